From an optimization exercise on the open Yosys and OpenROAD flow, aimed at small area; shortcuts taken in it are not production practice.
Where RTL was checked, it was by simulation tests only, not by an equivalence proof against the original.
Runs are listed by start time; runs that overlapped did not see each other's results, and the first one shown may already differ from the original design.
Not every run is shown, and edits may drop behaviour that the tests do not exercise.
For run 22, only the layout was checked, not whether the RTL still works.
In runs 13 to 23 the design's own scripts or RTL, not TritonCTS, make the clock network.
The flow treats the clock pin as an ideal source. Dropping or thinning the clock tree relies on that and would not hold on a real chip.
Power is estimated from default activity; no workload was simulated.

`flow/config.mk`:
```
export PLATFORM = sky130hd
export DESIGN_NAME = rotary_combination_lock
export DESIGN_NICKNAME = rotary_combination_lock
export VERILOG_FILES = /design/flow/design.v
export SDC_FILE = /design/flow/constraint.sdc
export NUM_CORES = 4
export LEC_CHECK = 0
export CAP_MARGIN = 20
export CORE_MARGIN = 2
export CORE_UTILIZATION = 40
export SLEW_MARGIN = 20
```
`flow/run.sh`:
```
#!/bin/bash
# synth_recipe.tcl (not shown) runs the flow's synth.tcl, then flattens the netlist and writes it again
# the make line also repeats each setting of config.mk as NAME=value (left out here)
make -C /OpenROAD-flow-scripts/flow DESIGN_CONFIG=/design/flow/config.mk WORK_HOME=/design/flow/orfs CLKGATE_MAP_FILE= SYNTH_SCRIPT=/design/flow/synth_recipe.tcl finish
```
`flow/constraint.sdc`:
```
create_clock -name core_clock -period 10.0 [get_ports {Clk}]
set_input_delay 2.0000 -clock core_clock [delete_from_list [all_inputs] [get_ports {Clk}]]
set_output_delay 2.0000 -clock core_clock [all_outputs]
set_load 0.01 [all_outputs]
```
`flow/design.v`:
```
`timescale 1ns / 1ps
module rotary_combination_lock(
    output wire LCD_E, LCD_RW, LCD_RS,
    output wire [3:0] SF_D,
    output wire [2:0] J1,
    input Clk,
    input Rst,
    input Center,
    input South,
    input wire rotA, rotB
);
    wire CenterSync, SouthSync;
    wire Right, Left;
    wire Locked;
    wire [4:0] Count;
    synchronizer syncA(CenterSync, Center, Clk, Rst);
    synchronizer syncB(SouthSync, South, Clk, Rst);
    rotary_encoder_module U0(
         .Left(Left),
         .Right(Right),
         .Clk(Clk),
         .Rst(Rst),
         .rotA(rotA),
         .rotB(rotB)
    );
    combination_lock_fsm U1(
         .Locked(Locked),
         .Right(Right),
         .state(J1),
         .Left(Left),
         .Center(CenterSync),
         .Clk(Clk),
         .South(SouthSync),
         .Count(Count),
         .Rst(Rst)
    );
    up_down_counter U2(
        .Count(Count),
        .Up (Left),
        .Down(Right),
        .Clk(Clk),
        .South(South),
        .Rst(Rst)
    );
    lcd_driver U3(Clk, Rst, South, Count, Locked, SF_D, LCD_E,
        LCD_RS, LCD_RW);
endmodule
`timescale 1ns / 1ps
module synchronizer(
     output wire OutSignal, 
     input wire InSignal, 
     input wire Clk,
     input wire Rst
);
     reg buff0, buff1, buff2;
     always@(posedge Clk)
            if (Rst)
            begin
               buff0 <= 1'b0;
               buff1 <= 1'b0;
               buff2 <= 1'b0;
            end
            else
            begin
               buff0 <= InSignal;
               buff1 <= buff0;
               buff2  <= buff1;
            end
     assign OutSignal = buff2;
endmodule
`timescale 1ns / 1ps
module combination_lock_fsm(output reg [2:0] state,
  output wire Locked,  
  input wire Right, Left,  
  input wire [4:0] Count,  
  input wire Center,  
  input wire Clk, South,  
  input wire Rst
  );
  parameter S0 = 3'b000,
            S1 = 3'b001,
            S2 = 3'b010,
            S3 = 3'b011,
            S4 = 3'b100,
            S5 = 3'b101;
  reg [2:0] nextState;
  always @ ( * ) begin
    case (state)
      S0: begin
        if (Right)
            nextState = S1;
        else
            nextState = S0;
        end
      S1: begin
        if (Left)
            if(Count == 5'b01101)
            	nextState = S2;
            else
            	nextState = S0;
        else
            nextState = S1;
        end
      S2: begin
        if (Right)
            if (Count == 5'b00111)
                nextState = S3;
            else
                nextState = S0;
        else
            nextState = S2;
        end
      S3: begin
        if (Left)
            if (Count == 5'b10001)
                nextState = S4;
            else
                nextState = S0;
        else
            nextState = S3;
        end
      S4: begin
        if (Center)
            if (Count == 5'b10001)
                nextState = S5;
            else
                nextState = S0;
            else if (Right)
                nextState = S0;
        else
            nextState = S4;
        end
      S5: begin
        nextState = S5;
        end
    default: begin
        nextState = S0;
    end
    endcase
  end
    assign Locked = (state == S5) ? 0:1;
    always@ (posedge Clk)
        if (Rst | South)
            state <= S0;
        else
            state <= nextState;
endmodule  
`timescale 1ns / 1ps
module up_down_counter(
  output reg [4:0] Count,
  input wire Up, Down,
  input wire Clk, South,
  input wire Rst
  );
  always @ (posedge Clk) begin
    if (Rst | South)
      Count <= 0;
    else if (Up)
      begin
      if (Count == 19)
        Count <= 0;
      else
        Count <= Count +1;
      end
    else if (Down)
      if (Count == 0)
        Count <= 19;
      else
        Count <= Count - 1;
end
endmodule  
`timescale 1ns / 1ps
module lcd_driver(clk, Rst, reset, Position, Locked, SF_D, LCD_E,
	LCD_RS, LCD_RW);
input [4:0] Position;  
input Locked;  
input clk, Rst, reset;
reg [63:0] status_ascii;  
reg [15:0] count_ascii;  
output [3:0] SF_D;
reg [3:0] SF_D;
output LCD_E, LCD_RS, LCD_RW;
reg LCD_E;
reg LCD_RS;
reg LCD_RW;
reg [20:0] count;
reg [7:0] d;
wire [255:0] display_data;
always @ (posedge clk)
if (Rst)
begin
	count <= 21'd0;
	d <= 8'd0;
	SF_D <= 4'd0;
	LCD_E <= 1'b0;
	LCD_RS <= 1'b0;
	LCD_RW <= 1'b0;
end
else
begin
case (reset)
1'b1:
begin
	count <= count + 21'd1;
	if ((count == 21'd750000) && (d==8'd0))
	begin
		d <= d + 8'd1;
		count <= 21'd0;
		SF_D <= 4'b0011;
		LCD_E <= 1'b1;
	end
	if ((count == 21'd20) && (d==8'd1))
	begin
		d <= d + 8'd1;
		count <= 21'd0;
		SF_D <= 4'b0000;
		LCD_E <= 1'b0;
	end
	if ((count == 21'd205000) && (d==8'd2))
	begin
		d <= d + 8'd1;
		count <= 21'd0;
		SF_D <= 4'b0011;
		LCD_E <= 1'b1;
	end
	if ((count == 21'd20) && (d==8'd3))
	begin
		d <= d + 8'd1;
		count <= 21'd0;
		SF_D <= 4'b0000;
		LCD_E <= 1'b0;
	end
	if ((count == 21'd5000) &&(d==8'd4))
	begin
		d <= d + 8'd1;
		count <= 21'd0;
		SF_D <= 4'b0011;
		LCD_E <= 1'b1;
	end
	if ((count == 21'd20) && (d==8'd5))
	begin
		d <= d + 8'd1;
		count <= 21'd0;
		SF_D <= 4'b0000;
		LCD_E <= 1'b0;
	end
	if ((count == 21'd2200) && (d==8'd6))
	begin
		d <= d + 8'd1;
		count <= 21'd0;
		SF_D <= 4'b0010;
		LCD_E <= 1'b1;
	end
	if ((count == 21'd20) && (d==8'd7))
	begin
		d <= d + 8'd1;
		count <= 21'd0;
		SF_D <= 4'b0000;
		LCD_E <= 1'b0;
	end
	if ((count == 21'd2200) && (d==8'd8))
	begin
		d <= d + 8'd1;
		count <= 21'd0;
		SF_D <= 4'b0010;
		LCD_E <= 1'b1;
	end
	if ((count == 21'd20) && (d==8'd9))
	begin
		d <= d + 8'd1;
		count <= 21'd0;
		SF_D <= 4'b0000;
		LCD_E <= 1'b0;
	end
	if ((count == 21'd60) && (d==8'd10))
	begin
		d <= d + 8'd1;
		count <= 21'd0;
		SF_D <= 4'b1000;
		LCD_E <= 1'b1;
	end
	if ((count == 21'd20) && (d==8'd11))
	begin
		d <= d + 8'd1;
		count <= 21'd0;
		SF_D <= 4'b0000;
		LCD_E <= 1'b0;
	end
	if ((count == 21'd2200) && (d==8'd12))
	begin
		d <= d + 8'd1;
		count <= 21'd0;
		SF_D <= 4'b0000;
		LCD_E <= 1'b1;
	end
	if ((count == 21'd20) && (d==8'd13))
	begin
		d <= d + 8'd1;
		count <= 21'd0;
		SF_D <= 4'b0000;
		LCD_E <= 1'b0;
	end
	if ((count == 21'd60) && (d==8'd14))
	begin
		d <= d + 8'd1;
		count <= 21'd0;
		SF_D <= 4'b0110;
		LCD_E <= 1'b1;
	end
	if ((count == 21'd20) && (d==8'd15))
	begin
		d <= d + 8'd1;
		count <= 21'd0;
		SF_D <= 4'b0000;
		LCD_E <= 1'b0;
	end
	if ((count == 21'd2200) && (d==8'd16))
	begin
		d <= d + 8'd1;
		count <= 21'd0;
		SF_D <= 4'b0000;
		LCD_E <= 1'b1;
	end
	if ((count == 21'd20) && (d==8'd17))
	begin
		d <= d + 8'd1;
		count <= 21'd0;
		SF_D <= 4'b0000;
		LCD_E <= 1'b0;
	end
	if ((count == 21'd60) && (d==8'd18))
	begin
		d <= d + 8'd1;
		count <= 21'd0;
		SF_D <= 4'b1111;
		LCD_E <= 1'b1;
	end
	if ((count == 21'd20) && (d==8'd19))
	begin
		d <= d + 8'd1;
		count <= 21'd0;
		SF_D <= 4'b0000;
		LCD_E <= 1'b0;
	end
	if ((count == 21'd2200) && (d==8'd20))
	begin
		d <= d + 8'd1;
		count <= 21'd0;
		SF_D <= 4'b0000;
		LCD_E <= 1'b1;
	end
	if ((count == 21'd20) && (d==8'd21))
	begin
		d <= d + 8'd1;
		count <= 21'd0;
		SF_D <= 4'b0000;
		LCD_E <= 1'b0;
	end
	if ((count == 21'd60) && (d==8'd22))
	begin
		d <= d + 8'd1;
		count <= 21'd0;
		SF_D <= 4'b0001;
		LCD_E <= 1'b1;
	end
	if ((count == 21'd20) && (d==8'd23))
	begin
		d <= d + 8'd1;
		count <= 21'd0;
		SF_D <= 4'b0000;
		LCD_E <= 1'b0;
	end
	if ((count == 21'd80000) && (d==8'd24))
	begin
		d <= d + 8'd1;
		count <= 21'd0;
		SF_D <= 4'b0000;
		LCD_E <= 1'b0;
	end
end
1'b0:
begin
	count <= count + 21'd1;
	if ((count == 21'd2000) && (d==8'd25))
	begin
		d <= d + 8'd1;
		count <= 21'd0;
		SF_D <= 4'b1000;
		LCD_E <= 1'b1;
		LCD_RS <= 1'b0;
		LCD_RW <=1'b0;
	end
	if ((count == 21'd20) && (d==8'd26))
	begin
		d <= d + 8'd1;
		count <= 21'd0;
		SF_D <= 4'b0000;
		LCD_E <= 1'b0;
		LCD_RS <= 1'b0;
		LCD_RW <=1'b0;
	end
	if ((count == 21'd60) && (d==8'd27))
	begin
		d <= d + 8'd1;
		count <= 21'd0;
		SF_D <= 4'b0000;
		LCD_E <= 1'b1;
		LCD_RS <= 1'b0;
		LCD_RW <=1'b0;
	end
	if ((count == 21'd20) && (d==8'd28))
	begin
		d <= d + 8'd1;
		count <= 21'd0;
		SF_D <= 4'b0000;
		LCD_E <= 1'b0;
	end
	if ((count == 21'd2200) && (d==8'd29))
	begin
		d <= d + 8'd1;
		count <= 21'd0;
		SF_D <= display_data[255:252];
		LCD_E <= 1'b1;
		LCD_RS <= 1'b1;
		LCD_RW <=1'b0;
	end
	if ((count == 21'd20) && (d==8'd30))
	begin
		d <= d + 8'd1;
		count <= 21'd0;
		SF_D <= 4'b0000;
		LCD_E <= 1'b0;
	end
	if ((count == 21'd60) && (d==8'd31))
	begin
		d <= d + 8'd1;
		count <= 21'd0;
		SF_D <= display_data[251:248];
		LCD_E <= 1'b1;
		LCD_RS <= 1'b1;
		LCD_RW <=1'b0;
	end
	if ((count == 21'd20) && (d==8'd32))
	begin
		d <= d + 8'd1;
		count <= 21'd0;
		SF_D <= 4'b0000;
		LCD_E <= 1'b0;
	end
	if ((count == 21'd2200) && (d==8'd33))
	begin
		d <= d + 8'd1;
		count <= 21'd0;
		SF_D <= display_data[247:244];
		LCD_E <= 1'b1;
		LCD_RS <= 1'b1;
		LCD_RW <=1'b0;
	end
	if ((count == 21'd20) && (d==8'd34))
	begin
		d <= d + 8'd1;
		count <= 21'd0;
		SF_D <= 4'b0000;
		LCD_E <= 1'b0;
	end
	if ((count == 21'd60) && (d==8'd35))
	begin
		d <= d + 8'd1;
		count <= 21'd0;
		SF_D <= display_data[243:240];
		LCD_E <= 1'b1;
		LCD_RS <= 1'b1;
		LCD_RW <=1'b0;
	end
	if ((count == 21'd20) && (d==8'd36))
	begin
		d <= d + 8'd1;
		count <= 21'd0;
		SF_D <= 4'b0000;
		LCD_E <= 1'b0;
	end
	if ((count == 21'd2200) && (d==8'd37))
	begin
		d <= d + 8'd1;
		count <= 21'd0;
		SF_D <= display_data[239:236];
		LCD_E <= 1'b1;
		LCD_RS <= 1'b1;
		LCD_RW <=1'b0;
	end
	if ((count == 21'd20) && (d==8'd38))
	begin
		d <= d + 8'd1;
		count <= 21'd0;
		SF_D <= 4'b0000;
		LCD_E <= 1'b0;
	end
	if ((count == 21'd60) && (d==8'd39))
	begin
		d <= d + 8'd1;
		count <= 21'd0;
		SF_D <= display_data[235:232];
		LCD_E <= 1'b1;
		LCD_RS <= 1'b1;
		LCD_RW <=1'b0;
	end
	if ((count == 21'd20) && (d==8'd40))
	begin
		d <= d + 8'd1;
		count <= 21'd0;
		SF_D <= 4'b0000;
		LCD_E <= 1'b0;
	end
	if ((count == 21'd2200) && (d==8'd41))
	begin
		d <= d + 8'd1;
		count <= 21'd0;
		SF_D <= display_data[231:228];
		LCD_E <= 1'b1;
		LCD_RS <= 1'b1;
		LCD_RW <=1'b0;
	end
	if ((count == 21'd20) && (d==8'd42))
	begin
		d <= d + 8'd1;
		count <= 21'd0;
		SF_D <= 4'b0000;
		LCD_E <= 1'b0;
	end
	if ((count == 21'd60) && (d==8'd43))
	begin
		d <= d + 8'd1;
		count <= 21'd0;
		SF_D <= display_data[227:224];
		LCD_E <= 1'b1;
		LCD_RS <= 1'b1;
		LCD_RW <=1'b0;
	end
	if ((count == 21'd20) && (d==8'd44))
	begin
		d <= d + 8'd1;
		count <= 21'd0;
		SF_D <= 4'b0000;
		LCD_E <= 1'b0;
	end
	if ((count == 21'd2200) && (d==8'd45))
	begin
		d <= d + 8'd1;
		count <= 21'd0;
		SF_D <= display_data[223:220];
		LCD_E <= 1'b1;
		LCD_RS <= 1'b1;
		LCD_RW <=1'b0;
	end
	if ((count == 21'd20) && (d==8'd46))
	begin
		d <= d + 8'd1;
		count <= 21'd0;
		SF_D <= 4'b0000;
		LCD_E <= 1'b0;
	end
	if ((count == 21'd60) && (d==8'd47))
	begin
		d <= d + 8'd1;
		count <= 21'd0;
		SF_D <= display_data[219:216];
		LCD_E <= 1'b1;
		LCD_RS <= 1'b1;
		LCD_RW <=1'b0;
	end
	if ((count == 21'd20) && (d==8'd48))
	begin
		d <= d + 8'd1;
		count <= 21'd0;
		SF_D <= 4'b0000;
		LCD_E <= 1'b0;
	end
	if ((count == 21'd2200) && (d==8'd49))
	begin
		d <= d + 8'd1;
		count <= 21'd0;
		SF_D <= display_data[215:212];
		LCD_E <= 1'b1;
		LCD_RS <= 1'b1;
		LCD_RW <=1'b0;
	end
	if ((count == 21'd20) && (d==8'd50))
	begin
		d <= d + 8'd1;
		count <= 21'd0;
		SF_D <= 4'b0000;
		LCD_E <= 1'b0;
	end
	if ((count == 21'd60) && (d==8'd51))
	begin
		d <= d + 8'd1;
		count <= 21'd0;
		SF_D <= display_data[211:208];
		LCD_E <= 1'b1;
		LCD_RS <= 1'b1;
		LCD_RW <=1'b0;
	end
	if ((count == 21'd20) && (d==8'd52))
	begin
		d <= d + 8'd1;
		count <= 21'd0;
		SF_D <= 4'b0000;
		LCD_E <= 1'b0;
	end
	if ((count == 21'd2200) && (d==8'd53))
	begin
		d <= d + 8'd1;
		count <= 21'd0;
		SF_D <= display_data[207:204];
		LCD_E <= 1'b1;
		LCD_RS <= 1'b1;
		LCD_RW <=1'b0;
	end
	if ((count == 21'd20) && (d==8'd54))
	begin
		d <= d + 8'd1;
		count <= 21'd0;
		SF_D <= 4'b0000;
		LCD_E <= 1'b0;
	end
	if ((count == 21'd60) && (d==8'd55))
	begin
		d <= d + 8'd1;
		count <= 21'd0;
		SF_D <= display_data[203:200];
		LCD_E <= 1'b1;
		LCD_RS <= 1'b1;
		LCD_RW <=1'b0;
	end
	if ((count == 21'd20) && (d==8'd56))
	begin
		d <= d + 8'd1;
		count <= 21'd0;
		SF_D <= 4'b0000;
		LCD_E <= 1'b0;
	end
	if ((count == 21'd2200) && (d==8'd57))
	begin
		d <= d + 8'd1;
		count <= 21'd0;
		SF_D <= display_data[199:196];
		LCD_E <= 1'b1;
		LCD_RS <= 1'b1;
		LCD_RW <=1'b0;
	end
	if ((count == 21'd20) && (d==8'd58))
	begin
		d <= d + 8'd1;
		count <= 21'd0;
		SF_D <= 4'b0000;
		LCD_E <= 1'b0;
	end
	if ((count == 21'd60) && (d==8'd59))
	begin
		d <= d + 8'd1;
		count <= 21'd0;
		SF_D <= display_data[195:192];
		LCD_E <= 1'b1;
		LCD_RS <= 1'b1;
		LCD_RW <=1'b0;
	end
	if ((count == 21'd20) && (d==8'd60))
	begin
		d <= d + 8'd1;
		count <= 21'd0;
		SF_D <= 4'b0000;
		LCD_E <= 1'b0;
	end
	if ((count == 21'd2200) && (d==8'd61))
	begin
		d <= d + 8'd1;
		count <= 21'd0;
		SF_D <= display_data[191:188];
		LCD_E <= 1'b1;
		LCD_RS <= 1'b1;
		LCD_RW <=1'b0;
	end
	if ((count == 21'd20) && (d==8'd62))
	begin
		d <= d + 8'd1;
		count <= 21'd0;
		SF_D <= 4'b0000;
		LCD_E <= 1'b0;
	end
	if ((count == 21'd60) && (d==8'd63))
	begin
		d <= d + 8'd1;
		count <= 21'd0;
		SF_D <= display_data[187:184];
		LCD_E <= 1'b1;
		LCD_RS <= 1'b1;
		LCD_RW <=1'b0;
	end
	if ((count == 21'd20) && (d==8'd64))
	begin
		d <= d + 8'd1;
		count <= 21'd0;
		SF_D <= 4'b0000;
		LCD_E <= 1'b0;
	end
	if ((count == 21'd2200) && (d==8'd65))
	begin
		d <= d + 8'd1;
		count <= 21'd0;
		SF_D <= display_data[183:180];
		LCD_E <= 1'b1;
		LCD_RS <= 1'b1;
		LCD_RW <=1'b0;
	end
	if ((count == 21'd20) && (d==8'd66))
	begin
		d <= d + 8'd1;
		count <= 21'd0;
		SF_D <= 4'b0000;
		LCD_E <= 1'b0;
	end
	if ((count == 21'd60) && (d==8'd67))
	begin
		d <= d + 8'd1;
		count <= 21'd0;
		SF_D <= display_data[179:176];
		LCD_E <= 1'b1;
		LCD_RS <= 1'b1;
		LCD_RW <=1'b0;
	end
	if ((count == 21'd20) && (d==8'd68))
	begin
		d <= d + 8'd1;
		count <= 21'd0;
		SF_D <= 4'b0000;
		LCD_E <= 1'b0;
	end
	if ((count == 21'd2200) && (d==8'd69))
	begin
		d <= d + 8'd1;
		count <= 21'd0;
		SF_D <= display_data[175:172];
		LCD_E <= 1'b1;
		LCD_RS <= 1'b1;
		LCD_RW <=1'b0;
	end
	if ((count == 21'd20) && (d==8'd70))
	begin
		d <= d + 8'd1;
		count <= 21'd0;
		SF_D <= 4'b0000;
		LCD_E <= 1'b0;
	end
	if ((count == 21'd60) && (d==8'd71))
	begin
		d <= d + 8'd1;
		count <= 21'd0;
		SF_D <= display_data[171:168];
		LCD_E <= 1'b1;
		LCD_RS <= 1'b1;
		LCD_RW <=1'b0;
	end
	if ((count == 21'd20) && (d==8'd72))
	begin
		d <= d + 8'd1;
		count <= 21'd0;
		SF_D <= 4'b0000;
		LCD_E <= 1'b0;
	end
	if ((count == 21'd2200) && (d==8'd73))
	begin
		d <= d + 8'd1;
		count <= 21'd0;
		SF_D <= display_data[167:164];
		LCD_E <= 1'b1;
		LCD_RS <= 1'b1;
		LCD_RW <=1'b0;
	end
	if ((count == 21'd20) && (d==8'd74))
	begin
		d <= d + 8'd1;
		count <= 21'd0;
		SF_D <= 4'b0000;
		LCD_E <= 1'b0;
	end
	if ((count == 21'd60) && (d==8'd75))
	begin
		d <= d + 8'd1;
		count <= 21'd0;
		SF_D <= display_data[163:160];
		LCD_E <= 1'b1;
		LCD_RS <= 1'b1;
		LCD_RW <=1'b0;
	end
	if ((count == 21'd20) && (d==8'd76))
	begin
		d <= d + 8'd1;
		count <= 21'd0;
		SF_D <= 4'b0000;
		LCD_E <= 1'b0;
	end
	if ((count == 21'd2200) && (d==8'd77))
	begin
		d <= d + 8'd1;
		count <= 21'd0;
		SF_D <= display_data[159:156];
		LCD_E <= 1'b1;
		LCD_RS <= 1'b1;
		LCD_RW <=1'b0;
	end
	if ((count == 21'd20) && (d==8'd78))
	begin
		d <= d + 8'd1;
		count <= 21'd0;
		SF_D <= 4'b0000;
		LCD_E <= 1'b0;
	end
	if ((count == 21'd60) && (d==8'd79))
	begin
		d <= d + 8'd1;
		count <= 21'd0;
		SF_D <= display_data[155:152];
		LCD_E <= 1'b1;
		LCD_RS <= 1'b1;
		LCD_RW <=1'b0;
	end
	if ((count == 21'd20) && (d==8'd80))
	begin
		d <= d + 8'd1;
		count <= 21'd0;
		SF_D <= 4'b0000;
		LCD_E <= 1'b0;
	end
	if ((count == 21'd2200) && (d==8'd81))
	begin
		d <= d + 8'd1;
		count <= 21'd0;
		SF_D <= display_data[151:148];
		LCD_E <= 1'b1;
		LCD_RS <= 1'b1;
		LCD_RW <=1'b0;
	end
	if ((count == 21'd20) && (d==8'd82))
	begin
		d <= d + 8'd1;
		count <= 21'd0;
		SF_D <= 4'b0000;
		LCD_E <= 1'b0;
	end
	if ((count == 21'd60) && (d==8'd83))
	begin
		d <= d + 8'd1;
		count <= 21'd0;
		SF_D <= display_data[147:144];
		LCD_E <= 1'b1;
		LCD_RS <= 1'b1;
		LCD_RW <=1'b0;
	end
	if ((count == 21'd20) && (d==8'd84))
	begin
		d <= d + 8'd1;
		count <= 21'd0;
		SF_D <= 4'b0000;
		LCD_E <= 1'b0;
	end
	if ((count == 21'd2200) && (d==8'd85))
	begin
		d <= d + 8'd1;
		count <= 21'd0;
		SF_D <= display_data[143:140];
		LCD_E <= 1'b1;
		LCD_RS <= 1'b1;
		LCD_RW <=1'b0;
	end
	if ((count == 21'd20) && (d==8'd86))
	begin
		d <= d + 8'd1;
		count <= 21'd0;
		SF_D <= 4'b0000;
		LCD_E <= 1'b0;
	end
	if ((count == 21'd60) && (d==8'd87))
	begin
		d <= d + 8'd1;
		count <= 21'd0;
		SF_D <= display_data[139:136];
		LCD_E <= 1'b1;
		LCD_RS <= 1'b1;
		LCD_RW <=1'b0;
	end
	if ((count == 21'd20) && (d==8'd88))
	begin
		d <= d + 8'd1;
		count <= 21'd0;
		SF_D <= 4'b0000;
		LCD_E <= 1'b0;
	end
	if ((count == 21'd2200) && (d==8'd89))
	begin
		d <= d + 8'd1;
		count <= 21'd0;
		SF_D <= display_data[135:132];
		LCD_E <= 1'b1;
		LCD_RS <= 1'b1;
		LCD_RW <=1'b0;
	end
	if ((count == 21'd20) && (d==8'd90))
	begin
		d <= d + 8'd1;
		count <= 21'd0;
		SF_D <= 4'b0000;
		LCD_E <= 1'b0;
	end
	if ((count == 21'd60) && (d==8'd91))
	begin
		d <= d + 8'd1;
		count <= 21'd0;
		SF_D <= display_data[131:128];
		LCD_E <= 1'b1;
		LCD_RS <= 1'b1;
		LCD_RW <=1'b0;
	end
	if ((count == 21'd20) && (d==8'd92))
	begin
		d <= d + 8'd1;
		count <= 21'd0;
		SF_D <= 4'b0000;
		LCD_E <= 1'b0;
	end
	if ((count == 21'd2000) && (d==8'd93))
	begin
		d <= d + 8'd1;
		count <= 21'd0;
		SF_D <= 4'b1100;
		LCD_E <= 1'b1;
		LCD_RS <= 1'b0;
		LCD_RW <=1'b0;
	end
	if ((count == 21'd20) && (d==8'd94))
	begin
		d <= d + 8'd1;
		count <= 21'd0;
		SF_D <= 4'b0000;
		LCD_E <= 1'b0;
	end
	if ((count == 21'd60) && (d==8'd95))
	begin
		d <= d + 8'd1;
		count <= 21'd0;
		SF_D <= 4'b0000;
		LCD_E <= 1'b1;
		LCD_RS <= 1'b0;
		LCD_RW <=1'b0;
	end
	if ((count == 21'd20) && (d==8'd96))
	begin
		d <= d + 8'd1;
		count <= 21'd0;
		SF_D <= 4'b0000;
		LCD_E <= 1'b0;
	end
	if ((count == 21'd2200) && (d==8'd97))
	begin
		d <= d + 8'd1;
		count <= 21'd0;
		SF_D <= display_data[127:124];
		LCD_E <= 1'b1;
		LCD_RS <= 1'b1;
		LCD_RW <=1'b0;
	end
	if ((count == 21'd20) && (d==8'd98))
	begin
		d <= d + 8'd1;
		count <= 21'd0;
		SF_D <= 4'b0000;
		LCD_E <= 1'b0;
	end
	if ((count == 21'd60) && (d==8'd99))
	begin
		d <= d + 8'd1;
		count <= 21'd0;
		SF_D <= display_data[123:120];
		LCD_E <= 1'b1;
		LCD_RS <= 1'b1;
		LCD_RW <=1'b0;
	end
	if ((count == 21'd20) && (d==8'd100))
	begin
		d <= d + 8'd1;
		count <= 21'd0;
		SF_D <= 4'b0000;
		LCD_E <= 1'b0;
	end
	if ((count == 21'd2200) && (d==8'd101))
	begin
		d <= d + 8'd1;
		count <= 21'd0;
		SF_D <= display_data[119:116];
		LCD_E <= 1'b1;
		LCD_RS <= 1'b1;
		LCD_RW <=1'b0;
	end
	if ((count == 21'd20) && (d==8'd102))
	begin
		d <= d + 8'd1;
		count <= 21'd0;
		SF_D <= 4'b0000;
		LCD_E <= 1'b0;
	end
	if ((count == 21'd60) && (d==8'd103))
	begin
		d <= d + 8'd1;
		count <= 21'd0;
		SF_D <= display_data[115:112];
		LCD_E <= 1'b1;
		LCD_RS <= 1'b1;
		LCD_RW <=1'b0;
	end
	if ((count == 21'd20) && (d==8'd104))
	begin
		d <= d + 8'd1;
		count <= 21'd0;
		SF_D <= 4'b0000;
		LCD_E <= 1'b0;
	end
	if ((count == 21'd2200) && (d==8'd105))
	begin
		d <= d + 8'd1;
		count <= 21'd0;
		SF_D <= display_data[111:108];
		LCD_E <= 1'b1;
		LCD_RS <= 1'b1;
		LCD_RW <=1'b0;
	end
	if ((count == 21'd20) && (d==8'd106))
	begin
		d <= d + 8'd1;
		count <= 21'd0;
		SF_D <= 4'b0000;
		LCD_E <= 1'b0;
	end
	if ((count == 21'd60) && (d==8'd107))
	begin
		d <= d + 8'd1;
		count <= 21'd0;
		SF_D <= display_data[107:104];
		LCD_E <= 1'b1;
		LCD_RS <= 1'b1;
		LCD_RW <=1'b0;
	end
	if ((count == 21'd20) && (d==8'd108))
	begin
		d <= d + 8'd1;
		count <= 21'd0;
		SF_D <= 4'b0000;
		LCD_E <= 1'b0;
	end
	if ((count == 21'd2200) && (d==8'd109))
	begin
		d <= d + 8'd1;
		count <= 21'd0;
		SF_D <= display_data[103:100];
		LCD_E <= 1'b1;
		LCD_RS <= 1'b1;
		LCD_RW <=1'b0;
	end
	if ((count == 21'd20) && (d==8'd110))
	begin
		d <= d + 8'd1;
		count <= 21'd0;
		SF_D <= 4'b0000;
		LCD_E <= 1'b0;
	end
	if ((count == 21'd60) && (d==8'd111))
	begin
		d <= d + 8'd1;
		count <= 21'd0;
		SF_D <= display_data[99:96];
		LCD_E <= 1'b1;
		LCD_RS <= 1'b1;
		LCD_RW <=1'b0;
	end
	if ((count == 21'd20) && (d==8'd112))
	begin
		d <= d + 8'd1;
		count <= 21'd0;
		SF_D <= 4'b0000;
		LCD_E <= 1'b0;
	end
	if ((count == 21'd2200) && (d==8'd113))
	begin
		d <= d + 8'd1;
		count <= 21'd0;
		SF_D <= display_data[95:92];
		LCD_E <= 1'b1;
		LCD_RS <= 1'b1;
		LCD_RW <=1'b0;
	end
	if ((count == 21'd20) && (d==8'd114))
	begin
		d <= d + 8'd1;
		count <= 21'd0;
		SF_D <= 4'b0000;
		LCD_E <= 1'b0;
	end
	if ((count == 21'd60) && (d==8'd115))
	begin
		d <= d + 8'd1;
		count <= 21'd0;
		SF_D <= display_data[91:88];
		LCD_E <= 1'b1;
		LCD_RS <= 1'b1;
		LCD_RW <=1'b0;
	end
	if ((count == 21'd20) && (d==8'd116))
	begin
		d <= d + 8'd1;
		count <= 21'd0;
		SF_D <= 4'b0000;
		LCD_E <= 1'b0;
	end
	if ((count == 21'd2200) && (d==8'd117))
	begin
		d <= d + 8'd1;
		count <= 21'd0;
		SF_D <= display_data[87:84];
		LCD_E <= 1'b1;
		LCD_RS <= 1'b1;
		LCD_RW <=1'b0;
	end
	if ((count == 21'd20) && (d==8'd118))
	begin
		d <= d + 8'd1;
		count <= 21'd0;
		SF_D <= 4'b0000;
		LCD_E <= 1'b0;
	end
	if ((count == 21'd60) && (d==8'd119))
	begin
		d <= d + 8'd1;
		count <= 21'd0;
		SF_D <= display_data[83:80];
		LCD_E <= 1'b1;
		LCD_RS <= 1'b1;
		LCD_RW <=1'b0;
	end
	if ((count == 21'd20) && (d==8'd120))
	begin
		d <= d + 8'd1;
		count <= 21'd0;
		SF_D <= 4'b0000;
		LCD_E <= 1'b0;
	end
	if ((count == 21'd2200) && (d==8'd121))
	begin
		d <= d + 8'd1;
		count <= 21'd0;
		SF_D <= display_data[79:76];
		LCD_E <= 1'b1;
		LCD_RS <= 1'b1;
		LCD_RW <=1'b0;
	end
	if ((count == 21'd20) && (d==8'd122))
	begin
		d <= d + 8'd1;
		count <= 21'd0;
		SF_D <= 4'b0000;
		LCD_E <= 1'b0;
	end
	if ((count == 21'd60) && (d==8'd123))
	begin
		d <= d + 8'd1;
		count <= 21'd0;
		SF_D <= display_data[75:72];
		LCD_E <= 1'b1;
		LCD_RS <= 1'b1;
		LCD_RW <=1'b0;
	end
	if ((count == 21'd20) && (d==8'd124))
	begin
		d <= d + 8'd1;
		count <= 21'd0;
		SF_D <= 4'b0000;
		LCD_E <= 1'b0;
	end
	if ((count == 21'd2200) && (d==8'd125))
	begin
		d <= d + 8'd1;
		count <= 21'd0;
		SF_D <= display_data[71:68];
		LCD_E <= 1'b1;
		LCD_RS <= 1'b1;
		LCD_RW <=1'b0;
	end
	if ((count == 21'd20) && (d==8'd126))
	begin
		d <= d + 8'd1;
		count <= 21'd0;
		SF_D <= 4'b0000;
		LCD_E <= 1'b0;
	end
	if ((count == 21'd60) && (d==8'd127))
	begin
		d <= d + 8'd1;
		count <= 21'd0;
		SF_D <= display_data[67:64];
		LCD_E <= 1'b1;
		LCD_RS <= 1'b1;
		LCD_RW <=1'b0;
	end
	if ((count == 21'd20) && (d==8'd128))
	begin
		d <= d + 8'd1;
		count <= 21'd0;
		SF_D <= 4'b0000;
		LCD_E <= 1'b0;
	end
	if ((count == 21'd2200) && (d==8'd129))
	begin
		d <= d + 8'd1;
		count <= 21'd0;
		SF_D <= display_data[63:60];
		LCD_E <= 1'b1;
		LCD_RS <= 1'b1;
		LCD_RW <=1'b0;
	end
	if ((count == 21'd20) && (d==8'd130))
	begin
		d <= d + 8'd1;
		count <= 21'd0;
		SF_D <= 4'b0000;
		LCD_E <= 1'b0;
	end
	if ((count == 21'd60) && (d==8'd131))
	begin
		d <= d + 8'd1;
		count <= 21'd0;
		SF_D <= display_data[59:56];
		LCD_E <= 1'b1;
		LCD_RS <= 1'b1;
		LCD_RW <=1'b0;
	end
	if ((count == 21'd20) && (d==8'd132))
	begin
		d <= d + 8'd1;
		count <= 21'd0;
		SF_D <= 4'b0000;
		LCD_E <= 1'b0;
	end
	if ((count == 21'd2200) && (d==8'd133))
	begin
		d <= d + 8'd1;
		count <= 21'd0;
		SF_D <= display_data[55:52];
		LCD_E <= 1'b1;
		LCD_RS <= 1'b1;
		LCD_RW <=1'b0;
	end
	if ((count == 21'd20) && (d==8'd134))
	begin
		d <= d + 8'd1;
		count <= 21'd0;
		SF_D <= 4'b0000;
		LCD_E <= 1'b0;
	end
	if ((count == 21'd60) && (d==8'd135))
	begin
		d <= d + 8'd1;
		count <= 21'd0;
		SF_D <= display_data[51:48];
		LCD_E <= 1'b1;
		LCD_RS <= 1'b1;
		LCD_RW <=1'b0;
	end
	if ((count == 21'd20) && (d==8'd136))
	begin
		d <= d + 8'd1;
		count <= 21'd0;
		SF_D <= 4'b0000;
		LCD_E <= 1'b0;
	end
	if ((count == 21'd2200) && (d==8'd137))
	begin
		d <= d + 8'd1;
		count <= 21'd0;
		SF_D <= display_data[47:44];
		LCD_E <= 1'b1;
		LCD_RS <= 1'b1;
		LCD_RW <=1'b0;
	end
	if ((count == 21'd20) && (d==8'd138))
	begin
		d <= d + 8'd1;
		count <= 21'd0;
		SF_D <= 4'b0000;
		LCD_E <= 1'b0;
	end
	if ((count == 21'd60) && (d==8'd139))
	begin
		d <= d + 8'd1;
		count <= 21'd0;
		SF_D <= display_data[43:40];
		LCD_E <= 1'b1;
		LCD_RS <= 1'b1;
		LCD_RW <=1'b0;
	end
	if ((count == 21'd20) && (d==8'd140))
	begin
		d <= d + 8'd1;
		count <= 21'd0;
		SF_D <= 4'b0000;
		LCD_E <= 1'b0;
	end
	if ((count == 21'd2200) && (d==8'd141))
	begin
		d <= d + 8'd1;
		count <= 21'd0;
		SF_D <= display_data[39:36];
		LCD_E <= 1'b1;
		LCD_RS <= 1'b1;
		LCD_RW <=1'b0;
	end
	if ((count == 21'd20) && (d==8'd142))
	begin
		d <= d + 8'd1;
		count <= 21'd0;
		SF_D <= 4'b0000;
		LCD_E <= 1'b0;
	end
	if ((count == 21'd60) && (d==8'd143))
	begin
		d <= d + 8'd1;
		count <= 21'd0;
		SF_D <= display_data[35:32];
		LCD_E <= 1'b1;
		LCD_RS <= 1'b1;
		LCD_RW <=1'b0;
	end
	if ((count == 21'd20) && (d==8'd144))
	begin
		d <= d + 8'd1;
		count <= 21'd0;
		SF_D <= 4'b0000;
		LCD_E <= 1'b0;
	end
	if ((count == 21'd2200) && (d==8'd145))
	begin
		d <= d + 8'd1;
		count <= 21'd0;
		SF_D <= display_data[31:28];
		LCD_E <= 1'b1;
		LCD_RS <= 1'b1;
		LCD_RW <=1'b0;
	end
	if ((count == 21'd20) && (d==8'd146))
	begin
		d <= d + 8'd1;
		count <= 21'd0;
		SF_D <= 4'b0000;
		LCD_E <= 1'b0;
	end
	if ((count == 21'd60) && (d==8'd147))
	begin
		d <= d + 8'd1;
		count <= 21'd0;
		SF_D <= display_data[27:24];
		LCD_E <= 1'b1;
		LCD_RS <= 1'b1;
		LCD_RW <=1'b0;
	end
	if ((count == 21'd20) && (d==8'd148))
	begin
		d <= d + 8'd1;
		count <= 21'd0;
		SF_D <= 4'b0000;
		LCD_E <= 1'b0;
	end
	if ((count == 21'd2200) && (d==8'd149))
	begin
		d <= d + 8'd1;
		count <= 21'd0;
		SF_D <= display_data[23:20];
		LCD_E <= 1'b1;
		LCD_RS <= 1'b1;
		LCD_RW <=1'b0;
	end
	if ((count == 21'd20) && (d==8'd150))
	begin
		d <= d + 8'd1;
		count <= 21'd0;
		SF_D <= 4'b0000;
		LCD_E <= 1'b0;
	end
	if ((count == 21'd60) && (d==8'd151))
	begin
		d <= d + 8'd1;
		count <= 21'd0;
		SF_D <= display_data[19:16];
		LCD_E <= 1'b1;
		LCD_RS <= 1'b1;
		LCD_RW <=1'b0;
	end
	if ((count == 21'd20) && (d==8'd152))
	begin
		d <= d + 8'd1;
		count <= 21'd0;
		SF_D <= 4'b0000;
		LCD_E <= 1'b0;
	end
	if ((count == 21'd2200) && (d==8'd153))
	begin
		d <= d + 8'd1;
		count <= 21'd0;
		SF_D <= display_data[15:12];
		LCD_E <= 1'b1;
		LCD_RS <= 1'b1;
		LCD_RW <=1'b0;
	end
	if ((count == 21'd20) && (d==8'd154))
	begin
		d <= d + 8'd1;
		count <= 21'd0;
		SF_D <= 4'b0000;
		LCD_E <= 1'b0;
	end
	if ((count == 21'd60) && (d==8'd155))
	begin
		d <= d + 8'd1;
		count <= 21'd0;
		SF_D <= display_data[11:8];
		LCD_E <= 1'b1;
		LCD_RS <= 1'b1;
		LCD_RW <=1'b0;
	end
	if ((count == 21'd20) && (d==8'd156))
	begin
		d <= d + 8'd1;
		count <= 21'd0;
		SF_D <= 4'b0000;
		LCD_E <= 1'b0;
	end
	if ((count == 21'd2200) && (d==8'd157))
	begin
		d <= d + 8'd1;
		count <= 21'd0;
		SF_D <= display_data[7:4];
		LCD_E <= 1'b1;
		LCD_RS <= 1'b1;
		LCD_RW <=1'b0;
	end
	if ((count == 21'd20) && (d==8'd158))
	begin
		d <= d + 8'd1;
		count <= 21'd0;
		SF_D <= 4'b0000;
		LCD_E <= 1'b0;
	end
	if ((count == 21'd60) && (d==8'd159))
	begin
		d <= d + 8'd1;
		count <= 21'd0;
		SF_D <= display_data[3:0];
		LCD_E <= 1'b1;
		LCD_RS <= 1'b1;
		LCD_RW <=1'b0;
	end
	if ((count == 21'd20) && (d==8'd160))
	begin
		d <= 8'd25;
		count <= 21'd0;
		SF_D <= 4'b0000;
		LCD_E <= 1'b0;
	end
end
endcase
end
always@(*)
    if(Locked) 
        status_ascii = {8'h20, 8'h20, 8'h4c, 8'h4f, 8'h43,
		 8'h4b, 8'h45, 8'h44};
    else  
        status_ascii = {8'h55, 8'h4e, 8'h4c, 8'h4f, 8'h43,
		8'h4b, 8'h45, 8'h44};
always@(*) 
    case(Position)
        5'd0:  count_ascii = 16'h3030;
        5'd1:  count_ascii = 16'h3031;
        5'd2:  count_ascii = 16'h3032;
        5'd3:  count_ascii = 16'h3033;
        5'd4:  count_ascii = 16'h3034;
        5'd5:  count_ascii = 16'h3035;
        5'd6:  count_ascii = 16'h3036;
        5'd7:  count_ascii = 16'h3037;
        5'd8:  count_ascii = 16'h3038;
        5'd9:  count_ascii = 16'h3039;
        5'd10: count_ascii = 16'h3130;
        5'd11: count_ascii = 16'h3131;
        5'd12: count_ascii = 16'h3132;
        5'd13: count_ascii = 16'h3133;
        5'd14: count_ascii = 16'h3134;
        5'd15: count_ascii = 16'h3135;
        5'd16: count_ascii = 16'h3136;
        5'd17: count_ascii = 16'h3137;
        5'd18: count_ascii = 16'h3138;
        5'd19: count_ascii = 16'h3139;
        5'd20: count_ascii = 16'h3230;
        5'd21: count_ascii = 16'h3231;
        5'd22: count_ascii = 16'h3232;
        5'd23: count_ascii = 16'h3233;
        5'd24: count_ascii = 16'h3234;
        5'd25: count_ascii = 16'h3235;
        5'd26: count_ascii = 16'h3236;
        5'd27: count_ascii = 16'h3237;
        5'd28: count_ascii = 16'h3238;
        5'd29: count_ascii = 16'h3239;
        5'd30: count_ascii = 16'h3330;
        5'd31: count_ascii = 16'h3331;
    endcase
assign display_data = {8'h3e, count_ascii, 8'h20,
 	8'h20, status_ascii, {19{8'h20}}};
endmodule
`timescale 1 ns / 1 ps
`default_nettype none
module rotary_encoder_module(
     output wire Left, Right,
     input Clk, Rst,
     input wire rotA, rotB
);
     wire buffA, buffB;  
     reg rotary_q1, rotary_q2;
     reg rotary_event, rotary_left;
     reg rotary_q1_old;
     synchronizer syncA(buffA, rotA, Clk, Rst);
     synchronizer syncB(buffB, rotB, Clk, Rst);
     always@(posedge Clk)
          if(Rst)
               rotary_q1 <= 1'b0;
          else if(buffA & buffB)
               rotary_q1 <= 1'b1;
          else if(~buffA & ~ buffB)
               rotary_q1 <= 1'b0;
     always@(posedge Clk)
          if(Rst)
               rotary_q2 <= 1'b0;
          else if(~buffA & buffB)
               rotary_q2 <= 1'b1;
          else if(buffA & ~buffB)
               rotary_q2 <= 1'b0;
    always@(posedge Clk)
          if(Rst)
               rotary_q1_old <= 1'b0;
          else
               rotary_q1_old <= rotary_q1;
     always@(posedge Clk)
          if(Rst)
               rotary_event <= 1'b0;
          else
               rotary_event <= ~rotary_q1_old & rotary_q1;
     always@(posedge Clk)
          if(Rst)
               rotary_left <= 1'b0;
          else if(~rotary_q1_old & rotary_q1)
               rotary_left <= rotary_q2;
     assign Left  = rotary_event & rotary_left;
     assign Right = rotary_event & ~rotary_left;
endmodule
```
==> results.py, run 1 <==
metrics = {
    "worst_setup_path": {
        "cp-start-kind": "flop",
        "crit_family": "simple AND/OR/NAND/NOR gates",
        "critPathMaxStageDelay_ps": 800,
        "cp_cell_sequence": "nor4_4 > nand4_1 > nor3_2 > a221oi_1 > a31oi_1 > a21oi_1 > and4_4 > nor2_2 > a311oi_1",
        "critPathSlowestCell": "nor3_2",
        "worstPathRequired_ps": 10170,
        "critical_path_arrival_ps": 4730,
        "cp_max_fo": 18,
        "critPathKind": "flop to flop",
        "path_buf_inv": 0,
        "endpoint_kind": "flop",
    },
    "yosys": {
        "syn_area_per_cell_um2": 7.18,
        "ys_types": 87,
        "synth_edf_count": 0,
        "ys_dominant_reg_cell": "dfxtp_1",
        "syn_nets": 851,
        "synth_seq_area_share_pct": 22.2,
        "yosys_warnings": 5,
        "synth.ff_latch_count": 66,
        "syn_inst": 829,
        "synth_async_sr_flop_share_pct": 0,
        "synth_area_um2": 5950,
    },
    "routing": {
        "wire_per_inst_um": 24.8,
        "drt_iter0_markers": 1211,
        "routed_via_density": 6.85,
        "drt_pass1_iterations": 6,
        "vias": 6870,
        "ant_nets": 0,
        "drc_errors": 0,
        "wirelength_mm": 24.9,
    },
    "die": {
        "dieArea_um2": 15900,
        "rows": 44,
        "fp.dieW_um": 126,
        "core-area_um2": 14500,
        "die_h_um": 126,
        "io_pins": 16,
        "start_util_pct": 40.9,
    },
    "power_and_ir_drop": {
        "comb_power_share_pct": 7.6,
        "power_w": 0.000652,
        "seqPwrFrac_pct": 41.4,
        "net-switching-power_w": 0.000171,
        "leakage_nw": 2.23,
        "p_int_w": 0.000481,
        "switching_share_pct": 26.3,
        "vdd_drop_max_mv": 0.122,
        "p_per_area_nw_per_um2": 100,
        "p_clk_share_pct": 51.1,
    },
    "grt": {
        "grt_pass1_vias": 6254,
        "grt_use_total_pct": 30.6,
        "grt_pass1_wl_mm": 37.8,
        "grt.overflow.total": 0,
        "antenna_found_initial": 0,
        "grt_max_degree": 50,
    },
    "sta": {
        "final-max-slew-violation-count": 0,
        "setup-violations-final": 0,
        "fin_crit_sh_pct": 45.7,
        "clock.fmax_mhz": 219,
        "skew_ps": 17.0,
        "worst_slack_ps": 5430,
        "relSlewSlack_pct": 31.3,
        "worst_slew_pin_slew_ps": 1020,
        "finalCriticalPeriod_ps": 4570,
        "grt_setup_unrepaired": "no",
        "tns_ps": 0,
        "finalHoldViolCount": 0,
    },
    "clocking": {
        "cts_resized": 0,
        "cts_root_buf": "clkbuf_16",
        "clkLatencyLatePin_ps": 350,
        "clkTransAtPathRegs_ps": 60,
        "postCtsHoldBufs": 0,
        "cts_buffers": 9,
        "cts.sinks": 66,
        "postCtsSetupRepairBufs": 0,
        "htreeDepth": 3,
        "cts_tree": "yes",
        "clk_path_buf_depth": 2,
    },
    "placement": {
        "hpwlAfterDp_mm": 17.8,
        "place_ws_ps": 5190,
        "dp_cells": 987,
        "place_congestion": 1.04,
        "port_buffers": 14,
    },
    "final_layout": {
        "nets": 836,
        "synthToLayoutAreaGrowth_pct": 9.23,
        "final_cells": 1003,
        "num_antenna_cells": 0,
        "drive_gt1_share_pct": 8.55,
    },
    "hold_path": {
        "hold_path_class": "flop to flop",
    },
    "flow_run": {
        "drv_cap": 0,
    },
    "status": {
        "status": "timing/DRC/antenna clean",
    },
}
[final cells by class]
type	count	area, µm²
repair buffers	29	248
fillers	1558	8030
flip-flops and latches	66	1320
clock inverters	7	82.6
inverters	30	113
clock buffers	9	225
well taps	184	230
multi-input cells	678	4280
[final timing paths]
path | from | end | slack [ps] | cells past startpoint
max | U3.count[9]$_SDFF_PP0_ | U3.SF_D[1]$_SDFFE_PP0P_ | 5430 | 9
max reg2reg | U3.count[9]$_SDFF_PP0_ | U3.SF_D[1]$_SDFFE_PP0P_ | 5430 | 9
min reg2reg | U0.syncB.buff1$_SDFF_PP0_ | U0.syncB.buff2$_SDFF_PP0_ | 430 | 1
min | U0.syncB.buff1$_SDFF_PP0_ | U0.syncB.buff2$_SDFF_PP0_ | 430 | 1
[registers in the layout, summed over array words and instances, names as in the netlist, 3 cells and up]
signal          cells
U3.SF_D             4
U2.Count            5
U3.count           21
U1.state            3
U3.count_ascii      6
U3.d                8
[logic make-up after synthesis]
| logic type | after synthesis | share of synthesized area [%] |
|---|---|---|
| AOI/OAI and AO/OA | 242 | 27.2 |
| xor gates and xnor gates | 21 | 3.09 |
| adders and majority gates | 16 | 3.36 |
| buffers and inverters | 85 | 6.01 |
| DFF | 66 | 22.2 |
| muxes | 11 | 1.85 |
| other | 1 | 0.0630 |
| and+or+nand+nor | 387 | 36.2 |
[cells in the mapped netlist, types with 21 or more instances]
| cell | number | area (µm²) |
|---|---|---|
| a21oi_1 | 59 | 295 |
| nor3_1 | 47 | 235 |
| clkbuf_1 | 33 | 124 |
| inv_1 | 29 | 109 |
| nor2_1 | 72 | 270 |
| o21ai_0 | 46 | 230 |
| dfxtp_1 | 66 | 1320 |
| nand2_1 | 85 | 319 |
| nand4_1 | 21 | 131 |
| nand3_1 | 33 | 165 |
| nor2b_1 | 24 | 150 |
| o22ai_1 | 22 | 138 |
[per-layer routing]
metal / GRT usage, % / share of wire [%]
met2: 43.5 / 41
met5: 0 / 0
met1: 43.5 / 42
met4: 15.3 / 6.2
met3: 6.71 / 11
[power groups by stage]
stage                     combinational, W  sequential (W)  clock (W)
after global routing             0.0000519        0.000270   0.000351
after global placement           0.0000477        0.000276          0
final                            0.0000493        0.000270   0.000333
after CTS                        0.0000475        0.000270   0.000340
after detailed placement         0.0000471        0.000275          0
after floorplan                  0.0000319        0.000275          0
[cells in the final DEF (no fill, tap or decap), drive strengths merged, types with 5 or more instances in the layout]
master and instances:
or4 9, nor3 54, and2 7, o21ai 49, o22ai 22, a22oi 9, nand3 34, nor4 14
dfxtp 66, a221oi 7, and3b 5, and4 7, and3 10, a21oi 59, mux2i 11, nor2 75
buf 16, xor2 14, or2 6, clkdlybuf4s50 13, ha 16, inv 33, o2111ai 5, a211oi 13
or3 7, clkbuf 9, nor4b 5, xnor2 7, a2111oi 5, nand2 87, nand4 24, a21o 5
a31oi 14, nand2b 6, nor2b 24, o32ai 8
[per-stage QoR]
stage | instance area (µm²) | hold slack (ps) | util (%)
2_1_floorplan | 5950 | 414 | -
3_3_place_gp | 6180 | 415 | 42.5
3_5_place_dp | 6180 | 424 | 42.5
4_1_cts | 6490 | 439 | 44.7
5_1_grt | 6500 | 459 | 44.7
6_report | 6500 | 433 | 44.7
==> inputs of run 2 (changes only) <==
==> flow/design.v (replaced) <==
`timescale 1ns / 1ps
module rotary_combination_lock(
    output wire LCD_E, LCD_RW, LCD_RS,
    output wire [3:0] SF_D,
    output wire [2:0] J1,
    input Clk,
    input Rst,
    input Center,
    input South,
    input wire rotA, rotB
);
    wire CenterSync, SouthSync;
    wire Right, Left;
    wire Locked;
    wire Tens;
    wire [3:0] Ones;
    synchronizer syncA(CenterSync, Center, Clk, Rst);
    synchronizer syncB(SouthSync, South, Clk, Rst);
    rotary_encoder_module U0(
         .Left(Left), .Right(Right), .Clk(Clk), .Rst(Rst),
         .rotA(rotA), .rotB(rotB));
    combination_lock_fsm U1(
         .state(J1), .Locked(Locked), .Right(Right), .Left(Left),
         .Tens(Tens), .Ones(Ones), .Center(CenterSync), .Clk(Clk),
         .South(SouthSync), .Rst(Rst));
    up_down_counter U2(
        .Tens(Tens), .Ones(Ones), .Up(Left), .Down(Right),
        .Clk(Clk), .South(South), .Rst(Rst));
    lcd_driver U3(Clk, Rst, South, Tens, Ones, Locked, SF_D, LCD_E,
        LCD_RS, LCD_RW);
endmodule
`timescale 1ns / 1ps
module synchronizer(
     output wire OutSignal,
     input wire InSignal,
     input wire Clk,
     input wire Rst
);
     reg buff0, buff1, buff2;
     always @(posedge Clk)
          if (Rst) begin
               buff0 <= 1'b0;
               buff1 <= 1'b0;
               buff2 <= 1'b0;
          end else begin
               buff0 <= InSignal;
               buff1 <= buff0;
               buff2 <= buff1;
          end
     assign OutSignal = buff2;
endmodule
`timescale 1ns / 1ps
module combination_lock_fsm(output reg [2:0] state,
  output wire Locked,
  input wire Right, Left,
  input wire Tens,
  input wire [3:0] Ones,
  input wire Center,
  input wire Clk, South,
  input wire Rst
  );
  wire at13 = Tens & (Ones == 4'd3);
  wire at7  = ~Tens & (Ones == 4'd7);
  wire at17 = Tens & (Ones == 4'd7);
  reg [2:0] nextState;
  always @(*) begin
    nextState = state;
    case (state)
      3'd0: if (Right) nextState = 3'd1;
      3'd1: if (Left) nextState = at13 ? 3'd2 : 3'd0;
      3'd2: if (Right) nextState = at7 ? 3'd3 : 3'd0;
      3'd3: if (Left) nextState = at17 ? 3'd4 : 3'd0;
      3'd4: if (Center) nextState = at17 ? 3'd5 : 3'd0;
            else if (Right) nextState = 3'd0;
      3'd5: nextState = 3'd5;
      default: nextState = 3'd0;
    endcase
  end
  assign Locked = (state != 3'd5);
  always @(posedge Clk)
    if (Rst | South)
      state <= 3'd0;
    else
      state <= nextState;
endmodule
`timescale 1ns / 1ps
module up_down_counter(
  output reg Tens,
  output reg [3:0] Ones,
  input wire Up, Down,
  input wire Clk, South,
  input wire Rst
  );
  always @(posedge Clk)
    if (Rst | South) begin
      Tens <= 1'b0;
      Ones <= 4'd0;
    end else if (Up) begin
      if (Ones == 4'd9) begin
        Ones <= 4'd0;
        Tens <= ~Tens;
      end else
        Ones <= Ones + 4'd1;
    end else if (Down) begin
      if (Ones == 4'd0) begin
        Ones <= 4'd9;
        Tens <= ~Tens;
      end else
        Ones <= Ones - 4'd1;
    end
endmodule
`timescale 1ns / 1ps
module lcd_driver(clk, Rst, reset, Tens, Ones, Locked, SF_D, LCD_E,
	LCD_RS, LCD_RW);
input clk, Rst, reset;
input Tens;
input [3:0] Ones;
input Locked;
output reg [3:0] SF_D;
output LCD_E;
output reg LCD_RS;
output LCD_RW;
localparam [20:0] K20     = 21'h100002;
localparam [20:0] K60     = 21'h140008;
localparam [20:0] K2000   = 21'h04ad05;
localparam [20:0] K2200   = 21'h0f672f;
localparam [20:0] K5000   = 21'h1d4136;
localparam [20:0] K80000  = 21'h145731;
localparam [20:0] K205000 = 21'h0532fd;
localparam [20:0] K750000 = 21'h06848b;
reg [20:0] x;
reg E, s1, A, L;
reg [3:0] c;
assign LCD_E = E;
assign LCD_RW = 1'b0;
wire P = A & c[3];                        
wire k24 = P & (c == 4'd15) & ~s1 & ~E;   
wire low = ~(|x[19:0]);
wire fire = low & ~x[20] & (P ? reset : ~reset);
wire fb = x[20] ^ x[1] ^ low;
reg [20:0] K;
always @(*) begin
	if (~E)
		K = k24 ? K2000 : K20;
	else if (~s1) begin
		if (P & (c == 4'd9)) K = K205000;
		else if (P & (c == 4'd10)) K = K2200;
		else K = K60;
	end else begin
		if (P & (c == 4'd9)) K = K5000;
		else if (P & (c == 4'd14)) K = K80000;
		else if (~A & (c == 4'd15)) K = K2000;
		else K = K2200;
	end
end
reg [3:0] N;
always @(*) begin
	N = 4'h0;
	if (P) begin
		if (~s1)
			case (c)
				4'd9, 4'd10: N = 4'h3;
				4'd11: N = 4'h2;
				default: N = 4'h0;
			endcase
		else
			case (c)
				4'd9: N = 4'h3;
				4'd10: N = 4'h2;
				4'd11: N = 4'h8;
				4'd12: N = 4'h6;
				4'd13: N = 4'hf;
				4'd14: N = 4'h1;
				default: N = 4'h0;
			endcase
	end else if (A) begin
		N = s1 ? 4'h0 : (L ? 4'hc : 4'h8);
	end else if (L) begin
		N = s1 ? 4'h0 : 4'h2;
	end else if (~s1) begin
		case (c)
			4'd0, 4'd1, 4'd2: N = 4'h3;
			4'd5: N = Locked ? 4'h2 : 4'h5;
			4'd6: N = Locked ? 4'h2 : 4'h4;
			4'd7, 4'd8, 4'd9, 4'd10, 4'd11, 4'd12: N = 4'h4;
			default: N = 4'h2;
		endcase
	end else begin
		case (c)
			4'd0: N = 4'he;
			4'd1: N = {3'b000, Tens};
			4'd2: N = Ones;
			4'd5: N = Locked ? 4'h0 : 4'h5;
			4'd6: N = Locked ? 4'h0 : 4'he;
			4'd7: N = 4'hc;
			4'd8: N = 4'hf;
			4'd9: N = 4'h3;
			4'd10: N = 4'hb;
			4'd11: N = 4'h5;
			4'd12: N = 4'h4;
			default: N = 4'h0;
		endcase
	end
end
wire grp = (s1 & E) | k24;
always @(posedge clk)
if (Rst) begin
	x <= K750000;
	E <= 1'b0;
	s1 <= 1'b0;
	c <= 4'd9;
	A <= 1'b1;
	L <= 1'b1;
	SF_D <= 4'd0;
	LCD_RS <= 1'b0;
end else if (fire) begin
	x <= K;
	SF_D <= E ? 4'd0 : N;
	if (~E & ~s1 & ~P)
		LCD_RS <= ~A;
	if (~k24)
		{s1, E} <= {s1, E} + 2'd1;
	if (grp) begin
		c <= (A & (c == 4'd0)) ? 4'd0 : c + 4'd1;
		if (c == 4'd15)
			L <= ~L;
		A <= A ? (c != 4'd0) : (c == 4'd15);
	end
end else begin
	x <= {x[19:0], fb};
end
endmodule
`timescale 1 ns / 1 ps
`default_nettype none
module rotary_encoder_module(
     output wire Left, Right,
     input wire Clk, Rst,
     input wire rotA, rotB
);
     wire buffA, buffB;
     reg rotary_q1, rotary_q2;
     reg [1:0] pulse;  
     synchronizer syncA(buffA, rotA, Clk, Rst);
     synchronizer syncB(buffB, rotB, Clk, Rst);
     wire rise = ~rotary_q1 & buffA & buffB;
     wire pend = pulse[1] & pulse[0];
     always @(posedge Clk)
          if (Rst) begin
               rotary_q1 <= 1'b0;
               rotary_q2 <= 1'b0;
               pulse <= 2'b00;
          end else begin
               if (buffA & buffB)
                    rotary_q1 <= 1'b1;
               else if (~buffA & ~buffB)
                    rotary_q1 <= 1'b0;
               if (~buffA & buffB)
                    rotary_q2 <= 1'b1;
               else if (buffA & ~buffB)
                    rotary_q2 <= 1'b0;
               pulse[1] <= rise | (pend & rotary_q2);
               pulse[0] <= rise | (pend & ~rotary_q2);
          end
     assign Left  = pulse[1] & ~pulse[0];
     assign Right = pulse[0] & ~pulse[1];
endmodule
`default_nettype wire
--- a/flow/config.mk
+++ b/flow/config.mk
@@ -5,6 +5,7 @@
 export SDC_FILE = /design/flow/constraint.sdc
 export NUM_CORES = 4
 export LEC_CHECK = 0
+export ABC_AREA = 1
 export CAP_MARGIN = 20
 export CORE_MARGIN = 2
 export CORE_UTILIZATION = 40
==> run 2 against run 1 <==
Net effect: critical path depth down 8; non-clock buffer count down 14; utilization up 2.7 points; global-route usage down 13 points; sequential cell count down 8; clock power down 34%; first-iteration DRC count down 87%; final area down 46%; largest power group is now sequential cells.
==> results.py, run 2 <==
metrics = {
    "final_layout": {
        "drive_gt1_share_pct": 8.46,
        "final_cells": 572,
        "num_antenna_cells": 0,
        "mostFrequentLayoutCell": "nand2_1",
        "fin_area_um2": 3480,
        "final_cell_mix": "nand2_1, nor2_1, inv_1, dfxtp_1, a21oi_1",
        "largest_register_ff_count": 21,
        "nets": 484,
        "regMostFlops": "U3.x",
        "synthToLayoutAreaGrowth_pct": 13.1,
    },
    "routing": {
        "routed_via_density": 4.98,
        "ant_nets": 0,
        "drt_pass1_iterations": 4,
        "drc_errors": 0,
        "vias": 2851,
        "drt_iter0_markers": 159,
        "wirelength_mm": 7.04,
        "wire_per_inst_um": 12.3,
    },
    "sta": {
        "grt_setup_unrepaired": "no",
        "worst_slack_ps": 6570,
        "setup-violations-final": 0,
        "final-max-slew-violation-count": 0,
        "finalCriticalPeriod_ps": 3430,
        "worst_slew_pin_slew_ps": 553,
        "fin_crit_sh_pct": 34.3,
        "clock.fmax_mhz": 291,
        "finalHoldViolCount": 0,
        "relSlewSlack_pct": 63.1,
        "tns_ps": 0,
        "hold_slack_ps": 405,
        "skew_ps": 6.64,
    },
    "grt": {
        "grt_pass1_wl_mm": 12.0,
        "grt_pass1_vias": 2598,
        "grt.overflow.total": 0,
        "antenna_found_initial": 0,
        "grt_use_total_pct": 17.7,
        "grt_max_degree": 30,
    },
    "yosys": {
        "synth_seq_area_share_pct": 37.8,
        "synth_area_um2": 3080,
        "yosys_warnings": 5,
        "syn_area_per_cell_um2": 6.76,
        "syn_nets": 471,
        "synth_top_family_by_area": "simple AND/OR/NAND/NOR gates",
        "syn_inst": 455,
        "synth_edf_count": 0,
        "yosysTopAreaCell": "dfxtp_1",
        "yosys-top-cells-count": "nand2_1, nor2_1, inv_1, dfxtp_1, a21oi_1",
        "ys_dominant_reg_cell": "dfxtp_1",
        "synth_top_area_share_pct": 37.8,
        "synth.ff_latch_count": 58,
        "ys_types": 37,
        "synth-adder-area-share_pct": 4.07,
        "synthSimpleGateAreaFrac_pct": 31.7,
        "synth.most_common_cell": "nand2_1",
        "synth_compound_area_share_pct": 14.3,
        "synth_async_sr_flop_share_pct": 0,
        "synthMuxAreaShare_pct": 0,
        "synth_area_leaders": "dfxtp_1, nand2_1, nor2_1",
        "synth_xor_area_share_pct": 0.854,
    },
    "die": {
        "die_h_um": 91.7,
        "rows": 31,
        "io_pins": 16,
        "dieArea_um2": 8410,
        "start_util_pct": 42.0,
        "core-area_um2": 7330,
        "fp.dieW_um": 91.7,
    },
    "clocking": {
        "postCtsHoldBufs": 0,
        "cts_buffers": 9,
        "clkLatencyLatePin_ps": 330,
        "cts.sinks": 58,
        "clkTransAtPathRegs_ps": 70,
        "cts_root_buf": "clkbuf_8",
        "htreeDepth": 3,
        "postCtsSetupRepairBufs": 0,
        "clk_path_buf_depth": 2,
        "cts_resized": 0,
        "cts_tree": "yes",
    },
    "power_and_ir_drop": {
        "vdd_drop_max_mv": 0.0855,
        "p_per_area_nw_per_um2": 138,
        "p_int_w": 0.000374,
        "p_clk_share_pct": 45.9,
        "leakage_nw": 1.53,
        "switching_share_pct": 22.2,
        "comb_power_share_pct": 3.9,
        "net-switching-power_w": 0.000107,
        "seqPwrFrac_pct": 50.2,
    },
    "worst_setup_path": {
        "critPathKind": "flop to primary output",
        "cp-start-kind": "flop",
        "cp_cell_sequence": "clkdlybuf4s50_1",
        "path_buf_inv": 1,
        "endpoint_kind": "primary output",
        "critPathMaxStageDelay_ps": 600,
        "critical_path_arrival_ps": 1430,
        "crit_family": "buffers and inverters",
        "critPathSlowestCell": "clkdlybuf4s50_1",
        "worstPathRequired_ps": 8000,
        "cp_max_fo": 9,
    },
    "status": {
        "status": "timing/DRC/antenna clean",
    },
    "placement": {
        "place_ws_ps": 6390,
        "place_congestion": 0.909,
        "dp_cells": 556,
        "hpwlAfterDp_mm": 5.31,
        "placed_area_um2": 3270,
        "port_buffers": 14,
    },
    "flow_run": {
        "drv_cap": 0,
    },
    "hold_path": {
        "hold_path_class": "flop to flop",
    },
}
-- run 2: cell types whose count changed in the layout (fill, tap and decap cells not counted), moves of 21 or more --
cell and delta:
nor3_1 -43, inv_1 +36, nor2b_1 -24, a21oi_1 -22
o21ai_0 -22, o22ai_1 -21
-- run 2: logic make-up after synthesis --
family | count (synthesis)
other | 1
adders and majority gates | 10
and+or+nand+nor | 218
DFF | 58
buffers and inverters | 84
AOI/OAI and AO/OA | 81
xor gates and xnor gates | 3
-- run 2: cell type report --
cell class / instances / area [µm²]
clock buffers: 12 / 155
clock inverters: 4 / 50.0
fillers: 748 / 3850
inverters: 71 / 272
multi-input cells: 313 / 1570
flip-flops and latches: 58 / 1160
well taps: 99 / 124
repair buffers: 15 / 148
-- run 2: power groups by stage --
stage                     clock network, W  logic (W)  registers (W)
final                             0.000221  0.0000187       0.000241
after global routing              0.000237  0.0000215       0.000242
after CTS                         0.000227  0.0000189       0.000241
after detailed placement                 0  0.0000189       0.000247
after global placement                   0  0.0000186       0.000247
after floorplan                          0  0.0000136       0.000246
-- run 2: worst paths after layout --
| kind | to | depth (start not counted) | startpoint | slack, ps |
|---|---|---|---|---|
| worst max-delay path | LCD_E | 1 | U3.E$_SDFFE_PP0P_ | 6570 |
| worst min-delay path | U0.syncB.buff2$_SDFF_PP0_ | 2 | U0.syncB.buff1$_SDFF_PP0_ | 400 |
| worst max register to register | U3.x[20]$_SDFF_PP0_ | 11 | U3.c[1]$_SDFFE_PP0P_ | 8060 |
| worst min register to register | U0.syncB.buff2$_SDFF_PP0_ | 2 | U0.syncB.buff1$_SDFF_PP0_ | 400 |
-- run 2: through the flow --
step | power [W] | util, %
global route | 0.000500 | 47.5
floorplan | 0.000259 | -
finish | 0.000481 | 47.5
CTS | 0.000487 | 47.5
global placement | 0.000265 | 44.7
detailed placement | 0.000265 | 44.7
-- run 2: per-layer routing --
layer  part of all wire (%)  up-vias  track usage [%]
li1                       -     1483                -
met1                     48     1301             23.1
met2                     47       54             28.4
met3                    3.5       13             4.44
met4                    1.7        0             6.44
met5                      0        -                0
==> inputs of run 3 (changes only) <==
==> flow/flow/run.sh (new file) <==
#!/bin/bash
# Own layout flow: the standard ORFS flow with an area-oriented ABC
# mapping script, minimum-size port buffers and a clock tree without dummy
# loads. Each tool's output goes to the logs under orfs/logs and to
# flow_*.log in this folder.
set -euo pipefail
W=$PWD
rm -rf "$W/scripts_mod"
cp -r "$FLOW_HOME/scripts" "$W/scripts_mod"
cp "$W/flow/abc_area.script" "$W/scripts_mod/abc_area.script"
CTS="-sink_clustering_enable -repair_clock_nets -dont_use_dummy_load"
bash standard.sh SCRIPTS_DIR="$W/scripts_mod" \
  "BUFFER_PORTS_ARGS=-buffer_cell sky130_fd_sc_hd__buf_1" \
  "CTS_ARGS=$CTS" finish > "$W/flow_standard.log" 2>&1
==> flow/flow/abc_area.script (new file) <==
strash
&get -n
&deepsyn -T 30
&put
dch -f
amap
==> flow/standard.sh (new file) <==
#!/bin/bash
# synth_recipe.tcl (not shown) runs the flow's synth.tcl, then flattens the netlist and writes it again
# the make line also repeats each setting of config.mk as NAME=value (left out here)
make -C /OpenROAD-flow-scripts/flow DESIGN_CONFIG=/design/flow/config.mk WORK_HOME=/design/flow/orfs CLKGATE_MAP_FILE= SYNTH_SCRIPT=/design/flow/synth_recipe.tcl "${@:-finish}"
removed: flow/run.sh
==> run 3 against run 2 <==
Net effect: routed wire length down 18%; clock-buffer cell count down 3; worst setup slack worse by 1200 ps; critical path depth up 12; register-to-register slack worse by 2200 ps; global-route usage down 0.17 points; critical path type is now primary input to flop.
==> results.py, run 3 <==
metrics = {
    "die": {
        "rows": 29,
        "die_h_um": 83.9,
        "core-area_um2": 6280,
        "dieArea_um2": 7040,
        "fp.dieW_um": 83.9,
        "start_util_pct": 40.7,
        "io_pins": 16,
    },
    "final_layout": {
        "final_util_pct": 45.0,
        "nets": 357,
        "num_antenna_cells": 0,
        "regMostFlops": "U3.x",
        "final_cell_mix": "nor2_1, dfxtp_1, clkinv_1, nand2_1, o21ai_0",
        "drive_gt1_share_pct": 2.95,
        "largest_register_ff_count": 21,
        "mostFrequentLayoutCell": "nor2_1",
        "synthToLayoutAreaGrowth_pct": 10.7,
    },
    "grt": {
        "met1_usage_pct": 22.6,
        "grt_pass1_wl_mm": 9.69,
        "grt_use_met3_pct": 6.23,
        "grtUsageMet2_pct": 26.5,
        "grt_use_total_pct": 17.6,
        "grt-busiest-layer": "met2",
        "grt_pass1_vias": 2056,
        "grt_max_degree": 37,
        "antenna_found_initial": 0,
        "grt.overflow.total": 0,
    },
    "hold_path": {
        "whs_endpoint": "U3.x[15]$_SDFF_PP1_",
        "hold_path_class": "flop to flop",
        "min_path_cells": 1,
        "hold_path_startpoint": "U3.x[14]$_SDFF_PP0_",
    },
    "power_and_ir_drop": {
        "vdd_drop_max_mv": 0.0759,
        "power_w": 0.000412,
        "leakage_nw": 1.01,
        "p_per_area_nw_per_um2": 146,
    },
    "sta": {
        "final-max-slew-violation-count": 0,
        "tns_ps": 0,
        "relSlewSlack_pct": 62.4,
        "finalHoldViolCount": 0,
        "fin_crit_sh_pct": 46.1,
        "clock.fmax_mhz": 217,
        "grt_setup_unrepaired": "no",
        "setup-violations-final": 0,
        "skew_ps": 29.1,
        "worst_slew_pin_slew_ps": 560,
        "finalCriticalPeriod_ps": 4610,
    },
    "yosys": {
        "synth_async_sr_flop_share_pct": 0,
        "syn_inst": 316,
        "syn_nets": 332,
        "synth_seq_area_share_pct": 45.5,
        "synth_top_area_share_pct": 45.5,
        "synth.ff_latch_count": 58,
        "yosys_warnings": 5,
        "ys_types": 38,
        "ys_dominant_reg_cell": "dfxtp_1",
        "synth.most_common_cell": "nor2_1",
        "synth_area_leaders": "dfxtp_1, nor2_1, clkinv_1",
        "synth_area_um2": 2550,
        "syn_area_per_cell_um2": 8.08,
        "yosys-top-cells-count": "nor2_1, dfxtp_1, clkinv_1, nand2_1, o21ai_0",
        "yosysTopAreaCell": "dfxtp_1",
        "synth_edf_count": 0,
    },
    "clocking": {
        "clkTransAtPathRegs_ps": 50,
        "cts_tree": "yes",
        "cts_root_buf": "clkbuf_8",
        "clkLatencyLatePin_ps": 340,
        "cts.sinks": 58,
        "cts_resized": 0,
        "clk_path_buf_depth": 2,
        "postCtsSetupRepairBufs": 0,
        "postCtsHoldBufs": 0,
        "cts_buffers": 9,
        "htreeDepth": 3,
    },
    "worst_setup_path": {
        "reg2reg_slack_ps": 5860,
        "startpoint": "South",
        "crit_family": "simple AND/OR/NAND/NOR gates",
        "worstRegToRegCells": 15,
        "worstPathRequired_ps": 10200,
        "cp_cell_sequence": "buf_1 > a211oi_1 > o21ai_0 > nor2_1 > clkinv_1 > nor2_1 > nor2_1 > or2_0 > o21ai_0 > nor2_1 > clkinv_1 > nor2_1 > or4_1",
        "cp-start-kind": "primary input",
        "path_buf_inv": 3,
        "critical_path_arrival_ps": 4810,
        "endpoint_kind": "flop",
        "r2r-start": "U3.c[3]$_SDFFE_PP1P_",
        "critPathKind": "primary input to flop",
        "crit_path_frequent_cell": "nor2_1",
        "critPathMaxStageDelay_ps": 410,
        "critPathSlowestCell": "or4_1",
        "cp_max_fo": 6,
        "regToRegEndpoint": "U3.x[1]$_SDFF_PP1_",
    },
    "status": {
        "status": "timing/DRC/antenna clean",
    },
    "routing": {
        "ant_nets": 0,
        "wirelength_mm": 5.79,
        "vias": 2218,
        "drc_errors": 0,
        "drt_pass1_iterations": 5,
        "wire_per_inst_um": 13.9,
        "drt_iter0_markers": 147,
        "routed_via_density": 5.33,
    },
    "placement": {
        "port_buffers": 14,
        "hpwlAfterDp_mm": 4.21,
        "place_congestion": 0.907,
    },
    "flow_run": {
        "drv_cap": 0,
    },
}
[run 3: cell count changes in the layout (fill, tap and decap cells not counted), moves of 6 or more]
cell	change
a21oi_1	-28
buf_1	+14
clkdlybuf4s50_1	-14
clkinv_1	+46
inv_1	-65
nand2_1	-64
nand3_1	-27
nor2_1	-9
nor2_2	-6
nor2b_1	+11
nor3_1	+7
o21ai_0	-7
o21ai_1	-6
[run 3: metrics by stage]
stage | worst slack (ps) | cells | hold WS (ps) | area [µm²]
after floorplan | 5620 | 316 | 400 | 2550
after global placement | 5240 | 407 | 416 | 2700
after detailed placement | 5100 | 407 | 413 | 2700
after CTS | 5440 | 416 | 425 | 2830
after global routing | 5110 | 416 | 449 | 2830
final | 5390 | 416 | 423 | 2830
[run 3: power breakdown]
group,switching [W],internal (W),leakage [nW]
Sequential,0.00000308,0.000238,0.475
Clock,0.0000765,0.0000795,0.0647
Combinational,0.00000881,0.00000595,0.469
Total,0.0000884,0.000324,1.01
[run 3: final cells by class]
cell class	count	area [µm²]
timing repair buffer	15	60.1
fill	649	3450
clock buffer	9	124
sequential	58	1160
tap	77	96.3
inverter	46	173
multi-input combinational	211	1210
[run 3: worst reg2reg max path: stages, from the launching register on]
cell and delay (ps):
dfxtp_1 460, clkinv_1 300, nor2_1 300, clkinv_1 190, a211oi_1 320, o21ai_0 200, nor2_1 290, clkinv_1 190
nor2_1 290, nor2_1 160, or2_0 300, o21ai_0 360, nor2_1 110, clkinv_1 70, nor2_1 50, or4_1 410
[run 3: worst max path at each step]
stage	to	slack (ps)	depth (start not counted)
final	U3.x[1]$_SDFF_PP1_	5390	13
after global routing	U3.x[1]$_SDFF_PP1_	5110	13
after CTS	U3.x[1]$_SDFF_PP1_	5440	13
after detailed placement	U3.x[1]$_SDFF_PP1_	5100	13
after global placement	U3.x[1]$_SDFF_PP1_	5240	13
after floorplan	U3.x[1]$_SDFF_PP1_	5620	12
[run 3: kinds of logic (layout without fill, tap and decap cells)]
kind of cell,after synthesis,in the layout,synth area share [%]
flip-flops,58,58,45.5
AND/OR/NAND/NOR,127,127,22.5
AO/OA/AOI/OAI,73,73,19.9
other,1,1,0.147
buffers and inverters,47,70,7.06
adder cells (fa/ha/maj),10,10,4.90
[run 3: per-layer routing]
layer | part of all wire, % | wire length (µm)
met5 | 0 | 0
met4 | 1.8 | 105
met3 | 5.5 | 318
met2 | 44 | 2560
met1 | 49 | 2810
==> inputs of run 4 (changes only) <==
--- a/flow/flow/run.sh
+++ b/flow/flow/run.sh
@@ -8,7 +8,7 @@
 rm -rf "$W/scripts_mod"
 cp -r "$FLOW_HOME/scripts" "$W/scripts_mod"
 cp "$W/flow/abc_area.script" "$W/scripts_mod/abc_area.script"
-CTS="-sink_clustering_enable -repair_clock_nets -dont_use_dummy_load"
+CTS="-sink_clustering_enable -repair_clock_nets -dont_use_dummy_load -buf_list sky130_fd_sc_hd__clkbuf_4 -root_buf sky130_fd_sc_hd__clkbuf_4 -sink_clustering_size 30 -sink_clustering_max_diameter 150"
 bash standard.sh SCRIPTS_DIR="$W/scripts_mod" \
   "BUFFER_PORTS_ARGS=-buffer_cell sky130_fd_sc_hd__buf_1" \
   "CTS_ARGS=$CTS" finish > "$W/flow_standard.log" 2>&1
==> run 4 against run 3 <==
Net effect: sequential cell count unchanged; critical path depth did not move; combinational power about the same; die area is the same; critical path type unchanged.
==> results.py, run 4 <==
metrics = {
    "grt": {
        "grt_pass1_wl_mm": 9.72,
        "grt_use_total_pct": 17.4,
        "grt_max_degree": 37,
        "grt.overflow.total": 0,
        "antenna_found_initial": 0,
        "grt_pass1_vias": 2046,
    },
    "placement": {
        "place_ws_ps": 5100,
        "port_buffers": 14,
        "place_congestion": 0.907,
        "hpwlAfterDp_mm": 4.21,
    },
    "clocking": {
        "clkLatencyLatePin_ps": 410,
        "htreeDepth": 3,
        "cts.sinks": 58,
        "cts_buffers": 9,
        "cts_resized": 0,
        "postCtsHoldBufs": 0,
        "clkTransAtPathRegs_ps": 120,
        "cts_tree": "yes",
        "postCtsSetupRepairBufs": 0,
        "cts_root_buf": "clkbuf_4",
        "clk_path_buf_depth": 2,
    },
    "routing": {
        "drt_iter0_markers": 166,
        "wirelength_mm": 5.78,
        "drc_errors": 0,
        "drt_pass1_iterations": 4,
        "routed_via_density": 5.33,
        "vias": 2218,
        "wire_per_inst_um": 13.9,
        "ant_nets": 0,
    },
    "die": {
        "core-area_um2": 6280,
        "fp.dieW_um": 83.9,
        "dieArea_um2": 7040,
        "rows": 29,
        "io_pins": 16,
        "start_util_pct": 40.7,
        "die_h_um": 83.9,
    },
    "power_and_ir_drop": {
        "leakage_nw": 0.985,
        "vdd_drop_max_mv": 0.0941,
        "p_per_area_nw_per_um2": 133,
    },
    "yosys": {
        "synth_async_sr_flop_share_pct": 0,
        "synthSimpleGateAreaFrac_pct": 22.5,
        "synth_compound_area_share_pct": 19.9,
        "ys_dominant_reg_cell": "dfxtp_1",
        "synth_area_leaders": "dfxtp_1, nor2_1, clkinv_1",
        "yosys-top-cells-count": "nor2_1, dfxtp_1, clkinv_1, nand2_1, o21ai_0",
        "synth_xor_area_share_pct": 0,
        "yosys_warnings": 5,
        "synth.ff_latch_count": 58,
        "synthMuxAreaShare_pct": 0,
        "synth_top_area_share_pct": 45.5,
        "ys_types": 38,
        "synth_top_family_by_area": "simple AND/OR/NAND/NOR gates",
        "synth_edf_count": 0,
        "synth_seq_area_share_pct": 45.5,
        "syn_area_per_cell_um2": 8.08,
        "synth.most_common_cell": "nor2_1",
        "yosysTopAreaCell": "dfxtp_1",
        "synth_area_um2": 2550,
        "synth-adder-area-share_pct": 4.90,
        "syn_nets": 332,
        "syn_inst": 316,
    },
    "worst_setup_path": {
        "worstPathRequired_ps": 10250,
        "endpoint_kind": "flop",
        "crit_path_frequent_cell": "nor2_1",
        "critical_path_arrival_ps": 4810,
        "cp_max_fo": 6,
        "critPathMaxStageDelay_ps": 410,
        "critPathSlowestCell": "or4_1",
        "worstRegToRegCells": 15,
        "critPathKind": "primary input to flop",
        "cp_cell_sequence": "buf_1 > a211oi_1 > o21ai_0 > nor2_1 > clkinv_1 > nor2_1 > nor2_1 > or2_0 > o21ai_0 > nor2_1 > clkinv_1 > nor2_1 > or4_1",
        "cp-start-kind": "primary input",
    },
    "sta": {
        "tns_ps": 0,
        "grt_setup_unrepaired": "no",
        "clock.fmax_mhz": 219,
        "skew_ps": 51.2,
        "worst_slack_ps": 5440,
        "setup-violations-final": 0,
        "finalCriticalPeriod_ps": 4560,
        "relSlewSlack_pct": 62.5,
        "fin_crit_sh_pct": 45.6,
        "finalHoldViolCount": 0,
        "worst_slew_pin_slew_ps": 558,
        "final-max-slew-violation-count": 0,
    },
    "hold_path": {
        "min_path_cells": 1,
        "hold_path_class": "flop to flop",
    },
    "final_layout": {
        "drive_gt1_share_pct": 2.95,
        "largest_register_ff_count": 21,
        "fill_cells": 660,
        "mostFrequentLayoutCell": "nor2_1",
        "num_antenna_cells": 0,
        "synthToLayoutAreaGrowth_pct": 8.48,
        "regMostFlops": "U3.x",
        "final_cell_mix": "nor2_1, dfxtp_1, clkinv_1, nand2_1, o21ai_0",
        "final_util_pct": 44.1,
        "nets": 357,
    },
    "status": {
        "status": "timing/DRC/antenna clean",
    },
    "flow_run": {
        "drv_cap": 0,
    },
}
[run 4: cell types whose count changed in the layout (fill, tap and decap cells not counted)]
| cell | delta |
|---|---|
| clkbuf_4 | +9 |
| clkbuf_8 | -9 |
[run 4: cell families after synthesis]
family | after synthesis
other | 1
AOI/OAI and AO/OA | 73
adders and majority gates | 10
buffers and inverters | 47
DFF | 58
and+or+nand+nor | 127
[run 4: critical path: cells and delay by family]
family                 cells  cell delay, ps
AOI/OAI and AO/OA          3             820
buffers and inverters      3             370
and+or+nand+nor            7            1600
[run 4: worst paths after layout]
path,slack (ps),end,from
setup reg to reg,5850,U3.x[1]$_SDFF_PP1_,U3.c[3]$_SDFFE_PP1P_
hold / removal,420,syncA.buff2$_SDFF_PP0_,syncA.buff1$_SDFF_PP0_
hold reg to reg,420,syncA.buff2$_SDFF_PP0_,syncA.buff1$_SDFF_PP0_
setup / recovery,5440,U3.x[1]$_SDFF_PP1_,South
[run 4: final cells by class]
type	instances	area, µm²	area share, %
clock buffer	9	67.6	2.44
sequential	58	1160	41.9
timing repair buffer	15	60.1	2.17
tap	77	96.3	3.48
multi-input combinational	211	1210	43.7
inverter	46	173	6.24
[run 4: layer usage]
layer / GRT usage (%) / routed length [µm] / share of wire (%)
met5: 0 / 0 / 0
met4: 6.45 / 129 / 2.2
met3: 5.64 / 283 / 4.9
met2: 26.5 / 2550 / 44
met1: 23.0 / 2820 / 49
[run 4: per-stage QoR]
| stage | std cells | total power [W] | hold slack (ps) | area (µm²) |
|---|---|---|---|---|
| after floorplan | 316 | 0.000255 | 400 | 2550 |
| after detailed placement | 407 | 0.000261 | 413 | 2700 |
| after CTS | 416 | 0.000375 | 426 | 2770 |
| final | 416 | 0.000368 | 418 | 2770 |
| after global routing | 416 | 0.000389 | 439 | 2770 |
| after global placement | 407 | 0.000261 | 416 | 2700 |
[run 4: where the power goes]
part | switching [W] | internal [W]
combinational | 0.00000884 | 0.00000594
clock | 0.0000710 | 0.0000417
sequential | 0.00000311 | 0.000238
total | 0.0000830 | 0.000285
==> inputs of run 5 (changes only) <==
--- a/flow/flow/run.sh
+++ b/flow/flow/run.sh
@@ -8,7 +8,7 @@
 rm -rf "$W/scripts_mod"
 cp -r "$FLOW_HOME/scripts" "$W/scripts_mod"
 cp "$W/flow/abc_area.script" "$W/scripts_mod/abc_area.script"
-CTS="-sink_clustering_enable -repair_clock_nets -dont_use_dummy_load -buf_list sky130_fd_sc_hd__clkbuf_4 -root_buf sky130_fd_sc_hd__clkbuf_4 -sink_clustering_size 30 -sink_clustering_max_diameter 150"
+CTS="-sink_clustering_enable -repair_clock_nets -dont_use_dummy_load -buf_list sky130_fd_sc_hd__clkbuf_8 -root_buf sky130_fd_sc_hd__clkbuf_8 -sink_clustering_size 60 -sink_clustering_max_diameter 300"
 bash standard.sh SCRIPTS_DIR="$W/scripts_mod" \
   "BUFFER_PORTS_ARGS=-buffer_cell sky130_fd_sc_hd__buf_1" \
   "CTS_ARGS=$CTS" finish > "$W/flow_standard.log" 2>&1
==> run 5 against run 4 <==
Net effect: largest power group unchanged; clock power up 38%; synthesized cell count unchanged; sequential cell count unchanged; power up 12%; register-to-register slack about the same; die area unchanged; global-route usage up 0.17 points; cell count unchanged; utilization up 0.90 points; clock-buffer cell count unchanged; critical endpoint unchanged.
==> results.py, run 5 <==
metrics = {
    "clocking": {
        "clk_path_buf_depth": 2,
        "htreeDepth": 3,
        "cts_tree": "yes",
        "cts_root_buf": "clkbuf_8",
        "cts.sinks": 58,
        "cts_buffers": 9,
        "clkLatencyLatePin_ps": 340,
        "postCtsSetupRepairBufs": 0,
        "clkTransAtPathRegs_ps": 50,
        "cts_resized": 0,
        "postCtsHoldBufs": 0,
    },
    "final_layout": {
        "mostFrequentLayoutCell": "nor2_1",
        "fill_cells": 649,
        "drive_gt1_share_pct": 2.95,
        "seq_area_um2": 1160,
        "final_util_pct": 45.0,
        "synthToLayoutAreaGrowth_pct": 10.7,
        "nets": 357,
        "fin_area_um2": 2830,
        "num_antenna_cells": 0,
        "multi_input_area_um2": 1210,
        "largest_register_ff_count": 21,
        "final_cell_mix": "nor2_1, dfxtp_1, clkinv_1, nand2_1, o21ai_0",
        "regMostFlops": "U3.x",
    },
    "power_and_ir_drop": {
        "leakage_nw": 1.01,
        "vdd_drop_max_mv": 0.0759,
        "power_w": 0.000412,
        "p_per_area_nw_per_um2": 146,
    },
    "routing": {
        "wire_per_inst_um": 13.9,
        "ant_nets": 0,
        "drt_iter0_markers": 147,
        "routed_via_density": 5.33,
        "drc_errors": 0,
        "vias": 2218,
        "wirelength_mm": 5.79,
        "drt_pass1_iterations": 5,
    },
    "yosys": {
        "yosysTopAreaCell": "dfxtp_1",
        "synth.ff_latch_count": 58,
        "yosys_warnings": 5,
        "syn_inst": 316,
        "synth_edf_count": 0,
        "yosys-top-cells-count": "nor2_1, dfxtp_1, clkinv_1, nand2_1, o21ai_0",
        "ys_types": 38,
        "synth.most_common_cell": "nor2_1",
        "synth_area_um2": 2550,
        "syn_nets": 332,
        "synth_top_area_share_pct": 45.5,
        "synth_area_leaders": "dfxtp_1, nor2_1, clkinv_1",
        "synth_async_sr_flop_share_pct": 0,
        "ys_dominant_reg_cell": "dfxtp_1",
        "syn_area_per_cell_um2": 8.08,
        "synth_seq_area_share_pct": 45.5,
    },
    "sta": {
        "setup-violations-final": 0,
        "fin_crit_sh_pct": 46.1,
        "worst_slew_pin_slew_ps": 560,
        "tns_ps": 0,
        "finalCriticalPeriod_ps": 4610,
        "grt_setup_unrepaired": "no",
        "worst_slack_ps": 5390,
        "final-max-slew-violation-count": 0,
        "skew_ps": 29.1,
        "finalHoldViolCount": 0,
        "relSlewSlack_pct": 62.4,
        "clock.fmax_mhz": 217,
    },
    "placement": {
        "hpwlAfterDp_mm": 4.21,
        "placed_area_um2": 2700,
        "place_ws_ps": 5100,
        "port_buffers": 14,
        "place_congestion": 0.907,
    },
    "grt": {
        "grt_pass1_wl_mm": 9.69,
        "grtUsageMet2_pct": 26.5,
        "antenna_found_initial": 0,
        "grt_max_degree": 37,
        "grt-busiest-layer": "met2",
        "met1_usage_pct": 22.6,
        "grt_use_total_pct": 17.6,
        "grt_use_met3_pct": 6.23,
        "grt_pass1_vias": 2056,
        "grt.overflow.total": 0,
    },
    "flow_run": {
        "drv_cap": 0,
    },
    "die": {
        "io_pins": 16,
        "core-area_um2": 6280,
        "fp.dieW_um": 83.9,
        "rows": 29,
        "die_h_um": 83.9,
        "dieArea_um2": 7040,
        "start_util_pct": 40.7,
    },
    "worst_setup_path": {
        "critical_path_arrival_ps": 4810,
        "critPathKind": "primary input to flop",
        "reg2reg_slack_ps": 5860,
        "crit_family": "simple AND/OR/NAND/NOR gates",
        "path_buf_inv": 3,
        "cp_max_fo": 6,
        "r2r-start": "U3.c[3]$_SDFFE_PP1P_",
        "critPathSlowestCell": "or4_1",
        "cp_cell_sequence": "buf_1 > a211oi_1 > o21ai_0 > nor2_1 > clkinv_1 > nor2_1 > nor2_1 > or2_0 > o21ai_0 > nor2_1 > clkinv_1 > nor2_1 > or4_1",
        "crit_path_frequent_cell": "nor2_1",
        "cp-start-kind": "primary input",
        "endpoint_kind": "flop",
        "critPathMaxStageDelay_ps": 410,
        "startpoint": "South",
        "worstPathRequired_ps": 10200,
    },
    "hold_path": {
        "hold_path_startpoint": "U3.x[14]$_SDFF_PP0_",
        "hold_path_class": "flop to flop",
    },
    "status": {
        "status": "timing/DRC/antenna clean",
    },
}
run 5: final timing paths:
path / cells past startpoint / endpoint
max: 13 / U3.x[1]$_SDFF_PP1_
max reg2reg: 15 / U3.x[1]$_SDFF_PP1_
min reg2reg: 1 / U3.x[15]$_SDFF_PP1_
min: 1 / U3.x[15]$_SDFF_PP1_
run 5: logic make-up after synthesis:
| logic type | count (synthesis) | synth area share [%] |
|---|---|---|
| adder cells (fa/ha/maj) | 10 | 4.90 |
| flip-flops | 58 | 45.5 |
| AND/OR/NAND/NOR | 127 | 22.5 |
| other | 1 | 0.147 |
| buffers and inverters | 47 | 7.06 |
| AO/OA/AOI/OAI | 73 | 19.9 |
run 5: per-layer routing:
metal / wire length [µm] / vias to the layer above
met5: 0 / -
met4: 105 / 0
met3: 318 / 9
met2: 2560 / 60
met1: 2810 / 1015
li1: - / 1134
run 5: stage by stage:
stage	hold WS, ps	std cells
detailed placement	413	407
global route	449	416
global placement	416	407
finish	423	416
floorplan	400	316
CTS	425	416
run 5: power by group:
group	internal, W	switching, W	total (W)
combinational	0.00000595	0.00000881	0.0000148
sequential	0.000238	0.00000308	0.000241
clock	0.0000795	0.0000765	0.000156
total	0.000324	0.0000884	0.000412
run 5: worst reg2reg max path, cell delays in order (launching register included):
cell and delay, ps:
dfxtp_1 460, clkinv_1 300, nor2_1 300, clkinv_1 190, a211oi_1 320, o21ai_0 200
nor2_1 290, clkinv_1 190, nor2_1 290, nor2_1 160, or2_0 300, o21ai_0 360
nor2_1 110, clkinv_1 70, nor2_1 50, or4_1 410
run 5: final cells by class:
| type | count | area share, % |
|---|---|---|
| Timing Repair Buffer | 15 | 2.13 |
| Tap cell | 77 | 3.41 |
| Clock buffer | 9 | 4.38 |
| Inverter | 46 | 6.11 |
| Multi-Input combinational cell | 211 | 42.9 |
| Sequential cell | 58 | 41.1 |
==> inputs of run 6 (changes only) <==
==> flow/flow/run.sh (replaced) <==
#!/bin/bash
# Own layout flow: the standard ORFS flow with an area-oriented ABC
# mapping script, minimum-size port buffers and a clock tree without dummy
# loads. Each tool's output goes to the logs under orfs/logs and to
# flow_*.log in this folder.
set -euo pipefail
W=$PWD
rm -rf "$W/scripts_mod"
cp -r "$FLOW_HOME/scripts" "$W/scripts_mod"
cp "$W/flow/abc_area.script" "$W/scripts_mod/abc_area.script"
CTS="-sink_clustering_enable -repair_clock_nets -dont_use_dummy_load -buf_list sky130_fd_sc_hd__clkbuf_4 -root_buf sky130_fd_sc_hd__clkbuf_4 -sink_clustering_size 30 -sink_clustering_max_diameter 150"
bash standard.sh SCRIPTS_DIR="$W/scripts_mod" ADDER_MAP_FILE= \
  "BUFFER_PORTS_ARGS=-buffer_cell sky130_fd_sc_hd__buf_1" \
  "CTS_ARGS=$CTS" finish > "$W/flow_standard.log" 2>&1
==> run 6 against run 5 <==
Net effect: via count is 5.8% lower; highest routed layer unchanged; synthesized area is 7.5% lower; sequential cell count stayed put.
==> results.py, run 6 <==
metrics = {
    "worst_setup_path": {
        "critPathKind": "primary input to flop",
        "reg2reg_slack_ps": 6330,
        "endpoint_kind": "flop",
        "worstPathRequired_ps": 10330,
        "worstRegToRegCells": 16,
        "startpoint": "South",
        "critical_path_arrival_ps": 4600,
        "cp_max_fo": 6,
        "regToRegEndpoint": "U3.x[20]$_SDFF_PP0_",
        "cp-start-kind": "primary input",
        "r2r-start": "U3.x[2]$_SDFF_PP0_",
    },
    "final_layout": {
        "final_cell_mix": "nor2_1, dfxtp_1, clkinv_1, nand2_1, o21ai_0",
        "nets": 332,
        "drive_gt1_share_pct": 3.40,
        "regMostFlops": "U3.x",
        "mostFrequentLayoutCell": "nor2_1",
        "multi_input_area_um2": 1070,
        "largest_register_ff_count": 21,
        "synthToLayoutAreaGrowth_pct": 9.22,
        "num_antenna_cells": 0,
        "fill_cells": 588,
        "seq_area_um2": 1160,
    },
    "die": {
        "start_util_pct": 42.1,
        "fp.dieW_um": 80.8,
        "die_h_um": 80.8,
        "io_pins": 16,
        "dieArea_um2": 6530,
        "core-area_um2": 5610,
        "rows": 27,
    },
    "yosys": {
        "synth_area_leaders": "dfxtp_1, nor2_1, clkinv_1",
        "synth_top_area_share_pct": 49.2,
        "synth_seq_area_share_pct": 49.2,
        "synth_area_um2": 2360,
        "ys_types": 36,
        "syn_nets": 306,
        "yosys-top-cells-count": "nor2_1, dfxtp_1, clkinv_1, nand2_1, o21ai_0",
        "synth.most_common_cell": "nor2_1",
        "ys_dominant_reg_cell": "dfxtp_1",
        "yosysTopAreaCell": "dfxtp_1",
        "synth_async_sr_flop_share_pct": 0,
        "synth.ff_latch_count": 58,
        "synth_edf_count": 0,
        "syn_area_per_cell_um2": 7.87,
        "syn_inst": 300,
        "yosys_warnings": 5,
    },
    "sta": {
        "fin_crit_sh_pct": 42.7,
        "final-max-slew-violation-count": 0,
        "hold_slack_ps": 443,
        "worst_slew_pin_slew_ps": 623,
        "clock.fmax_mhz": 234,
        "finalCriticalPeriod_ps": 4270,
        "finalHoldViolCount": 0,
        "grt_setup_unrepaired": "no",
        "worst_slack_ps": 5730,
        "skew_ps": 22.1,
        "setup-violations-final": 0,
        "relSlewSlack_pct": 58.2,
        "tns_ps": 0,
    },
    "routing": {
        "routed_via_density": 5.28,
        "drt_iter0_markers": 155,
        "vias": 2089,
        "drt_pass1_iterations": 4,
        "drc_errors": 0,
        "ant_nets": 0,
        "wire_per_inst_um": 13.1,
        "wirelength_mm": 5.19,
    },
    "clocking": {
        "clkLatencyLatePin_ps": 400,
        "cts.sinks": 58,
        "cts_root_buf": "clkbuf_4",
        "htreeDepth": 3,
        "cts_resized": 0,
        "cts_buffers": 9,
        "clk_path_buf_depth": 2,
        "postCtsHoldBufs": 0,
        "clkTransAtPathRegs_ps": 100,
        "postCtsSetupRepairBufs": 0,
        "cts_tree": "yes",
    },
    "grt": {
        "grt_use_met3_pct": 6.67,
        "antenna_found_initial": 0,
        "met1_usage_pct": 23.3,
        "grt.overflow.total": 0,
        "grt_pass1_wl_mm": 8.87,
        "grtUsageMet2_pct": 27.5,
        "grt_pass1_vias": 1930,
        "grt_max_degree": 38,
        "grt_use_total_pct": 17.8,
        "grt-busiest-layer": "met2",
    },
    "power_and_ir_drop": {
        "p_per_area_nw_per_um2": 142,
        "vdd_drop_max_mv": 0.0802,
        "leakage_nw": 0.919,
    },
    "placement": {
        "hpwlAfterDp_mm": 3.72,
        "place_congestion": 0.911,
        "place_ws_ps": 5380,
        "port_buffers": 14,
    },
    "flow_run": {
        "drv_cap": 0,
    },
    "status": {
        "status": "timing/DRC/antenna clean",
    },
    "hold_path": {
        "hold_path_startpoint": "syncA.buff0$_SDFF_PP0_",
        "min_path_cells": 1,
        "whs_endpoint": "syncA.buff1$_SDFF_PP0_",
        "hold_path_class": "flop to flop",
    },
}
[run 6: how the worst max path moves through the flow]
| stage | endpoint | slack [ps] | cells after the start |
|---|---|---|---|
| final | U3.x[20]$_SDFF_PP0_ | 5730 | 15 |
| after detailed placement | U3.x[13]$_SDFF_PP0_ | 5380 | 14 |
| after CTS | U3.x[20]$_SDFF_PP0_ | 5780 | 15 |
| after global routing | U3.x[2]$_SDFF_PP0_ | 5340 | 14 |
| after floorplan | U3.x[2]$_SDFF_PP0_ | 5270 | 12 |
| after global placement | U3.x[13]$_SDFF_PP0_ | 5500 | 14 |
[run 6: routing by layer]
metal,vias up,share of wire (%)
li1,1080,-
met1,944,49
met2,56,44
met3,9,5.7
met4,0,1.5
met5,-,0
[run 6: final cells by class]
class                      count  share of cell area, %
inverter                      33                   4.80
timing repair buffer          16                   2.62
tap                           72                   3.49
sequential                    58                   45.0
clock buffer                   9                   2.62
multi-input combinational    208                   41.4
[run 6: through the flow]
stage / cells / util (%) / total power, W / instance area [µm²]
6_report: 396 / 46.0 / 0.000367 / 2580
5_1_grt: 396 / 46.0 / 0.000386 / 2580
4_1_cts: 396 / 46.0 / 0.000373 / 2580
3_5_place_dp: 387 / 44.8 / 0.000259 / 2510
3_3_place_gp: 387 / 44.8 / 0.000259 / 2510
2_1_floorplan: 300 / - / 0.000254 / 2360
[run 6: critical path, stage by stage]
cell and delay, ps:
buf_1 110, nor2_1 60, a2111oi_0 340, buf_4 220
clkinv_1 140, nor2_1 160, clkinv_1 130, nor2_1 170
clkinv_1 130, a21oi_1 280, a311oi_1 160, nor3_1 360
a21o_1 220, nor2_1 50, nor2_1 70
[run 6: cells by family (layout without fill, tap and decap cells)]
| kind of cell | after synthesis | count (layout) | share of synthesized area, % |
|---|---|---|---|
| other | 1 | 1 | 0.159 |
| AND/OR/NAND/NOR | 149 | 149 | 29.0 |
| AO/OA/AOI/OAI | 58 | 58 | 16.1 |
| flip-flops | 58 | 58 | 49.2 |
| buffers and inverters | 34 | 58 | 5.56 |
[run 6: power by group]
part	total, W	switching (W)	internal, W
combinational	0.0000130	0.00000771	0.00000532
clock	0.000114	0.0000720	0.0000417
sequential	0.000241	0.00000315	0.000238
==> inputs of run 7 (changes only) <==
--- a/flow/flow/run.sh
+++ b/flow/flow/run.sh
@@ -8,7 +8,7 @@
 rm -rf "$W/scripts_mod"
 cp -r "$FLOW_HOME/scripts" "$W/scripts_mod"
 cp "$W/flow/abc_area.script" "$W/scripts_mod/abc_area.script"
-CTS="-sink_clustering_enable -repair_clock_nets -dont_use_dummy_load -buf_list sky130_fd_sc_hd__clkbuf_4 -root_buf sky130_fd_sc_hd__clkbuf_4 -sink_clustering_size 30 -sink_clustering_max_diameter 150"
+CTS="-sink_clustering_enable -repair_clock_nets -dont_use_dummy_load -buf_list sky130_fd_sc_hd__clkbuf_16 -root_buf sky130_fd_sc_hd__clkbuf_16 -sink_clustering_size 60 -sink_clustering_max_diameter 500 -sink_clustering_levels 1"
 bash standard.sh SCRIPTS_DIR="$W/scripts_mod" ADDER_MAP_FILE= \
   "BUFFER_PORTS_ARGS=-buffer_cell sky130_fd_sc_hd__buf_1" \
   "CTS_ARGS=$CTS" finish > "$W/flow_standard.log" 2>&1
==> run 7 against run 6 <==
Net effect: final area rose by 6.1%; die area did not move; cell count did not move; combinational power barely moved; worst hold slack got worse by 11 ps; critical endpoint is now U3.x[2]$_SDFF_PP0_; largest power group is now clock.
==> results.py, run 7 <==
metrics = {
    "worst_setup_path": {
        "path_buf_inv": 5,
        "endpoint": "U3.x[2]$_SDFF_PP0_",
        "cp_cell_sequence": "buf_1 > nor2_1 > a2111oi_0 > buf_4 > clkinv_1 > nor2_1 > clkinv_1 > nor2_1 > clkinv_1 > a21oi_1 > a311oi_1 > nor3_1 > a21o_1 > a21oi_1",
        "critPathKind": "primary input to flop",
        "r2r-start": "U3.x[2]$_SDFF_PP0_",
        "path_depth": 14,
        "reg2reg_slack_ps": 6270,
        "critPathSlowestCell": "nor3_1",
        "endpoint_kind": "flop",
        "crit_family": "compound AO/OA/AOI/OAI gates",
        "startpoint": "South",
        "cp_max_fo": 6,
        "worstPathRequired_ps": 10210,
        "critical_path_arrival_ps": 4580,
        "worstRegToRegCells": 15,
        "regToRegEndpoint": "U3.x[2]$_SDFF_PP0_",
        "cp-start-kind": "primary input",
        "critPathMaxStageDelay_ps": 380,
    },
    "yosys": {
        "synth_area_leaders": "dfxtp_1, nor2_1, clkinv_1",
        "yosysTopAreaCell": "dfxtp_1",
        "synth.most_common_cell": "nor2_1",
        "syn_nets": 306,
        "synth_edf_count": 0,
        "syn_inst": 300,
        "synth_top_area_share_pct": 49.2,
        "yosys-top-cells-count": "nor2_1, dfxtp_1, clkinv_1, nand2_1, o21ai_0",
        "syn_area_per_cell_um2": 7.87,
        "synth_seq_area_share_pct": 49.2,
        "ys_types": 36,
        "synth_area_um2": 2360,
        "synth.ff_latch_count": 58,
        "ys_dominant_reg_cell": "dfxtp_1",
        "yosys_warnings": 5,
        "synth_async_sr_flop_share_pct": 0,
    },
    "final_layout": {
        "final_util_pct": 48.8,
        "final_cell_mix": "nor2_1, dfxtp_1, clkinv_1, nand2_1, o21ai_0",
        "nets": 332,
        "multi_input_area_um2": 1070,
        "final_cells": 396,
        "largest_register_ff_count": 21,
        "num_antenna_cells": 0,
        "regMostFlops": "U3.x",
        "mostFrequentLayoutCell": "nor2_1",
        "seq_area_um2": 1160,
        "drive_gt1_share_pct": 3.40,
        "synthToLayoutAreaGrowth_pct": 15.9,
        "fill_cells": 565,
    },
    "sta": {
        "clock.fmax_mhz": 229,
        "tns_ps": 0,
        "relSlewSlack_pct": 54.8,
        "skew_ps": 15.9,
        "grt_setup_unrepaired": "no",
        "final-max-slew-violation-count": 0,
        "finalHoldViolCount": 0,
        "worst_slew_pin_slew_ps": 673,
        "finalCriticalPeriod_ps": 4370,
        "setup-violations-final": 0,
        "fin_crit_sh_pct": 43.7,
    },
    "die": {
        "die_h_um": 80.8,
        "start_util_pct": 42.1,
        "rows": 27,
        "core-area_um2": 5610,
        "fp.dieW_um": 80.8,
        "dieArea_um2": 6530,
        "io_pins": 16,
    },
    "grt": {
        "grt.overflow.total": 0,
        "grt_pass1_vias": 1943,
        "grt_pass1_wl_mm": 8.97,
        "grt_use_total_pct": 18.4,
        "grt_max_degree": 38,
        "antenna_found_initial": 0,
    },
    "clocking": {
        "clk_path_buf_depth": 2,
        "cts_tree": "yes",
        "postCtsSetupRepairBufs": 0,
        "cts_buffers": 9,
        "cts.sinks": 58,
        "htreeDepth": 3,
        "postCtsHoldBufs": 0,
        "clkTransAtPathRegs_ps": 50,
        "cts_root_buf": "clkbuf_16",
        "cts_resized": 0,
        "clkLatencyLatePin_ps": 320,
    },
    "placement": {
        "hpwlAfterDp_mm": 3.72,
        "port_buffers": 14,
        "dp_cells": 387,
        "place_congestion": 0.911,
    },
    "routing": {
        "vias": 2079,
        "ant_nets": 0,
        "routed_via_density": 5.25,
        "drt_pass1_iterations": 4,
        "drc_errors": 0,
        "drt_iter0_markers": 131,
        "wire_per_inst_um": 13.4,
        "wirelength_mm": 5.32,
    },
    "flow_run": {
        "drv_cap": 0,
    },
    "power_and_ir_drop": {
        "p_per_area_nw_per_um2": 182,
        "leakage_nw": 0.988,
        "vdd_drop_max_mv": 0.107,
    },
    "status": {
        "status": "timing/DRC/antenna clean",
    },
    "hold_path": {
        "hold_path_class": "flop to flop",
    },
}
run 7: logic make-up (layout without fill, tap and decap cells):
group                  count (synthesis)  in the layout  share of synthesized area, %
AOI/OAI and AO/OA                     58             58                          16.1
buffers and inverters                 34             58                          5.56
DFF                                   58             58                          49.2
other                                  1              1                         0.159
and+or+nand+nor                      149            149                          29.0
run 7: how the worst min path moves through the flow:
stage	slack [ps]	depth (start not counted)	from	to
2_1_floorplan	400	1	U3.x[0]$_SDFF_PP1_	U3.x[1]$_SDFF_PP1_
3_3_place_gp	410	1	U3.x[14]$_SDFF_PP0_	U3.x[15]$_SDFF_PP1_
3_5_place_dp	420	1	syncA.buff0$_SDFF_PP0_	syncA.buff1$_SDFF_PP0_
4_1_cts	430	1	syncA.buff0$_SDFF_PP0_	syncA.buff1$_SDFF_PP0_
5_1_grt	450	1	U0.syncA.buff0$_SDFF_PP0_	U0.syncA.buff1$_SDFF_PP0_
6_report	430	1	syncA.buff0$_SDFF_PP0_	syncA.buff1$_SDFF_PP0_
run 7: power by group:
part | total [W] | leakage, nW | switching (W) | internal (W)
clock network | 0.000244 | 0.111 | 0.0000877 | 0.000156
registers | 0.000242 | 0.475 | 0.00000318 | 0.000239
logic | 0.0000131 | 0.402 | 0.00000775 | 0.00000532
run 7: routing by layer:
metal  global-route usage, %  wire length (µm)  vias up  part of all wire, %
li1                        -                 -     1084                    -
met1                    23.7              2600      940                   49
met2                    27.9              2400       50                   45
met3                    7.33               272        5                  5.1
met4                    6.95                42        0                 0.79
met5                       0                 0        -                    0
run 7: final cells by class:
type	instances	share of cell area, %
clock buffers	9	8.23
inverters	33	4.53
well taps	72	3.29
multi-input cells	208	39.0
repair buffers	16	2.47
flip-flops and latches	58	42.4
run 7: metrics by stage:
step	total power [W]	area (µm²)	hold WS (ps)	worst slack, ps
3_3_place_gp	0.000259	2510	415	5500
4_1_cts	0.000507	2740	433	5690
5_1_grt	0.000521	2740	450	5250
6_report	0.000499	2740	432	5630
2_1_floorplan	0.000254	2360	400	5270
3_5_place_dp	0.000259	2510	420	5380
==> inputs of run 8 (changes only) <==
==> flow/flow/run.sh (replaced) <==
#!/bin/bash
# Own layout flow: the standard ORFS flow with an area-oriented ABC
# mapping script, minimum-size port buffers and a clock tree without dummy
# loads. Each tool's output goes to the logs under orfs/logs and to
# flow_*.log in this folder.
set -euo pipefail
W=$PWD
rm -rf "$W/scripts_mod"
cp -r "$FLOW_HOME/scripts" "$W/scripts_mod"
cp "$W/flow/abc_area.script" "$W/scripts_mod/abc_area.script"
CTS="-repair_clock_nets -dont_use_dummy_load -buf_list sky130_fd_sc_hd__clkbuf_2 -root_buf sky130_fd_sc_hd__clkbuf_4"
bash standard.sh SCRIPTS_DIR="$W/scripts_mod" ADDER_MAP_FILE= \
  "BUFFER_PORTS_ARGS=-buffer_cell sky130_fd_sc_hd__buf_1" \
  "CTS_ARGS=$CTS" finish > "$W/flow_standard.log" 2>&1
==> run 8 against run 7 <==
Net effect: critical path depth grew 1; largest cell class unchanged; synthesized area is the same; cell count is the same; clock power shrank 53%; sequential power is essentially flat; highest routed layer unchanged; register-to-register slack gained 60 ps; clock-buffer cell count is the same; synthesized cell count is the same; sequential share of layout area grew 2.6 points; sequential cell count is the same; global-route usage shrank 0.63 points; final area shrank 5.8%.
==> results.py, run 8 <==
metrics = {
    "status": {
        "status": "timing/DRC/antenna clean",
    },
    "final_layout": {
        "final_cell_mix": "nor2_1, dfxtp_1, clkinv_1, nand2_1, o21ai_0",
        "final_util_pct": 46.0,
        "seq_area_um2": 1160,
        "mostFrequentLayoutCell": "nor2_1",
        "multi_input_area_um2": 1070,
        "regMostFlops": "U3.x",
        "final_cells": 396,
        "nets": 332,
        "drive_gt1_share_pct": 3.40,
        "fill_cells": 588,
        "synthToLayoutAreaGrowth_pct": 9.22,
        "num_antenna_cells": 0,
        "largest_register_ff_count": 21,
    },
    "routing": {
        "wirelength_mm": 5.19,
        "drt_pass1_iterations": 4,
        "routed_via_density": 5.28,
        "wire_per_inst_um": 13.1,
        "drt_iter0_markers": 155,
        "vias": 2089,
        "drc_errors": 0,
        "ant_nets": 0,
    },
    "grt": {
        "grt_pass1_vias": 1930,
        "grt.overflow.total": 0,
        "grt_pass1_wl_mm": 8.87,
        "grt_use_total_pct": 17.8,
        "antenna_found_initial": 0,
        "grt_max_degree": 38,
    },
    "worst_setup_path": {
        "cp_cell_sequence": "buf_1 > nor2_1 > a2111oi_0 > buf_4 > clkinv_1 > nor2_1 > clkinv_1 > nor2_1 > clkinv_1 > a21oi_1 > a311oi_1 > nor3_1 > a21o_1 > nor2_1 > nor2_1",
        "path_depth": 15,
        "cp-start-kind": "primary input",
        "worstPathRequired_ps": 10330,
        "critPathKind": "primary input to flop",
        "worstRegToRegCells": 16,
        "r2r-start": "U3.x[2]$_SDFF_PP0_",
        "path_buf_inv": 5,
        "startpoint": "South",
        "critical_path_arrival_ps": 4600,
        "cp_max_fo": 6,
        "endpoint_kind": "flop",
        "crit_path_frequent_cell": "nor2_1",
        "critPathMaxStageDelay_ps": 360,
        "critPathSlowestCell": "nor3_1",
        "crit_family": "compound AO/OA/AOI/OAI gates",
    },
    "die": {
        "core-area_um2": 5610,
        "start_util_pct": 42.1,
        "die_h_um": 80.8,
        "fp.dieW_um": 80.8,
        "io_pins": 16,
        "rows": 27,
        "dieArea_um2": 6530,
    },
    "sta": {
        "relSlewSlack_pct": 58.2,
        "grt_setup_unrepaired": "no",
        "skew_ps": 22.1,
        "worst_slew_pin_slew_ps": 623,
        "tns_ps": 0,
        "clock.fmax_mhz": 234,
        "hold_slack_ps": 443,
        "final-max-slew-violation-count": 0,
        "setup-violations-final": 0,
        "finalCriticalPeriod_ps": 4270,
        "finalHoldViolCount": 0,
        "fin_crit_sh_pct": 42.7,
    },
    "clocking": {
        "cts.sinks": 58,
        "clkTransAtPathRegs_ps": 100,
        "postCtsSetupRepairBufs": 0,
        "clk_path_buf_depth": 2,
        "htreeDepth": 3,
        "cts_resized": 0,
        "cts_tree": "yes",
        "cts_root_buf": "clkbuf_4",
        "clkLatencyLatePin_ps": 400,
        "cts_buffers": 9,
        "postCtsHoldBufs": 0,
    },
    "power_and_ir_drop": {
        "switching_share_pct": 22.5,
        "vdd_drop_max_mv": 0.0802,
        "seqPwrFrac_pct": 65.5,
        "p_int_w": 0.000285,
        "net-switching-power_w": 0.0000828,
        "leakage_nw": 0.919,
        "p_clk_share_pct": 30.9,
        "p_per_area_nw_per_um2": 142,
        "comb_power_share_pct": 3.5,
    },
    "yosys": {
        "syn_area_per_cell_um2": 7.87,
        "synth_edf_count": 0,
        "synth_async_sr_flop_share_pct": 0,
        "yosys-top-cells-count": "nor2_1, dfxtp_1, clkinv_1, nand2_1, o21ai_0",
        "synth.most_common_cell": "nor2_1",
        "syn_nets": 306,
        "synth_area_leaders": "dfxtp_1, nor2_1, clkinv_1",
        "yosys_warnings": 5,
        "synth_top_area_share_pct": 49.2,
        "ys_types": 36,
        "yosysTopAreaCell": "dfxtp_1",
        "synth_area_um2": 2360,
        "synth_seq_area_share_pct": 49.2,
        "syn_inst": 300,
        "synth.ff_latch_count": 58,
        "ys_dominant_reg_cell": "dfxtp_1",
    },
    "hold_path": {
        "hold_path_class": "flop to flop",
        "hold_path_startpoint": "syncA.buff0$_SDFF_PP0_",
        "min_path_cells": 1,
    },
    "flow_run": {
        "drv_cap": 0,
    },
    "placement": {
        "port_buffers": 14,
        "place_congestion": 0.911,
        "hpwlAfterDp_mm": 3.72,
        "dp_cells": 387,
    },
}
## run 8: cell types whose count changed in the layout (fill, tap and decap cells not counted)
cell       change
clkbuf_16      -9
clkbuf_4       +9
## run 8: cell type report
cell class                      count  area share, %
Sequential cell                    58           45.0
Multi-Input combinational cell    208           41.4
Inverter                           33           4.80
Tap cell                           72           3.49
Clock buffer                        9           2.62
Timing Repair Buffer               16           2.62
## run 8: cell families after synthesis
logic type / Yosys count / share of synthesized area (%)
DFF: 58 / 49.2
and+or+nand+nor: 149 / 29.0
buffers and inverters: 34 / 5.56
other: 1 / 0.159
AOI/OAI and AO/OA: 58 / 16.1
## run 8: power by group through the flow
stage | clock (W) | combinational [W] | sequential [W]
finish | 0.000114 | 0.0000130 | 0.000241
detailed placement | 0 | 0.0000133 | 0.000246
CTS | 0.000119 | 0.0000133 | 0.000241
global placement | 0 | 0.0000132 | 0.000246
global route | 0.000130 | 0.0000150 | 0.000242
floorplan | 0 | 0.00000847 | 0.000245
## run 8: path summary, 6_finish.rpt
check,endpoint,slack [ps]
min reg2reg,syncA.buff1$_SDFF_PP0_,440
max reg2reg,U3.x[20]$_SDFF_PP0_,6330
max,U3.x[20]$_SDFF_PP0_,5730
min,syncA.buff1$_SDFF_PP0_,440
## run 8: metal layers
| metal | up-vias | part of all wire, % | track usage (%) |
|---|---|---|---|
| met2 | 56 | 44 | 27.5 |
| met1 | 944 | 49 | 23.3 |
| li1 | 1080 | - | - |
| met5 | - | 0 | 0 |
| met4 | 0 | 1.5 | 4.92 |
| met3 | 9 | 5.7 | 6.67 |
## run 8: stage by stage
step                instance area [µm²]  power (W)  worst slack, ps
floorplan                          2360   0.000254             5270
global route                       2580   0.000386             5340
global placement                   2510   0.000259             5500
detailed placement                 2510   0.000259             5380
CTS                                2580   0.000373             5780
finish                             2580   0.000367             5730
==> inputs of run 9 (changes only) <==
--- a/flow/flow/run.sh
+++ b/flow/flow/run.sh
@@ -8,7 +8,7 @@
 rm -rf "$W/scripts_mod"
 cp -r "$FLOW_HOME/scripts" "$W/scripts_mod"
 cp "$W/flow/abc_area.script" "$W/scripts_mod/abc_area.script"
-CTS="-repair_clock_nets -dont_use_dummy_load -buf_list sky130_fd_sc_hd__clkbuf_2 -root_buf sky130_fd_sc_hd__clkbuf_4"
+CTS="-sink_clustering_enable -repair_clock_nets -dont_use_dummy_load -buf_list sky130_fd_sc_hd__clkbuf_8 -root_buf sky130_fd_sc_hd__clkbuf_8 -sink_buffer_max_cap_derate 1.0 -sink_clustering_size 30 -sink_clustering_max_diameter 200"
 bash standard.sh SCRIPTS_DIR="$W/scripts_mod" ADDER_MAP_FILE= \
   "BUFFER_PORTS_ARGS=-buffer_cell sky130_fd_sc_hd__buf_1" \
   "CTS_ARGS=$CTS" finish > "$W/flow_standard.log" 2>&1
==> run 9 against run 8 <==
Net effect: fmax decreased by 1.8%; clock-buffer cell count unchanged; clock skew decreased by 8.7 ps; utilization increased by 1.0 points; worst setup slack got worse by 78 ps; worst hold slack got worse by 8.2 ps; critical path depth decreased by 1; largest cell class unchanged; synthesized area unchanged; sequential share of layout area decreased by 0.96 points; sequential power about the same; register-to-register slack about the same.
==> results.py, run 9 <==
metrics = {
    "routing": {
        "drt_pass1_iterations": 4,
        "vias": 2078,
        "wire_per_inst_um": 13.3,
        "wirelength_mm": 5.26,
        "routed_via_density": 5.25,
        "wl_met2_mm": 2.33,
        "maxUsedRoutingLayer": "met4",
        "drc_errors": 0,
        "dr_wl_met3_um": 271,
        "ant_nets": 0,
        "wl_met1_mm": 2.58,
        "drt_iter0_markers": 173,
    },
    "yosys": {
        "synth_compound_area_share_pct": 16.1,
        "ys_types": 36,
        "synth-adder-area-share_pct": 0,
        "yosysTopAreaCell": "dfxtp_1",
        "synth_seq_area_share_pct": 49.2,
        "synth.ff_latch_count": 58,
        "synth_async_sr_flop_share_pct": 0,
        "yosys_warnings": 5,
        "yosys-top-cells-count": "nor2_1, dfxtp_1, clkinv_1, nand2_1, o21ai_0",
        "synth.most_common_cell": "nor2_1",
        "syn_inst": 300,
        "synth_area_um2": 2360,
        "synth_xor_area_share_pct": 0,
        "syn_area_per_cell_um2": 7.87,
        "syn_nets": 306,
        "synth_edf_count": 0,
        "synthMuxAreaShare_pct": 0,
        "ys_dominant_reg_cell": "dfxtp_1",
        "synth_top_family_by_area": "simple AND/OR/NAND/NOR gates",
        "synth_top_area_share_pct": 49.2,
        "synth_area_leaders": "dfxtp_1, nor2_1, clkinv_1",
        "synthSimpleGateAreaFrac_pct": 29.0,
    },
    "placement": {
        "hpwlAfterDp_mm": 3.72,
        "port_buffers": 14,
        "place_congestion": 0.911,
        "place_ws_ps": 5380,
        "dp_cells": 387,
    },
    "sta": {
        "final-max-slew-violation-count": 0,
        "hold_slack_ps": 435,
        "worst_slew_pin_slew_ps": 655,
        "setup-violations-final": 0,
        "tns_ps": 0,
        "finalCriticalPeriod_ps": 4340,
        "fin_crit_sh_pct": 43.4,
        "relSlewSlack_pct": 56.0,
        "grt_setup_unrepaired": "no",
        "clock.fmax_mhz": 230,
        "skew_ps": 13.4,
        "finalHoldViolCount": 0,
        "worst_slack_ps": 5660,
    },
    "clocking": {
        "clkLatencyLatePin_ps": 340,
        "cts_tree": "yes",
        "clkTransAtPathRegs_ps": 60,
        "cts_resized": 0,
        "clk_path_buf_depth": 2,
        "postCtsSetupRepairBufs": 0,
        "cts.sinks": 58,
        "postCtsHoldBufs": 0,
        "cts_buffers": 9,
        "htreeDepth": 3,
        "cts_root_buf": "clkbuf_8",
    },
    "power_and_ir_drop": {
        "leakage_nw": 0.942,
        "p_int_w": 0.000323,
        "switching_share_pct": 21.6,
        "comb_power_share_pct": 3.2,
        "p_per_area_nw_per_um2": 156,
        "net-switching-power_w": 0.0000892,
        "vdd_drop_max_mv": 0.0985,
        "p_clk_share_pct": 38.3,
        "power_w": 0.000412,
        "seqPwrFrac_pct": 58.5,
    },
    "die": {
        "rows": 27,
        "dieArea_um2": 6530,
        "io_pins": 16,
        "core-area_um2": 5610,
        "start_util_pct": 42.1,
        "fp.dieW_um": 80.8,
        "die_h_um": 80.8,
    },
    "status": {
        "status": "timing/DRC/antenna clean",
    },
    "hold_path": {
        "hold_path_class": "flop to flop",
    },
    "final_layout": {
        "multi_input_area_um2": 1070,
        "seq_area_um2": 1160,
        "drive_gt1_share_pct": 3.40,
        "num_antenna_cells": 0,
        "largest_register_ff_count": 21,
        "fill_cells": 581,
        "mostFrequentLayoutCell": "nor2_1",
        "final_cell_mix": "nor2_1, dfxtp_1, clkinv_1, nand2_1, o21ai_0",
        "regMostFlops": "U3.x",
        "final_cells": 396,
        "nets": 332,
        "synthToLayoutAreaGrowth_pct": 11.6,
    },
    "grt": {
        "grt_max_degree": 38,
        "grt.overflow.total": 0,
        "grt_pass1_wl_mm": 8.93,
        "antenna_found_initial": 0,
        "grt_use_total_pct": 18.2,
        "grt_pass1_vias": 1932,
    },
    "worst_setup_path": {
        "critical_path_arrival_ps": 4550,
        "endpoint_kind": "flop",
        "critPathKind": "primary input to flop",
        "cp_max_fo": 6,
        "worstPathRequired_ps": 10210,
        "cp-start-kind": "primary input",
    },
    "flow_run": {
        "drv_cap": 0,
    },
}
-- run 9: cell types whose count changed in the layout (fill, tap and decap cells not counted) --
cell and delta:
clkbuf_4 -9, clkbuf_8 +9
-- run 9: per-layer routing --
layer	vias to the layer above	GRT usage [%]
met2	53	27.6
met4	0	6.44
met1	935	23.6
met5	-	0
met3	9	7.00
li1	1081	-
-- run 9: final timing paths --
path | startpoint | end | slack [ps] | depth (start not counted)
hold reg to reg | syncA.buff0$_SDFF_PP0_ | syncA.buff1$_SDFF_PP0_ | 440 | 1
hold / removal | syncA.buff0$_SDFF_PP0_ | syncA.buff1$_SDFF_PP0_ | 440 | 1
setup / recovery | South | U3.x[13]$_SDFF_PP0_ | 5660 | 14
setup reg to reg | U3.x[2]$_SDFF_PP0_ | U3.x[13]$_SDFF_PP0_ | 6320 | 15
-- run 9: kinds of logic (layout without fill, tap and decap cells) --
logic type	count (synthesis)	in the layout
buf+inv	34	58
flops	58	58
other cells	1	1
simple gates	149	149
compound gates	58	58
-- run 9: layout make-up --
class	count	share of cell area [%]
Sequential cell	58	44.1
Tap cell	72	3.42
Timing Repair Buffer	16	2.56
Inverter	33	4.70
Clock buffer	9	4.70
Multi-Input combinational cell	208	40.6
-- run 9: power groups by stage --
stage               Sequential, W  Combinational (W)  Clock [W]
detailed placement       0.000246          0.0000133          0
global placement         0.000246          0.0000132          0
CTS                      0.000241          0.0000133   0.000163
global route             0.000242          0.0000150   0.000175
floorplan                0.000245         0.00000847          0
finish                   0.000241          0.0000131   0.000158
-- run 9: metrics by stage --
stage          util [%]  instance area (µm²)
2_1_floorplan         -                 2360
3_3_place_gp       44.8                 2510
3_5_place_dp       44.8                 2510
4_1_cts            47.0                 2640
5_1_grt            47.0                 2640
6_report           47.0                 2640
-- run 9: worst max-delay path, stage by stage --
cell and delay, ps:
buf_1 110, nor2_1 60, a2111oi_0 340, buf_4 220, clkinv_1 150, nor2_1 160
clkinv_1 130, nor2_1 180, clkinv_1 130, a21oi_1 270, a311oi_1 170, nor3_1 360
a21o_1 220, nor3_1 60
==> inputs of run 10 (changes only) <==
==> flow/flow/run.sh (replaced) <==
#!/bin/bash
# Own layout flow: the standard ORFS flow with an area-oriented ABC
# mapping script, minimum-size port buffers and a clock tree without dummy
# loads. Each tool's output goes to the logs under orfs/logs and to
# flow_*.log in this folder.
set -euo pipefail
W=$PWD
rm -rf "$W/scripts_mod"
cp -r "$FLOW_HOME/scripts" "$W/scripts_mod"
cp "$W/flow/abc_area.script" "$W/scripts_mod/abc_area.script"
CTS="-sink_clustering_enable -repair_clock_nets -dont_use_dummy_load -buf_list sky130_fd_sc_hd__clkbuf_4 -root_buf sky130_fd_sc_hd__clkbuf_4 -sink_buffer_max_cap_derate 1.0 -sink_clustering_size 20 -sink_clustering_max_diameter 200"
bash standard.sh SCRIPTS_DIR="$W/scripts_mod" ADDER_MAP_FILE= \
  "BUFFER_PORTS_ARGS=-buffer_cell sky130_fd_sc_hd__buf_1" \
  "CTS_ARGS=$CTS" finish > "$W/flow_standard.log" 2>&1
==> run 10 against run 9 <==
Net effect: sequential cell count is the same; global-route usage shrank 0.40 points; first-iteration DRC count shrank 10%; sequential share of layout area grew 0.96 points; clock skew grew 8.7 ps.
==> results.py, run 10 <==
metrics = {
    "die": {
        "die_h_um": 80.8,
        "core-area_um2": 5610,
        "start_util_pct": 42.1,
        "rows": 27,
        "fp.dieW_um": 80.8,
        "dieArea_um2": 6530,
        "io_pins": 16,
    },
    "yosys": {
        "synth_area_um2": 2360,
        "syn_inst": 300,
        "ys_dominant_reg_cell": "dfxtp_1",
        "syn_area_per_cell_um2": 7.87,
        "synth_async_sr_flop_share_pct": 0,
        "yosys-top-cells-count": "nor2_1, dfxtp_1, clkinv_1, nand2_1, o21ai_0",
        "ys_types": 36,
        "synth_seq_area_share_pct": 49.2,
        "syn_nets": 306,
        "synth_edf_count": 0,
        "synth_area_leaders": "dfxtp_1, nor2_1, clkinv_1",
        "synth.ff_latch_count": 58,
        "yosys_warnings": 5,
        "synth_top_area_share_pct": 49.2,
        "yosysTopAreaCell": "dfxtp_1",
        "synth.most_common_cell": "nor2_1",
    },
    "power_and_ir_drop": {
        "net-switching-power_w": 0.0000828,
        "p_clk_share_pct": 30.9,
        "vdd_drop_max_mv": 0.0802,
        "seqPwrFrac_pct": 65.5,
        "comb_power_share_pct": 3.5,
        "p_int_w": 0.000285,
        "p_per_area_nw_per_um2": 142,
        "leakage_nw": 0.919,
        "switching_share_pct": 22.5,
    },
    "clocking": {
        "cts_buffers": 9,
        "cts_tree": "yes",
        "cts.sinks": 58,
        "clkLatencyLatePin_ps": 400,
        "htreeDepth": 3,
        "cts_root_buf": "clkbuf_4",
        "clk_path_buf_depth": 2,
        "postCtsHoldBufs": 0,
        "postCtsSetupRepairBufs": 0,
        "clkTransAtPathRegs_ps": 100,
        "cts_resized": 0,
    },
    "sta": {
        "skew_ps": 22.1,
        "relSlewSlack_pct": 58.2,
        "worst_slack_ps": 5730,
        "finalHoldViolCount": 0,
        "grt_setup_unrepaired": "no",
        "worst_slew_pin_slew_ps": 623,
        "fin_crit_sh_pct": 42.7,
        "tns_ps": 0,
        "final-max-slew-violation-count": 0,
        "clock.fmax_mhz": 234,
        "finalCriticalPeriod_ps": 4270,
        "setup-violations-final": 0,
    },
    "placement": {
        "dp_cells": 387,
        "place_congestion": 0.911,
        "hpwlAfterDp_mm": 3.72,
        "port_buffers": 14,
        "place_ws_ps": 5380,
    },
    "worst_setup_path": {
        "endpoint_kind": "flop",
        "crit_family": "compound AO/OA/AOI/OAI gates",
        "cp_cell_sequence": "buf_1 > nor2_1 > a2111oi_0 > buf_4 > clkinv_1 > nor2_1 > clkinv_1 > nor2_1 > clkinv_1 > a21oi_1 > a311oi_1 > nor3_1 > a21o_1 > nor2_1 > nor2_1",
        "path_buf_inv": 5,
        "critPathKind": "primary input to flop",
        "critPathMaxStageDelay_ps": 360,
        "cp_max_fo": 6,
        "cp-start-kind": "primary input",
        "critPathSlowestCell": "nor3_1",
        "crit_path_frequent_cell": "nor2_1",
        "critical_path_arrival_ps": 4600,
        "worstPathRequired_ps": 10330,
    },
    "routing": {
        "drt_pass1_iterations": 4,
        "drt_iter0_markers": 155,
        "drc_errors": 0,
        "wire_per_inst_um": 13.1,
        "vias": 2089,
        "wirelength_mm": 5.19,
        "routed_via_density": 5.28,
        "ant_nets": 0,
    },
    "hold_path": {
        "hold_path_class": "flop to flop",
    },
    "final_layout": {
        "fill_cells": 588,
        "final_cell_mix": "nor2_1, dfxtp_1, clkinv_1, nand2_1, o21ai_0",
        "nets": 332,
        "largest_register_ff_count": 21,
        "seq_area_um2": 1160,
        "regMostFlops": "U3.x",
        "final_cells": 396,
        "num_antenna_cells": 0,
        "mostFrequentLayoutCell": "nor2_1",
        "synthToLayoutAreaGrowth_pct": 9.22,
        "drive_gt1_share_pct": 3.40,
        "multi_input_area_um2": 1070,
    },
    "grt": {
        "grt_pass1_wl_mm": 8.87,
        "antenna_found_initial": 0,
        "grt_max_degree": 38,
        "grt_use_total_pct": 17.8,
        "grt.overflow.total": 0,
        "grt_pass1_vias": 1930,
    },
    "status": {
        "status": "timing/DRC/antenna clean",
    },
    "flow_run": {
        "drv_cap": 0,
    },
}
## run 10: path summary, 6_finish.rpt
check,depth (start not counted),startpoint,slack [ps],endpoint
min,1,syncA.buff0$_SDFF_PP0_,440,syncA.buff1$_SDFF_PP0_
max,15,South,5730,U3.x[20]$_SDFF_PP0_
max reg2reg,16,U3.x[2]$_SDFF_PP0_,6330,U3.x[20]$_SDFF_PP0_
min reg2reg,1,syncA.buff0$_SDFF_PP0_,440,syncA.buff1$_SDFF_PP0_
## run 10: metal layers
metal | up-vias | routed length, µm | track usage [%]
met2 | 56 | 2300 | 27.5
met5 | - | 0 | 0
met4 | 0 | 76 | 4.92
met3 | 9 | 296 | 6.67
met1 | 944 | 2520 | 23.3
li1 | 1080 | - | -
## run 10: layout make-up
cell class | count | share of cell area [%]
Tap cell | 72 | 3.49
Inverter | 33 | 4.80
Timing Repair Buffer | 16 | 2.62
Sequential cell | 58 | 45.0
Clock buffer | 9 | 2.62
Multi-Input combinational cell | 208 | 41.4
## run 10: per-stage QoR
| stage | power (W) | cell area [µm²] | utilization [%] | hold slack (ps) |
|---|---|---|---|---|
| floorplan | 0.000254 | 2360 | - | 400 |
| global placement | 0.000259 | 2510 | 44.8 | 415 |
| detailed placement | 0.000259 | 2510 | 44.8 | 420 |
| CTS | 0.000373 | 2580 | 46.0 | 446 |
| global route | 0.000386 | 2580 | 46.0 | 462 |
| finish | 0.000367 | 2580 | 46.0 | 443 |
## run 10: worst register-to-register path: cells and delay by family, from the launching register on
kind / cells / cell delay (ps)
AND/OR/NAND/NOR: 8 / 1700
AO/OA/AOI/OAI: 4 / 970
buffers and inverters: 4 / 620
flip-flops: 1 / 320
## run 10: cell families (layout without fill, tap and decap cells)
family	after synthesis	in the layout	share of synthesized area, %
AND/OR/NAND/NOR	149	149	29.0
flip-flops	58	58	49.2
AO/OA/AOI/OAI	58	58	16.1
other	1	1	0.159
buffers and inverters	34	58	5.56
## run 10: power groups by stage
stage | clock network (W) | registers (W) | logic [W]
3_5_place_dp | 0 | 0.000246 | 0.0000133
6_report | 0.000114 | 0.000241 | 0.0000130
2_1_floorplan | 0 | 0.000245 | 0.00000847
4_1_cts | 0.000119 | 0.000241 | 0.0000133
5_1_grt | 0.000130 | 0.000242 | 0.0000150
3_3_place_gp | 0 | 0.000246 | 0.0000132
==> inputs of run 11 (changes only) <==
--- a/flow/design.v
+++ b/flow/design.v
@@ -14,8 +14,8 @@
     wire Locked;
     wire Tens;
     wire [3:0] Ones;
-    synchronizer syncA(CenterSync, Center, Clk, Rst);
-    synchronizer syncB(SouthSync, South, Clk, Rst);
+    synchronizer_nr syncA(CenterSync, Center, Clk);
+    synchronizer_nr syncB(SouthSync, South, Clk);
     rotary_encoder_module U0(
          .Left(Left), .Right(Right), .Clk(Clk), .Rst(Rst),
          .rotA(rotA), .rotB(rotB));
@@ -47,6 +47,19 @@
                buff1 <= buff0;
                buff2 <= buff1;
           end
+     assign OutSignal = buff2;
+endmodule
+module synchronizer_nr(
+     output wire OutSignal,
+     input wire InSignal,
+     input wire Clk
+);
+     reg buff0, buff1, buff2;
+     always @(posedge Clk) begin
+          buff0 <= InSignal;
+          buff1 <= buff0;
+          buff2 <= buff1;
+     end
      assign OutSignal = buff2;
 endmodule
 `timescale 1ns / 1ps
@@ -91,22 +104,22 @@
   input wire Clk, South,
   input wire Rst
   );
+  wire o0 = Ones[0], o1 = Ones[1], o2 = Ones[2], o3 = Ones[3];
+  wire zero = ~(o3 | o2 | o1 | o0);
+  wire nine = o3 & o0;
+  wire [3:0] t;
+  assign t[0] = Up | Down;
+  assign t[1] = (Up & o0 & ~o3) | (Down & ~o0 & ~zero);
+  assign t[2] = (Up & o1 & o0) | (Down & ~o1 & ~o0 & ~zero);
+  assign t[3] = (Up & ((o2 & o1 & o0) | nine)) | (Down & ((o3 & ~o0) | zero));
+  wire tt = (Up & nine) | (Down & zero);
   always @(posedge Clk)
     if (Rst | South) begin
       Tens <= 1'b0;
       Ones <= 4'd0;
-    end else if (Up) begin
-      if (Ones == 4'd9) begin
-        Ones <= 4'd0;
-        Tens <= ~Tens;
-      end else
-        Ones <= Ones + 4'd1;
-    end else if (Down) begin
-      if (Ones == 4'd0) begin
-        Ones <= 4'd9;
-        Tens <= ~Tens;
-      end else
-        Ones <= Ones - 4'd1;
+    end else begin
+      Tens <= Tens ^ tt;
+      Ones <= Ones ^ t;
     end
 endmodule
 `timescale 1ns / 1ps
@@ -174,8 +187,8 @@
 				default: N = 4'h0;
 			endcase
 	end else if (A) begin
-		N = s1 ? 4'h0 : (L ? 4'hc : 4'h8);
-	end else if (L) begin
+		N = s1 ? 4'h0 : (L ? 4'h8 : 4'hc);
+	end else if (~L) begin
 		N = s1 ? 4'h0 : 4'h2;
 	end else if (~s1) begin
 		case (c)
@@ -210,7 +223,7 @@
 	s1 <= 1'b0;
 	c <= 4'd9;
 	A <= 1'b1;
-	L <= 1'b1;
+	L <= 1'b0;
 	SF_D <= 4'd0;
 	LCD_RS <= 1'b0;
 end else if (fire) begin
==> flow/flow/run.sh (replaced) <==
#!/bin/bash
# Own layout flow: the standard ORFS flow with
#  - an area-oriented ABC mapping script (flow/abc_area.script),
#  - minimum-size port buffers,
#  - a small hand-built clock buffer stage in place of TritonCTS
#    (flow/manual_cts.tcl).
# Tool output goes to flow_standard.log here and to the ORFS logs.
set -euo pipefail
W=$PWD
rm -rf "$W/scripts_mod"
cp -r "$FLOW_HOME/scripts" "$W/scripts_mod"
cp "$W/flow/abc_area.script" "$W/scripts_mod/abc_area.script"
cp "$W/flow/manual_cts.tcl" "$W/scripts_mod/manual_cts.tcl"
sed -i 's|^log_cmd clock_tree_synthesis {\*}\$cts_args|source $::env(SCRIPTS_DIR)/manual_cts.tcl|' "$W/scripts_mod/cts.tcl"
grep -q manual_cts.tcl "$W/scripts_mod/cts.tcl"
export MCTS_N=${MCTS_N:-2}
export MCTS_CELL=${MCTS_CELL:-sky130_fd_sc_hd__clkbuf_4}
bash standard.sh SCRIPTS_DIR="$W/scripts_mod" ADDER_MAP_FILE= \
  "BUFFER_PORTS_ARGS=-buffer_cell sky130_fd_sc_hd__buf_1" \
  finish > "$W/flow_standard.log" 2>&1
==> flow/flow/abc_area.script (replaced) <==
strash
&get -n
&deepsyn -J 100
&put
dch -f
amap
==> flow/flow/manual_cts.tcl (new file) <==
# Clock buffering in place of TritonCTS: the flip-flop clock pins are split
# into MCTS_N groups of nearby sinks (by x, then y), and each group is driven
# by one MCTS_CELL buffer placed at its centroid and fed from the clock port.
set mcts_n $::env(MCTS_N)
set mcts_cell $::env(MCTS_CELL)
set db [ord::get_db]
set block [ord::get_db_block]
set master [$db findMaster $mcts_cell]
foreach clk_port [get_ports [get_property [all_clocks] sources]] {
  set clk_net [$block findNet [get_full_name $clk_port]]
  set sinks {}
  foreach it [$clk_net getITerms] {
    set inst [$it getInst]
    set bb [$inst getBBox]
    lappend sinks [list [expr {([$bb xMin] + [$bb xMax]) / 2}] [expr {([$bb yMin] + [$bb yMax]) / 2}] $it]
  }
  set sinks [lsort -integer -index 0 $sinks]
  set n [llength $sinks]
  set per [expr {int(ceil(double($n) / $mcts_n))}]
  for {set g 0} {$g < $mcts_n} {incr g} {
    set grp [lrange $sinks [expr {$g * $per}] [expr {($g + 1) * $per - 1}]]
    if {[llength $grp] == 0} { continue }
    set sx 0; set sy 0
    foreach s $grp { incr sx [lindex $s 0]; incr sy [lindex $s 1] }
    set cx [expr {$sx / [llength $grp]}]
    set cy [expr {$sy / [llength $grp]}]
    set buf [odb::dbInst_create $block $master "mcts_buf_$g"]
    set net [odb::dbNet_create $block "mcts_net_$g"]
    $net setSigType CLOCK
    foreach s $grp {
      set it [lindex $s 2]
      $it disconnect
      $it connect $net
    }
    [$buf findITerm A] connect $clk_net
    [$buf findITerm X] connect $net
    $buf setLocation $cx $cy
    $buf setPlacementStatus PLACED
    puts "mcts: buffer mcts_buf_$g ($mcts_cell) drives [llength $grp] sinks at ($cx, $cy)"
  }
}
set_propagated_clock [all_clocks]
==> run 11 against run 10 <==
Net effect: the flow now stops in 4_1_cts; synthesized cell count up 3.0%; synthesized area is 0.37% lower.
==> results.py, run 11 <==
metrics = {
    "yosys": {
        "syn_inst": 309,
        "yosys_warnings": 6,
        "yosys-top-cells-count": "nor2_1, dfxtp_1, clkinv_1, nand2_1, o21ai_0",
        "synth_area_leaders": "dfxtp_1, nor2_1, clkinv_1",
        "synth_async_sr_flop_share_pct": 0,
        "synth.ff_latch_count": 58,
        "ys_types": 34,
        "synth_area_um2": 2350,
        "syn_nets": 315,
        "syn_area_per_cell_um2": 7.61,
        "yosysTopAreaCell": "dfxtp_1",
        "ys_dominant_reg_cell": "dfxtp_1",
        "synth_edf_count": 0,
        "synth_seq_area_share_pct": 49.4,
        "synth_top_area_share_pct": 49.4,
        "synth.most_common_cell": "nor2_1",
    },
    "placement": {
        "port_buffers": 14,
        "place_congestion": 0.922,
        "hpwlAfterDp_mm": 3.88,
    },
    "status": {
        "status": "stopped before the end",
        "haltStage": "4_1_cts",
        "stop_error": "[ERROR STA-0333] object '_f2771120c87f0000_p_Pin' is not a port.",
    },
    "die": {
        "die_h_um": 80.7,
        "fp.dieW_um": 80.7,
        "start_util_pct": 41.9,
        "rows": 27,
        "io_pins": 16,
    },
}
-- run 11: cell types whose count changed after synthesis, moves of 3 or more --
cell      change
clkinv_1      +3
a211oi_1      -6
nor2b_1       -7
nand2_1       +8
a21oi_1       +7
nand3_1       -5
or3_1         -3
nor2_1        +9
-- run 11: worst min path at each step --
stage                        startpoint             endpoint  cells past startpoint
detailed placement  syncB.buff1$_DFF_P_  syncB.buff2$_DFF_P_                      0
global placement    syncA.buff1$_DFF_P_  syncA.buff2$_DFF_P_                      0
floorplan           syncA.buff0$_DFF_P_  syncA.buff1$_DFF_P_                      0
-- run 11: power by group through the flow --
| stage | sequential, W | clock (W) | combinational, W |
|---|---|---|---|
| after floorplan | 0.000246 | 0 | 0.00000796 |
| after detailed placement | 0.000247 | 0 | 0.0000126 |
| after global placement | 0.000247 | 0 | 0.0000124 |
-- run 11: logic make-up after synthesis --
group,Yosys count,share of synthesized area (%)
buf+inv,37,6.06
other cells,1,0.159
compound gates,62,16.5
simple gates,151,27.9
flops,58,49.4
-- run 11: through the flow --
stage	utilization (%)	setup slack, ps	std cells	power (W)	instance area (µm²)
global placement	44.6	4760	396	0.000259	2500
detailed placement	44.6	4550	396	0.000259	2500
floorplan	-	4930	309	0.000254	2350
==> inputs of run 12 (changes only) <==
--- a/flow/flow/run.sh
+++ b/flow/flow/run.sh
@@ -13,8 +13,8 @@
 cp "$W/flow/manual_cts.tcl" "$W/scripts_mod/manual_cts.tcl"
 sed -i 's|^log_cmd clock_tree_synthesis {\*}\$cts_args|source $::env(SCRIPTS_DIR)/manual_cts.tcl|' "$W/scripts_mod/cts.tcl"
 grep -q manual_cts.tcl "$W/scripts_mod/cts.tcl"
-export MCTS_N=${MCTS_N:-2}
-export MCTS_CELL=${MCTS_CELL:-sky130_fd_sc_hd__clkbuf_4}
+export MCTS_N=${MCTS_N:-1}
+export MCTS_CELL=${MCTS_CELL:-sky130_fd_sc_hd__clkbuf_8}
 bash standard.sh SCRIPTS_DIR="$W/scripts_mod" ADDER_MAP_FILE= \
   "BUFFER_PORTS_ARGS=-buffer_cell sky130_fd_sc_hd__buf_1" \
   finish > "$W/flow_standard.log" 2>&1
==> run 12 against run 11 <==
Net effect: synthesized area stayed put; synthesized cell count stayed put; the flow again stops in 4_1_cts.
==> results.py, run 12 <==
metrics = {
    "status": {
        "status": "stopped before the end",
        "haltStage": "4_1_cts",
        "stop_error": "[ERROR STA-0333] object '_32713145847f0000_p_Pin' is not a port.",
    },
    "yosys": {
        "syn_inst": 309,
        "synth_edf_count": 0,
        "synth_top_family_by_area": "simple AND/OR/NAND/NOR gates",
        "synth_area_um2": 2350,
        "syn_area_per_cell_um2": 7.61,
        "ys_types": 34,
        "synth_xor_area_share_pct": 0,
        "synth_compound_area_share_pct": 16.5,
        "synth.most_common_cell": "nor2_1",
        "synthSimpleGateAreaFrac_pct": 27.9,
        "synth_async_sr_flop_share_pct": 0,
        "synth_area_leaders": "dfxtp_1, nor2_1, clkinv_1",
        "synth_seq_area_share_pct": 49.4,
        "synthMuxAreaShare_pct": 0,
        "yosysTopAreaCell": "dfxtp_1",
        "synth.ff_latch_count": 58,
        "synth-adder-area-share_pct": 0,
        "ys_dominant_reg_cell": "dfxtp_1",
        "yosys-top-cells-count": "nor2_1, dfxtp_1, clkinv_1, nand2_1, o21ai_0",
        "yosys_warnings": 6,
        "synth_top_area_share_pct": 49.4,
        "syn_nets": 315,
    },
    "die": {
        "die_h_um": 80.7,
        "fp.dieW_um": 80.7,
        "io_pins": 16,
        "start_util_pct": 41.9,
        "rows": 27,
    },
    "placement": {
        "place_congestion": 0.922,
        "hpwlAfterDp_mm": 3.88,
        "place_ws_ps": 4550,
        "port_buffers": 14,
    },
}
[run 12: cell counts after synthesis]
Identical to the previous run, type by type.
[run 12: power by group through the flow]
stage / combinational [W] / sequential, W / clock, W
2_1_floorplan: 0.00000796 / 0.000246 / 0
3_3_place_gp: 0.0000124 / 0.000247 / 0
3_5_place_dp: 0.0000126 / 0.000247 / 0
[run 12: worst max-delay path by stage]
stage / cells past startpoint / start / end
after floorplan: 14 / South / U3.x[1]$_SDFF_PP1_
after global placement: 19 / South / U3.x[9]$_SDFF_PP0_
after detailed placement: 19 / South / U3.x[9]$_SDFF_PP0_
[run 12: through the flow]
step	std cells	instance area, µm²	total power [W]
floorplan	309	2350	0.000254
global placement	396	2500	0.000259
detailed placement	396	2500	0.000259
[run 12: kinds of logic after synthesis]
group                  Yosys count
buffers and inverters           37
other                            1
DFF                             58
and+or+nand+nor                151
AOI/OAI and AO/OA               62
==> inputs of run 13 (changes only) <==
--- a/flow/flow/run.sh
+++ b/flow/flow/run.sh
@@ -13,7 +13,7 @@
 cp "$W/flow/manual_cts.tcl" "$W/scripts_mod/manual_cts.tcl"
 sed -i 's|^log_cmd clock_tree_synthesis {\*}\$cts_args|source $::env(SCRIPTS_DIR)/manual_cts.tcl|' "$W/scripts_mod/cts.tcl"
 grep -q manual_cts.tcl "$W/scripts_mod/cts.tcl"
-export MCTS_N=${MCTS_N:-1}
+export MCTS_N=${MCTS_N:-3}
 export MCTS_CELL=${MCTS_CELL:-sky130_fd_sc_hd__clkbuf_8}
 bash standard.sh SCRIPTS_DIR="$W/scripts_mod" ADDER_MAP_FILE= \
   "BUFFER_PORTS_ARGS=-buffer_cell sky130_fd_sc_hd__buf_1" \
--- a/flow/flow/manual_cts.tcl
+++ b/flow/flow/manual_cts.tcl
@@ -6,20 +6,38 @@
 set db [ord::get_db]
 set block [ord::get_db_block]
 set master [$db findMaster $mcts_cell]
-foreach clk_port [get_ports [get_property [all_clocks] sources]] {
-  set clk_net [$block findNet [get_full_name $clk_port]]
+foreach clk_src [get_property [all_clocks] sources] {
+  set clk_net [$block findNet [get_full_name $clk_src]]
   set sinks {}
   foreach it [$clk_net getITerms] {
     set inst [$it getInst]
     set bb [$inst getBBox]
     lappend sinks [list [expr {([$bb xMin] + [$bb xMax]) / 2}] [expr {([$bb yMin] + [$bb yMax]) / 2}] $it]
   }
+  # grid partition: cols columns by x, then each column split by y
+  set cols [expr {int(ceil(sqrt($mcts_n)))}]
   set sinks [lsort -integer -index 0 $sinks]
   set n [llength $sinks]
-  set per [expr {int(ceil(double($n) / $mcts_n))}]
-  for {set g 0} {$g < $mcts_n} {incr g} {
-    set grp [lrange $sinks [expr {$g * $per}] [expr {($g + 1) * $per - 1}]]
-    if {[llength $grp] == 0} { continue }
+  set groups {}
+  set left $mcts_n
+  set start 0
+  for {set c 0} {$c < $cols} {incr c} {
+    set ng [expr {int(ceil(double($left) / ($cols - $c)))}]
+    set cnt [expr {int(round(double($n - $start) * $ng / $left))}]
+    set colsinks [lsort -integer -index 1 [lrange $sinks $start [expr {$start + $cnt - 1}]]]
+    set start [expr {$start + $cnt}]
+    set left [expr {$left - $ng}]
+    set m [llength $colsinks]
+    set s0 0
+    for {set r 0} {$r < $ng} {incr r} {
+      set k [expr {int(round(double($m - $s0) / ($ng - $r)))}]
+      lappend groups [lrange $colsinks $s0 [expr {$s0 + $k - 1}]]
+      set s0 [expr {$s0 + $k}]
+    }
+  }
+  set g -1
+  foreach grp $groups {
+    incr g
     set sx 0; set sy 0
     foreach s $grp { incr sx [lindex $s 0]; incr sy [lindex $s 1] }
     set cx [expr {$sx / [llength $grp]}]
==> run 13 against run 12 <==
Net effect: now clean on timing, DRC and antenna; synthesized cell count is the same; synthesized area is the same.
==> results.py, run 13 <==
metrics = {
    "yosys": {
        "synth_async_sr_flop_share_pct": 0,
        "synth.most_common_cell": "nor2_1",
        "syn_nets": 315,
        "synth_top_area_share_pct": 49.4,
        "ys_dominant_reg_cell": "dfxtp_1",
        "synth_edf_count": 0,
        "syn_inst": 309,
        "yosysTopAreaCell": "dfxtp_1",
        "yosys-top-cells-count": "nor2_1, dfxtp_1, clkinv_1, nand2_1, o21ai_0",
        "syn_area_per_cell_um2": 7.61,
        "ys_types": 34,
        "synth_seq_area_share_pct": 49.4,
        "yosys_warnings": 6,
        "synth.ff_latch_count": 58,
        "synth_area_um2": 2350,
        "synth_area_leaders": "dfxtp_1, nor2_1, clkinv_1",
    },
    "routing": {
        "ant_nets": 0,
        "wirelength_mm": 5.14,
        "wire_per_inst_um": 12.9,
        "drc_errors": 0,
        "routed_via_density": 5.16,
        "drt_pass1_iterations": 4,
        "drt_iter0_markers": 105,
        "vias": 2058,
    },
    "final_layout": {
        "multi_input_area_um2": 1050,
        "nets": 335,
        "mostFrequentLayoutCell": "nor2_1",
        "fill_cells": 595,
        "regMostFlops": "U3.x",
        "num_antenna_cells": 0,
        "seq_area_um2": 1160,
        "synthToLayoutAreaGrowth_pct": 8.14,
        "final_cell_mix": "nor2_1, dfxtp_1, clkinv_1, nand2_1, o21ai_0",
        "largest_register_ff_count": 21,
        "drive_gt1_share_pct": 1.53,
    },
    "power_and_ir_drop": {
        "p_per_area_nw_per_um2": 134,
        "p_int_w": 0.000271,
        "seqPwrFrac_pct": 70.9,
        "leakage_nw": 0.916,
        "net-switching-power_w": 0.0000688,
        "power_w": 0.000340,
        "p_clk_share_pct": 25.4,
        "vdd_drop_max_mv": 0.0763,
        "comb_power_share_pct": 3.6,
        "switching_share_pct": 20.2,
    },
    "sta": {
        "hold_slack_ps": 330,
        "finalCriticalPeriod_ps": 5300,
        "worst_slew_pin_slew_ps": 529,
        "final-max-slew-violation-count": 0,
        "relSlewSlack_pct": 64.4,
        "setup-violations-final": 0,
        "fin_crit_sh_pct": 53.0,
        "grt_setup_unrepaired": "no",
        "skew_ps": 10.0,
        "finalHoldViolCount": 0,
        "tns_ps": 0,
        "worst_slack_ps": 4700,
        "clock.fmax_mhz": 189,
    },
    "status": {
        "status": "timing/DRC/antenna clean",
    },
    "flow_run": {
        "drv_cap": 0,
    },
    "die": {
        "die_h_um": 80.7,
        "rows": 27,
        "io_pins": 16,
        "core-area_um2": 5610,
        "start_util_pct": 41.9,
        "fp.dieW_um": 80.7,
        "dieArea_um2": 6510,
    },
    "worst_setup_path": {
        "worstPathRequired_ps": 10060,
        "endpoint_kind": "flop",
        "cp-start-kind": "primary input",
        "cp_max_fo": 5,
        "critPathKind": "primary input to flop",
        "critical_path_arrival_ps": 5360,
    },
    "grt": {
        "antenna_found_initial": 0,
        "grt_pass1_wl_mm": 8.81,
        "grt_pass1_vias": 1942,
        "grt_use_total_pct": 16.6,
        "grt_max_degree": 35,
        "grt.overflow.total": 0,
    },
    "clocking": {
        "clkTransAtPathRegs_ps": 120,
        "cts_resized": 0,
        "clkLatencyLatePin_ps": 170,
        "postCtsSetupRepairBufs": 0,
        "postCtsHoldBufs": 0,
    },
    "placement": {
        "hpwlAfterDp_mm": 3.88,
        "port_buffers": 14,
        "place_ws_ps": 4550,
        "place_congestion": 0.922,
    },
    "hold_path": {
        "hold_path_class": "flop to flop",
    },
}
==> run 13: cell counts after synthesis <==
Identical to the previous run, type by type.
==> run 13: area by class of cell <==
type	count	area share [%]
Buffer	3	1.62
Inverter	36	5.31
Multi-Input combinational cell	214	41.2
Sequential cell	58	45.6
Tap cell	72	3.54
Timing Repair Buffer	16	2.66
==> run 13: cells by family (layout without fill, tap and decap cells) <==
| kind of cell | count (synthesis) | after routing | synth area share, % |
|---|---|---|---|
| AOI/OAI and AO/OA | 62 | 62 | 16.5 |
| buffers and inverters | 37 | 55 | 6.06 |
| DFF | 58 | 58 | 49.4 |
| and+or+nand+nor | 151 | 151 | 27.9 |
| other | 1 | 1 | 0.159 |
==> run 13: routing by layer <==
layer	vias to the layer above	global-route usage, %	wire (µm)
met5	-	0	0
met2	46	28.7	2410
met1	925	23.0	2470
li1	1080	-	-
met3	7	1.35	194
met4	0	2.71	64
==> run 13: stage by stage <==
stage	cells	utilization (%)	cell area, µm²
6_report	399	45.4	2540
5_1_grt	399	45.4	2540
4_1_cts	399	45.4	2540
3_5_place_dp	396	44.6	2500
3_3_place_gp	396	44.6	2500
2_1_floorplan	309	-	2350
==> run 13: final timing paths <==
kind,cells after the start,slack [ps],startpoint,endpoint
setup / recovery,19,4700,South,U3.x[16]$_SDFF_PP0_
hold reg to reg,0,330,syncB.buff1$_DFF_P_,syncB.buff2$_DFF_P_
hold / removal,0,330,syncB.buff1$_DFF_P_,syncB.buff2$_DFF_P_
setup reg to reg,20,5470,U3.c[3]$_SDFFE_PP1P_,U3.x[16]$_SDFF_PP0_
==> run 13: power by group through the flow <==
stage	Sequential, W	Combinational (W)	Clock, W
2_1_floorplan	0.000246	0.00000796	0
3_3_place_gp	0.000247	0.0000124	0
3_5_place_dp	0.000247	0.0000126	0
4_1_cts	0.000242	0.0000127	0.0000901
5_1_grt	0.000243	0.0000142	0.0000982
6_report	0.000241	0.0000123	0.0000865
==> run 13: critical path, cell delays in order <==
cell       delay (ps)
buf_1             140
nor2_1             60
a2111oi_0         340
buf_4             210
clkinv_1           90
nor2_1            210
clkinv_1          120
o21ai_0           460
clkinv_1          230
nor2_1            220
nand2_1           100
nor2_1            200
a21oi_1           120
nor2_1            280
clkinv_1          150
nor2_1            210
nor2_1             60
nor2_1            100
nor2_1             50
==> inputs of run 14 (changes only) <==
--- a/flow/design.v
+++ b/flow/design.v
@@ -133,21 +133,21 @@
 output LCD_E;
 output reg LCD_RS;
 output LCD_RW;
-localparam [20:0] K20     = 21'h100002;
-localparam [20:0] K60     = 21'h140008;
-localparam [20:0] K2000   = 21'h04ad05;
-localparam [20:0] K2200   = 21'h0f672f;
-localparam [20:0] K5000   = 21'h1d4136;
-localparam [20:0] K80000  = 21'h145731;
-localparam [20:0] K205000 = 21'h0532fd;
-localparam [20:0] K750000 = 21'h06848b;
+localparam [20:0] K20      = 21'h100002;
+localparam [20:0] K60      = 21'h140008;
+localparam [20:0] K2000    = 21'h04ad05;
+localparam [20:0] K2200    = 21'h0f672f;
+localparam [20:0] K5000    = 21'h1d4136;
+localparam [20:0] K80000   = 21'h145731;
+localparam [20:0] K205000  = 21'h0532fd;
+localparam [20:0] K750000  = 21'h06848b;
 reg [20:0] x;
 reg E, s1, A, L;
 reg [3:0] c;
 assign LCD_E = E;
 assign LCD_RW = 1'b0;
-wire P = A & c[3];                        
-wire k24 = P & (c == 4'd15) & ~s1 & ~E;   
+wire P = A & (~c[0] | c[3]);   
+wire k24 = P & (c == 4'd0) & ~s1 & ~E;   
 wire low = ~(|x[19:0]);
 wire fire = low & ~x[20] & (P ? reset : ~reset);
 wire fb = x[20] ^ x[1] ^ low;
@@ -156,13 +156,13 @@
 	if (~E)
 		K = k24 ? K2000 : K20;
 	else if (~s1) begin
-		if (P & (c == 4'd9)) K = K205000;
-		else if (P & (c == 4'd10)) K = K2200;
+		if (P & (c == 4'd10)) K = K205000;
+		else if (P & (c == 4'd11)) K = K2200;
 		else K = K60;
 	end else begin
-		if (P & (c == 4'd9)) K = K5000;
-		else if (P & (c == 4'd14)) K = K80000;
-		else if (~A & (c == 4'd15)) K = K2000;
+		if (P & (c == 4'd10)) K = K5000;
+		else if (P & (c == 4'd15)) K = K80000;
+		else if (~A & (c == 4'd0)) K = K2000;
 		else K = K2200;
 	end
 end
@@ -172,18 +172,19 @@
 	if (P) begin
 		if (~s1)
 			case (c)
-				4'd9, 4'd10: N = 4'h3;
-				4'd11: N = 4'h2;
+				4'd10: N = 4'h3;
+				4'd11: N = 4'h3;
+				4'd12: N = 4'h2;
 				default: N = 4'h0;
 			endcase
 		else
 			case (c)
-				4'd9: N = 4'h3;
-				4'd10: N = 4'h2;
-				4'd11: N = 4'h8;
-				4'd12: N = 4'h6;
-				4'd13: N = 4'hf;
-				4'd14: N = 4'h1;
+				4'd10: N = 4'h3;
+				4'd11: N = 4'h2;
+				4'd12: N = 4'h8;
+				4'd13: N = 4'h6;
+				4'd14: N = 4'hf;
+				4'd15: N = 4'h1;
 				default: N = 4'h0;
 			endcase
 	end else if (A) begin
@@ -192,25 +193,32 @@
 		N = s1 ? 4'h0 : 4'h2;
 	end else if (~s1) begin
 		case (c)
-			4'd0, 4'd1, 4'd2: N = 4'h3;
-			4'd5: N = Locked ? 4'h2 : 4'h5;
-			4'd6: N = Locked ? 4'h2 : 4'h4;
-			4'd7, 4'd8, 4'd9, 4'd10, 4'd11, 4'd12: N = 4'h4;
+			4'd1: N = 4'h3;
+			4'd2: N = 4'h3;
+			4'd3: N = 4'h3;
+			4'd6: N = Locked ? 4'h2 : 4'h5;
+			4'd7: N = Locked ? 4'h2 : 4'h4;
+			4'd8: N = 4'h4;
+			4'd9: N = 4'h4;
+			4'd10: N = 4'h4;
+			4'd11: N = 4'h4;
+			4'd12: N = 4'h4;
+			4'd13: N = 4'h4;
 			default: N = 4'h2;
 		endcase
 	end else begin
 		case (c)
-			4'd0: N = 4'he;
-			4'd1: N = {3'b000, Tens};
-			4'd2: N = Ones;
-			4'd5: N = Locked ? 4'h0 : 4'h5;
-			4'd6: N = Locked ? 4'h0 : 4'he;
-			4'd7: N = 4'hc;
-			4'd8: N = 4'hf;
-			4'd9: N = 4'h3;
-			4'd10: N = 4'hb;
-			4'd11: N = 4'h5;
-			4'd12: N = 4'h4;
+			4'd1: N = 4'he;
+			4'd2: N = {3'b000, Tens};
+			4'd3: N = Ones;
+			4'd6: N = Locked ? 4'h0 : 4'h5;
+			4'd7: N = Locked ? 4'h0 : 4'he;
+			4'd8: N = 4'hc;
+			4'd9: N = 4'hf;
+			4'd10: N = 4'h3;
+			4'd11: N = 4'hb;
+			4'd12: N = 4'h5;
+			4'd13: N = 4'h4;
 			default: N = 4'h0;
 		endcase
 	end
@@ -221,7 +229,7 @@
 	x <= K750000;
 	E <= 1'b0;
 	s1 <= 1'b0;
-	c <= 4'd9;
+	c <= 4'd10;
 	A <= 1'b1;
 	L <= 1'b0;
 	SF_D <= 4'd0;
@@ -234,10 +242,10 @@
 	if (~k24)
 		{s1, E} <= {s1, E} + 2'd1;
 	if (grp) begin
-		c <= (A & (c == 4'd0)) ? 4'd0 : c + 4'd1;
-		if (c == 4'd15)
+		c <= (A & (c == 4'd1)) ? 4'd1 : c + 4'd1;
+		if (c == 4'd0)
 			L <= ~L;
-		A <= A ? (c != 4'd0) : (c == 4'd15);
+		A <= A ? (c != 4'd1) : (c == 4'd0);
 	end
 end else begin
 	x <= {x[19:0], fb};
==> run 14 against run 13 <==
Net effect: first-iteration DRC count up 45%; critical path type unchanged; final area down 0.64%; worst setup slack better by 880 ps; fmax up 20%; combinational power about the same; largest cell class unchanged; critical endpoint is now U3.x[3]$_SDFF_PP1_; sequential power about the same; clock power down 2%.
==> results.py, run 14 <==
metrics = {
    "power_and_ir_drop": {
        "p_per_area_nw_per_um2": 134,
        "p_int_w": 0.000271,
        "p_clk_share_pct": 25.1,
        "switching_share_pct": 19.9,
        "power_w": 0.000338,
        "vdd_drop_max_mv": 0.0680,
        "net-switching-power_w": 0.0000671,
        "leakage_nw": 0.849,
        "seqPwrFrac_pct": 71.4,
        "comb_power_share_pct": 3.6,
    },
    "final_layout": {
        "nets": 326,
        "largest_register_ff_count": 21,
        "mostFrequentLayoutCell": "nor2_1",
        "final_cell_mix": "nor2_1, dfxtp_1, clkinv_1, nand2_1",
        "regMostFlops": "U3.x",
        "drive_gt1_share_pct": 1.57,
        "fill_cells": 577,
        "synthToLayoutAreaGrowth_pct": 8.19,
        "num_antenna_cells": 0,
    },
    "grt": {
        "antenna_found_initial": 0,
        "grt_pass1_vias": 1867,
        "grt_max_degree": 38,
        "grt_use_total_pct": 15.9,
        "grt.overflow.total": 0,
        "grt_pass1_wl_mm": 8.57,
    },
    "routing": {
        "wire_per_inst_um": 13.0,
        "vias": 2077,
        "routed_via_density": 5.33,
        "wirelength_mm": 5.06,
        "drt_pass1_iterations": 6,
        "drt_iter0_markers": 152,
        "ant_nets": 0,
        "drc_errors": 0,
    },
    "sta": {
        "setup-violations-final": 0,
        "skew_ps": 6.76,
        "final-max-slew-violation-count": 0,
        "tns_ps": 0,
        "relSlewSlack_pct": 63.4,
        "grt_setup_unrepaired": "no",
        "finalHoldViolCount": 0,
        "worst_slew_pin_slew_ps": 542,
        "clock.fmax_mhz": 226,
        "finalCriticalPeriod_ps": 4430,
        "fin_crit_sh_pct": 44.3,
    },
    "worst_setup_path": {
        "endpoint_kind": "flop",
        "cp-start-kind": "primary input",
        "worstPathRequired_ps": 10060,
        "critical_path_arrival_ps": 4480,
        "critPathKind": "primary input to flop",
        "cp_max_fo": 5,
    },
    "placement": {
        "port_buffers": 14,
        "place_congestion": 0.909,
        "hpwlAfterDp_mm": 3.77,
    },
    "clocking": {
        "clkLatencyLatePin_ps": 170,
        "postCtsHoldBufs": 0,
        "cts_resized": 0,
        "clkTransAtPathRegs_ps": 110,
        "postCtsSetupRepairBufs": 0,
    },
    "die": {
        "fp.dieW_um": 80.4,
        "rows": 27,
        "io_pins": 16,
        "dieArea_um2": 6470,
        "core-area_um2": 5570,
        "die_h_um": 80.4,
        "start_util_pct": 41.9,
    },
    "yosys": {
        "yosysTopAreaCell": "dfxtp_1",
        "synth_edf_count": 0,
        "synth_area_leaders": "dfxtp_1, nor2_1, clkinv_1",
        "syn_inst": 300,
        "synth_seq_area_share_pct": 49.7,
        "synth.most_common_cell": "nor2_1",
        "synth.ff_latch_count": 58,
        "yosys_warnings": 6,
        "yosys-top-cells-count": "nor2_1, dfxtp_1, clkinv_1, nand2_1, o21ai_0",
        "ys_dominant_reg_cell": "dfxtp_1",
        "synth_async_sr_flop_share_pct": 0,
        "synth_area_um2": 2340,
        "syn_area_per_cell_um2": 7.79,
        "synth_top_area_share_pct": 49.7,
        "syn_nets": 306,
        "ys_types": 31,
    },
    "status": {
        "status": "timing/DRC/antenna clean",
    },
    "flow_run": {
        "drv_cap": 0,
    },
    "hold_path": {
        "hold_path_class": "flop to flop",
    },
}
[run 14: final cells by class]
type / count / area, µm² / share of cell area, %
well taps: 72 / 90.1 / 3.56
plain buffers: 3 / 41.3 / 1.63
inverters: 42 / 158 / 6.24
flip-flops and latches: 58 / 1160 / 45.9
repair buffers: 16 / 67.6 / 2.67
multi-input cells: 199 / 1010 / 40.0
[run 14: path summary, 6_finish.rpt]
check | slack [ps] | start | to | cells past startpoint
worst max-delay path | 5570 | South | U3.x[3]$_SDFF_PP1_ | 12
worst min-delay path | 330 | syncB.buff1$_DFF_P_ | syncB.buff2$_DFF_P_ | 0
worst max register to register | 6450 | U3.x[8]$_SDFF_PP0_ | U3.x[3]$_SDFF_PP1_ | 13
worst min register to register | 330 | syncB.buff1$_DFF_P_ | syncB.buff2$_DFF_P_ | 0
[run 14: critical path: stages]
cell	delay [ps]
buf_1	100
clkinv_1	120
a2111oi_0	370
buf_4	210
nand2_1	120
nor2_1	180
clkinv_1	100
nor2_1	220
clkinv_1	120
nor3_1	440
o31ai_1	160
or3_1	330
[run 14: per-stage QoR]
| stage | instance area [µm²] | hold slack, ps | utilization [%] | cells | worst slack (ps) |
|---|---|---|---|---|---|
| 2_1_floorplan | 2340 | 310 | - | 300 | 5430 |
| 3_3_place_gp | 2490 | 310 | 44.6 | 387 | 5550 |
| 3_5_place_dp | 2490 | 312 | 44.6 | 387 | 5440 |
| 4_1_cts | 2530 | 332 | 45.3 | 390 | 5620 |
| 5_1_grt | 2530 | 338 | 45.3 | 390 | 5300 |
| 6_report | 2530 | 332 | 45.3 | 390 | 5570 |
[run 14: cells by family after synthesis]
| kind of cell | count (synthesis) | synth area share, % |
|---|---|---|
| other | 1 | 0.161 |
| buffers and inverters | 43 | 7.07 |
| AND/OR/NAND/NOR | 136 | 25.8 |
| AO/OA/AOI/OAI | 62 | 17.2 |
| flip-flops | 58 | 49.7 |
[run 14: routing by layer]
| metal | global-route usage (%) | wire length [µm] | share of wire [%] |
|---|---|---|---|
| met4 | 2.71 | 102 | 2.0 |
| met5 | 0 | 0 | 0 |
| met2 | 26.7 | 2230 | 44 |
| met3 | 1.24 | 229 | 4.5 |
| met1 | 22.8 | 2500 | 49 |
[run 14: power by group through the flow]
| stage | combinational [W] | sequential, W | clock [W] |
|---|---|---|---|
| floorplan | 0.00000763 | 0.000245 | 0 |
| global placement | 0.0000122 | 0.000247 | 0 |
| detailed placement | 0.0000123 | 0.000246 | 0 |
| CTS | 0.0000122 | 0.000241 | 0.0000899 |
| global route | 0.0000137 | 0.000242 | 0.0000980 |
| finish | 0.0000121 | 0.000241 | 0.0000847 |
==> inputs of run 15 (changes only) <==
==> flow/flow/run.sh (replaced) <==
#!/bin/bash
# Own layout flow: the standard ORFS flow (standard.sh) with
#  - synthesis run once per area-oriented ABC script in flow/abc_*.script
#    (in parallel, each in its own ORFS work folder syn_N/), keeping the
#    smallest netlist; only the combinational mapping differs between them,
#  - minimum-size port buffers,
#  - a small hand-built clock buffer stage in place of TritonCTS
#    (flow/manual_cts.tcl).
# Each run's output goes to syn_N/synth.log and flow_standard.log here, and
# to the ORFS logs under syn_N/orfs/logs and orfs/logs.
set -euo pipefail
W=$PWD
R=results/sky130hd/rotary_combination_lock/base
mkscripts() {
  rm -rf "$1"
  cp -r "$FLOW_HOME/scripts" "$1"
  cp "$W/flow/manual_cts.tcl" "$1/manual_cts.tcl"
  sed -i 's|^log_cmd clock_tree_synthesis {\*}\$cts_args|source $::env(SCRIPTS_DIR)/manual_cts.tcl|' "$1/cts.tcl"
  grep -q manual_cts.tcl "$1/cts.tcl"
}
i=0
for s in "$W"/flow/abc_*.script; do
  i=$((i + 1))
  d="$W/syn_$i"
  rm -rf "$d"; mkdir -p "$d"
  mkscripts "$d/scripts"
  cp "$s" "$d/scripts/abc_area.script"
  sed "s|WORK_HOME=[^ ]*|WORK_HOME=$d/orfs|" standard.sh > "$d/std.sh"
  ( bash "$d/std.sh" SCRIPTS_DIR="$d/scripts" ADDER_MAP_FILE= synth > "$d/synth.log" 2>&1 || true ) &
done
wait
best=""; besta=""
for d in "$W"/syn_*; do
  f="$d/orfs/reports/sky130hd/rotary_combination_lock/base/synth_stat.txt"
  [ -f "$d/orfs/$R/1_synth.odb" ] && [ -f "$f" ] || continue
  a=$(grep -i "chip area for module" "$f" | awk '{print $NF}')
  echo "$d $a" >> "$W/flow_synth_choice.log"
  if [ -z "$best" ] || awk "BEGIN{exit !($a < $besta)}"; then best=$d; besta=$a; fi
done
[ -n "$best" ]
echo "chosen: $best $besta" >> "$W/flow_synth_choice.log"
rm -rf "$W/orfs"
cp -a "$best/orfs" "$W/orfs"
mkscripts "$W/scripts_mod"
cp "$best/scripts/abc_area.script" "$W/scripts_mod/abc_area.script"
export MCTS_N=${MCTS_N:-3}
export MCTS_CELL=${MCTS_CELL:-sky130_fd_sc_hd__clkbuf_8}
bash standard.sh SCRIPTS_DIR="$W/scripts_mod" ADDER_MAP_FILE= \
  "BUFFER_PORTS_ARGS=-buffer_cell sky130_fd_sc_hd__buf_1" \
  finish > "$W/flow_standard.log" 2>&1
==> flow/flow/abc_1.script (new file) <==
strash
&get -n
&deepsyn -J 100
&put
dch -f
amap
==> flow/flow/abc_2.script (new file) <==
strash
&get -n
&deepsyn -J 100
&put
dc2
dch -f
amap
==> flow/flow/abc_3.script (new file) <==
strash
&get -n
&deepsyn -J 100 -S 7
&put
dch -f
amap
==> flow/flow/abc_4.script (new file) <==
strash
&get -n
&deepsyn -J 500
&put
dch -f
amap
removed: flow/flow/abc_area.script
==> run 15 against run 14 <==
Net effect: critical path type unchanged; routed wire length fell by 1.0%; critical endpoint unchanged; still clean; cell count shrank 2.6%; sequential share of layout area is 0.32 points higher; final area is 0.69% lower; register-to-register slack worse by 40 ps.
==> results.py, run 15 <==
metrics = {
    "routing": {
        "drt_iter0_markers": 109,
        "wire_per_inst_um": 13.2,
        "drc_errors": 0,
        "ant_nets": 0,
        "routed_via_density": 5.24,
        "wirelength_mm": 5.01,
        "drt_pass1_iterations": 4,
        "vias": 1993,
    },
    "final_layout": {
        "mostFrequentLayoutCell": "nor2_1",
        "fill_cells": 580,
        "drive_gt1_share_pct": 1.62,
        "nets": 316,
        "synthToLayoutAreaGrowth_pct": 8.26,
        "final_cell_mix": "nor2_1, dfxtp_1, clkinv_1, nand2_1, o21ai_0",
        "largest_register_ff_count": 21,
        "regMostFlops": "U3.x",
        "num_antenna_cells": 0,
    },
    "grt": {
        "grt_max_degree": 32,
        "grt_use_total_pct": 16.3,
        "grt_pass1_vias": 1827,
        "antenna_found_initial": 0,
        "grt.overflow.total": 0,
        "grt_pass1_wl_mm": 8.63,
    },
    "hold_path": {
        "hold_path_class": "flop to flop",
    },
    "worst_setup_path": {
        "worstPathRequired_ps": 10070,
        "critical_path_arrival_ps": 4570,
        "endpoint_kind": "flop",
        "critPathKind": "primary input to flop",
        "cp-start-kind": "primary input",
        "cp_max_fo": 6,
    },
    "sta": {
        "setup-violations-final": 0,
        "grt_setup_unrepaired": "no",
        "clock.fmax_mhz": 222,
        "final-max-slew-violation-count": 0,
        "fin_crit_sh_pct": 45.0,
        "worst_slack_ps": 5500,
        "tns_ps": 0,
        "finalHoldViolCount": 0,
        "skew_ps": 8.93,
        "finalCriticalPeriod_ps": 4500,
    },
    "yosys": {
        "syn_nets": 296,
        "synth_seq_area_share_pct": 50.1,
        "synth_area_leaders": "dfxtp_1, nor2_1, clkinv_1",
        "syn_inst": 290,
        "yosys_warnings": 6,
        "synth_edf_count": 0,
        "synth_async_sr_flop_share_pct": 0,
        "ys_dominant_reg_cell": "dfxtp_1",
        "ys_types": 32,
        "syn_area_per_cell_um2": 7.99,
        "yosysTopAreaCell": "dfxtp_1",
        "synth_area_um2": 2320,
        "synth.most_common_cell": "nor2_1",
        "synth_top_area_share_pct": 50.1,
        "yosys-top-cells-count": "nor2_1, dfxtp_1, clkinv_1, nand2_1, o21ai_0",
        "synth.ff_latch_count": 58,
    },
    "placement": {
        "hpwlAfterDp_mm": 3.77,
        "place_ws_ps": 5330,
        "place_congestion": 0.921,
        "port_buffers": 14,
    },
    "die": {
        "dieArea_um2": 6420,
        "rows": 27,
        "fp.dieW_um": 80.1,
        "io_pins": 16,
        "start_util_pct": 41.8,
        "core-area_um2": 5540,
        "die_h_um": 80.1,
    },
    "clocking": {
        "postCtsHoldBufs": 0,
        "postCtsSetupRepairBufs": 0,
        "cts_resized": 0,
        "clkTransAtPathRegs_ps": 120,
        "clkLatencyLatePin_ps": 170,
    },
    "power_and_ir_drop": {
        "p_per_area_nw_per_um2": 135,
        "vdd_drop_max_mv": 0.0866,
        "leakage_nw": 0.856,
    },
    "status": {
        "status": "timing/DRC/antenna clean",
    },
    "flow_run": {
        "drv_cap": 0,
    },
}
==> run 15: changes by cell type after synthesis, moves of 3 or more <==
cell and change:
nor2_1 -8, o22ai_1 -7, clkinv_1 -6, a21oi_1 -5, a31oi_1 +4, a31o_1 +3, nand3_1 +3, nor2b_1 +3
o21a_1 +3
==> run 15: cell type report <==
type                    count  area (µm²)  share of cell area (%)
inverters                  36         135                    5.38
well taps                  72        90.1                    3.59
multi-input cells         195        1010                    40.4
flip-flops and latches     58        1160                    46.3
plain buffers               3        41.3                    1.65
repair buffers             16        67.6                    2.69
==> run 15: path summary, 6_finish.rpt <==
| path | start | to | slack (ps) | cells after the start |
|---|---|---|---|---|
| setup / recovery | South | U3.x[3]$_SDFF_PP1_ | 5500 | 16 |
| setup reg to reg | U3.x[12]$_SDFF_PP0_ | U3.x[3]$_SDFF_PP1_ | 6410 | 17 |
| hold / removal | syncA.buff1$_DFF_P_ | syncA.buff2$_DFF_P_ | 340 | 0 |
| hold reg to reg | syncA.buff1$_DFF_P_ | syncA.buff2$_DFF_P_ | 340 | 0 |
==> run 15: routing by layer <==
layer | vias up | track usage [%] | share of wire (%) | wire length, µm
met5 | - | 0 | 0 | 0
met4 | 0 | 3.22 | 1.6 | 82
met3 | 10 | 1.24 | 4.2 | 211
met2 | 55 | 26.0 | 45 | 2250
met1 | 890 | 24.1 | 49 | 2470
li1 | 1038 | - | - | -
==> run 15: cells by family (layout without fill, tap and decap cells) <==
group	count (synthesis)	after routing	share of synthesized area [%]
AOI/OAI and AO/OA	61	61	17.7
buffers and inverters	37	55	6.15
DFF	58	58	50.1
other	1	1	0.162
and+or+nand+nor	133	133	25.9
==> run 15: where the power goes <==
group,internal [W],total (W),switching (W)
sequential,0.000238,0.000242,0.00000353
combinational,0.00000500,0.0000122,0.00000723
clock,0.0000281,0.0000853,0.0000571
==> run 15: stage by stage <==
step,util (%),area (µm²),cells,hold WS [ps],power [W]
2_1_floorplan,-,2320,290,310,0.000254
3_3_place_gp,44.6,2470,377,310,0.000259
3_5_place_dp,44.6,2470,377,315,0.000259
4_1_cts,45.3,2510,380,346,0.000343
5_1_grt,45.3,2510,380,352,0.000355
6_report,45.3,2510,380,342,0.000339
==> run 15: worst max-delay path, stage by stage <==
cell       delay, ps
buf_1            130
clkinv_1         110
a2111oi_0        380
buf_4            210
clkinv_1          80
nor2_1           170
nand2_1           90
nor2_1           150
clkinv_1         110
nor2_1           180
clkinv_1         110
nor2_1           290
nor2_1           120
nand2_1           70
nand2_1           60
or3_1            300
==> inputs of run 16 (changes only) <==
--- a/flow/config.mk
+++ b/flow/config.mk
@@ -6,7 +6,8 @@
 export NUM_CORES = 4
 export LEC_CHECK = 0
 export ABC_AREA = 1
-export CAP_MARGIN = 20
+export CAP_MARGIN = 0
 export CORE_MARGIN = 2
 export CORE_UTILIZATION = 40
-export SLEW_MARGIN = 20
+export GPL_TIMING_DRIVEN = 0
+export SLEW_MARGIN = 0
==> run 16 against run 15 <==
Net effect: register-to-register slack got worse by 350 ps; final area did not move; utilization did not move; still clean; power barely moved; fmax fell by 8.1%; global-route usage fell by 0.53 points; cell count did not move; sequential cell count did not move; worst setup slack got worse by 400 ps; first-iteration DRC count fell by 19%; clock skew rose by 5.8 ps; synthesized cell count did not move.
==> results.py, run 16 <==
metrics = {
    "status": {
        "status": "timing/DRC/antenna clean",
    },
    "hold_path": {
        "hold_path_class": "flop to flop",
        "hold_path_startpoint": "syncA.buff0$_DFF_P_",
    },
    "worst_setup_path": {
        "critPathSlowestCell": "a2111oi_1",
        "cp_cell_sequence": "buf_1 > clkinv_1 > a2111oi_1 > clkinv_1 > nor2_1 > clkinv_1 > nor2_1 > clkinv_1 > o21bai_1 > nor2b_1 > clkinv_1 > nor2_1 > nand2_1 > nand2_1 > or3_1",
        "startpoint": "South",
        "endpoint_kind": "flop",
        "r2r-start": "U3.x[12]$_SDFF_PP0_",
        "cp_max_fo": 5,
        "critPathKind": "primary input to flop",
        "worstPathRequired_ps": 10070,
        "critPathMaxStageDelay_ps": 730,
        "crit_path_frequent_cell": "clkinv_1",
        "cp-start-kind": "primary input",
        "critical_path_arrival_ps": 4970,
    },
    "routing": {
        "vias": 1994,
        "drt_pass1_iterations": 4,
        "wirelength_mm": 4.91,
        "wire_per_inst_um": 12.9,
        "routed_via_density": 5.25,
        "drt_iter0_markers": 88,
        "ant_nets": 0,
        "drc_errors": 0,
    },
    "clocking": {
        "clkTransAtPathRegs_ps": 120,
        "cts_resized": 0,
        "clkLatencyLatePin_ps": 170,
        "postCtsSetupRepairBufs": 0,
        "postCtsHoldBufs": 0,
    },
    "final_layout": {
        "regMostFlops": "U3.x",
        "nets": 316,
        "mostFrequentLayoutCell": "nor2_1",
        "synthToLayoutAreaGrowth_pct": 8.26,
        "num_antenna_cells": 0,
        "final_cell_mix": "nor2_1, dfxtp_1, clkinv_1, nand2_1, o21ai_0",
        "largest_register_ff_count": 21,
        "drive_gt1_share_pct": 1.95,
    },
    "sta": {
        "relSlewSlack_pct": 46.4,
        "worst_slack_ps": 5100,
        "skew_ps": 14.8,
        "finalCriticalPeriod_ps": 4900,
        "tns_ps": 0,
        "finalHoldViolCount": 0,
        "worst_slew_pin_slew_ps": 802,
        "grt_setup_unrepaired": "no",
        "clock.fmax_mhz": 204,
        "final-max-slew-violation-count": 0,
        "setup-violations-final": 0,
        "fin_crit_sh_pct": 49.0,
    },
    "power_and_ir_drop": {
        "net-switching-power_w": 0.0000677,
        "switching_share_pct": 20.0,
        "p_per_area_nw_per_um2": 135,
        "leakage_nw": 0.860,
        "comb_power_share_pct": 3.6,
        "power_w": 0.000339,
        "p_clk_share_pct": 25.2,
        "p_int_w": 0.000271,
        "vdd_drop_max_mv": 0.0695,
        "seqPwrFrac_pct": 71.2,
    },
    "die": {
        "io_pins": 16,
        "dieArea_um2": 6420,
        "core-area_um2": 5540,
        "rows": 27,
        "start_util_pct": 41.8,
        "die_h_um": 80.1,
        "fp.dieW_um": 80.1,
    },
    "placement": {
        "place_congestion": 0.903,
        "place_ws_ps": 4990,
        "port_buffers": 14,
        "hpwlAfterDp_mm": 3.68,
    },
    "yosys": {
        "synth_seq_area_share_pct": 50.1,
        "yosysTopAreaCell": "dfxtp_1",
        "synth_area_um2": 2320,
        "syn_inst": 290,
        "syn_nets": 296,
        "yosys-top-cells-count": "nor2_1, dfxtp_1, clkinv_1, nand2_1, o21ai_0",
        "synth.most_common_cell": "nor2_1",
        "ys_types": 32,
        "syn_area_per_cell_um2": 7.99,
        "yosys_warnings": 6,
        "ys_dominant_reg_cell": "dfxtp_1",
        "synth.ff_latch_count": 58,
        "synth_area_leaders": "dfxtp_1, nor2_1, clkinv_1",
        "synth_edf_count": 0,
        "synth_top_area_share_pct": 50.1,
        "synth_async_sr_flop_share_pct": 0,
    },
    "grt": {
        "grt_max_degree": 32,
        "grt.overflow.total": 0,
        "grt_pass1_wl_mm": 8.36,
        "grt_pass1_vias": 1780,
        "grt_use_total_pct": 15.7,
        "antenna_found_initial": 0,
    },
    "flow_run": {
        "drv_cap": 0,
    },
}
-- run 16: layout make-up --
cell class                 instances  area, µm²
tap                               72       90.1
fill                             588       3030
multi-input combinational        195       1020
inverter                          36        135
sequential                        58       1160
buffer                             4       48.8
timing repair buffer              15       58.8
-- run 16: logic make-up (layout without fill, tap and decap cells) --
family	after synthesis	after routing	share of synthesized area, %
compound gates	61	61	17.7
simple gates	133	133	25.9
flops	58	58	50.1
other cells	1	1	0.162
buf+inv	37	55	6.15
-- run 16: layer usage --
| layer | routed length [µm] | global-route usage, % | vias to the layer above |
|---|---|---|---|
| met2 | 2160 | 25.6 | 41 |
| li1 | - | - | 1038 |
| met4 | 48 | 1.86 | 0 |
| met5 | 0 | 0 | - |
| met3 | 193 | 1.01 | 6 |
| met1 | 2510 | 23.6 | 909 |
-- run 16: power by group through the flow --
stage,registers (W),clock network [W],logic (W)
after floorplan,0.000246,0,0.00000804
after detailed placement,0.000246,0,0.0000124
after CTS,0.000241,0.0000894,0.0000124
after global placement,0.000246,0,0.0000123
final,0.000241,0.0000855,0.0000123
after global routing,0.000242,0.0000973,0.0000141
-- run 16: final timing paths --
path	endpoint	slack [ps]	cells past startpoint
max	U3.x[3]$_SDFF_PP1_	5100	15
min	syncA.buff1$_DFF_P_	340	0
max reg2reg	U3.x[3]$_SDFF_PP1_	6060	16
min reg2reg	syncA.buff1$_DFF_P_	340	0
-- run 16: per-stage QoR --
| step | cells | hold slack, ps | utilization [%] | instance area [µm²] |
|---|---|---|---|---|
| final | 380 | 341 | 45.3 | 2510 |
| after global routing | 380 | 347 | 45.3 | 2510 |
| after CTS | 380 | 343 | 45.3 | 2510 |
| after detailed placement | 377 | 314 | 44.5 | 2470 |
| after global placement | 376 | 310 | 44.4 | 2460 |
| after floorplan | 290 | 310 | - | 2320 |
-- run 16: worst max-delay path, delay by kind of cell --
kind            cells  cell delay, ps
compound gates      2            1080
buf+inv             6             840
simple gates        7            1040
==> inputs of run 17 (changes only) <==
--- a/flow/flow/run.sh
+++ b/flow/flow/run.sh
@@ -3,7 +3,8 @@
 #  - synthesis run once per area-oriented ABC script in flow/abc_*.script
 #    (in parallel, each in its own ORFS work folder syn_N/), keeping the
 #    smallest netlist; only the combinational mapping differs between them,
-#  - minimum-size port buffers,
+#  - no extra synthesis buffer on the constant output, minimum-size port
+#    buffers,
 #  - a small hand-built clock buffer stage in place of TritonCTS
 #    (flow/manual_cts.tcl).
 # Each run's output goes to syn_N/synth.log and flow_standard.log here, and
@@ -26,7 +27,7 @@
   mkscripts "$d/scripts"
   cp "$s" "$d/scripts/abc_area.script"
   sed "s|WORK_HOME=[^ ]*|WORK_HOME=$d/orfs|" standard.sh > "$d/std.sh"
-  ( bash "$d/std.sh" SCRIPTS_DIR="$d/scripts" ADDER_MAP_FILE= synth > "$d/synth.log" 2>&1 || true ) &
+  ( bash "$d/std.sh" SCRIPTS_DIR="$d/scripts" ADDER_MAP_FILE= SYNTH_INSBUF=0 synth > "$d/synth.log" 2>&1 || true ) &
 done
 wait
 best=""; besta=""
@@ -45,6 +46,6 @@
 cp "$best/scripts/abc_area.script" "$W/scripts_mod/abc_area.script"
 export MCTS_N=${MCTS_N:-3}
 export MCTS_CELL=${MCTS_CELL:-sky130_fd_sc_hd__clkbuf_8}
-bash standard.sh SCRIPTS_DIR="$W/scripts_mod" ADDER_MAP_FILE= \
+bash standard.sh SCRIPTS_DIR="$W/scripts_mod" ADDER_MAP_FILE= SYNTH_INSBUF=0 \
   "BUFFER_PORTS_ARGS=-buffer_cell sky130_fd_sc_hd__buf_1" \
   finish > "$W/flow_standard.log" 2>&1
--- a/flow/config.mk
+++ b/flow/config.mk
@@ -6,8 +6,7 @@
 export NUM_CORES = 4
 export LEC_CHECK = 0
 export ABC_AREA = 1
-export CAP_MARGIN = 0
+export CAP_MARGIN = 20
 export CORE_MARGIN = 2
 export CORE_UTILIZATION = 40
-export GPL_TIMING_DRIVEN = 0
-export SLEW_MARGIN = 0
+export SLEW_MARGIN = 20
==> run 17 against run 16 <==
Net effect: still clean; register-to-register slack better by 440 ps; fmax rose by 11%; power increased by 0.24%; critical path type unchanged; highest routed layer unchanged.
==> results.py, run 17 <==
metrics = {
    "routing": {
        "drc_errors": 0,
        "wirelength_mm": 4.86,
        "vias": 1993,
        "wire_per_inst_um": 12.8,
        "wl_met1_mm": 2.36,
        "routed_via_density": 5.24,
        "drt_pass1_iterations": 4,
        "wl_met2_mm": 2.21,
        "ant_nets": 0,
        "dr_wl_met3_um": 234,
        "maxUsedRoutingLayer": "met4",
        "drt_iter0_markers": 111,
    },
    "worst_setup_path": {
        "regToRegEndpoint": "U3.x[3]$_SDFF_PP1_",
        "endpoint_kind": "flop",
        "endpoint": "U3.x[3]$_SDFF_PP1_",
        "startpoint": "South",
        "cp_max_fo": 6,
        "r2r-start": "U3.x[12]$_SDFF_PP0_",
        "reg2reg_slack_ps": 6500,
        "worstRegToRegCells": 17,
        "critical_path_arrival_ps": 4500,
        "cp-start-kind": "primary input",
        "worstPathRequired_ps": 10080,
        "critPathKind": "primary input to flop",
    },
    "yosys": {
        "synth_top_area_share_pct": 50.2,
        "yosys_warnings": 6,
        "yosys-top-cells-count": "nor2_1, dfxtp_1, clkinv_1, nand2_1, o21ai_0",
        "synth_area_leaders": "dfxtp_1, nor2_1, clkinv_1",
        "syn_area_per_cell_um2": 8.00,
        "synth_seq_area_share_pct": 50.2,
        "ys_types": 31,
        "synth_async_sr_flop_share_pct": 0,
        "syn_nets": 295,
        "yosysTopAreaCell": "dfxtp_1",
        "syn_inst": 289,
        "synth.ff_latch_count": 58,
        "synth.most_common_cell": "nor2_1",
        "synth_area_um2": 2310,
        "synth_edf_count": 0,
        "ys_dominant_reg_cell": "dfxtp_1",
    },
    "clocking": {
        "cts_resized": 0,
        "postCtsHoldBufs": 0,
        "clkLatencyLatePin_ps": 170,
        "clkTransAtPathRegs_ps": 120,
        "postCtsSetupRepairBufs": 0,
    },
    "die": {
        "io_pins": 16,
        "die_h_um": 80.0,
        "core-area_um2": 5540,
        "rows": 27,
        "fp.dieW_um": 80.0,
        "dieArea_um2": 6400,
        "start_util_pct": 41.7,
    },
    "sta": {
        "setup-violations-final": 0,
        "finalHoldViolCount": 0,
        "skew_ps": 12.3,
        "grt_setup_unrepaired": "no",
        "fin_crit_sh_pct": 44.3,
        "tns_ps": 0,
        "finalCriticalPeriod_ps": 4430,
        "clock.fmax_mhz": 226,
        "final-max-slew-violation-count": 0,
    },
    "final_layout": {
        "nets": 316,
        "drive_gt1_share_pct": 1.62,
        "num_antenna_cells": 0,
        "largest_register_ff_count": 21,
        "final_util_pct": 45.3,
        "fin_area_um2": 2510,
        "fill_cells": 561,
        "mostFrequentLayoutCell": "nor2_1",
        "regMostFlops": "U3.x",
        "final_cell_mix": "nor2_1, dfxtp_1, clkinv_1, nand2_1, o21ai_0",
        "final_cells": 380,
        "synthToLayoutAreaGrowth_pct": 8.61,
    },
    "hold_path": {
        "hold_path_class": "flop to flop",
        "min_path_cells": 0,
    },
    "grt": {
        "grt_pass1_wl_mm": 8.32,
        "antenna_found_initial": 0,
        "grt_use_total_pct": 15.7,
        "grt_pass1_vias": 1793,
        "grt.overflow.total": 0,
        "grt_max_degree": 32,
    },
    "placement": {
        "place_congestion": 0.915,
        "port_buffers": 14,
        "dp_cells": 377,
        "placed_area_um2": 2470,
        "hpwlAfterDp_mm": 3.66,
    },
    "power_and_ir_drop": {
        "comb_power_share_pct": 3.5,
        "p_clk_share_pct": 25.4,
        "seqPwrFrac_pct": 71.0,
        "p_per_area_nw_per_um2": 135,
        "switching_share_pct": 20.2,
        "net-switching-power_w": 0.0000685,
        "vdd_drop_max_mv": 0.0794,
        "p_int_w": 0.000271,
        "power_w": 0.000340,
        "leakage_nw": 0.856,
    },
    "flow_run": {
        "drv_cap": 0,
    },
    "status": {
        "status": "timing/DRC/antenna clean",
    },
}
==> run 17: cell types whose count changed in the layout (fill, tap and decap cells not counted), sizes merged <==
cell and change:
buf +1, clkbuf -1
==> run 17: cell families (layout without fill, tap and decap cells) <==
kind of cell	after synthesis	in the layout	share of synthesized area, %
compound gates	61	61	17.8
buf+inv	36	55	5.85
flops	58	58	50.2
other cells	1	1	0.162
simple gates	133	133	26.0
==> run 17: worst min path at each step <==
stage,startpoint,endpoint,slack (ps)
4_1_cts,syncA.buff0$_DFF_P_,syncA.buff1$_DFF_P_,340
5_1_grt,syncA.buff0$_DFF_P_,syncA.buff1$_DFF_P_,340
3_5_place_dp,syncA.buff0$_DFF_P_,syncA.buff1$_DFF_P_,310
2_1_floorplan,syncA.buff0$_DFF_P_,syncA.buff1$_DFF_P_,310
6_report,syncA.buff0$_DFF_P_,syncA.buff1$_DFF_P_,340
3_3_place_gp,syncA.buff0$_DFF_P_,syncA.buff1$_DFF_P_,310
==> run 17: worst max-delay path, cell delays in order <==
cell	delay, ps
buf_1	110
clkinv_1	100
a2111oi_0	380
buf_4	220
clkinv_1	90
nor2_1	170
nand2_1	90
nor2_1	140
clkinv_1	100
nor2_1	180
clkinv_1	110
nor2_1	250
nor2_1	120
nand2_1	70
nand2_1	60
or3_1	300
==> run 17: metrics by stage <==
stage	hold slack, ps	setup WS, ps
floorplan	310	5210
global placement	311	5470
detailed placement	313	5430
CTS	341	5610
global route	343	5260
finish	339	5570
==> run 17: layout make-up <==
cell class | instances | area [µm²] | area share [%]
flip-flops and latches | 58 | 1160 | 46.3
multi-input cells | 195 | 1010 | 40.4
inverters | 36 | 135 | 5.38
well taps | 72 | 90.1 | 3.59
repair buffers | 16 | 67.6 | 2.69
plain buffers | 3 | 41.3 | 1.65
==> run 17: metal layers <==
metal | vias to the layer above | global-route usage [%]
met5 | - | 0
met4 | 0 | 2.37
met3 | 10 | 1.13
met2 | 52 | 26.3
met1 | 891 | 22.5
li1 | 1040 | -
==> run 17: power by group through the flow <==
| stage | Clock, W | Sequential [W] | Combinational (W) |
|---|---|---|---|
| after floorplan | 0 | 0.000246 | 0.00000775 |
| after global placement | 0 | 0.000247 | 0.0000123 |
| after detailed placement | 0 | 0.000247 | 0.0000122 |
| after CTS | 0.0000896 | 0.000241 | 0.0000123 |
| after global routing | 0.0000998 | 0.000242 | 0.0000139 |
| final | 0.0000863 | 0.000241 | 0.0000120 |
==> inputs of run 18 (changes only) <==
--- a/flow/config.mk
+++ b/flow/config.mk
@@ -6,7 +6,8 @@
 export NUM_CORES = 4
 export LEC_CHECK = 0
 export ABC_AREA = 1
-export CAP_MARGIN = 20
+export CAP_MARGIN = 0
 export CORE_MARGIN = 2
 export CORE_UTILIZATION = 40
-export SLEW_MARGIN = 20
+export GPL_TIMING_DRIVEN = 0
+export SLEW_MARGIN = 0
==> run 18 against run 17 <==
Net effect: still clean on timing, DRC and antenna; worst setup slack worse by 410 ps; synthesized area unchanged; clock skew down 1.7 ps; cell count down 0.26%; sequential cell count unchanged; critical path depth down 1; die area unchanged; critical path type unchanged; register-to-register slack worse by 430 ps; worst hold slack worse by 1.5 ps; sequential power about the same; first-iteration DRC count down 32%; largest power group unchanged.
==> results.py, run 18 <==
metrics = {
    "status": {
        "status": "timing/DRC/antenna clean",
    },
    "routing": {
        "maxUsedRoutingLayer": "met4",
        "drt_iter0_markers": 76,
        "wirelength_mm": 4.85,
        "wl_met2_mm": 2.21,
        "ant_nets": 0,
        "vias": 1990,
        "drt_pass1_iterations": 4,
        "drc_errors": 0,
        "wl_met1_mm": 2.42,
        "wire_per_inst_um": 12.8,
        "dr_wl_met3_um": 170,
        "routed_via_density": 5.25,
    },
    "final_layout": {
        "num_antenna_cells": 0,
        "drive_gt1_share_pct": 1.30,
        "synthToLayoutAreaGrowth_pct": 8.23,
        "nets": 315,
        "largest_register_ff_count": 21,
        "mostFrequentLayoutCell": "nor2_1",
        "regMostFlops": "U3.x",
        "final_cell_mix": "nor2_1, dfxtp_1, clkinv_1, nand2_1, o21ai_0",
    },
    "clocking": {
        "cts_resized": 0,
        "clkLatencyLatePin_ps": 170,
        "clkTransAtPathRegs_ps": 110,
        "postCtsSetupRepairBufs": 0,
        "postCtsHoldBufs": 0,
    },
    "yosys": {
        "synth.most_common_cell": "nor2_1",
        "syn_nets": 295,
        "synth_seq_area_share_pct": 50.2,
        "ys_types": 31,
        "yosys-top-cells-count": "nor2_1, dfxtp_1, clkinv_1, nand2_1, o21ai_0",
        "synth_edf_count": 0,
        "synth_area_leaders": "dfxtp_1, nor2_1, clkinv_1",
        "yosys_warnings": 6,
        "synth.ff_latch_count": 58,
        "yosysTopAreaCell": "dfxtp_1",
        "syn_inst": 289,
        "synth_area_um2": 2310,
        "syn_area_per_cell_um2": 8.00,
        "synth_top_area_share_pct": 50.2,
        "synth_async_sr_flop_share_pct": 0,
        "ys_dominant_reg_cell": "dfxtp_1",
    },
    "worst_setup_path": {
        "critPathMaxStageDelay_ps": 710,
        "endpoint_kind": "flop",
        "startpoint": "South",
        "critical_path_arrival_ps": 4910,
        "critPathKind": "primary input to flop",
        "cp_max_fo": 5,
        "cp_cell_sequence": "buf_1 > clkinv_1 > a2111oi_1 > clkinv_1 > nor2_1 > nand2_1 > nor2_1 > clkinv_1 > nor2_1 > clkinv_1 > nor2_1 > nor2_1 > nand2_1 > nand2_1 > or3_1",
        "crit_path_frequent_cell": "nor2_1",
        "worstPathRequired_ps": 10070,
        "r2r-start": "U3.x[8]$_SDFF_PP0_",
        "cp-start-kind": "primary input",
        "critPathSlowestCell": "a2111oi_1",
    },
    "sta": {
        "worst_slew_pin_slew_ps": 1340,
        "finalCriticalPeriod_ps": 4840,
        "clock.fmax_mhz": 207,
        "relSlewSlack_pct": 10.6,
        "setup-violations-final": 0,
        "finalHoldViolCount": 0,
        "skew_ps": 10.6,
        "final-max-slew-violation-count": 0,
        "worst_slack_ps": 5160,
        "fin_crit_sh_pct": 48.4,
        "tns_ps": 0,
        "grt_setup_unrepaired": "no",
    },
    "grt": {
        "grt_pass1_vias": 1800,
        "grt.overflow.total": 0,
        "grt_use_total_pct": 15.9,
        "grt_pass1_wl_mm": 8.45,
        "grt_max_degree": 32,
        "antenna_found_initial": 0,
    },
    "die": {
        "dieArea_um2": 6400,
        "core-area_um2": 5540,
        "die_h_um": 80.0,
        "rows": 27,
        "io_pins": 16,
        "start_util_pct": 41.7,
        "fp.dieW_um": 80.0,
    },
    "flow_run": {
        "drv_cap": 0,
    },
    "power_and_ir_drop": {
        "leakage_nw": 0.852,
        "p_per_area_nw_per_um2": 134,
        "vdd_drop_max_mv": 0.0874,
    },
    "hold_path": {
        "hold_path_class": "flop to flop",
        "hold_path_startpoint": "syncB.buff1$_DFF_P_",
    },
    "placement": {
        "place_congestion": 0.907,
        "place_ws_ps": 4980,
        "port_buffers": 14,
        "hpwlAfterDp_mm": 3.68,
    },
}
-- run 18: worst paths after layout --
kind	endpoint	slack (ps)	cells past startpoint
worst min-delay path	syncB.buff2$_DFF_P_	340	0
worst min register to register	syncB.buff2$_DFF_P_	340	0
worst max-delay path	U3.x[3]$_SDFF_PP1_	5160	15
worst max register to register	U3.x[3]$_SDFF_PP1_	6070	16
-- run 18: metrics by stage --
stage / power, W / hold slack (ps) / area (µm²) / instances / util (%)
floorplan: 0.000253 / 310 / 2310 / 289 / -
global placement: 0.000258 / 310 / 2450 / 375 / 44.3
detailed placement: 0.000259 / 312 / 2460 / 376 / 44.4
CTS: 0.000342 / 339 / 2500 / 379 / 45.1
global route: 0.000354 / 357 / 2500 / 379 / 45.1
finish: 0.000336 / 338 / 2500 / 379 / 45.1
-- run 18: layer usage --
layer | track usage, % | up-vias
met5 | 0 | -
met2 | 26.8 | 32
met4 | 1.53 | 0
met1 | 23.1 | 917
li1 | - | 1036
met3 | 1.13 | 5
-- run 18: critical path, delay by kind of cell --
family | cells | cell delay [ps]
simple gates | 9 | 1510
compound gates | 1 | 710
buf+inv | 5 | 690
-- run 18: power by group --
| part | internal [W] | switching (W) |
|---|---|---|
| clock network | 0.0000281 | 0.0000553 |
| logic | 0.00000482 | 0.00000705 |
| registers | 0.000238 | 0.00000318 |
-- run 18: layout make-up --
class	count	area, µm²
plain buffers	3	41.3
fillers	588	3040
inverters	36	135
multi-input cells	195	1020
flip-flops and latches	58	1160
well taps	72	90.1
repair buffers	15	57.6
-- run 18: kinds of logic (layout without fill, tap and decap cells) --
group                  after synthesis  count (layout)  share of synthesized area (%)
AO/OA/AOI/OAI                       61              61                           17.8
buffers and inverters               36              54                           5.85
flip-flops                          58              58                           50.2
other                                1               1                          0.162
AND/OR/NAND/NOR                    133             133                           26.0
==> inputs of run 19 (changes only) <==
--- a/flow/config.mk
+++ b/flow/config.mk
@@ -6,8 +6,8 @@
 export NUM_CORES = 4
 export LEC_CHECK = 0
 export ABC_AREA = 1
-export CAP_MARGIN = 0
+export CAP_MARGIN = 10
 export CORE_MARGIN = 2
 export CORE_UTILIZATION = 40
 export GPL_TIMING_DRIVEN = 0
-export SLEW_MARGIN = 0
+export SLEW_MARGIN = 10
==> run 19 against run 18 <==
Net effect: still clean on timing, DRC and antenna; routed wire length is essentially flat; worst setup slack gained 42 ps; global-route usage shrank 0.11 points; cell count is the same; sequential power is essentially flat; critical path depth is the same; worst hold slack gained 0.71 ps; critical path type unchanged; largest power group unchanged; highest routed layer unchanged.
==> results.py, run 19 <==
metrics = {
    "sta": {
        "final-max-slew-violation-count": 0,
        "grt_setup_unrepaired": "no",
        "finalHoldViolCount": 0,
        "clock.fmax_mhz": 208,
        "worst_slew_pin_slew_ps": 808,
        "fin_crit_sh_pct": 48.0,
        "setup-violations-final": 0,
        "tns_ps": 0,
        "worst_slack_ps": 5200,
        "finalCriticalPeriod_ps": 4800,
        "relSlewSlack_pct": 46.0,
        "skew_ps": 14.7,
    },
    "yosys": {
        "syn_nets": 295,
        "synth_edf_count": 0,
        "synth.most_common_cell": "nor2_1",
        "yosys-top-cells-count": "nor2_1, dfxtp_1, clkinv_1, nand2_1, o21ai_0",
        "synth_top_area_share_pct": 50.2,
        "synth_area_leaders": "dfxtp_1, nor2_1, clkinv_1",
        "synth.ff_latch_count": 58,
        "syn_area_per_cell_um2": 8.00,
        "syn_inst": 289,
        "ys_types": 31,
        "synth_seq_area_share_pct": 50.2,
        "synth_async_sr_flop_share_pct": 0,
        "yosysTopAreaCell": "dfxtp_1",
        "ys_dominant_reg_cell": "dfxtp_1",
        "synth_area_um2": 2310,
        "yosys_warnings": 6,
    },
    "die": {
        "io_pins": 16,
        "dieArea_um2": 6400,
        "fp.dieW_um": 80.0,
        "die_h_um": 80.0,
        "start_util_pct": 41.7,
        "core-area_um2": 5540,
        "rows": 27,
    },
    "worst_setup_path": {
        "worstPathRequired_ps": 10080,
        "critPathKind": "primary input to flop",
        "cp-start-kind": "primary input",
        "critical_path_arrival_ps": 4880,
        "endpoint_kind": "flop",
        "cp_max_fo": 5,
    },
    "final_layout": {
        "drive_gt1_share_pct": 1.63,
        "mostFrequentLayoutCell": "nor2_1",
        "regMostFlops": "U3.x",
        "synthToLayoutAreaGrowth_pct": 8.28,
        "final_cell_mix": "nor2_1, dfxtp_1, clkinv_1, nand2_1, o21ai_0",
        "final_util_pct": 45.2,
        "largest_register_ff_count": 21,
        "nets": 315,
        "num_antenna_cells": 0,
    },
    "placement": {
        "port_buffers": 14,
        "hpwlAfterDp_mm": 3.67,
        "place_ws_ps": 5010,
        "place_congestion": 0.907,
    },
    "grt": {
        "grt.overflow.total": 0,
        "grt_use_total_pct": 15.8,
        "grt_max_degree": 32,
        "antenna_found_initial": 0,
        "grt_pass1_wl_mm": 8.36,
        "grt_pass1_vias": 1770,
    },
    "power_and_ir_drop": {
        "seqPwrFrac_pct": 71.1,
        "vdd_drop_max_mv": 0.0816,
        "p_per_area_nw_per_um2": 136,
        "p_clk_share_pct": 25.4,
        "switching_share_pct": 20.1,
        "net-switching-power_w": 0.0000681,
        "p_int_w": 0.000271,
        "comb_power_share_pct": 3.5,
        "power_w": 0.000339,
        "leakage_nw": 0.854,
    },
    "hold_path": {
        "hold_path_class": "flop to flop",
    },
    "routing": {
        "routed_via_density": 5.24,
        "drc_errors": 0,
        "ant_nets": 0,
        "wirelength_mm": 4.85,
        "drt_pass1_iterations": 4,
        "wire_per_inst_um": 12.8,
        "drt_iter0_markers": 90,
        "vias": 1985,
    },
    "clocking": {
        "clkTransAtPathRegs_ps": 120,
        "postCtsSetupRepairBufs": 0,
        "clkLatencyLatePin_ps": 180,
        "cts_resized": 0,
        "postCtsHoldBufs": 0,
    },
    "flow_run": {
        "drv_cap": 0,
    },
    "status": {
        "status": "timing/DRC/antenna clean",
    },
}
## run 19: cell counts after synthesis
No cell type changed its count.
## run 19: cell type report
class	instances	area [µm²]
Sequential cell	58	1160
Timing Repair Buffer	15	58.8
Fill cell	578	3040
Tap cell	72	90.1
Buffer	3	41.3
Multi-Input combinational cell	195	1020
Inverter	36	135
## run 19: metal layers
layer	track usage [%]	share of wire, %	wire length (µm)
met1	23.1	51	2480
met2	26.5	44	2150
met3	1.13	3.4	164
met4	1.36	0.95	46
met5	0	0	0
## run 19: stage by stage
stage	area (µm²)	hold slack (ps)	std cells
final	2500	339	379
after global routing	2500	352	379
after floorplan	2310	310	289
after CTS	2500	339	379
after global placement	2450	310	375
after detailed placement	2460	312	376
## run 19: power by group through the flow
stage	sequential [W]	clock, W	combinational (W)
finish	0.000241	0.0000860	0.0000119
detailed placement	0.000246	0	0.0000120
floorplan	0.000246	0	0.00000775
CTS	0.000241	0.0000897	0.0000120
global placement	0.000246	0	0.0000119
global route	0.000242	0.0000971	0.0000137
## run 19: critical path, stage by stage
cell	delay [ps]
buf_1	120
clkinv_1	110
a2111oi_1	730
clkinv_1	230
nor2_1	210
nand2_1	90
nor2_1	130
clkinv_1	100
nor2_1	180
clkinv_1	110
nor2_1	300
nor2_1	130
nand2_1	80
nand2_1	60
or3_1	310
## run 19: cells by family after synthesis
logic type	share of synthesized area, %
AO/OA/AOI/OAI	17.8
AND/OR/NAND/NOR	26.0
flip-flops	50.2
buffers and inverters	5.85
other	0.162
## run 19: path summary, 6_finish.rpt
kind / end / slack, ps / depth (start not counted) / startpoint
hold reg to reg: syncB.buff2$_DFF_P_ / 340 / 0 / syncB.buff1$_DFF_P_
setup reg to reg: U3.x[3]$_SDFF_PP1_ / 6090 / 16 / U3.x[8]$_SDFF_PP0_
hold / removal: syncB.buff2$_DFF_P_ / 340 / 0 / syncB.buff1$_DFF_P_
setup / recovery: U3.x[3]$_SDFF_PP1_ / 5200 / 15 / South
==> inputs of run 20 (changes only) <==
--- a/flow/config.mk
+++ b/flow/config.mk
@@ -8,6 +8,6 @@
 export ABC_AREA = 1
 export CAP_MARGIN = 10
 export CORE_MARGIN = 2
-export CORE_UTILIZATION = 40
+export CORE_UTILIZATION = 60
 export GPL_TIMING_DRIVEN = 0
 export SLEW_MARGIN = 10
==> run 20 against run 19 <==
Net effect: still clean; synthesized area stayed put; synthesized cell count stayed put; final area is 1.2% lower; clock power hardly changed; die area is 32% lower; largest cell class unchanged; largest power group unchanged.
==> results.py, run 20 <==
metrics = {
    "status": {
        "status": "timing/DRC/antenna clean",
    },
    "yosys": {
        "yosysTopAreaCell": "dfxtp_1",
        "synth.most_common_cell": "nor2_1",
        "synth_seq_area_share_pct": 50.2,
        "syn_nets": 295,
        "synth_area_um2": 2310,
        "synth_top_area_share_pct": 50.2,
        "synth.ff_latch_count": 58,
        "ys_dominant_reg_cell": "dfxtp_1",
        "yosys-top-cells-count": "nor2_1, dfxtp_1, clkinv_1, nand2_1, o21ai_0",
        "synth_async_sr_flop_share_pct": 0,
        "synth_edf_count": 0,
        "syn_inst": 289,
        "syn_area_per_cell_um2": 8.00,
        "ys_types": 31,
        "yosys_warnings": 6,
        "synth_area_leaders": "dfxtp_1, nor2_1, clkinv_1",
    },
    "placement": {
        "port_buffers": 14,
        "hpwlAfterDp_mm": 3.62,
        "placed_area_um2": 2430,
        "place_congestion": 0.900,
    },
    "power_and_ir_drop": {
        "comb_power_share_pct": 3.6,
        "p_per_area_nw_per_um2": 137,
        "vdd_drop_max_mv": 0.102,
        "p_clk_share_pct": 25.3,
        "leakage_nw": 0.855,
        "switching_share_pct": 20.1,
        "p_int_w": 0.000271,
        "net-switching-power_w": 0.0000682,
        "power_w": 0.000339,
        "seqPwrFrac_pct": 71.2,
    },
    "final_layout": {
        "num_antenna_cells": 0,
        "multi_input_area_um2": 1020,
        "largest_register_ff_count": 21,
        "final_cell_mix": "nor2_1, dfxtp_1, clkinv_1, nand2_1, o21ai_0",
        "regMostFlops": "U3.x",
        "seq_area_um2": 1160,
        "mostFrequentLayoutCell": "nor2_1",
        "nets": 315,
        "fill_cells": 331,
        "synthToLayoutAreaGrowth_pct": 6.98,
        "drive_gt1_share_pct": 1.63,
        "fin_area_um2": 2470,
    },
    "die": {
        "dieArea_um2": 4360,
        "core-area_um2": 3690,
        "io_pins": 16,
        "start_util_pct": 62.7,
        "die_h_um": 66.1,
        "rows": 22,
        "fp.dieW_um": 66.1,
    },
    "routing": {
        "drc_errors": 0,
        "drt_pass1_iterations": 4,
        "routed_via_density": 5.68,
        "drt_iter0_markers": 97,
        "wire_per_inst_um": 13.7,
        "vias": 2015,
        "wirelength_mm": 4.86,
        "ant_nets": 0,
    },
    "worst_setup_path": {
        "critPathKind": "primary input to flop",
        "cp-start-kind": "primary input",
        "worstPathRequired_ps": 10060,
        "endpoint_kind": "flop",
        "cp_max_fo": 5,
        "critical_path_arrival_ps": 5020,
    },
    "sta": {
        "setup-violations-final": 0,
        "skew_ps": 16.4,
        "tns_ps": 0,
        "fin_crit_sh_pct": 49.6,
        "hold_slack_ps": 340,
        "final-max-slew-violation-count": 0,
        "clock.fmax_mhz": 202,
        "finalHoldViolCount": 0,
        "worst_slew_pin_slew_ps": 856,
        "relSlewSlack_pct": 42.8,
        "grt_setup_unrepaired": "no",
        "finalCriticalPeriod_ps": 4960,
    },
    "grt": {
        "antenna_found_initial": 0,
        "grt_pass1_wl_mm": 8.20,
        "grt.overflow.total": 0,
        "grt_use_total_pct": 23.3,
        "grt_pass1_vias": 1803,
        "grt_max_degree": 32,
    },
    "clocking": {
        "postCtsHoldBufs": 0,
        "clkLatencyLatePin_ps": 180,
        "cts_resized": 0,
        "postCtsSetupRepairBufs": 0,
        "clkTransAtPathRegs_ps": 110,
    },
    "flow_run": {
        "drv_cap": 0,
    },
    "hold_path": {
        "hold_path_class": "flop to flop",
    },
}
run 20: final timing paths:
kind	from	endpoint	slack (ps)	cells past startpoint
worst max-delay path	South	U3.x[3]$_SDFF_PP1_	5040	15
worst min-delay path	syncB.buff1$_DFF_P_	syncB.buff2$_DFF_P_	340	0
worst max register to register	U3.x[12]$_SDFF_PP0_	U3.x[3]$_SDFF_PP1_	5990	16
worst min register to register	syncB.buff1$_DFF_P_	syncB.buff2$_DFF_P_	340	0
run 20: logic make-up (layout without fill, tap and decap cells):
family	count (synthesis)	after routing	share of synthesized area (%)
AND/OR/NAND/NOR	133	133	26.0
AO/OA/AOI/OAI	61	61	17.8
flip-flops	58	58	50.2
other	1	1	0.162
buffers and inverters	36	54	5.85
run 20: final cells by class:
cell class                 instances  area share [%]
buffer                             3            1.67
timing repair buffer              15            2.38
sequential                        58            47.0
inverter                          36            5.47
tap                               48            2.43
multi-input combinational        195            41.1
run 20: stage by stage:
stage | worst slack [ps] | cells | utilization [%]
final | 5040 | 355 | 67.0
after global routing | 4650 | 355 | 67.0
after CTS | 5050 | 355 | 67.0
after detailed placement | 4880 | 352 | 65.9
after global placement | 4060 | 351 | 65.7
after floorplan | 5210 | 289 | -
run 20: power groups by stage:
stage	registers (W)	clock network [W]	logic (W)
6_report	0.000241	0.0000857	0.0000121
5_1_grt	0.000242	0.0000941	0.0000138
4_1_cts	0.000242	0.0000860	0.0000122
3_5_place_dp	0.000247	0	0.0000121
3_3_place_gp	0.000246	0	0.0000117
2_1_floorplan	0.000246	0	0.00000775
run 20: critical path, cell delays in order:
cell	delay (ps)
buf_1	150
clkinv_1	120
a2111oi_1	770
clkinv_1	240
nor2_1	230
nand2_1	90
nor2_1	140
clkinv_1	100
nor2_1	180
clkinv_1	120
nor2_1	310
nor2_1	130
nand2_1	80
nand2_1	70
or3_1	310
run 20: routing by layer:
layer / routed length (µm) / vias to the layer above / global-route usage, % / part of all wire [%]
li1: - / 1031 / - / -
met1: 2310 / 921 / 32.9 / 48
met2: 2180 / 54 / 40.4 / 45
met3: 292 / 9 / 1.70 / 6.0
met4: 74 / 0 / 2.55 / 1.5
met5: 0 / - / 0 / 0
==> inputs of run 21 (changes only) <==
--- a/flow/config.mk
+++ b/flow/config.mk
@@ -8,6 +8,6 @@
 export ABC_AREA = 1
 export CAP_MARGIN = 10
 export CORE_MARGIN = 2
-export CORE_UTILIZATION = 60
+export CORE_UTILIZATION = 70
 export GPL_TIMING_DRIVEN = 0
 export SLEW_MARGIN = 10
==> run 21 against run 20 <==
Net effect: global-route usage is 3.1 points higher; sequential share of layout area increased by 0.095 points; worst setup slack lost 3.4 ps; routed wire length fell by 0.66%; largest power group unchanged; still clean on timing, DRC and antenna.
==> results.py, run 21 <==
metrics = {
    "status": {
        "status": "timing/DRC/antenna clean",
    },
    "die": {
        "fp.dieW_um": 61.5,
        "core-area_um2": 3100,
        "die_h_um": 61.5,
        "dieArea_um2": 3780,
        "io_pins": 16,
        "rows": 20,
        "start_util_pct": 74.5,
    },
    "sta": {
        "finalCriticalPeriod_ps": 4970,
        "final-max-slew-violation-count": 0,
        "grt_setup_unrepaired": "no",
        "tns_ps": 0,
        "setup-violations-final": 0,
        "fin_crit_sh_pct": 49.7,
        "relSlewSlack_pct": 45.7,
        "skew_ps": 9.63,
        "finalHoldViolCount": 0,
        "clock.fmax_mhz": 201,
        "worst_slack_ps": 5030,
        "worst_slew_pin_slew_ps": 813,
    },
    "final_layout": {
        "mostFrequentLayoutCell": "nor2_1",
        "synthToLayoutAreaGrowth_pct": 6.77,
        "drive_gt1_share_pct": 1.63,
        "final_cell_mix": "nor2_1, dfxtp_1, clkinv_1, nand2_1, o21ai_0",
        "regMostFlops": "U3.x",
        "final_cells": 351,
        "nets": 315,
        "final_util_pct": 79.5,
        "num_antenna_cells": 0,
        "largest_register_ff_count": 21,
    },
    "power_and_ir_drop": {
        "switching_share_pct": 19.3,
        "vdd_drop_max_mv": 0.0964,
        "p_int_w": 0.000271,
        "comb_power_share_pct": 3.6,
        "p_clk_share_pct": 24.5,
        "seqPwrFrac_pct": 71.9,
        "leakage_nw": 0.855,
        "power_w": 0.000336,
        "p_per_area_nw_per_um2": 136,
        "net-switching-power_w": 0.0000650,
    },
    "clocking": {
        "postCtsHoldBufs": 0,
        "clkTransAtPathRegs_ps": 110,
        "postCtsSetupRepairBufs": 0,
        "cts_resized": 0,
        "clkLatencyLatePin_ps": 170,
    },
    "yosys": {
        "synth_area_leaders": "dfxtp_1, nor2_1, clkinv_1",
        "synth_compound_area_share_pct": 17.8,
        "synthMuxAreaShare_pct": 0,
        "yosys-top-cells-count": "nor2_1, dfxtp_1, clkinv_1, nand2_1, o21ai_0",
        "synth_area_um2": 2310,
        "synth_top_area_share_pct": 50.2,
        "synthSimpleGateAreaFrac_pct": 26.0,
        "synth_top_family_by_area": "simple AND/OR/NAND/NOR gates",
        "yosysTopAreaCell": "dfxtp_1",
        "synth-adder-area-share_pct": 0,
        "synth_seq_area_share_pct": 50.2,
        "synth_async_sr_flop_share_pct": 0,
        "synth_xor_area_share_pct": 0,
        "synth_edf_count": 0,
        "ys_dominant_reg_cell": "dfxtp_1",
        "ys_types": 31,
        "yosys_warnings": 6,
        "synth.ff_latch_count": 58,
        "synth.most_common_cell": "nor2_1",
        "syn_nets": 295,
        "syn_area_per_cell_um2": 8.00,
        "syn_inst": 289,
    },
    "routing": {
        "vias": 2078,
        "wirelength_mm": 4.83,
        "drc_errors": 0,
        "ant_nets": 0,
        "drt_pass1_iterations": 5,
        "drt_iter0_markers": 189,
        "wire_per_inst_um": 13.8,
        "routed_via_density": 5.92,
    },
    "grt": {
        "grt_use_total_pct": 26.3,
        "grt_max_degree": 32,
        "grt_pass1_vias": 1842,
        "antenna_found_initial": 0,
        "grt.overflow.total": 0,
        "grt_pass1_wl_mm": 7.76,
    },
    "hold_path": {
        "hold_path_class": "flop to flop",
        "hold_path_startpoint": "syncA.buff1$_DFF_P_",
    },
    "placement": {
        "hpwlAfterDp_mm": 3.66,
        "place_congestion": 0.946,
        "dp_cells": 348,
        "place_ws_ps": 4970,
        "port_buffers": 14,
    },
    "worst_setup_path": {
        "cp-start-kind": "primary input",
        "startpoint": "South",
        "critPathKind": "primary input to flop",
        "cp_max_fo": 5,
        "critical_path_arrival_ps": 5020,
        "r2r-start": "U3.x[12]$_SDFF_PP0_",
        "endpoint_kind": "flop",
        "worstPathRequired_ps": 10050,
    },
    "flow_run": {
        "drv_cap": 0,
    },
}
run 21: power groups by stage:
stage	clock [W]	combinational [W]	sequential, W
3_3_place_gp	0	0.0000116	0.000246
6_report	0.0000822	0.0000122	0.000241
4_1_cts	0.0000827	0.0000122	0.000241
2_1_floorplan	0	0.00000775	0.000246
3_5_place_dp	0	0.0000122	0.000247
5_1_grt	0.0000903	0.0000139	0.000242
run 21: worst paths after layout:
kind,end,slack (ps),cells past startpoint
worst max register to register,U3.x[3]$_SDFF_PP1_,5930,16
worst min register to register,syncA.buff2$_DFF_P_,340,0
worst min-delay path,syncA.buff2$_DFF_P_,340,0
worst max-delay path,U3.x[3]$_SDFF_PP1_,5030,15
run 21: per-stage QoR:
step                      hold WS [ps]  cell area, µm²
after global routing               350            2470
after CTS                          347            2470
after detailed placement           315            2420
after global placement             312            2420
after floorplan                    310            2310
final                              342            2470
run 21: logic make-up after synthesis:
group                  Yosys count
AO/OA/AOI/OAI                   61
AND/OR/NAND/NOR                133
flip-flops                      58
other                            1
buffers and inverters           36
run 21: critical path, stage by stage:
cell	delay, ps
buf_1	130
clkinv_1	110
a2111oi_1	730
clkinv_1	250
nor2_1	230
nand2_1	100
nor2_1	160
clkinv_1	100
nor2_1	170
clkinv_1	110
nor2_1	290
nor2_1	130
nand2_1	80
nand2_1	80
or3_1	330
run 21: final cells by class:
type	instances	area, µm²
repair buffers	15	58.8
inverters	36	135
flip-flops and latches	58	1160
plain buffers	3	41.3
multi-input cells	195	1020
well taps	44	55.1
fillers	226	636
run 21: per-layer routing:
| layer | wire (µm) | GRT usage [%] | vias to the layer above |
|---|---|---|---|
| li1 | - | - | 1034 |
| met1 | 2200 | 36.5 | 957 |
| met2 | 2240 | 44.8 | 77 |
| met3 | 314 | 2.73 | 10 |
| met4 | 76 | 5.78 | 0 |
| met5 | 0 | 0 | - |
==> inputs of run 22 (changes only) <==
--- a/flow/design.v
+++ b/flow/design.v
@@ -146,8 +146,8 @@
 reg [3:0] c;
 assign LCD_E = E;
 assign LCD_RW = 1'b0;
-wire P = A & (~c[0] | c[3]);   
-wire k24 = P & (c == 4'd0) & ~s1 & ~E;   
+wire P = A & (c[0] | ~c[3]);   
+wire k24 = P & (c == 4'd15) & ~s1 & ~E;   
 wire low = ~(|x[19:0]);
 wire fire = low & ~x[20] & (P ? reset : ~reset);
 wire fb = x[20] ^ x[1] ^ low;
@@ -156,13 +156,13 @@
 	if (~E)
 		K = k24 ? K2000 : K20;
 	else if (~s1) begin
-		if (P & (c == 4'd10)) K = K205000;
-		else if (P & (c == 4'd11)) K = K2200;
+		if (P & (c == 4'd5)) K = K205000;
+		else if (P & (c == 4'd4)) K = K2200;
 		else K = K60;
 	end else begin
-		if (P & (c == 4'd10)) K = K5000;
-		else if (P & (c == 4'd15)) K = K80000;
-		else if (~A & (c == 4'd0)) K = K2000;
+		if (P & (c == 4'd5)) K = K5000;
+		else if (P & (c == 4'd0)) K = K80000;
+		else if (~A & (c == 4'd15)) K = K2000;
 		else K = K2200;
 	end
 end
@@ -172,19 +172,19 @@
 	if (P) begin
 		if (~s1)
 			case (c)
-				4'd10: N = 4'h3;
-				4'd11: N = 4'h3;
-				4'd12: N = 4'h2;
+				4'd5: N = 4'h3;
+				4'd4: N = 4'h3;
+				4'd3: N = 4'h2;
 				default: N = 4'h0;
 			endcase
 		else
 			case (c)
-				4'd10: N = 4'h3;
-				4'd11: N = 4'h2;
-				4'd12: N = 4'h8;
-				4'd13: N = 4'h6;
-				4'd14: N = 4'hf;
-				4'd15: N = 4'h1;
+				4'd5: N = 4'h3;
+				4'd4: N = 4'h2;
+				4'd3: N = 4'h8;
+				4'd2: N = 4'h6;
+				4'd1: N = 4'hf;
+				4'd0: N = 4'h1;
 				default: N = 4'h0;
 			endcase
 	end else if (A) begin
@@ -193,32 +193,32 @@
 		N = s1 ? 4'h0 : 4'h2;
 	end else if (~s1) begin
 		case (c)
-			4'd1: N = 4'h3;
-			4'd2: N = 4'h3;
-			4'd3: N = 4'h3;
-			4'd6: N = Locked ? 4'h2 : 4'h5;
-			4'd7: N = Locked ? 4'h2 : 4'h4;
-			4'd8: N = 4'h4;
-			4'd9: N = 4'h4;
-			4'd10: N = 4'h4;
-			4'd11: N = 4'h4;
-			4'd12: N = 4'h4;
-			4'd13: N = 4'h4;
+			4'd14: N = 4'h3;
+			4'd13: N = 4'h3;
+			4'd12: N = 4'h3;
+			4'd9: N = Locked ? 4'h2 : 4'h5;
+			4'd8: N = Locked ? 4'h2 : 4'h4;
+			4'd7: N = 4'h4;
+			4'd6: N = 4'h4;
+			4'd5: N = 4'h4;
+			4'd4: N = 4'h4;
+			4'd3: N = 4'h4;
+			4'd2: N = 4'h4;
 			default: N = 4'h2;
 		endcase
 	end else begin
 		case (c)
-			4'd1: N = 4'he;
-			4'd2: N = {3'b000, Tens};
-			4'd3: N = Ones;
-			4'd6: N = Locked ? 4'h0 : 4'h5;
-			4'd7: N = Locked ? 4'h0 : 4'he;
-			4'd8: N = 4'hc;
-			4'd9: N = 4'hf;
-			4'd10: N = 4'h3;
-			4'd11: N = 4'hb;
-			4'd12: N = 4'h5;
-			4'd13: N = 4'h4;
+			4'd14: N = 4'he;
+			4'd13: N = {3'b000, Tens};
+			4'd12: N = Ones;
+			4'd9: N = Locked ? 4'h0 : 4'h5;
+			4'd8: N = Locked ? 4'h0 : 4'he;
+			4'd7: N = 4'hc;
+			4'd6: N = 4'hf;
+			4'd5: N = 4'h3;
+			4'd4: N = 4'hb;
+			4'd3: N = 4'h5;
+			4'd2: N = 4'h4;
 			default: N = 4'h0;
 		endcase
 	end
@@ -229,7 +229,7 @@
 	x <= K750000;
 	E <= 1'b0;
 	s1 <= 1'b0;
-	c <= 4'd10;
+	c <= 4'd5;
 	A <= 1'b1;
 	L <= 1'b0;
 	SF_D <= 4'd0;
@@ -242,10 +242,10 @@
 	if (~k24)
 		{s1, E} <= {s1, E} + 2'd1;
 	if (grp) begin
-		c <= (A & (c == 4'd1)) ? 4'd1 : c + 4'd1;
-		if (c == 4'd0)
+		c <= (A & (c == 4'd14)) ? 4'd14 : c - 4'd1;
+		if (c == 4'd15)
 			L <= ~L;
-		A <= A ? (c != 4'd1) : (c == 4'd0);
+		A <= A ? (c != 4'd14) : (c == 4'd15);
 	end
 end else begin
 	x <= {x[19:0], fb};
==> run 22 against run 21 <==
Net effect: first-iteration DRC count is 14% lower; critical endpoint is now U3.x[1]$_SDFF_PP1_; die area is 0.46% higher; critical path type unchanged; critical path depth stayed put.
==> results.py, run 22 <==
metrics = {
    "sta": {
        "finalCriticalPeriod_ps": 5720,
        "skew_ps": 12.3,
        "clock.fmax_mhz": 175,
        "worst_slew_pin_slew_ps": 874,
        "finalHoldViolCount": 0,
        "hold_slack_ps": 328,
        "grt_setup_unrepaired": "no",
        "tns_ps": 0,
        "final-max-slew-violation-count": 0,
        "relSlewSlack_pct": 41.2,
        "fin_crit_sh_pct": 57.2,
        "setup-violations-final": 0,
    },
    "final_layout": {
        "nets": 321,
        "largest_register_ff_count": 21,
        "final_cell_mix": "nor2_1, dfxtp_1, clkinv_1, o21ai_0, nand2_1",
        "regMostFlops": "U3.x",
        "drive_gt1_share_pct": 1.28,
        "num_antenna_cells": 0,
        "synthToLayoutAreaGrowth_pct": 6.47,
        "mostFrequentLayoutCell": "nor2_1",
    },
    "grt": {
        "grt_max_degree": 31,
        "grt_pass1_wl_mm": 8.34,
        "grt_pass1_vias": 1924,
        "antenna_found_initial": 0,
        "grt.overflow.total": 0,
        "grt_use_total_pct": 28.5,
    },
    "die": {
        "rows": 20,
        "core-area_um2": 3100,
        "start_util_pct": 74.8,
        "die_h_um": 61.6,
        "io_pins": 16,
        "fp.dieW_um": 61.6,
        "dieArea_um2": 3790,
    },
    "routing": {
        "routed_via_density": 6.06,
        "wire_per_inst_um": 14.2,
        "ant_nets": 0,
        "drt_pass1_iterations": 4,
        "wirelength_mm": 5.08,
        "drt_iter0_markers": 162,
        "vias": 2164,
        "drc_errors": 0,
    },
    "clocking": {
        "postCtsHoldBufs": 0,
        "clkLatencyLatePin_ps": 170,
        "clkTransAtPathRegs_ps": 120,
        "cts_resized": 0,
        "postCtsSetupRepairBufs": 0,
    },
    "placement": {
        "hpwlAfterDp_mm": 3.77,
        "port_buffers": 14,
        "place_congestion": 0.941,
    },
    "yosys": {
        "syn_area_per_cell_um2": 7.85,
        "ys_types": 36,
        "yosys-top-cells-count": "nor2_1, dfxtp_1, clkinv_1, o21ai_0, nand2_1",
        "ys_dominant_reg_cell": "dfxtp_1",
        "syn_inst": 296,
        "synth_top_area_share_pct": 50.0,
        "synth_edf_count": 0,
        "yosys_warnings": 6,
        "synth_seq_area_share_pct": 50.0,
        "synth_area_um2": 2320,
        "synth_async_sr_flop_share_pct": 0,
        "synth_area_leaders": "dfxtp_1, nor2_1, clkinv_1",
        "syn_nets": 302,
        "yosysTopAreaCell": "dfxtp_1",
        "synth.most_common_cell": "nor2_1",
        "synth.ff_latch_count": 58,
    },
    "worst_setup_path": {
        "worstPathRequired_ps": 10050,
        "critPathKind": "primary input to flop",
        "cp_max_fo": 6,
        "cp-start-kind": "primary input",
        "r2r-start": "U3.c[3]$_SDFFE_PP0P_",
        "endpoint_kind": "flop",
        "critical_path_arrival_ps": 5770,
        "startpoint": "South",
    },
    "power_and_ir_drop": {
        "vdd_drop_max_mv": 0.123,
        "p_per_area_nw_per_um2": 137,
        "power_w": 0.000338,
        "leakage_nw": 0.840,
    },
    "flow_run": {
        "drv_cap": 0,
    },
    "status": {
        "status": "timing/DRC/antenna clean",
    },
    "hold_path": {
        "hold_path_startpoint": "syncB.buff0$_DFF_P_",
        "hold_path_class": "flop to flop",
    },
}
-- run 22: cell types whose count changed in the layout (fill, tap and decap cells not counted), sizes merged, moves of 5 or more --
cell,previous run,this run
nor4,2,8
a21oi,8,17
o21ai,16,27
nor2,67,62
a31oi,7,2
-- run 22: layout make-up --
| cell class | instances | area, µm² |
|---|---|---|
| Fill cell | 238 | 631 |
| Inverter | 40 | 150 |
| Multi-Input combinational cell | 198 | 1010 |
| Tap cell | 44 | 55.1 |
| Buffer | 3 | 41.3 |
| Timing Repair Buffer | 14 | 53.8 |
| Sequential cell | 58 | 1160 |
-- run 22: cells by family (layout without fill, tap and decap cells) --
family / count (synthesis) / after routing / share of synthesized area (%)
buffers and inverters: 40 / 57 / 6.47
DFF: 58 / 58 / 50.0
other: 1 / 1 / 0.161
AOI/OAI and AO/OA: 72 / 72 / 19.1
and+or+nand+nor: 125 / 125 / 24.3
-- run 22: routing by layer --
layer  routed length [µm]  vias up  global-route usage, %
met2                 2430      111                   49.6
met1                 2210      982                   38.0
met4                  107        0                   6.38
li1                     -     1057                      -
met3                  336       14                   3.36
met5                    0        -                      0
-- run 22: critical path, stage by stage --
cell      delay, ps
buf_1           120
clkinv_1         80
a21oi_1          50
nor4_1          770
nand2_1         300
nor2_1          230
clkinv_1        110
o21ai_0         340
or2_0           270
nor2_1           60
o21ai_0         190
clkinv_1        240
o21ai_0         200
o21ai_0         330
or4_1           460
-- run 22: power by group --
part	leakage, nW	switching (W)	internal (W)
combinational	0.342	0.00000820	0.00000458
sequential	0.476	0.00000324	0.000238
clock	0.0216	0.0000561	0.0000281
-- run 22: path summary, 6_finish.rpt --
kind / slack [ps] / to / cells after the start
worst min-delay path: 330 / syncB.buff1$_DFF_P_ / 0
worst min register to register: 330 / syncB.buff1$_DFF_P_ / 0
worst max-delay path: 4280 / U3.x[1]$_SDFF_PP1_ / 15
worst max register to register: 5310 / U3.x[1]$_SDFF_PP1_ / 15
-- run 22: metrics by stage --
| stage | instances | area (µm²) | setup slack (ps) | utilization, % |
|---|---|---|---|---|
| after floorplan | 296 | 2320 | 5240 | - |
| after global placement | 354 | 2430 | 4270 | 78.3 |
| after detailed placement | 354 | 2430 | 4280 | 78.3 |
| after CTS | 357 | 2470 | 4430 | 79.6 |
| after global routing | 357 | 2470 | 4010 | 79.7 |
| final | 357 | 2470 | 4280 | 79.7 |
==> inputs of run 23 (changes only) <==
--- a/flow/design.v
+++ b/flow/design.v
@@ -142,12 +142,16 @@
 localparam [20:0] K205000  = 21'h0532fd;
 localparam [20:0] K750000  = 21'h06848b;
 reg [20:0] x;
-reg E, s1, A, L;
-reg [3:0] c;
+reg E, L;
+reg [3:0] c_q;
+reg A_q, s1_q;
+wire [3:0] c = c_q ^ 4'd0;
+wire A = A_q ^ 1'b0;
+wire s1 = s1_q ^ 1'b1;
 assign LCD_E = E;
 assign LCD_RW = 1'b0;
-wire P = A & (c[0] | ~c[3]);   
-wire k24 = P & (c == 4'd15) & ~s1 & ~E;   
+wire P = A & (~c[0] | c[3]);   
+wire k24 = P & (c == 4'd0) & ~s1 & ~E;   
 wire low = ~(|x[19:0]);
 wire fire = low & ~x[20] & (P ? reset : ~reset);
 wire fb = x[20] ^ x[1] ^ low;
@@ -156,13 +160,13 @@
 	if (~E)
 		K = k24 ? K2000 : K20;
 	else if (~s1) begin
-		if (P & (c == 4'd5)) K = K205000;
-		else if (P & (c == 4'd4)) K = K2200;
+		if (P & (c == 4'd10)) K = K205000;
+		else if (P & (c == 4'd11)) K = K2200;
 		else K = K60;
 	end else begin
-		if (P & (c == 4'd5)) K = K5000;
-		else if (P & (c == 4'd0)) K = K80000;
-		else if (~A & (c == 4'd15)) K = K2000;
+		if (P & (c == 4'd10)) K = K5000;
+		else if (P & (c == 4'd15)) K = K80000;
+		else if (~A & (c == 4'd0)) K = K2000;
 		else K = K2200;
 	end
 end
@@ -172,19 +176,19 @@
 	if (P) begin
 		if (~s1)
 			case (c)
-				4'd5: N = 4'h3;
-				4'd4: N = 4'h3;
-				4'd3: N = 4'h2;
+				4'd10: N = 4'h3;
+				4'd11: N = 4'h3;
+				4'd12: N = 4'h2;
 				default: N = 4'h0;
 			endcase
 		else
 			case (c)
-				4'd5: N = 4'h3;
-				4'd4: N = 4'h2;
-				4'd3: N = 4'h8;
-				4'd2: N = 4'h6;
-				4'd1: N = 4'hf;
-				4'd0: N = 4'h1;
+				4'd10: N = 4'h3;
+				4'd11: N = 4'h2;
+				4'd12: N = 4'h8;
+				4'd13: N = 4'h6;
+				4'd14: N = 4'hf;
+				4'd15: N = 4'h1;
 				default: N = 4'h0;
 			endcase
 	end else if (A) begin
@@ -193,32 +197,32 @@
 		N = s1 ? 4'h0 : 4'h2;
 	end else if (~s1) begin
 		case (c)
-			4'd14: N = 4'h3;
-			4'd13: N = 4'h3;
-			4'd12: N = 4'h3;
-			4'd9: N = Locked ? 4'h2 : 4'h5;
-			4'd8: N = Locked ? 4'h2 : 4'h4;
-			4'd7: N = 4'h4;
-			4'd6: N = 4'h4;
-			4'd5: N = 4'h4;
-			4'd4: N = 4'h4;
-			4'd3: N = 4'h4;
-			4'd2: N = 4'h4;
+			4'd1: N = 4'h3;
+			4'd2: N = 4'h3;
+			4'd3: N = 4'h3;
+			4'd6: N = Locked ? 4'h2 : 4'h5;
+			4'd7: N = Locked ? 4'h2 : 4'h4;
+			4'd8: N = 4'h4;
+			4'd9: N = 4'h4;
+			4'd10: N = 4'h4;
+			4'd11: N = 4'h4;
+			4'd12: N = 4'h4;
+			4'd13: N = 4'h4;
 			default: N = 4'h2;
 		endcase
 	end else begin
 		case (c)
-			4'd14: N = 4'he;
-			4'd13: N = {3'b000, Tens};
-			4'd12: N = Ones;
-			4'd9: N = Locked ? 4'h0 : 4'h5;
-			4'd8: N = Locked ? 4'h0 : 4'he;
-			4'd7: N = 4'hc;
-			4'd6: N = 4'hf;
-			4'd5: N = 4'h3;
-			4'd4: N = 4'hb;
-			4'd3: N = 4'h5;
-			4'd2: N = 4'h4;
+			4'd1: N = 4'he;
+			4'd2: N = {3'b000, Tens};
+			4'd3: N = Ones;
+			4'd6: N = Locked ? 4'h0 : 4'h5;
+			4'd7: N = Locked ? 4'h0 : 4'he;
+			4'd8: N = 4'hc;
+			4'd9: N = 4'hf;
+			4'd10: N = 4'h3;
+			4'd11: N = 4'hb;
+			4'd12: N = 4'h5;
+			4'd13: N = 4'h4;
 			default: N = 4'h0;
 		endcase
 	end
@@ -228,9 +232,9 @@
 if (Rst) begin
 	x <= K750000;
 	E <= 1'b0;
-	s1 <= 1'b0;
-	c <= 4'd5;
-	A <= 1'b1;
+	s1_q <= 1'b1;
+	c_q <= 4'd10;
+	A_q <= 1'b1;
 	L <= 1'b0;
 	SF_D <= 4'd0;
 	LCD_RS <= 1'b0;
@@ -240,12 +244,12 @@
 	if (~E & ~s1 & ~P)
 		LCD_RS <= ~A;
 	if (~k24)
-		{s1, E} <= {s1, E} + 2'd1;
+		{s1_q, E} <= ({s1, E} + 2'd1) ^ {1'b1, 1'b0};
 	if (grp) begin
-		c <= (A & (c == 4'd14)) ? 4'd14 : c - 4'd1;
-		if (c == 4'd15)
+		c_q <= ((A & (c == 4'd1)) ? 4'd1 : c + 4'd1) ^ 4'd0;
+		if (c == 4'd0)
 			L <= ~L;
-		A <= A ? (c != 4'd14) : (c == 4'd15);
+		A_q <= (A ? (c != 4'd1) : (c == 4'd0)) ^ 1'b0;
 	end
 end else begin
 	x <= {x[19:0], fb};
==> run 23 against run 22 <==
Net effect: critical path type unchanged; cell count is 6.2% lower; first-iteration DRC count is 30% higher; utilization down 0.41 points; synthesized cell count fell by 7.4%; still clean; die area down 1.6%; clock power decreased by 2%; routed wire length is 3.8% lower; final area shrank 1.3%; sequential power barely moved.
==> results.py, run 23 <==
metrics = {
    "status": {
        "status": "timing/DRC/antenna clean",
    },
    "final_layout": {
        "regMostFlops": "U3.x",
        "num_antenna_cells": 0,
        "mostFrequentLayoutCell": "dfxtp_1",
        "final_cell_mix": "dfxtp_1, nor2_1, clkinv_1, nand2_1, o21ai_0",
        "nets": 299,
        "synthToLayoutAreaGrowth_pct": 6.85,
        "largest_register_ff_count": 21,
        "drive_gt1_share_pct": 1.72,
    },
    "die": {
        "fp.dieW_um": 61.1,
        "dieArea_um2": 3740,
        "core-area_um2": 3080,
        "io_pins": 16,
        "start_util_pct": 74.2,
        "rows": 20,
        "die_h_um": 61.1,
    },
    "power_and_ir_drop": {
        "leakage_nw": 0.853,
        "p_per_area_nw_per_um2": 139,
        "vdd_drop_max_mv": 0.141,
    },
    "clocking": {
        "clkTransAtPathRegs_ps": 110,
        "cts_resized": 0,
        "clkLatencyLatePin_ps": 170,
        "postCtsHoldBufs": 0,
        "postCtsSetupRepairBufs": 0,
    },
    "sta": {
        "skew_ps": 13.3,
        "relSlewSlack_pct": 40.0,
        "setup-violations-final": 0,
        "finalCriticalPeriod_ps": 6480,
        "tns_ps": 0,
        "final-max-slew-violation-count": 0,
        "clock.fmax_mhz": 154,
        "fin_crit_sh_pct": 64.8,
        "worst_slew_pin_slew_ps": 899,
        "finalHoldViolCount": 0,
        "hold_slack_ps": 336,
        "grt_setup_unrepaired": "no",
    },
    "routing": {
        "vias": 2073,
        "wirelength_mm": 4.89,
        "drc_errors": 0,
        "ant_nets": 0,
        "drt_iter0_markers": 211,
        "drt_pass1_iterations": 7,
        "routed_via_density": 6.19,
        "wire_per_inst_um": 14.6,
    },
    "worst_setup_path": {
        "cp_max_fo": 7,
        "worstPathRequired_ps": 10100,
        "endpoint_kind": "flop",
        "cp-start-kind": "primary input",
        "critPathSlowestCell": "a2111oi_2",
        "critical_path_arrival_ps": 6580,
        "critPathMaxStageDelay_ps": 780,
        "cp_cell_sequence": "buf_1 > nor2_1 > a2111oi_2 > clkinv_1 > or2_0 > a31oi_1 > nor2_1 > clkinv_1 > nor2_1 > nand2_1 > a21oi_1 > nor3_1 > o21ai_0 > nor2_1 > nor2b_1 > nor2_1 > nor2_1 > o21ai_0",
        "crit_path_frequent_cell": "nor2_1",
        "critPathKind": "primary input to flop",
        "reg2reg_slack_ps": 4340,
    },
    "placement": {
        "port_buffers": 14,
        "place_congestion": 0.920,
        "hpwlAfterDp_mm": 3.67,
    },
    "hold_path": {
        "hold_path_class": "flop to flop",
    },
    "grt": {
        "grt_pass1_vias": 1803,
        "grt_use_total_pct": 27.3,
        "grt_max_degree": 32,
        "antenna_found_initial": 0,
        "grt.overflow.total": 0,
        "grt_pass1_wl_mm": 7.94,
    },
    "yosys": {
        "synth.ff_latch_count": 58,
        "synth.most_common_cell": "dfxtp_1",
        "syn_inst": 274,
        "synth_area_um2": 2280,
        "yosysTopAreaCell": "dfxtp_1",
        "synth_top_area_share_pct": 50.8,
        "yosys_warnings": 6,
        "syn_area_per_cell_um2": 8.33,
        "syn_nets": 280,
        "synth_async_sr_flop_share_pct": 0,
        "ys_types": 34,
        "yosys-top-cells-count": "dfxtp_1, nor2_1, clkinv_1, nand2_1, o21ai_0",
        "synth_edf_count": 0,
        "synth_seq_area_share_pct": 50.8,
        "synth_area_leaders": "dfxtp_1, nor2_1, clkinv_1",
        "ys_dominant_reg_cell": "dfxtp_1",
    },
    "flow_run": {
        "drv_cap": 0,
    },
}
## run 23: area by class of cell
type / instances / area (µm²)
fillers: 221 / 638
well taps: 44 / 55.1
inverters: 29 / 109
flip-flops and latches: 58 / 1160
multi-input cells: 187 / 1020
plain buffers: 3 / 41.3
repair buffers: 14 / 53.8
## run 23: final timing paths
kind / start / end / cells past startpoint
worst min-delay path: syncB.buff0$_DFF_P_ / syncB.buff1$_DFF_P_ / 0
worst max-delay path: South / U3.x[0]$_SDFF_PP1_ / 18
worst min register to register: syncB.buff0$_DFF_P_ / syncB.buff1$_DFF_P_ / 0
worst max register to register: U3.c_q[0]$_SDFFE_PP0P_ / U3.x[0]$_SDFF_PP1_ / 19
## run 23: logic make-up after synthesis
kind of cell	Yosys count	share of synthesized area (%)
buf+inv	29	4.77
compound gates	66	20.2
simple gates	120	24.0
other cells	1	0.164
flops	58	50.8
## run 23: power by group
group / switching (W) / internal [W]
logic: 0.00000860 / 0.00000536
registers: 0.00000368 / 0.000239
clock network: 0.0000547 / 0.0000280
total: 0.0000670 / 0.000272
## run 23: per-layer routing
metal / part of all wire (%) / vias up / wire length [µm] / track usage [%]
met5: 0 / - / 0 / 0
met4: 0.82 / 0 / 40 / 3.11
met3: 8.1 / 4 / 394 / 1.26
met2: 46 / 91 / 2230 / 45.7
met1: 45 / 965 / 2220 / 40.6
li1: - / 1013 / - / -
## run 23: through the flow
step	area (µm²)	power [W]	utilization [%]	cells	setup slack, ps
2_1_floorplan	2280	0.000255	-	274	4490
3_3_place_gp	2390	0.000260	77.7	332	2630
3_5_place_dp	2400	0.000261	77.9	332	3590
4_1_cts	2440	0.000340	79.2	335	3760
5_1_grt	2440	0.000351	79.3	335	3240
6_report	2440	0.000339	79.3	335	3520
## run 23: critical path, delay by kind of cell
family,cells,cell delay [ps]
buffers and inverters,3,650
and+or+nand+nor,10,2190
AOI/OAI and AO/OA,5,1720

-- separate check: timing with driven ports --
Ports are ideal in the flow. The routed layouts listed here were re-timed in OpenROAD.
Step 1: set_driving_cell puts a clkbuf_16 on Clk and a buf_2 on each other input, an assumption about the parent block.
Step 2 adds t to the input delays and takes it off the output delays; t is the mean of the earliest and latest rising clock arrival at the registers after step 1. Input paths then give back, and output paths get back, about the clock's delay inside the block.
Slacks: ideal ports / drivers / drivers and shift; pairs: ideal ports / drivers.
run | t (ns) | setup slack, ns | latest minus earliest clock arrival (ns) | pins driven straight from the clock port
run 1 | 0.382 | 5.434 / 5.434 / 5.091 | 0.017 / 0.017 | 1
run 2 | 0.361 | 6.568 / 6.536 / 6.373 | 0.007 / 0.007 | 1
run 3 | 0.357 | 5.385 / 5.395 / 5.038 | 0.029 / 0.029 | 1
run 4 | 0.407 | 5.440 / 5.448 / 5.041 | 0.051 / 0.052 | 1
run 5 | 0.357 | 5.385 / 5.395 / 5.038 | 0.029 / 0.029 | 1
run 6 | 0.411 | 5.733 / 5.737 / 5.326 | 0.022 / 0.022 | 1
run 7 | 0.348 | 5.629 / 5.641 / 5.293 | 0.016 / 0.016 | 1
run 8 | 0.411 | 5.733 / 5.737 / 5.326 | 0.022 / 0.022 | 1
run 9 | 0.357 | 5.656 / 5.662 / 5.305 | 0.015 / 0.014 | 1
run 10 | 0.411 | 5.733 / 5.737 / 5.326 | 0.022 / 0.022 | 1
run 13 | 0.213 | 4.697 / 4.719 / 4.506 | 0.010 / 0.010 | 3
run 14 | 0.210 | 5.575 / 5.599 / 5.388 | 0.007 / 0.007 | 3
run 15 | 0.214 | 5.501 / 5.523 / 5.308 | 0.009 / 0.009 | 3
run 16 | 0.213 | 5.105 / 5.122 / 4.908 | 0.015 / 0.015 | 3
run 17 | 0.217 | 5.571 / 5.585 / 5.368 | 0.012 / 0.012 | 3
run 18 | 0.214 | 5.158 / 5.166 / 4.952 | 0.011 / 0.010 | 3
run 19 | 0.215 | 5.200 / 5.209 / 4.993 | 0.015 / 0.015 | 3
run 20 | 0.214 | 5.038 / 5.061 / 4.847 | 0.017 / 0.017 | 3
run 21 | 0.209 | 5.034 / 5.050 / 4.841 | 0.010 / 0.010 | 3
run 22 | 0.209 | 4.281 / 4.307 / 4.098 | 0.013 / 0.012 | 3
run 23 | 0.208 | 3.517 / 3.542 / 3.334 | 0.013 / 0.013 | 3
After both steps every run listed still meets setup and hold.
